This design comes from an exercise in tuning for a short achievable clock period and few clock cycles on the open sky130 flow, not from production work. Where RTL was checked, it was by simulation tests only, not by an equivalence proof against the original. Runs are listed by start time; runs that overlapped did not see each other's results, and the first one shown may already differ from the original design. The series may have gaps, and a smaller design here may also do less where the tests do not look. Function not checked in run 2: the RTL went through the layout flow alone. No activity file was given, so power comes from the tool's default toggle rates.

$ cat design/flow/design.v
module mux2 #(parameter WIDTH = 32)
             (d0, d1,
              s, y);
    input  [WIDTH-1:0] d0, d1;
    input              s;
    output [WIDTH-1:0] y;
    assign y = ( s == 1'b1 ) ? d1:d0;
endmodule
module mux2_5 #(parameter WIDTH = 5)
             (d0, d1,
              s, y);
    input  [WIDTH-1:0] d0, d1;
    input              s;
    output [WIDTH-1:0] y;
    assign y = ( s == 1'b1 ) ? d1:d0;
endmodule
module mux2_1(d0, d1,
              s, y);
    input  d0, d1;
    input   s;
    output  y;
    assign y = ( s == 1'b1 ) ? d1:d0;
endmodule
module mux4 #(parameter WIDTH = 32)
             (d0, d1, d2, d3,
              s, y);
    input  [WIDTH-1:0] d0, d1, d2, d3;
    input  [1:0] s;
    output [WIDTH-1:0] y;
    reg [WIDTH-1:0] y_r;
    always @( * ) begin
        case ( s )
            2'b00: y_r = d0;
            2'b01: y_r = d1;
            2'b10: y_r = d2;
            2'b11: y_r = d3;
            default: ;
        endcase
    end  
    assign y = y_r;
endmodule
module mux4_5 #(parameter WIDTH = 5)
             (d0, d1, d2, d3,
              s, y);
    input  [WIDTH-1:0] d0, d1, d2, d3;
    input  [1:0] s;
    output [WIDTH-1:0] y;
    reg [WIDTH-1:0] y_r;
    always @( * ) begin
        case ( s )
            2'b00: y_r = d0;
            2'b01: y_r = d1;
            2'b10: y_r = d2;
            2'b11: y_r = d3;
            default: ;
        endcase
    end  
    assign y = y_r;
endmodule
module mux8 #(parameter WIDTH = 8)
             (d0, d1, d2, d3,
              d4, d5, d6, d7,
              s, y);
    input  [WIDTH-1:0] d0, d1, d2, d3;
    input  [WIDTH-1:0] d4, d5, d6, d7;
    input  [2:0]       s;
    output [WIDTH-1:0] y;
    reg [WIDTH-1:0] y_r;
    always @( * ) begin
        case ( s )
            3'd0: y_r = d0;
            3'd1: y_r = d1;
            3'd2: y_r = d2;
            3'd3: y_r = d3;
            3'd4: y_r = d4;
            3'd5: y_r = d5;
            3'd6: y_r = d6;
            3'd7: y_r = d7;
            default: ;
        endcase
    end  
    assign y = y_r;
endmodule
module mux16 #(parameter WIDTH = 8)
             (d0, d1, d2, d3,
              d4, d5, d6, d7,
              d8, d9, d10, d11,
              d12, d13, d14, d15,
              s, y);
    input [WIDTH-1:0] d0, d1, d2, d3;
    input [WIDTH-1:0] d4, d5, d6, d7;
    input [WIDTH-1:0] d8, d9, d10, d11;
    input [WIDTH-1:0] d12, d13, d14, d15;
    input [3:0] s;
    output [WIDTH-1:0] y;
    reg [WIDTH-1:0] y_r;
    always @( * ) begin
        case ( s )
            4'd0:  y_r = d0;
            4'd1:  y_r = d1;
            4'd2:  y_r = d2;
            4'd3:  y_r = d3;
            4'd4:  y_r = d4;
            4'd5:  y_r = d5;
            4'd6:  y_r = d6;
            4'd7:  y_r = d7;
            4'd8:  y_r = d8;
            4'd9:  y_r = d9;
            4'd10: y_r = d10;
            4'd11: y_r = d11;
            4'd12: y_r = d12;
            4'd13: y_r = d13;
            4'd14: y_r = d14;
            4'd15: y_r = d15;
            default: ;
        endcase
    end  
    assign y = y_r;
endmodule
module EXT16( Imm16,EXTOp,Imm32 );
   input  [15:0] Imm16;
   input         EXTOp;
   output [31:0] Imm32;
   assign Imm32 = (EXTOp) ? {{16{Imm16[15]}}, Imm16} : {16'd0, Imm16};  
endmodule
module EXT8( Imm8,EXTOp,Imm32 );
   input  [7:0]  Imm8;
   input         EXTOp;
   output [31:0] Imm32;
   assign Imm32 = (EXTOp) ? {{24{Imm8[7]}}, Imm8} : {24'd0, Imm8};  
endmodule
module alu(
   input  signed [31:0] A, B,
   input         [4:0]  ALUOp,
   output reg signed [31:0] C,
   output Zero
);
   integer    i;
   always @( * )
    begin
      case ( ALUOp )
          5'b00000:  C = A;                           
          5'b00010:  C = A + B;                       
          5'b00110:  C = A - B;                       
          5'b00011:  C = A & B;                       
          5'b00001:   C = A | B;                       
          5'b01101:  C = ~(A | B);                    
          5'b01110:  C = A ^ B;                       
          5'b00111:  C = (A < B) ? 32'd1 : 32'd0;     
          5'b01001:  C = (A > B) ? 32'd1 : 32'd0;     
          5'b01100: C = ({1'b0, A} < {1'b0, B}) ? 32'd1 : 32'd0;  
          5'b01111:  C = {B[15:0],16'b0};             
          5'b00100:  C = B << A[4:0];
          5'b00101:  C = B >>> A[4:0];
          5'b01000:  C = B >> A[4:0];
          5'b10000:  C = A | {16'b0,B[15:0]};
          5'b10010: C = A & {16'b0,B[15:0]};
          5'b10001: C = A ^ {16'b0,B[15:0]};
          5'b10011: C = (A > 0) ? 32'd0 : 32'd1; 
          5'b10100: C = (A >= 0) ? 32'd0 : 32'd1;
          5'b10101: C = (A <= 0) ? 32'd0 : 32'd1;
          5'b10110: C = (A < 0) ? 32'd0 : 32'd1;
          5'b10111:  C = (A != B) ? 32'd0 : 32'd1;
          default:   C = A;                           
      endcase
   end  
   assign Zero = (C == 32'b0);
endmodule
module PC( clk, rst, NPC, PC, PC_Write_Final );
  input              clk;
  input              rst;
  input             PC_Write_Final;
  input       [31:0] NPC;
  output reg  [31:0] PC;
  always @(posedge clk, posedge rst) 
    begin
    if (rst) 
      PC <= 32'h0000_0000;
    else
      begin
        if(PC_Write_Final)
          PC <= NPC;
        else
          PC <= PC;
      end
    end
endmodule
  module RF(   input         clk, 
               input         rst,
               input         RFWr, 
               input  [4:0]  A1, A2, A3, 
               input  [31:0] WD, 
               output [31:0] RD1, RD2,
               input  [4:0]  reg_sel,
               output [31:0] reg_data);
  reg [31:0] rf[0:31];
  integer i;
  always @(negedge clk, posedge rst) 
    if (rst) begin     
      for (i=0; i<32; i=i+1)
        rf[i] <= 0;  
    end
    else 
      if (RFWr) begin 
        rf[A3] <= (A3 != 0) ? WD : 0;
      end
  assign RD1 = (A1 != 0) ? rf[A1] : 0;
  assign RD2 = (A2 != 0) ? rf[A2] : 0;
  assign reg_data = (reg_sel != 0) ? rf[reg_sel] : 0; 
endmodule 
module Adder_PCPlus4(PC_o,PCPlus4);
    input [31:0] PC_o;
	output reg [31:0] PCPlus4;
	always@(*)
		begin
		PCPlus4 = PC_o + 32'd4;
		end
endmodule
module BranchAdd(
    input [31:0] PCPlus4,
    input [31:0] SignEXTOffset,
    output reg [31:0] BranchPC
);
always@(*)
		begin
		BranchPC <= PCPlus4 + (SignEXTOffset << 2);
		end
endmodule
module Branch_Jump_Detect(
    input [1:0] NPCType,
    input Zero,
    output reg [1:0] NextType
);
always@(*)
begin
    case(NPCType)
    2'b00:
    begin
        NextType <= 2'b00;  
    end
    2'b01:
    begin
        if(Zero == 1)  
        begin
            NextType <= 2'b01;
        end
        else  
        begin
            NextType <= 2'b10;  
        end
    end
    2'b10:
    begin
        NextType <= 2'b11;  
    end
    default:
        NextType <= 2'b00;
    endcase
end
endmodule
module JumpAddress(
    input [31:0] IDEXPCPlus4,
    input [31:0] IDEXInstruction,
    input [31:0] GPR_RS,
    input IDEXJumpSrc,
    output reg [31:0] JumpPC
);
always @(*)
begin
    if(IDEXJumpSrc == 0)  
    begin
        JumpPC <= {IDEXPCPlus4[31:28],IDEXInstruction[25:0],2'b00};
    end
    else  
    begin
        JumpPC <= GPR_RS;
    end
end
endmodule
module ForwardUnit(
    input EXMEMRegWrite,
    input [4:0] EXMEMRegRd,
    input [4:0] IDEXRegRs,
    input [4:0] IDEXRegRt,
    input MEMWBRegWrite,
    input MEMWBMemRead,
    input EXMEMMemWrite,
    input [4:0] MEMWBRegRd,
    output reg [1:0] ForwardA,
    output reg [1:0] ForwardB,
    output reg ForwardC
);
always @(*)
    begin
        ForwardA <= 2'b00;
        ForwardB <= 2'b00;
        ForwardC <= 1'b0;
        if(EXMEMRegWrite && (EXMEMRegRd != 5'b0) && (EXMEMRegRd == IDEXRegRs))
            begin
            ForwardA <=  2'b10;
            end
        if(EXMEMRegWrite && (EXMEMRegRd != 5'b0) && (EXMEMRegRd == IDEXRegRt))
            begin
            ForwardB <=  2'b10;
            end
        if(MEMWBRegWrite && (MEMWBRegRd!= 5'b0) &&
        !(EXMEMRegWrite && (EXMEMRegRd != 5'b0) && (EXMEMRegRd == IDEXRegRs)) &&
        (MEMWBRegRd == IDEXRegRs))
            begin
            ForwardA <= 2'b01;
            end
        if(MEMWBRegWrite && (MEMWBRegRd!= 5'b0) &&
        !(EXMEMRegWrite && (EXMEMRegRd != 5'b0) && (EXMEMRegRd == IDEXRegRt)) &&
        (MEMWBRegRd == IDEXRegRt))
            begin
            ForwardB <= 2'b01;
            end 
        if(MEMWBMemRead &&  EXMEMMemWrite && (MEMWBRegRd == EXMEMRegRd) && (MEMWBRegRd != 5'b0))
            begin
            ForwardC <= 1'b1;
            end
    end
endmodule
module Hazard_Detect(
    input [1:0] Nexttype, 
    input IDEXMEMRead,
    input [4:0] IDEXRt,  
    input [4:0] IFIDRs,
    input [4:0] IFIDRt,
    output reg IFIDStall,
    output reg IFIDFlush,
    output reg [1:0] PCSrc,  
    output reg PCWrite,
    output reg IDEXFlush
);
always @(*)
    begin
        PCSrc <= 2'b00;
        IFIDFlush <= 1'b0;
        if(IDEXMEMRead && ((IDEXRt == IFIDRs) || (IDEXRt == IFIDRt)))  
            begin
                PCWrite <= 1'b0;  
                IFIDStall <= 1'b1;
                IDEXFlush <= 1'b1;
            end
        else
            begin
                case(Nexttype)
                    2'b00:
                    begin
                        PCWrite <= 1'b1;
                        PCSrc <= 2'b00;   
                        IFIDStall <= 1'b0;
                        IFIDFlush <= 1'b0;
                        IDEXFlush <= 1'b0;
                    end
                    2'b01:
                    begin
                        PCWrite <= 1'b1;
                        PCSrc <= 2'b00;   
                        IFIDStall <= 1'b0;
                        IFIDFlush <= 1'b0;
                        IDEXFlush <= 1'b1;
                    end
                    2'b10:
                    begin
                        PCWrite <= 1'b1;
                        PCSrc <= 2'b10;   
                        IFIDStall <= 1'b0;
                        IFIDFlush <= 1'b1;
                        IDEXFlush <= 1'b1; 
                    end
                    2'b11:
                    begin
                        PCWrite <= 1'b1;
                        PCSrc <= 2'b01;   
                        IFIDStall <= 1'b0;
                        IFIDFlush <= 1'b1;
                        IDEXFlush <= 1'b1;
                    end
                endcase
            end
    end
endmodule
module Control(clk,rst,Op,Funct,Rs,Rt,PCSrc,NPCType,RegDst,MemRead,MemtoReg,ALUOp,MemWrite,ALUSrc_A,ALUSrc_B,RegWrite,MemWrBits,MemRBits,JumpSrc);
    input clk;
    input rst;
    input [5:0] Op;
    input [4:0] Rs; 
    input [4:0] Rt;  
    input [5:0] Funct;
    output reg  MemRead,MemWrite,RegWrite;
    output reg [1:0] NPCType;
    output reg [4:0] ALUOp;
    output reg [2:0] MemRBits;
    output reg [1:0] MemWrBits;
    output reg [1:0] MemtoReg;
    output reg [1:0] ALUSrc_A;
    output reg [1:0] ALUSrc_B;
    output reg [1:0] RegDst;
    output reg PCSrc;
    output reg JumpSrc;  
    always@(*)
    begin
    {MemRead,MemWrite,RegWrite} <= 3'b0;
    NPCType <= 2'b00;
    ALUOp <= 5'b00000;
    MemRBits <= 3'b0;
    MemWrBits <= 2'b0;
    MemtoReg <= 2'b0;
    ALUSrc_A <= 2'b0;
    ALUSrc_B <= 2'b0;
    RegDst <= 2'b0;
    PCSrc <= 1'b0;
    JumpSrc <= 1'b0;
    if(rst)
    begin
        {MemRead,MemWrite,RegWrite} <= 3'b0;
        NPCType <= 2'b00;
        ALUOp <= 4'b0000;
        MemRBits <= 3'b0;
        MemWrBits <= 2'b0;
        MemtoReg <= 2'b0;
        ALUSrc_A <= 2'b0;
        ALUSrc_B <= 2'b0;
        RegDst <= 2'b0;
        PCSrc <= 1'b0;
    end
    else
    begin
        case(Op)
            6'b000000,
            6'b000000,6'b000000:
            begin
                case(Funct)
                    6'b100000:
                    begin
                        RegWrite <= 1'b1;
                        RegDst <= 2'b01;  
                        MemtoReg <= 2'b00;
                        NPCType <= 2'b00;  
                        ALUOp <= 5'b00010;
                        MemRead <= 1'b0;
                        MemWrite <= 1'b0;
                        PCSrc <= 1'b0;  
                        ALUSrc_A <= 2'b00;  
                        ALUSrc_B <= 2'b00;  
                    end
                    6'b100001:
                    begin
                        RegWrite <= 1'b1;
                        RegDst <= 2'b01;  
                        MemtoReg <= 2'b00;
                        NPCType <= 2'b00;  
                        ALUOp <= 5'b00010;
                        MemRead <= 1'b0;
                        MemWrite <= 1'b0;
                        PCSrc <= 1'b0;  
                        ALUSrc_A <= 2'b00;  
                        ALUSrc_B <= 2'b00;  
                    end
                    6'b100010:
                    begin
                        RegWrite <= 1'b1;
                        RegDst <= 2'b01;  
                        MemtoReg <= 2'b00;
                        NPCType <= 2'b00;  
                        ALUOp <= 5'b00110;
                        MemRead <= 1'b0;
                        MemWrite <= 1'b0;
                        PCSrc <= 1'b0;  
                        ALUSrc_A <= 2'b00;  
                        ALUSrc_B <= 2'b00;  
                    end
                    6'b100011:
                    begin
                        RegWrite <= 1'b1;
                        RegDst <= 2'b01;  
                        MemtoReg <= 2'b00;
                        NPCType <= 2'b00;  
                        ALUOp <= 5'b00110;
                        MemRead <= 1'b0;
                        MemWrite <= 1'b0;
                        PCSrc <= 1'b0;  
                        ALUSrc_A <= 2'b00;  
                        ALUSrc_B <= 2'b00;  
                    end
                    6'b000000:
                    begin
                        RegWrite <= 1'b1;
                        RegDst <= 2'b01;  
                        MemtoReg <= 2'b00;
                        NPCType <= 2'b00;  
                        ALUOp <= 5'b00100;
                        MemRead <= 1'b0;
                        MemWrite <= 1'b0;
                        PCSrc <= 1'b0;  
                        ALUSrc_A <= 2'b01;  
                        ALUSrc_B <= 2'b00;  
                    end
                    6'b000011:
                    begin
                        RegWrite <= 1'b1;
                        RegDst <= 2'b01;  
                        MemtoReg <= 2'b00;
                        NPCType <= 2'b00;  
                        ALUOp <= 5'b00101;
                        MemRead <= 1'b0;
                        MemWrite <= 1'b0;
                        PCSrc <= 1'b0;  
                        ALUSrc_A <= 2'b01;  
                        ALUSrc_B <= 2'b00;  
                    end
                    6'b000010:
                    begin
                        RegWrite <= 1'b1;
                        RegDst <= 2'b01;  
                        MemtoReg <= 2'b00;
                        NPCType <= 2'b00;  
                        ALUOp <= 5'b01000;
                        MemRead <= 1'b0;
                        MemWrite <= 1'b0;
                        PCSrc <= 1'b0;  
                        ALUSrc_A <= 2'b01;  
                        ALUSrc_B <= 2'b00;  
                    end
                    6'b000110:
                    begin
                        RegWrite <= 1'b1;
                        RegDst <= 2'b01;  
                        MemtoReg <= 2'b00;
                        NPCType <= 2'b00;  
                        ALUOp <= 5'b01000;
                        MemRead <= 1'b0;
                        MemWrite <= 1'b0;
                        PCSrc <= 1'b0;  
                        ALUSrc_A <= 2'b00;  
                        ALUSrc_B <= 2'b00;  
                    end
                    6'b000111:
                    begin
                        RegWrite <= 1'b1;
                        RegDst <= 2'b01;  
                        MemtoReg <= 2'b00;
                        NPCType <= 2'b00;  
                        ALUOp <= 5'b00101;
                        MemRead <= 1'b0;
                        MemWrite <= 1'b0;
                        PCSrc <= 1'b0;  
                        ALUSrc_A <= 2'b00;  
                        ALUSrc_B <= 2'b00;  
                    end
                    6'b000100:
                    begin
                        RegWrite <= 1'b1;
                        RegDst <= 2'b01;  
                        MemtoReg <= 2'b00;
                        NPCType <= 2'b00;  
                        ALUOp <= 5'b00100;
                        MemRead <= 1'b0;
                        MemWrite <= 1'b0;
                        PCSrc <= 1'b0;  
                        ALUSrc_A <= 2'b00;  
                        ALUSrc_B <= 2'b00;  
                    end
                    6'b100100:
                    begin
                        RegWrite <= 1'b1;
                        RegDst <= 2'b01;  
                        MemtoReg <= 2'b00;
                        NPCType <= 2'b00;  
                        ALUOp <= 5'b00011;
                        MemRead <= 1'b0;
                        MemWrite <= 1'b0;
                        PCSrc <= 1'b0;  
                        ALUSrc_A <= 2'b00;  
                        ALUSrc_B <= 2'b00;  
                    end
                    6'b100101:
                    begin
                        RegWrite <= 1'b1;
                        RegDst <= 2'b01;  
                        MemtoReg <= 2'b00;
                        NPCType <= 2'b00;  
                        ALUOp <= 5'b00001;
                        MemRead <= 1'b0;
                        MemWrite <= 1'b0;
                        PCSrc <= 1'b0;  
                        ALUSrc_A <= 2'b00;  
                        ALUSrc_B <= 2'b00;  
                    end
                    6'b100110:
                    begin
                        RegWrite <= 1'b1;
                        RegDst <= 2'b01;  
                        MemtoReg <= 2'b00;
                        NPCType <= 2'b00;  
                        ALUOp <= 5'b01110;
                        MemRead <= 1'b0;
                        MemWrite <= 1'b0;
                        PCSrc <= 1'b0;  
                        ALUSrc_A <= 2'b00;  
                        ALUSrc_B <= 2'b00;  
                    end
                    6'b100111:
                    begin
                        RegWrite <= 1'b1;
                        RegDst <= 2'b01;  
                        MemtoReg <= 2'b00;
                        NPCType <= 2'b00;  
                        ALUOp <= 5'b01101;
                        MemRead <= 1'b0;
                        MemWrite <= 1'b0;
                        PCSrc <= 1'b0;  
                        ALUSrc_A <= 2'b00;  
                        ALUSrc_B <= 2'b00;  
                    end
                    6'b101010:
                    begin
                        RegWrite <= 1'b1;
                        RegDst <= 2'b01;  
                        MemtoReg <= 2'b00;
                        NPCType <= 2'b00;  
                        ALUOp <= 5'b00111;
                        MemRead <= 1'b0;
                        MemWrite <= 1'b0;
                        PCSrc <= 1'b0;  
                        ALUSrc_A <= 2'b00;  
                        ALUSrc_B <= 2'b00;  
                    end
                    6'b101011:
                    begin
                        RegWrite <= 1'b1;
                        RegDst <= 2'b01;  
                        MemtoReg <= 2'b00;
                        NPCType <= 2'b00;  
                        ALUOp <= 5'b01100;
                        MemRead <= 1'b0;
                        MemWrite <= 1'b0;
                        PCSrc <= 1'b0;  
                        ALUSrc_A <= 2'b00;  
                        ALUSrc_B <= 2'b00;  
                    end
                    6'b001001:
                    begin
                        RegWrite <= 1'b1;  
                        RegDst <= 2'b01;  
                        MemtoReg <= 2'b10;  
                        NPCType <= 2'b10;  
                        ALUOp <= 5'b00111;
                        MemRead <= 1'b0;
                        MemWrite <= 1'b0;
                        PCSrc <= 1'b0;  
                        ALUSrc_A <= 2'b00;  
                        ALUSrc_B <= 2'b00;  
                        JumpSrc <= 1'b1;  
                    end
                    6'b001000:  
                    begin
                        RegWrite <= 1'b0; 
                        RegDst <= 2'b00;
                        MemtoReg <= 2'b10;  
                        NPCType <= 2'b10;  
                        ALUOp <= 5'b00111;
                        MemRead <= 1'b0;
                        MemWrite <= 1'b0;
                        PCSrc <= 1'b0;  
                        ALUSrc_A <= 2'b00;  
                        ALUSrc_B <= 2'b00;  
                        JumpSrc <= 1'b1;  
                    end
                endcase
            end  
        6'b001000:
        begin
            RegDst <= 2'b00;  
            RegWrite <= 1'b1;
            MemtoReg <= 2'b00;  
            MemWrite <= 1'b0;
            MemRead <= 1'b0;
            PCSrc <= 1'b0;
            ALUSrc_A <= 2'b00 ;  
            ALUSrc_B <= 2'b01 ;  
            NPCType <= 2'b00 ;  
            ALUOp <= 5'b00010;
        end
        6'b001001:
        begin
            RegDst <= 2'b00;  
            RegWrite <= 1'b1;
            MemtoReg <= 2'b00;  
            MemWrite <= 1'b0;
            MemRead <= 1'b0;
            PCSrc <= 1'b0;
            ALUSrc_A <= 2'b00 ;  
            ALUSrc_B <= 2'b01 ;  
            NPCType <= 2'b00 ;  
            ALUOp <= 5'b00010;
        end
        6'b001100:
        begin
            RegDst <= 2'b00;  
            RegWrite <= 1'b1;
            MemtoReg <= 2'b00;  
            MemWrite <= 1'b0;
            MemRead <= 1'b0;
            PCSrc <= 1'b0;
            ALUSrc_A <= 2'b00 ;  
            ALUSrc_B <= 2'b01 ;  
            NPCType <= 2'b00 ;  
            ALUOp <= 5'b10010;
        end
        6'b001101:
        begin
            RegDst <= 2'b00;  
            RegWrite <= 1'b1;
            MemtoReg <= 2'b00;  
            MemWrite <= 1'b0;
            MemRead <= 1'b0;
            PCSrc <= 1'b0;
            ALUSrc_A <= 2'b00 ;  
            ALUSrc_B <= 2'b01 ;  
            NPCType <= 2'b00 ;  
            ALUOp <= 5'b10000;
        end
        6'b001110:
        begin
            RegDst <= 2'b00 ; 
            RegWrite <= 1'b1;
            MemtoReg <= 2'b00;  
            MemWrite <= 1'b0;
            MemRead <= 1'b0;
            PCSrc <= 1'b0;
            ALUSrc_A <= 2'b00 ;  
            ALUSrc_B <= 2'b01 ;  
            NPCType <= 2'b00 ;  
            ALUOp <= 5'b10001;
        end
        6'b001111:
        begin
            RegDst <= 2'b00;  
            RegWrite <= 1'b1;
            MemtoReg <= 2'b00;  
            MemWrite <= 1'b0;
            MemRead <= 1'b0;
            PCSrc <= 1'b0;
            ALUSrc_A <= 2'b00 ;  
            ALUSrc_B <= 2'b01 ;  
            NPCType <= 2'b00 ;  
            ALUOp <= 5'b01111;
        end
        6'b001010:
        begin
            RegDst <= 2'b00 ; 
            RegWrite <= 1'b1;
            MemtoReg <= 2'b00;  
            MemWrite <= 1'b0;
            MemRead <= 1'b0;
            PCSrc <= 1'b0;
            ALUSrc_A <= 2'b00 ;  
            ALUSrc_B <= 2'b01 ;  
            NPCType <= 2'b00 ;  
            ALUOp <= 5'b00111;
        end
        6'b001011:
        begin
            RegDst <= 2'b00;  
            RegWrite <= 1'b1;
            MemtoReg <= 2'b00;  
            MemWrite <= 1'b0;
            MemRead <= 1'b0;
            PCSrc <= 1'b0;
            ALUSrc_A <= 2'b00 ;  
            ALUSrc_B <= 2'b01 ;  
            NPCType <= 2'b00 ;  
            ALUOp <= 5'b01100;
        end
        6'b100011:
        begin
            RegDst <= 2'b00;  
            RegWrite <= 1'b1;
            MemtoReg <= 2'b01;  
            MemWrite <= 1'b0;
            MemRead <= 1'b1;
            MemRBits <= 3'b000;  
            PCSrc <= 1'b0;  
            ALUSrc_A <= 2'b00 ;  
            ALUSrc_B <= 2'b01 ;  
            NPCType <= 2'b00 ;  
            ALUOp <= 5'b00010;  
        end
        6'b100000:
        begin
            RegDst <= 2'b00;  
            RegWrite <= 1'b1;
            MemtoReg <= 2'b01;  
            MemWrite <= 1'b0;
            MemRead <= 1'b1;
            MemRBits <= 3'b011;  
            PCSrc <= 1'b0;  
            ALUSrc_A <= 2'b00 ;  
            ALUSrc_B <= 2'b01 ;  
            NPCType <= 2'b00 ;  
            ALUOp <= 5'b00010;  
        end
        6'b100100:
        begin
            RegDst <= 2'b00;  
            RegWrite <= 1'b1;
            MemtoReg <= 2'b01;  
            MemWrite <= 1'b0;
            MemRead <= 1'b1;
            MemRBits <= 3'b100;  
            PCSrc <= 1'b0;  
            ALUSrc_A <= 2'b00 ;  
            ALUSrc_B <= 2'b01 ;  
            NPCType <= 2'b00 ;  
            ALUOp <= 5'b00010;  
        end
        6'b100001:
        begin
            RegDst <= 2'b00; 
            RegWrite <= 1'b1;
            MemtoReg <= 2'b01;  
            MemWrite <= 1'b0;
            MemRead <= 1'b1;
            MemRBits <= 3'b001;  
            PCSrc <= 1'b0;  
            ALUSrc_A <= 2'b00 ;  
            ALUSrc_B <= 2'b01 ;  
            NPCType <= 2'b00 ;  
            ALUOp <= 5'b00010;  
        end
        6'b100101:
        begin
            RegDst <= 2'b00;  
            RegWrite <= 1'b1;
            MemtoReg <= 2'b01;  
            MemWrite <= 1'b0;
            MemRead <= 1'b1;
            MemRBits <= 3'b010;  
            PCSrc <= 1'b0;  
            ALUSrc_A <= 2'b00 ;  
            ALUSrc_B <= 2'b01 ;  
            NPCType <= 2'b00 ;  
            ALUOp <= 5'b00010;  
        end
        6'b101011:
        begin
            RegWrite <= 1'b0;
            MemWrite <= 1'b1;
            MemRead <= 1'b0;
            MemWrBits <= 2'b00;  
            PCSrc <= 1'b0;  
            ALUSrc_A <= 2'b00 ;  
            ALUSrc_B <= 2'b01 ;  
            NPCType <= 2'b00 ;  
            ALUOp <= 5'b00010;  
        end
        6'b101001:
        begin
            RegWrite <= 1'b0;
            MemWrite <= 1'b1;
            MemRead <= 1'b0;
            MemWrBits <= 2'b01;  
            PCSrc <= 1'b0;  
            ALUSrc_A <= 2'b00 ;  
            ALUSrc_B <= 2'b01 ;  
            NPCType <= 2'b00 ;  
            ALUOp <= 5'b00010;  
        end
        6'b101000:
        begin
            RegWrite <= 1'b0;
            MemWrite <= 1'b1;
            MemRead <= 1'b0;
            MemWrBits <= 2'b10;  
            PCSrc <= 1'b0;  
            ALUSrc_A <= 2'b00 ;  
            ALUSrc_B <= 2'b01 ;  
            NPCType <= 2'b00 ;  
            ALUOp <= 5'b00010;  
        end
        6'b000100:
        begin
            RegWrite <= 1'b0;
            MemWrite <= 1'b0;
            MemRead <= 1'b0;
            PCSrc <= 1'b1;  
            ALUSrc_A <= 2'b00 ;  
            ALUSrc_B <= 2'b00 ;  
            NPCType <= 2'b01 ;  
            ALUOp <= 5'b00110 ;  
        end
        6'b000110:
        begin
            RegWrite <= 1'b0;
            MemWrite <= 1'b0;
            MemRead <= 1'b0;
            PCSrc <= 1'b1;  
            ALUSrc_A <= 2'b00 ;  
            ALUSrc_B <= 2'b00 ;  
            NPCType <= 2'b01 ;  
            ALUOp <= 5'b10101 ;  
        end
        6'b000111:
        begin
            RegWrite <= 1'b0;
            MemWrite <= 1'b0;
            MemRead <= 1'b0;
            PCSrc <= 1'b1;  
            ALUSrc_A <= 2'b00 ;  
            ALUSrc_B <= 2'b00 ;  
            NPCType <= 2'b01 ;  
            ALUOp <= 5'b10011 ;  
        end
        6'b000101:
        begin
            RegWrite <= 1'b0;
            MemWrite <= 1'b0;
            MemRead <= 1'b0;
            PCSrc <= 1'b1;  
            ALUSrc_A <= 2'b00 ;  
            ALUSrc_B <= 2'b00 ;  
            NPCType <= 2'b01 ;  
            ALUOp <= 5'b10111;  
        end
        6'b000001:
        begin
            case(Rt)
                5'b00000:  
                begin
                    RegWrite <= 1'b0;
                    MemWrite <= 1'b0;
                    MemRead <= 1'b0;
                    PCSrc <= 1'b1;  
                    ALUSrc_A <= 2'b00 ;  
                    ALUSrc_B <= 2'b00 ;  
                    NPCType <= 2'b01 ;  
                    ALUOp <= 5'b10110 ; 
                end
                5'b00001:  
                begin
                    RegWrite <= 1'b0;
                    MemWrite <= 1'b0;
                    MemRead <= 1'b0;
                    PCSrc <= 1'b1;  
                    ALUSrc_A <= 2'b00 ;  
                    ALUSrc_B <= 2'b00 ;  
                    NPCType <= 2'b01 ;  
                    ALUOp <= 5'b10100 ; 
                end
            endcase
        end
        6'b000010:
        begin
            RegWrite <= 1'b0;
            MemWrite <= 1'b0;
            MemRead <= 1'b0;
            PCSrc <= 1'b0;  
            ALUSrc_A <= 2'b00 ;  
            ALUSrc_B <= 2'b00 ;  
            NPCType <= 2'b10 ;  
            ALUOp <= 5'b00000 ;   
            JumpSrc <= 1'b0;  
        end
        6'b000011:
        begin
            RegWrite <= 1'b1;
            RegDst <= 2'b10 ;  
            MemtoReg <= 2'b10;  
            MemWrite <= 1'b0;
            MemRead <= 1'b0;
            PCSrc <= 1'b0;  
            ALUSrc_A <= 2'b00 ;  
            ALUSrc_B <= 2'b00 ;  
            NPCType <= 2'b10 ;  
            ALUOp <= 5'b00000 ;   
            JumpSrc <= 1'b0 ;  
        end
        endcase
    end
    end
endmodule
module IFIDReg(clk,rst,IFIDStall,IFIDFlush,PCPlus4_i,PCPlus4_o,Instruction_i,IFIDInstruction);
    input clk;
    input rst;
    input IFIDStall;
    input IFIDFlush;
    input [31:0] PCPlus4_i;
    input [31:0] Instruction_i;
    output reg [31:0] PCPlus4_o;
    output reg [31:0] IFIDInstruction;
    always @(posedge clk) 
    begin
        if(rst)
        begin
            PCPlus4_o <= 32'b0;
            IFIDInstruction <= 32'b0;
        end
        else if(!IFIDStall)
        begin
            if(IFIDFlush)
                begin
                    PCPlus4_o <= 32'b0;
                    IFIDInstruction <= 32'b0;
                end
            else
                begin
                    PCPlus4_o <= PCPlus4_i;
                    IFIDInstruction <= Instruction_i;
                end
        end
    end
endmodule
module IDEXReg(
    input clk,
    input rst,
    input IDEXStall,
    input IDEXFlush,
    input [31:0] RD1_i,
    output reg [31:0] IDEXRD1,
    input [31:0] RD2_i,
    output reg [31:0] IDEXRD2,
    input [31:0] PCPlus4_i,
    output reg [31:0] IDEXPCPlus4,
    input [31:0] SignEXT_i,
    output reg [31:0] IDEXSignEXT,
    input [31:0] Instruction,
    output reg [31:0] IDEXInstruction,
    input [4:0] WriteBackDst, 
    output reg [4:0] IDEXRegRd,
    input RegWrite,
    output reg IDEXRegWrite,
    input [4:0] ALUOp,
    output reg [4:0] IDEXALUOp,
    input MemRead,
    output reg IDEXMemRead,
    input MemWrite,
    output reg IDEXMemWrite,
    input [1:0] NPCType,
    output reg [1:0] IDEXNPCType,
    input [2:0] MemRBits,
    output reg [2:0] IDEXMemRBits,
    input [1:0] MemWrBits,
    output reg [1:0] IDEXMemWrBits,
    input [1:0] MemtoReg,
    output reg [1:0] IDEXMemtoReg,
    input [1:0] ALUSrc_A,
    output reg [1:0] IDEXALUSrc_A,
    input [1:0] ALUSrc_B,
    output reg [1:0] IDEXALUSrc_B,
    input JumpSrc,
    output reg IDEXJumpSrc    
);
always @(posedge clk)
begin
    if(rst)
    begin
        IDEXALUSrc_A <= 2'b0;
        IDEXALUSrc_B <= 2'b0;
        IDEXSignEXT <= 1'b0;
        IDEXRegWrite <= 1'b0;
        IDEXRD2 <= 32'b0;
        IDEXRD1 <= 32'b0;
        IDEXPCPlus4 <= 32'b0;
        IDEXNPCType<= 2'b0;
        IDEXMemWrite <= 1'b0;
        IDEXMemWrBits <= 2'b0;
        IDEXMemtoReg <= 2'b0;
        IDEXMemRead <= 1'b0;
        IDEXMemRBits <= 3'b0;
        IDEXJumpSrc <= 1'b0;
        IDEXInstruction <= 32'b0;
        IDEXALUOp <= 5'b0;
        IDEXRegRd  <= 5'b0;
    end
    else if(!IDEXStall)
    begin
        if(IDEXFlush)
        begin
            IDEXALUSrc_A <= 2'b0;
            IDEXALUSrc_B <= 2'b0;
            IDEXSignEXT <= 1'b0;
            IDEXRegWrite <= 1'b0;
            IDEXRD2 <= 32'b0;
            IDEXRD1 <= 32'b0;
            IDEXPCPlus4 <= 32'b0;
            IDEXNPCType<= 2'b0;
            IDEXMemWrite <= 1'b0;
            IDEXMemWrBits <= 2'b0;
            IDEXMemtoReg <= 2'b0;
            IDEXMemRead <= 1'b0;
            IDEXMemRBits <= 3'b0;
            IDEXJumpSrc <= 1'b0;
            IDEXInstruction <= 32'b0;
            IDEXALUOp <= 5'b0;
            IDEXRegRd  <= 5'b0;
        end
        else
        begin
            IDEXALUSrc_A <= ALUSrc_A;
            IDEXALUSrc_B <= ALUSrc_B;
            IDEXSignEXT <= SignEXT_i;
            IDEXRegWrite <= RegWrite;
            IDEXRD2 <= RD2_i;
            IDEXRD1 <= RD1_i;
            IDEXPCPlus4 <= PCPlus4_i;
            IDEXNPCType<= NPCType;
            IDEXMemWrite <= MemWrite;
            IDEXMemWrBits <= MemWrBits;
            IDEXMemtoReg <= MemtoReg;
            IDEXMemRead <= MemRead;
            IDEXMemRBits <= MemRBits;
            IDEXJumpSrc <= JumpSrc;
            IDEXInstruction <= Instruction;
            IDEXALUOp <= ALUOp;
            IDEXRegRd  <= WriteBackDst;
        end
    end
end
endmodule
module EXMEMReg(
    input clk,
    input rst,
    input EXMEMStall,
    input EXMEMFlush,
    input [31:0] IDEXInstruction,
    output reg [31:0] EXMEMInstruction,
    input [31:0] IDEXPCPlus4,
    output reg [31:0] EXMEMPCPlus4,
    input [31:0] IDEXMemWriteData,
    output reg [31:0] EXMEMMemWriteData,
    input [31:0] ALUResult,
    output reg [31:0] EXMEMALUResult,
    input [4:0] IDEXRegRd,
    output reg [4:0] EXMEMRegRd,
    input IDEXRegWrite,
    output reg EXMEMRegWrite,
    input IDEXMemWrite,
    output reg EXMEMMemWrite,
    input [1:0] IDEXMemWrBits,
    output reg [1:0] EXMEMMemWrBits,
    input IDEXMemRead,
    output reg EXMEMMemRead,
    input [2:0] IDEXMemRBits,
    output reg [2:0] EXMEMMemRBits,
    input [1:0] IDEXMemtoReg,
    output reg [1:0] EXMEMMemtoReg
    );
always @(posedge clk)
    begin
        if(rst)
        begin
        EXMEMRegWrite <= 1'b0;
        EXMEMRegRd <= 5'b0;
        EXMEMPCPlus4 <= 32'b0;
        EXMEMMemWriteData <= 32'b0;
        EXMEMMemWrite<= 1'b0;
        EXMEMMemWrBits<= 2'b0;
        EXMEMMemtoReg<= 2'b0;
        EXMEMMemRead<= 1'b0;
        EXMEMMemRBits<= 3'b0;
        EXMEMInstruction<= 32'b0;
        EXMEMALUResult<= 32'b0;
        end
        else if(!EXMEMStall)
            begin
                if(EXMEMFlush)
                    begin
                        EXMEMRegWrite <= 1'b0;
                        EXMEMRegRd <= 5'b0;
                        EXMEMPCPlus4 <= 32'b0;
                        EXMEMMemWriteData <= 32'b0;
                        EXMEMMemWrite<= 1'b0;
                        EXMEMMemWrBits<= 2'b0;
                        EXMEMMemtoReg<= 2'b0;
                        EXMEMMemRead<= 1'b0;
                        EXMEMMemRBits<= 3'b0;
                        EXMEMInstruction<= 32'b0;
                        EXMEMALUResult<= 32'b0;
                    end
                else
                    begin
                        EXMEMRegWrite <= IDEXRegWrite;
                        EXMEMRegRd <= IDEXRegRd;
                        EXMEMPCPlus4 <= IDEXPCPlus4;
                        EXMEMMemWriteData <= IDEXMemWriteData;
                        EXMEMMemWrite<= IDEXMemWrite;
                        EXMEMMemWrBits<= IDEXMemWrBits;
                        EXMEMMemtoReg<= IDEXMemtoReg;
                        EXMEMMemRead<= IDEXMemRead;
                        EXMEMMemRBits<= IDEXMemRBits;
                        EXMEMInstruction<= IDEXInstruction;
                        EXMEMALUResult<= ALUResult;
                    end
            end
    end
endmodule
module MEMWBReg(
    input clk,
    input rst,
    input MEMWBStall,
    input MEMWBFlush,
    input [31:0] EXMEMInstruction,
    output reg [31:0] MEMWBInstruction,
    input [31:0] EXMEMPCPlus4,
    output reg [31:0] MEMWBPCPlus4,
    input [31:0] EXMEMALUResult,
    output reg [31:0] MEMWBALUResult,
    input [31:0] MemoryData,
    output reg [31:0] MEMWBMemoryData,
    input [4:0] EXMEMRegRd,
    output reg [4:0] MEMWBRegRd,
    input EXMEMRegWrite,
    output reg MEMWBRegWrite,
    input [1:0] EXMEMMemtoReg,
    output reg [1:0] MEMWBMemtoReg,
    input EXMEMMemRead,
    output reg MEMWBMemRead
);
always @(posedge clk)
    begin
        if(rst)
        begin
        MEMWBInstruction <= 32'b0;
        MEMWBPCPlus4  <= 32'b0;
        MEMWBALUResult  <= 32'b0;
        MEMWBMemoryData  <= 32'b0;
        MEMWBRegRd  <= 5'b0;
        MEMWBRegWrite  <= 1'b0;
        MEMWBMemtoReg  <= 2'b0;
        MEMWBMemRead <= 1'b0;
        end
        else if(!MEMWBStall)
        begin
            if(MEMWBFlush)
                begin
                    MEMWBInstruction <= 32'b0;
                    MEMWBPCPlus4  <= 32'b0;
                    MEMWBALUResult  <= 32'b0;
                    MEMWBMemoryData  <= 32'b0;
                    MEMWBRegRd  <= 5'b0;
                    MEMWBRegWrite  <= 1'b0;
                    MEMWBMemtoReg  <= 2'b0;
                    MEMWBMemRead <= 1'b0;
                end
            else
                begin
                    MEMWBInstruction <= EXMEMInstruction;
                    MEMWBPCPlus4 <= EXMEMPCPlus4;
                    MEMWBALUResult <= EXMEMALUResult;
                    MEMWBMemoryData <= MemoryData;
                    MEMWBRegRd <= EXMEMRegRd;
                    MEMWBRegWrite <= EXMEMRegWrite;
                    MEMWBMemtoReg <= EXMEMMemtoReg;
                    MEMWBMemRead <= EXMEMMemRead;
                end
        end
    end
endmodule
module PCPU(
    input clk,
    input reset,
    input MIO_ready,
    input [31:0]inst_in,
	input [31:0]Data_in,	
	input INT,
	output mem_w,
	output[31:0]PC_out,
	output[31:0]Addr_out,
	output[31:0]Data_out, 
	output CPU_MIO
);
    wire [1:0] NextType;
    wire IDEXFlush;
    wire [31:0] PCPlus4;
    wire [31:0] JumpPC;
    wire [31:0] IDEXPCPlus4; 
    wire [1:0] PCSrc1;
    wire [31:0] NPC_First;
    mux4 MUX_NPC1(
        .d0(PCPlus4),
        .d1(JumpPC),
        .d2(IDEXPCPlus4),
        .d3(32'b0),
        .s(PCSrc1),
        .y(NPC_First)
        );
    wire [31:0] BranchPC;
    wire [31:0] NPC;
    wire PCSrc2;
    mux2 MUX_NPC2(
        .d0(NPC_First),
        .d1(BranchPC),
        .s(PCSrc2 & (NextType == 2'b00)),
        .y(NPC)
        );
    wire [31:0] PC_o;
    wire PCWrite;
    PC my_PC(
        .clk(clk),
        .rst(reset),
        .NPC(NPC),
        .PC(PC_o),
        .PC_Write_Final(PCWrite)
        );
    wire [31:0] Instruction;
   Adder_PCPlus4 PCAdder4(
       .PC_o(PC_o),
       .PCPlus4(PCPlus4)
       );
   wire IFIDStall;
   wire IFIDFlush;
   wire [31:0] IFIDInstruction;
   wire [31:0] IFIDPCPlus4;
   IFIDReg IFIDReg(
       .clk(clk),
       .rst(reset),
       .IFIDStall(IFIDStall),
       .IFIDFlush(IFIDFlush),
       .PCPlus4_i(PCPlus4),
       .Instruction_i(Instruction),
       .PCPlus4_o(IFIDPCPlus4),
       .IFIDInstruction(IFIDInstruction)
       );
    wire [4:0] MEMWBRegRd;
    wire [31:0]WriteDataFinal;
    wire [31:0] ReadData1;
    wire [31:0] ReadData2;
    wire MEMWBRegWrite;
     RF my_RF(
         .clk(clk),
         .rst(reset),
         .RFWr(MEMWBRegWrite),
         .A1(IFIDInstruction[25:21]),
         .A2(IFIDInstruction[20:16]),
         .A3(MEMWBRegRd),
         .WD(WriteDataFinal),
         .RD1(ReadData1),
         .RD2(ReadData2),
         .reg_sel(5'b0),
         .reg_data()
         );
    wire [1:0] RegDst; 
    wire [4:0] RegDstIn;
    mux4_5 MUX_RegDst(
        .d0(IFIDInstruction[20:16]),
        .d1(IFIDInstruction[15:11]),
        .d2(5'b11111),
        .d3(5'b0),
        .s(RegDst),
        .y(RegDstIn)
        );
    wire [31:0] SignEXTOffset;
    EXT16 EXTOffset(
        .Imm16(IFIDInstruction[15:0]),
        .EXTOp(1'b1),
        .Imm32(SignEXTOffset)
        );
    BranchAdd BranchAdd(.PCPlus4(IFIDPCPlus4),.SignEXTOffset(SignEXTOffset),.BranchPC(BranchPC));
    wire MemRead;
    wire [1:0] MemtoReg;
    wire [4:0] ALUOp;
    wire MemWrite;
    wire [1:0] Sig_ALUSrcA;
    wire [1:0] Sig_ALUSrcB;
    wire [1:0] MemWrBits;
    wire [2:0] MemRBits;
    wire [1:0] NPCType;
    wire JumpSrc;
    wire RegWrite;
    Control Control(
        .clk(clk),
        .rst(reset),
        .Op(IFIDInstruction[31:26]),
        .Funct(IFIDInstruction[5:0]),
        .Rs(IFIDInstruction[25:21]),
        .Rt(IFIDInstruction[20:16]),
        .PCSrc(PCSrc2),
        .NPCType(NPCType),
        .JumpSrc(JumpSrc),
        .RegDst(RegDst),
        .MemRead(MemRead),
        .MemtoReg(MemtoReg),
        .ALUOp(ALUOp),
        .MemWrite(MemWrite),
        .ALUSrc_A(Sig_ALUSrcA),
        .ALUSrc_B(Sig_ALUSrcB),
        .RegWrite(RegWrite),
        .MemWrBits(MemWrBits),
        .MemRBits(MemRBits)
        );
    wire [31:0] IDEXInstruction;
    wire IDEXMemRead ;
    Hazard_Detect Hazard_Detect(
        .Nexttype(NextType),
        .IDEXMEMRead(IDEXMemRead),
        .IDEXRt(IDEXInstruction[20:16]),
        .IFIDRs(IFIDInstruction[25:21]),
        .IFIDRt(IFIDInstruction[20:16]),
        .IFIDStall(IFIDStall),
        .IFIDFlush(IFIDFlush),
        .PCSrc(PCSrc1),
        .PCWrite(PCWrite),
        .IDEXFlush(IDEXFlush)
        );
    wire IDEXStall;
    assign IDEXStall = 1'b0;
    wire [31:0] IDEXRD1;
    wire [31:0] IDEXRD2;
    wire [1:0] IDEXALUSrc_A ;
    wire [1:0] IDEXALUSrc_B;
    wire [31:0] IDEXSignEXT;  
    wire [1:0] IDEXNPCType ;
    wire IDEXMemWrite ;
    wire [1:0] IDEXMemWrBits; 
    wire [1:0] IDEXMemtoReg ;
    wire [2:0] IDEXMemRBits; 
    wire IDEXJumpSrc ;
    wire [4:0] IDEXALUOp ;
    wire [4:0] IDEXRegRd ;
    wire IDEXRegWrite;
    IDEXReg IDEXReg(
        .clk(clk),
        .rst(reset),
        .IDEXStall(IDEXStall),
        .IDEXFlush(IDEXFlush),
        .RD1_i(ReadData1),
        .IDEXRD1(IDEXRD1),
        .RD2_i(ReadData2),
        .IDEXRD2(IDEXRD2),
        .PCPlus4_i(IFIDPCPlus4),
        .IDEXPCPlus4(IDEXPCPlus4),
        .SignEXT_i(SignEXTOffset),
        .IDEXSignEXT(IDEXSignEXT),
        .Instruction(IFIDInstruction),
        .IDEXInstruction(IDEXInstruction),
        .WriteBackDst(RegDstIn),
        .IDEXRegRd(IDEXRegRd),
        .RegWrite(RegWrite),
        .IDEXRegWrite(IDEXRegWrite),
        .ALUOp(ALUOp),
        .IDEXALUOp(IDEXALUOp),
        .MemRead(MemRead),
        .IDEXMemRead(IDEXMemRead),
        .MemWrite(MemWrite),
        .IDEXMemWrite(IDEXMemWrite),
        .NPCType(NPCType),
        .IDEXNPCType(IDEXNPCType),
        .MemRBits(MemRBits),
        .IDEXMemRBits(IDEXMemRBits),
        .MemWrBits(MemWrBits),
        .IDEXMemWrBits(IDEXMemWrBits),
        .MemtoReg(MemtoReg),
        .IDEXMemtoReg(IDEXMemtoReg),
        .ALUSrc_A(Sig_ALUSrcA),
        .IDEXALUSrc_A(IDEXALUSrc_A),
        .ALUSrc_B(Sig_ALUSrcB),
        .IDEXALUSrc_B(IDEXALUSrc_B),
        .JumpSrc(JumpSrc),
        .IDEXJumpSrc(IDEXJumpSrc)
        );
    wire [1:0] ForwardA;
    wire  [31:0] ALUSrcA_First;
    wire [31:0] EXMEMALUResult;
    mux4 MUX_ForwardA(
        .d0(IDEXRD1),
        .d1(WriteDataFinal),
        .d2(EXMEMALUResult),
        .d3(32'b0),
        .s(ForwardA),
        .y(ALUSrcA_First)
        );
    wire [31:0] ALUSrcAData;
    mux4 MUX_ALUSrcA(
        .d0(ALUSrcA_First),
        .d1({27'b0,IDEXInstruction[10:6]}),
        .d2(32'b0),
        .d3(32'b0),
        .s(IDEXALUSrc_A),
        .y(ALUSrcAData)
        );
   JumpAddress JumpAddress(
       .IDEXPCPlus4(IDEXPCPlus4),
       .IDEXInstruction(IDEXInstruction),
       .GPR_RS(ALUSrcA_First),
       .IDEXJumpSrc(IDEXJumpSrc),
       .JumpPC(JumpPC)
       );
    wire [1:0] ForwardB;
    wire [31:0] ALUSrcB_First;
    mux4 MUX_ForwardB(
        .d0(IDEXRD2),
        .d1(WriteDataFinal),
        .d2(EXMEMALUResult),
        .d3(32'b0),
        .s(ForwardB),
        .y(ALUSrcB_First)
        );
    wire [31:0] ALUSrcBData;
    mux4 MUX_ALUSrcB(
        .d0(ALUSrcB_First),
        .d1(IDEXSignEXT),
        .d2(32'b0),
        .d3(32'b0),
        .s(IDEXALUSrc_B),
        .y(ALUSrcBData)
        );
    wire Zero;
    wire [31:0] ALUResult;
    alu ALU(
        .A(ALUSrcAData),
        .B(ALUSrcBData),
        .ALUOp(IDEXALUOp),
        .C(ALUResult),
        .Zero(Zero)
        );
    Branch_Jump_Detect Branch_Jump_Detect(
        .NPCType(IDEXNPCType),
        .Zero(Zero),
        .NextType(NextType)
        );
    wire EXMEMRegWrite;
    wire [4:0] EXMEMRegRd;
    wire ForwardC;
    wire MEMWBMemRead;
    wire EXMEMMemWrite;
    ForwardUnit ForwardUnit(
        .EXMEMRegWrite(EXMEMRegWrite),
        .EXMEMRegRd(EXMEMRegRd),
        .IDEXRegRs(IDEXInstruction[25:21]),
        .IDEXRegRt(IDEXInstruction[20:16]),
        .MEMWBRegWrite(MEMWBRegWrite),
        .MEMWBRegRd(MEMWBRegRd),
        .ForwardA(ForwardA),
        .ForwardB(ForwardB),
        .ForwardC(ForwardC),
        .MEMWBMemRead(MEMWBMemRead),
        .EXMEMMemWrite(EXMEMMemWrite)
        );
    wire EXMEMStall;
    assign EXMEMStall = 1'b0;
    wire EXMEMFlush;
    assign EXMEMFlush = 1'b0;
    wire [31:0] EXMEMInstruction;
    wire [31:0] EXMEMPCPlus4;
    wire [31:0] EXMEMMemWriteData;
    wire [1:0] EXMEMMemWrBits;
    wire EXMEMMemRead;
    wire [2:0] EXMEMMemRBits;
    wire [1:0] EXMEMMemtoReg;
    EXMEMReg EXMEMReg(
     .clk(clk),
     .rst(reset),
     .EXMEMStall(EXMEMStall),
     .EXMEMFlush(EXMEMFlush),
     .IDEXInstruction(IDEXInstruction),
     .EXMEMInstruction(EXMEMInstruction),
     .IDEXPCPlus4(IDEXPCPlus4),
     .EXMEMPCPlus4(EXMEMPCPlus4),
     .IDEXMemWriteData(ALUSrcB_First),  
     .EXMEMMemWriteData(EXMEMMemWriteData),
     .ALUResult(ALUResult),
     .EXMEMALUResult(EXMEMALUResult),
     .IDEXRegRd(IDEXRegRd),
     .EXMEMRegRd(EXMEMRegRd),
     .IDEXRegWrite(IDEXRegWrite),
     .EXMEMRegWrite(EXMEMRegWrite),
     .IDEXMemWrite(IDEXMemWrite),
     .EXMEMMemWrite(EXMEMMemWrite),
     .IDEXMemWrBits(IDEXMemWrBits),
     .EXMEMMemWrBits(EXMEMMemWrBits),
     .IDEXMemRead(IDEXMemRead),
     .EXMEMMemRead(EXMEMMemRead),
     .IDEXMemRBits(IDEXMemRBits),
     .EXMEMMemRBits(EXMEMMemRBits),
     .IDEXMemtoReg(IDEXMemtoReg),
     .EXMEMMemtoReg(EXMEMMemtoReg)
    );
    wire [31:0] EXMEMMemWriteDataFinal;
    mux2 MUX_ForwardC(
        .d0(EXMEMMemWriteData),
        .d1(WriteDataFinal),
        .s(ForwardC),
        .y(EXMEMMemWriteDataFinal)
        );
    wire [31:0] EXMEMMemReadData;
    wire MEMWBStall;
    assign MEMWBStall = 1'b0;
    wire MEMWBFlush;
    assign MEMWBFlush = 1'b0;
    wire [31:0] MEMWBInstruction;
    wire [31:0] MEMWBPCPlus4;
    wire [31:0] MEMWBALUResult;
    wire [31:0] MEMWBMemoryData;
    wire [1:0] MEMWBMemtoReg;
    MEMWBReg MEMWBReg(
        .clk(clk),
        .rst(reset),
        .MEMWBStall(MEMWBStall),
        .MEMWBFlush(MEMWBFlush),
        .EXMEMInstruction(EXMEMInstruction),
        .MEMWBInstruction(MEMWBInstruction),
        .EXMEMPCPlus4(EXMEMPCPlus4),
        .MEMWBPCPlus4(MEMWBPCPlus4),
        .EXMEMALUResult(EXMEMALUResult),
        .MEMWBALUResult(MEMWBALUResult),
        .MemoryData(EXMEMMemReadData),
        .MEMWBMemoryData(MEMWBMemoryData),
        .EXMEMRegRd(EXMEMRegRd),
        .MEMWBRegRd(MEMWBRegRd),
        .EXMEMRegWrite(EXMEMRegWrite),
        .MEMWBRegWrite(MEMWBRegWrite),
        .EXMEMMemtoReg(EXMEMMemtoReg),
        .MEMWBMemtoReg(MEMWBMemtoReg),
        .EXMEMMemRead(EXMEMMemRead),
        .MEMWBMemRead(MEMWBMemRead)
        );
    mux4 MUX_MemtoReg(
        .d0(MEMWBALUResult),
        .d1(MEMWBMemoryData),
        .d2(MEMWBPCPlus4),
        .d3(32'b0),
        .s(MEMWBMemtoReg),
        .y(WriteDataFinal)
        );
    assign EXMEMMemReadData = Data_in;
    assign Instruction = inst_in;
    assign PC_out = PC_o;
    assign mem_w = EXMEMMemWrite;
    assign Addr_out = EXMEMALUResult;
    assign Data_out = EXMEMMemWriteDataFinal;
    assign CPU_MIO = 1'b0;
endmodule
$ cat design/flow/run.sh
#!/bin/bash
# synth_recipe.tcl (not shown) runs the flow's synth.tcl, then flattens the netlist and writes it again
# the make line also repeats each setting of config.mk as NAME=value (left out here)
make -C /OpenROAD-flow-scripts/flow DESIGN_CONFIG=/design/flow/config.mk WORK_HOME=/design/flow/orfs CLKGATE_MAP_FILE= SYNTH_SCRIPT=/design/flow/synth_recipe.tcl finish
$ cat design/flow/config.mk
export PLATFORM = sky130hd
export DESIGN_NAME = PCPU
export DESIGN_NICKNAME = PCPU
export VERILOG_FILES = /design/flow/design.v
export SDC_FILE = /design/flow/constraint.sdc
export NUM_CORES = 4
export LEC_CHECK = 0
export CAP_MARGIN = 20
export CORE_MARGIN = 2
export CORE_UTILIZATION = 40
export PLACE_DENSITY = 0.6
export SLEW_MARGIN = 20
$ cat design/flow/constraint.sdc
create_clock -name core_clock -period 12.0 [get_ports {clk}]
set_input_delay 2.4000 -clock core_clock [delete_from_list [all_inputs] [get_ports {clk}]]
set_output_delay 2.4000 -clock core_clock [all_outputs]
set_load 0.01 [all_outputs]
==> metrics.yaml, run 1 <==
min_path:
  hold_path_depth: 2
  whs_endpoint: "EXMEMReg.EXMEMPCPlus4[1]"
  hold_path_class: "flop to flop"
  hp-start: "IDEXReg.IDEXPCPlus4[1]"
global_route:
  grt_max_degree: 116
  grt_use_total: 0.409
  grt_pass1_wl_um: 564000
  overflow: 0
  grt_pass1_vias: 72672
  antenna_found_initial: 17
clock_tree:
  cts_resized: 0
  htree_levels: 4
  cts_made_buffers: 152
  holdBufCountCts: 0
  cts_setup_buffers: 0
  cts_sinks: 1441
  clockRootBuffer: "clkbuf_16"
  clk_path_buf_depth: 3
  clock_latency_ns: 0.84
  cts.clk_slew.worst_paths_ns: 0.06
  cts_tree: "built"
power:
  power.switching_mw: 3.44
  p_int_mw: 8.31
  p_leak_nw: 35.1
  power.density_mw_per_mm2: 137
  switching_share: 0.293
  ir_drop_mv: 0.150
  combPwrFrac: 0.134
  seqPwrFrac: 0.447
  clkPwrFrac: 0.420
setup_path:
  r2r-start: "MEMWBReg.MEMWBRegRd[0]"
  critPathSlowestCell: "a2111oi_0"
  worstSetupPathType: "flop to flop"
  crit_path_end_kind: "flop"
  r2r_end: "my_PC.PC[16]"
  crit_arrival_ns: 11.76
  cpPeakStageDelay_ns: 0.92
  cp_data_required_time_ns: 12.73
  crit_path_start_kind: "flop"
  reg2reg_depth: 26
  cp_max_fo: 40
  cpMostUsedCell: "or4_1"
  rrSetupSlack_ns: 0.97
synth:
  synth_area_leaders: "dfrtn_1 (33%), dfxtp_1 (11%), o21ai_0 (8.0%), nand2_1 (6.9%), a22o_1 (4.0%)"
  synth_area_per_cell_sq_um: 8.70
  ys_types: 98
  synth_edf_count: 0
  ys_ff_latch: 1441
  synth.largest_area_cell: "dfrtn_1"
  synth-main-ff-cell: "dfrtn_1"
  ys_warn_count: 17
  async_flop_share: 0.711
  netlist.area_leader.share: 0.327
  netlist_instances: 8736
  ys_seq_area_frac: 0.447
  syn-cell-area_sq_mm: 0.0760
layout:
  multi_input_area_sq_mm: 0.0394
  area_growth_pct: 13.2
  nNetsFinal: 8731
  final_common_cell: "nand2_1"
  layout-drive-gt1-share: 0.0864
  fillers: 18175
  mostFrequentLayoutCells: "nand2_1 (1374), o21ai_0 (1207), dfrtn_1 (992)"
  final_util: 0.457
  finalInstanceArea_sq_mm: 0.0860
  seq_area_sq_mm: 0.0340
placed_design:
  hpwl_um: 254000
  place.gp.congestion: 1.08
  placed_area_sq_mm: 0.0807
  dp_worst_setup_slack_ns: 1.30
  io_buffers: 162
drt:
  wl_per_cell_um: 36.4
  routed_via_density: 7.02
  drtAntennaViolNets: 0
  vias: 78456
  drt_wl_total_um: 407000
  drc_errors: 0
  first_iter_violations: 12538
  first_pass_iters: 10
timing:
  setup_viol: 0
  tightest_slew_ns: 1.35
  rsz0062_at_grt: "no"
  final.setup.tns_ns: 0
  fin_crit_sh: 0.919
  worst_slack_ns: 0.968
  maxSlewViolCount: 0
  clock.fmax_mhz: 90.6
  hold_violations: 0
  fin_skew_ns: 0.105
  hold_ws_ns: 0.430
  max_slew_margin: 0.0929
  period_minus_slack_ns: 11.03
floorplan:
  rows: 159
  fp.dieW_um: 440
  start_util: 0.404
  core_area_sq_mm: 0.188
  die-area_sq_mm: 0.193
  die_h_um: 440
  io_pins: 166
status:
  status: "timing/DRC/antenna clean"
run:
  maxCapViolations: 0
stage by stage:
step / instances / total power [mW]
final: 11182 / 11.8
after global placement: 10865 / 6.82
after global routing: 11152 / 12.0
after floorplan: 8736 / 6.07
after detailed placement: 10867 / 6.83
after CTS: 11146 / 11.7
worst max-delay path by stage:
stage	start	to	cells past startpoint
global route	MEMWBReg.MEMWBRegRd[0]	my_PC.PC[16]	26
floorplan	reset	my_RF.rf[10][0]	3
finish	MEMWBReg.MEMWBRegRd[0]	my_PC.PC[16]	26
detailed placement	MEMWBReg.MEMWBRegRd[0]	my_PC.PC[16]	28
CTS	MEMWBReg.MEMWBRegRd[0]	my_PC.PC[16]	28
global placement	MEMWBReg.MEMWBRegRd[0]	my_PC.PC[16]	28
registers in the layout, summed over array words and instances (netlist names), 5 cells and up:
register,cells
my_RF.rf,992
EXMEMReg.EXMEMALUResult,32
EXMEMReg.EXMEMMemWriteData,32
EXMEMReg.EXMEMPCPlus4,32
IDEXReg.IDEXPCPlus4,32
IDEXReg.IDEXRD1,32
IDEXReg.IDEXRD2,32
IFIDReg.IFIDInstruction,32
IFIDReg.PCPlus4_o,32
MEMWBReg.MEMWBALUResult,32
MEMWBReg.MEMWBMemoryData,32
MEMWBReg.MEMWBPCPlus4,32
my_PC.PC,32
IDEXReg.IDEXInstruction,26
EXMEMReg.EXMEMRegRd,5
IDEXReg.IDEXALUOp,5
IDEXReg.IDEXRegRd,5
MEMWBReg.MEMWBRegRd,5
final cells by class:
cell class	count	share of cell area
clock buffer	223	0.0522
antenna	31	0.000902
tap	2495	0.0363
multi-input combinational	6375	0.458
timing repair buffer	434	0.0447
inverter	127	0.00563
clock inverter	56	0.00733
sequential	1441	0.395
power groups by stage:
stage               sequential, mW  clock [mW]  combinational [mW]
floorplan                     5.23           0               0.835
global placement              5.33           0                1.50
detailed placement            5.33           0                1.50
CTS                           5.24        4.92                1.51
global route                  5.26        5.11                1.63
finish                        5.25        4.93                1.57
metal layers:
| metal | vias up | share of wire | track usage |
|---|---|---|---|
| met3 | 2000 | 0.15 | 0.166 |
| met1 | 37859 | 0.37 | 0.517 |
| met2 | 6787 | 0.39 | 0.554 |
| met5 | - | 0.0012 | 0.0132 |
| met4 | 14 | 0.093 | 0.301 |
| li1 | 31796 | - | - |
logic make-up (layout without fill, tap and decap cells):
group	after synthesis	count (layout)	share of synthesized area
AO/OA/AOI/OAI	3125	3125	0.279
flip-flops	1441	1441	0.447
other	1	32	0.0000494
multiplexers	199	199	0.0275
AND/OR/NAND/NOR	2819	2819	0.167
buffers and inverters	920	840	0.0464
XOR/XNOR	99	99	0.0114
adder cells (fa/ha/maj)	132	132	0.0220
synthesized netlist by cell type (all sizes together) (112+ instances only):
cell type and n:
a21oi 271, a221oi 347, a22o 346, a22oi 299, clkbuf 693, dfrtn 992, dfxtp 417, ha 129
inv 123, mux2i 158, nand2 1400, nand3 216, nand4 112, nor2 449, nor2b 162, nor3 179
o21ai 1248
critical path: cells and delay by family (launching register included):
kind / cells / cell delay [ns]
AOI/OAI and AO/OA: 12 / 4.80
and+or+nand+nor: 9 / 3.74
buffers and inverters: 3 / 0.80
DFF: 1 / 0.67
adders and majority gates: 1 / 0.52
muxes: 1 / 0.35
Testbench counts, summed over its fixed seeds: cycles 117,420.
==> inputs of run 2 (changes only) <==
==> design/flow/design.v (replaced) <==
module PCPU(
    input clk,
    input reset,
    input MIO_ready,
    input [31:0]inst_in,
    input [31:0]Data_in,
    input INT,
    output mem_w,
    output[31:0]PC_out,
    output[31:0]Addr_out,
    output[31:0]Data_out,
    output CPU_MIO
);
    reg  [31:0] pc;
    reg  [31:0] ir;           
    reg  [31:0] id_pc4;
    reg  [4:0]  ex_rd;        
    reg         ex_load, ex_store;
    reg         ex_br;        
    reg  [2:0]  ex_brt;       
    reg  [31:0] ex_pc4;
    reg  [31:0] ex_a, ex_b, ex_sd;
    reg  [4:0]  ex_sh;
    reg         ex_shv;
    reg         ex_fa, ex_fb, ex_fsd, ex_fsdl;
    reg         ex_sub;
    reg         op_add, op_slt, op_sltu, op_and, op_or, op_xor, op_nor,
                op_sll, op_srl, op_sra, op_b;
    reg  [4:0]  mem_rd;
    reg         mem_load, mem_store;
    reg  [31:0] mem_res, mem_sd;
    reg  [31:0] rf [1:31];
    wire [31:0] wb_data = mem_load ? Data_in : mem_res;
    integer k;
    always @(posedge clk)
        for (k = 1; k < 32; k = k + 1)
            if (mem_rd == k) rf[k] <= wb_data;
    assign mem_w    = mem_store;
    assign Addr_out = mem_res;
    assign Data_out = mem_sd;
    assign CPU_MIO  = 1'b0;
    wire [31:0] a  = ex_fa ? mem_res : ex_a;
    wire [31:0] b  = ex_fb ? mem_res : ex_b;
    wire [31:0] sd = ex_fsdl ? Data_in : (ex_fsd ? mem_res : ex_sd);
    wire [31:0] bx  = b ^ {32{ex_sub}};
    wire [31:0] sum = a + bx + {31'b0, ex_sub};
    wire        lt  = (a[31] ^ b[31]) ? a[31] : sum[31];
    wire        ltu = (a[31] ^ b[31]) ? b[31] : sum[31];
    wire [4:0]  sha = ex_shv ? a[4:0] : ex_sh;
    wire [31:0] shl = b << sha;
    wire [32:0] shx = $signed({op_sra & b[31], b}) >>> sha;
    wire [31:0] shr = shx[31:0];
    wire [31:0] res =
          ({32{op_add}}  & sum)
        | ({32{op_slt}}  & {31'b0, lt})
        | ({32{op_sltu}} & {31'b0, ltu})
        | ({32{op_and}}  & (a & b))
        | ({32{op_or}}   & (a | b))
        | ({32{op_xor}}  & (a ^ b))
        | ({32{op_nor}}  & ~(a | b))
        | ({32{op_sll}}  & shl)
        | ({32{op_srl | op_sra}} & shr)
        | ({32{op_b}}    & b);
    wire a_zero = (a == 32'b0);
    reg  ex_taken;
    always @(*) begin
        case (ex_brt)
            3'd0: ex_taken = (a == b);             
            3'd1: ex_taken = (a != b);             
            3'd2: ex_taken = a[31] | a_zero;       
            3'd3: ex_taken = ~a[31] & ~a_zero;     
            3'd4: ex_taken = a[31];                
            default: ex_taken = ~a[31];            
        endcase
    end
    wire ex_redirect = ex_br & ~ex_taken;    
    wire [5:0]  op = ir[31:26];
    wire [5:0]  fn = ir[5:0];
    wire [4:0]  rs = ir[25:21];
    wire [4:0]  rt = ir[20:16];
    wire [4:0]  rdf = ir[15:11];
    wire [15:0] imm = ir[15:0];
    wire rtype   = (op == 6'h00);
    wire f_add   = rtype & (fn == 6'h20 || fn == 6'h21);
    wire f_sub   = rtype & (fn == 6'h22 || fn == 6'h23);
    wire f_and   = rtype & (fn == 6'h24);
    wire f_or    = rtype & (fn == 6'h25);
    wire f_xor   = rtype & (fn == 6'h26);
    wire f_nor   = rtype & (fn == 6'h27);
    wire f_slt   = rtype & (fn == 6'h2a);
    wire f_sltu  = rtype & (fn == 6'h2b);
    wire f_sll   = rtype & (fn == 6'h00);
    wire f_srl   = rtype & (fn == 6'h02);
    wire f_sra   = rtype & (fn == 6'h03);
    wire f_sllv  = rtype & (fn == 6'h04);
    wire f_srlv  = rtype & (fn == 6'h06);
    wire f_srav  = rtype & (fn == 6'h07);
    wire f_jr    = rtype & (fn == 6'h08);
    wire f_jalr  = rtype & (fn == 6'h09);
    wire r_alu   = f_add | f_sub | f_and | f_or | f_xor | f_nor | f_slt | f_sltu |
                   f_sll | f_srl | f_sra | f_sllv | f_srlv | f_srav;
    wire i_addi  = (op == 6'h08) | (op == 6'h09);
    wire i_slti  = (op == 6'h0a);
    wire i_sltiu = (op == 6'h0b);
    wire i_andi  = (op == 6'h0c);
    wire i_ori   = (op == 6'h0d);
    wire i_xori  = (op == 6'h0e);
    wire i_lui   = (op == 6'h0f);
    wire i_imm   = i_addi | i_slti | i_sltiu | i_andi | i_ori | i_xori | i_lui;
    wire i_load  = (op == 6'h23) | (op == 6'h20) | (op == 6'h24) | (op == 6'h21) | (op == 6'h25);
    wire i_store = (op == 6'h2b) | (op == 6'h28) | (op == 6'h29);
    wire b_beq   = (op == 6'h04);
    wire b_bne   = (op == 6'h05);
    wire b_blez  = (op == 6'h06);
    wire b_bgtz  = (op == 6'h07);
    wire b_rimm  = (op == 6'h01);
    wire i_br    = b_beq | b_bne | b_blez | b_bgtz | b_rimm;
    wire i_jal   = (op == 6'h03);
    wire i_j     = (op == 6'h02);
    wire i_jr    = f_jr | f_jalr;
    wire [2:0] brt = b_beq ? 3'd0 : b_bne ? 3'd1 : b_blez ? 3'd2 : b_bgtz ? 3'd3 :
                     rt[0] ? 3'd5 : 3'd4;
    wire uses_rs = ~(i_j | i_jal | i_lui | f_sll | f_srl | f_sra);
    wire uses_rt = r_alu | b_beq | b_bne;       
    wire rs_nz = (rs != 5'd0);
    wire rt_nz = (rt != 5'd0);
    wire [4:0] dest = (r_alu | f_jalr) ? rdf :
                      (i_imm | i_load) ? rt :
                      i_jal ? 5'd31 : 5'd0;
    wire [31:0] rf_rs = rs_nz ? rf[rs] : 32'b0;
    wire [31:0] rf_rt = rt_nz ? rf[rt] : 32'b0;
    wire byp_rs = rs_nz & (mem_rd == rs);
    wire byp_rt = rt_nz & (mem_rd == rt);
    wire [31:0] rsv_n = byp_rs ? mem_res : rf_rs;
    wire [31:0] rtv_n = byp_rt ? mem_res : rf_rt;
    wire [31:0] rsv   = byp_rs ? wb_data : rf_rs;
    wire [31:0] rtv   = byp_rt ? wb_data : rf_rt;
    wire dep_ex_rs  = rs_nz & (ex_rd == rs);
    wire dep_ex_rt  = rt_nz & (ex_rd == rt);
    wire dep_ml_rs  = rs_nz & mem_load & (mem_rd == rs);
    wire dep_ml_rt  = rt_nz & mem_load & (mem_rd == rt);
    wire load_use = ex_load & ((uses_rs & dep_ex_rs) | (uses_rt & dep_ex_rt));
    wire jr_haz   = i_jr & (dep_ex_rs | dep_ml_rs);
    wire id_stall = load_use | jr_haz;
    wire br_defer = (dep_ex_rs | dep_ml_rs) | (uses_rt & (dep_ex_rt | dep_ml_rt));
    wire rsn_zero = (rsv_n == 32'b0);
    reg  id_taken;
    always @(*) begin
        case (brt)
            3'd0: id_taken = (rsv_n == rtv_n);
            3'd1: id_taken = (rsv_n != rtv_n);
            3'd2: id_taken = rsv_n[31] | rsn_zero;
            3'd3: id_taken = ~rsv_n[31] & ~rsn_zero;
            3'd4: id_taken = rsv_n[31];
            default: id_taken = ~rsv_n[31];
        endcase
    end
    wire id_br_nt    = i_br & ~br_defer & ~id_taken;
    wire id_redirect = ~id_stall & (id_br_nt | i_jr);
    wire [31:0] id_target = i_jr ? rsv_n : id_pc4;
    wire [31:0] sext = {{16{imm[15]}}, imm};
    wire [31:0] zext = {16'b0, imm};
    wire [31:0] bsel = (i_addi | i_slti | i_sltiu | i_load | i_store) ? sext :
                       (i_andi | i_ori | i_xori) ? zext :
                       i_lui ? {imm, 16'b0} :
                       (i_jal | f_jalr) ? id_pc4 : rtv;
    wire b_is_rt = ~(i_imm | i_load | i_store | i_jal | f_jalr);
    wire [31:0] pc4 = pc + 32'd4;
    wire [5:0]  fop = inst_in[31:26];
    wire f_isbr = (fop == 6'h01) | (fop == 6'h04) | (fop == 6'h05) |
                  (fop == 6'h06) | (fop == 6'h07);
    wire f_isj  = (fop == 6'h02) | (fop == 6'h03);
    wire [16:0] lo    = {1'b0, pc4[17:2]} + {1'b0, inst_in[15:0]};
    wire [13:0] hi0   = pc4[31:18];
    wire [13:0] hip1  = pc4[31:18] + 14'd1;
    wire [13:0] him1  = pc4[31:18] - 14'd1;
    wire [13:0] hi    = inst_in[15] ? (lo[16] ? hi0 : him1) : (lo[16] ? hip1 : hi0);
    wire [31:0] brtgt = {hi, lo[15:0], 2'b00};
    wire [31:0] jtgt  = {pc4[31:28], inst_in[25:0], 2'b00};
    wire [31:0] npc = ex_redirect ? ex_pc4 :
                      id_stall    ? pc :
                      id_redirect ? id_target :
                      f_isj       ? jtgt :
                      f_isbr      ? brtgt : pc4;
    assign PC_out = pc;
    wire flush_if = ex_redirect | id_redirect;
    wire bubble_id = ex_redirect | id_stall;
    always @(posedge clk or posedge reset) begin
        if (reset) begin
            pc <= 32'b0;
            ir <= 32'b0;
        end else begin
            pc <= npc;
            if (flush_if)
                ir <= 32'b0;
            else if (!id_stall)
                ir <= inst_in;
        end
    end
    always @(posedge clk)
        if (!id_stall) id_pc4 <= pc4;
    always @(posedge clk or posedge reset) begin
        if (reset) begin
            ex_rd <= 5'b0; ex_load <= 1'b0; ex_store <= 1'b0; ex_br <= 1'b0;
        end else if (bubble_id) begin
            ex_rd <= 5'b0; ex_load <= 1'b0; ex_store <= 1'b0; ex_br <= 1'b0;
        end else begin
            ex_rd <= dest; ex_load <= i_load; ex_store <= i_store;
            ex_br <= i_br & br_defer;
        end
    end
    always @(posedge clk) begin
        ex_brt  <= brt;
        ex_pc4  <= id_pc4;
        ex_a    <= rsv;
        ex_b    <= bsel;
        ex_sd   <= rtv;
        ex_sh   <= ir[10:6];
        ex_shv  <= f_sllv | f_srlv | f_srav;
        ex_fa   <= uses_rs & dep_ex_rs;
        ex_fb   <= b_is_rt & dep_ex_rt;
        ex_fsd  <= dep_ex_rt & ~ex_load;
        ex_fsdl <= dep_ex_rt & ex_load;
        ex_sub  <= f_sub | f_slt | f_sltu | i_slti | i_sltiu;
        op_add  <= f_add | i_addi | i_load | i_store | f_sub;
        op_slt  <= f_slt | i_slti;
        op_sltu <= f_sltu | i_sltiu;
        op_and  <= f_and | i_andi;
        op_or   <= f_or | i_ori;
        op_xor  <= f_xor | i_xori;
        op_nor  <= f_nor;
        op_sll  <= f_sll | f_sllv;
        op_srl  <= f_srl | f_srlv;
        op_sra  <= f_sra | f_srav;
        op_b    <= i_lui | i_jal | f_jalr;
    end
    always @(posedge clk or posedge reset) begin
        if (reset) begin
            mem_rd <= 5'b0; mem_load <= 1'b0; mem_store <= 1'b0;
        end else begin
            mem_rd <= ex_rd; mem_load <= ex_load; mem_store <= ex_store;
        end
    end
    always @(posedge clk) begin
        mem_res <= res;
        mem_sd  <= sd;
    end
endmodule
--- a/design/flow/config.mk
+++ b/design/flow/config.mk
@@ -6,7 +6,9 @@
 export NUM_CORES = 4
 export LEC_CHECK = 0
+export ABC_CLOCK_PERIOD_IN_PS = 3000
 export CAP_MARGIN = 20
 export CORE_MARGIN = 2
 export CORE_UTILIZATION = 40
 export PLACE_DENSITY = 0.6
+export SETUP_SLACK_MARGIN = 5
 export SLEW_MARGIN = 20
==> run 2 against run 1 <==
Net effect: clock skew decreased by 0.041 ns; total power increased by 34%; largest cell class is now sequential cells; routed wire length decreased by 6.7%; design area decreased by 8.3%; final cell count decreased by 22%; critical path type unchanged; count of clock-buffer cells in the layout decreased by 43; maximum frequency increased by 51%; global-route usage increased by 0.94 points; setup slack improved by 3.7 ns; sequential cell count decreased by 121.
==> metrics.yaml, run 2 <==
status:
  status: "timing/DRC/antenna clean"
global_route:
  grt_max_degree: 107  # -7.8%
  overflow: 0  # unchanged
  antenna_found_initial: 56  # +39
  grt_pass1_wl_um: 503000  # -11%
  grt_use_total: 0.418  # +0.00937
  grt_pass1_vias: 59721  # -18%
synth:
  ys_top_cells_by_count: "edfxtp_1 (1024), and3_1 (732), nand2_1 (434)"
  netlist_instances: 6245  # -29%
  synth.largest_area_cell: "edfxtp_1"
  syn-cell-area_sq_mm: 0.0686  # -9.7%
  async_flop_share: 0.0598  # -0.651
  ys_types: 98  # unchanged
  ys_warn_count: 34  # +17
  ys_seq_area_frac: 0.540  # +0.0933
  synth_edf_count: 1024  # +1024
  synth_area_per_cell_sq_um: 11.0  # +26%
  netlist.area_leader.share: 0.448  # +0.122
  synth-main-ff-cell: "edfxtp_1"
  ys_ff_latch: 1320  # -8.4%
  synth_most_common_cell: "edfxtp_1"
  synth_area_leaders: "edfxtp_1 (45%), and3_1 (6.7%), dfxtp_1 (6.3%), a22oi_1 (3.5%), mux2i_1 (3.3%)"
timing:
  setup_viol: 0  # unchanged
  fin_crit_sh: 0.609  # -0.311
  clock.fmax_mhz: 137  # +51%
  maxSlewViolCount: 0  # unchanged
  rsz0062_at_grt: "no"
  fin_skew_ns: 0.0638  # -0.0413 ns
  max_slew_margin: 0.171  # +0.0783
  hold_violations: 0  # unchanged
  tightest_slew_ns: 1.24  # -0.110 ns
  period_minus_slack_ns: 7.31  # -3.73 ns
  hold_ws_ns: 0.348  # -0.0817 ns
  final.setup.tns_ns: 0  # unchanged
layout:
  fillers: 15423  # -15%
  mostFrequentLayoutCells: "edfxtp_1 (1024), and3_1 (730), nand2_1 (433)"
  area_growth_pct: 15.0
  top_register: "rf"
  largest_reg_flops: 992  # unchanged
  nNetsFinal: 6486  # -26%
  final_common_cell: "edfxtp_1"
  final_util: 0.464  # +0.00739
  layout-drive-gt1-share: 0.118  # +0.0314
  fin_cells: 8709  # -22%
floorplan:
  start_util: 0.404  # about the same
  die-area_sq_mm: 0.175  # -9.6%
  fp.dieW_um: 418  # -4.9%
  die_h_um: 418  # -4.9%
  io_pins: 166  # unchanged
  core_area_sq_mm: 0.170  # -9.7%
  rows: 151  # -5.0%
setup_path:
  crit_end: "pc[14]"
  crit_path_end_kind: "flop"
  worstSetupPathType: "flop to flop"
  crit_path_start_kind: "flop"
  cp.buffers_inverters: 2  # -1
  rrSetupSlack_ns: 4.69  # +3.73 ns
  reg2reg_depth: 16  # -38%
  worstPathCellList: "buf_4, or3b_2, nor2_4, buf_4, a2111oi_0, nand4_1, o21a_1, a21oi_1, xnor2_1, nor4_2, nand4_1, o211a_1, o31ai_4, nand2_4, a221oi_1, mux2_2"
  cp_data_required_time_ns: 12.79  # +0.06 ns
  cpPeakStageDelay_ns: 0.74  # -0.18 ns
  path_depth: 16  # -38%
  r2r-start: "ir[19]"
  critPathSlowestCell: "or3b_2"
  cp-startpoint: "ir[19]"
  crit_arrival_ns: 8.10  # -3.66 ns
  cp_max_fo: 26  # -35%
  r2r_end: "pc[14]"
  crit_family: "simple AND/OR/NAND/NOR gates"
drt:
  drt_wl_total_um: 380000  # -6.7%
  vias: 66369  # -15%
  first_pass_iters: 19  # +9
  drc_errors: 0  # unchanged
  drtAntennaViolNets: 0  # unchanged
  routed_via_density: 7.62  # +8.6%
  wl_per_cell_um: 43.6  # +20%
  first_iter_violations: 14881  # +19%
power:
  power.density_mw_per_mm2: 200  # +46%
  ir_drop_mv: 0.180  # +20%
  p_leak_nw: 30.3  # -14%
clock_tree:
  clk_path_buf_depth: 3  # unchanged
  clockRootBuffer: "clkbuf_16"
  cts.clk_slew.worst_paths_ns: 0.07  # about the same
  cts_tree: "built"
  htree_levels: 4  # unchanged
  cts_made_buffers: 146  # -3.9%
  clock_latency_ns: 0.88  # +0.04 ns
  holdBufCountCts: 0  # unchanged
  cts_sinks: 1320  # -8.4%
placed_design:
  dp.cells: 8356  # -23%
  place.gp.congestion: 1.06  # -1.6%
  io_buffers: 162  # unchanged
  hpwl_um: 236000  # -7.2%
min_path:
  hold_path_class: "flop to flop"
run:
  maxCapViolations: 0  # unchanged
[run 2: cell families (layout without fill, tap and decap cells)]
logic type                 count (synthesis)  count (layout)  share of synthesized area
DFF                                     1320            1320                      0.540
and+or+nand+nor                         2121            2122                      0.168
xor gates and xnor gates                 153             153                     0.0195
adders and majority gates                115             115                     0.0212
other                                      1              69                  0.0000547
muxes                                    294             294                     0.0442
buffers and inverters                    608             785                     0.0367
AOI/OAI and AO/OA                       1633            1633                      0.170
[run 2: timing repair]
| item | in CTS | in global routing |
|---|---|---|
| buffers inserted | 3 | 12 |
| setup endpoints to repair | 64 | 62 |
| pin swaps | 2 | 5 |
| cloned | 0 | 1 |
| gates resized for setup | 32 | 22 |
[run 2: through the flow]
step / power [mW] / setup WS, ns / area [sq um]
after floorplan: 8.52 / 6.39 / 68600
after global placement: 10.7 / 3.60 / 73300
after detailed placement: 10.7 / 3.53 / 73400
after CTS: 15.3 / 5.00 / 78400
after global routing: 16.0 / 5.10 / 78700
final: 15.8 / 4.69 / 78900
[run 2: worst min-delay path by stage]
stage	from	endpoint	slack (ns)	cells after the start
floorplan	ex_store	mem_store	0.33	0
global placement	ex_store	mem_store	0.33	0
detailed placement	ex_store	mem_store	0.35	0
CTS	ex_store	mem_store	0.35	0
global route	ex_store	mem_store	0.37	0
finish	ex_store	mem_store	0.35	0
[run 2: cell type report]
class / count / area, sq um / share of cell area
Antenna cell: 68 / 170 / 0.00216
Clock buffer: 180 / 3860 / 0.0490
Clock inverter: 88 / 1050 / 0.0133
Inverter: 113 / 425 / 0.00539
Multi-Input combinational cell: 4318 / 29900 / 0.379
Sequential cell: 1320 / 37100 / 0.470
Tap cell: 2218 / 2780 / 0.0352
Timing Repair Buffer: 404 / 3570 / 0.0452
[run 2: power breakdown]
group / total [mW] / internal, mW / leakage, nW / switching, mW
Combinational: 4.80 / 1.46 / 15.7 / 3.33
Sequential: 6.25 / 5.71 / 12.2 / 0.540
Clock: 4.72 / 2.63 / 2.36 / 2.09
[run 2: routing by layer]
metal,global-route usage,wire length (um),share of wire,vias to the layer above
met2,0.572,150000,0.40,7449
met4,0.320,36800,0.097,36
li1,-,-,-,24648
met5,0.0245,724,0.0019,-
met1,0.494,126000,0.33,31942
met3,0.210,66100,0.17,2294
==> inputs of run 3 (changes only) <==
==> design/flow/design.v (replaced) <==
module PCPU(
    input clk,
    input reset,
    input MIO_ready,
    input [31:0]inst_in,
    input [31:0]Data_in,
    input INT,
    output mem_w,
    output[31:0]PC_out,
    output[31:0]Addr_out,
    output[31:0]Data_out,
    output CPU_MIO
);
    function [32:0] ks_add32(input [31:0] x, input [31:0] y, input ci);
        reg [31:0] g, p, gn, pn;
        integer i, d;
        begin
            g = x & y;
            p = x ^ y;
            g[0] = g[0] | (p[0] & ci);
            for (d = 1; d < 32; d = d * 2) begin
                gn = g; pn = p;
                for (i = d; i < 32; i = i + 1) begin
                    gn[i] = g[i] | (p[i] & g[i-d]);
                    pn[i] = p[i] & p[i-d];
                end
                g = gn; p = pn;
            end
            ks_add32 = {g[31], (x ^ y) ^ {g[30:0], ci}};
        end
    endfunction
    function [16:0] ks_add16(input [15:0] x, input [15:0] y);
        reg [15:0] g, p, gn, pn;
        integer i, d;
        begin
            g = x & y;
            p = x ^ y;
            for (d = 1; d < 16; d = d * 2) begin
                gn = g; pn = p;
                for (i = d; i < 16; i = i + 1) begin
                    gn[i] = g[i] | (p[i] & g[i-d]);
                    pn[i] = p[i] & p[i-d];
                end
                g = gn; p = pn;
            end
            ks_add16 = {g[15], (x ^ y) ^ {g[14:0], 1'b0}};
        end
    endfunction
    reg  [31:0] pc;
    reg         id_v;         
    reg  [31:0] ir;
    reg  [31:0] id_pc4;
    reg  [31:0] id_ptgt;      
    reg  [31:0] id_rs_r, id_rt_r;    
    reg         bm_rs, bm_rt;        
    reg         bw_rs, bw_rt;        
    reg  [31:0] ras [0:3];
    reg  [1:0]  ras_p;        
    reg  [4:0]  ex_rd;        
    reg         ex_load, ex_store;
    reg         ex_br;        
    reg         ex_push, ex_pop;      
    reg         ex_fast;      
    reg  [2:0]  ex_brt;       
    reg  [31:0] ex_pc4;
    reg  [31:0] ex_a, ex_b, ex_sd;
    reg  [4:0]  ex_sh;
    reg         ex_shv;
    reg         ex_fa, ex_fb, ex_fsd, ex_fsdl;
    reg         ex_sub;
    reg         op_add, op_slt, op_sltu, op_and, op_or, op_xor, op_nor,
                op_sll, op_srl, op_sra, op_b;
    reg  [4:0]  mem_rd;
    reg         mem_load, mem_store;
    reg  [31:0] mem_res, mem_sd, mem_addr;
    reg  [31:0] wb_val;
    reg  [31:0] rf [1:31];
    wire [31:0] wb_data = mem_load ? Data_in : mem_res;
    integer k;
    always @(posedge clk)
        for (k = 1; k < 32; k = k + 1)
            if (mem_rd == k) rf[k] <= wb_data;
    always @(posedge clk) wb_val <= wb_data;
    assign mem_w    = mem_store;
    assign Addr_out = mem_addr;
    assign Data_out = mem_sd;
    assign CPU_MIO  = 1'b0;
    wire [31:0] a  = ex_fa ? mem_res : ex_a;
    wire [31:0] bx = ex_fb ? (mem_res ^ {32{ex_sub}}) : ex_b;
    wire [31:0] b  = bx;              
    wire [31:0] sd = ex_fsdl ? Data_in : (ex_fsd ? mem_res : ex_sd);
    wire [32:0] sumc = ks_add32(a, bx, ex_sub);
    wire [31:0] sum  = sumc[31:0];
    wire        lt   = (a[31] ^ ~bx[31]) ? a[31] : sum[31];
    wire        ltu  = (a[31] ^ ~bx[31]) ? ~bx[31] : sum[31];
    wire [4:0]  sha  = ex_shv ? a[4:0] : ex_sh;
    wire [31:0] shl  = b << sha;
    wire signed [32:0] shi = {op_sra & b[31], b};
    wire signed [32:0] shx = shi >>> sha;
    wire [31:0] shr  = shx[31:0];
    wire [31:0] res =
          ({32{op_add}}  & sum)
        | ({32{op_slt}}  & {31'b0, lt})
        | ({32{op_sltu}} & {31'b0, ltu})
        | ({32{op_and}}  & (a & b))
        | ({32{op_or}}   & (a | b))
        | ({32{op_xor}}  & (a ^ b))
        | ({32{op_nor}}  & ~(a | b))
        | ({32{op_sll}}  & shl)
        | ({32{op_srl | op_sra}} & shr)
        | ({32{op_b}}    & b);
    wire [31:0] fres = op_b ? b : (a | b);
    wire a_zero = ex_fa ? (mem_res == 32'b0) : (ex_a == 32'b0);
    wire a_neg  = ex_fa ? mem_res[31] : ex_a[31];
    wire ab_eq  = (ex_fa & ex_fb) | (ex_fa ? (mem_res == ex_b) :
                                     ex_fb ? (ex_a == mem_res) : (ex_a == ex_b));
    reg  ex_taken;
    always @(*) begin
        case (ex_brt)
            3'd0: ex_taken = ab_eq;                
            3'd1: ex_taken = ~ab_eq;               
            3'd2: ex_taken = a_neg | a_zero;       
            3'd3: ex_taken = ~a_neg & ~a_zero;     
            3'd4: ex_taken = a_neg;                
            default: ex_taken = ~a_neg;            
        endcase
    end
    wire ex_redirect = ex_br & ~ex_taken;    
    wire [5:0]  op = ir[31:26];
    wire [5:0]  fn = ir[5:0];
    wire [4:0]  rs = ir[25:21];
    wire [4:0]  rt = ir[20:16];
    wire [4:0]  rdf = ir[15:11];
    wire [15:0] imm = ir[15:0];
    wire rtype   = (op == 6'h00);
    wire f_add   = rtype & (fn == 6'h20 || fn == 6'h21);
    wire f_sub   = rtype & (fn == 6'h22 || fn == 6'h23);
    wire f_and   = rtype & (fn == 6'h24);
    wire f_or    = rtype & (fn == 6'h25);
    wire f_xor   = rtype & (fn == 6'h26);
    wire f_nor   = rtype & (fn == 6'h27);
    wire f_slt   = rtype & (fn == 6'h2a);
    wire f_sltu  = rtype & (fn == 6'h2b);
    wire f_sll   = rtype & (fn == 6'h00);
    wire f_srl   = rtype & (fn == 6'h02);
    wire f_sra   = rtype & (fn == 6'h03);
    wire f_sllv  = rtype & (fn == 6'h04);
    wire f_srlv  = rtype & (fn == 6'h06);
    wire f_srav  = rtype & (fn == 6'h07);
    wire f_jr    = id_v & rtype & (fn == 6'h08);
    wire f_jalr  = id_v & rtype & (fn == 6'h09);
    wire r_alu   = f_add | f_sub | f_and | f_or | f_xor | f_nor | f_slt | f_sltu |
                   f_sll | f_srl | f_sra | f_sllv | f_srlv | f_srav;
    wire i_addi  = (op == 6'h08) | (op == 6'h09);
    wire i_slti  = (op == 6'h0a);
    wire i_sltiu = (op == 6'h0b);
    wire i_andi  = (op == 6'h0c);
    wire i_ori   = (op == 6'h0d);
    wire i_xori  = (op == 6'h0e);
    wire i_lui   = (op == 6'h0f);
    wire i_imm   = i_addi | i_slti | i_sltiu | i_andi | i_ori | i_xori | i_lui;
    wire i_ld    = (op == 6'h23) | (op == 6'h20) | (op == 6'h24) | (op == 6'h21) | (op == 6'h25);
    wire i_st    = (op == 6'h2b) | (op == 6'h28) | (op == 6'h29);
    wire i_load  = id_v & i_ld;
    wire i_store = id_v & i_st;
    wire b_beq   = (op == 6'h04);
    wire b_bne   = (op == 6'h05);
    wire b_blez  = (op == 6'h06);
    wire b_bgtz  = (op == 6'h07);
    wire b_rimm  = (op == 6'h01);
    wire i_br    = id_v & (b_beq | b_bne | b_blez | b_bgtz | b_rimm);
    wire i_jal   = id_v & (op == 6'h03);
    wire i_j     = (op == 6'h02);
    wire i_jr    = f_jr | f_jalr;
    wire [2:0] brt = b_beq ? 3'd0 : b_bne ? 3'd1 : b_blez ? 3'd2 : b_bgtz ? 3'd3 :
                     rt[0] ? 3'd5 : 3'd4;
    wire uses_rs = id_v & ~(i_j | i_jal | i_lui | f_sll | f_srl | f_sra);
    wire uses_rt = id_v & (r_alu | b_beq | b_bne);    
    wire rs_nz = (rs != 5'd0);
    wire rt_nz = (rt != 5'd0);
    wire [4:0] dest = ~id_v ? 5'd0 :
                      (r_alu | f_jalr) ? rdf :
                      (i_imm | i_ld) ? rt :
                      i_jal ? 5'd31 : 5'd0;
    wire [31:0] rs_w  = bw_rs ? wb_val : id_rs_r;
    wire [31:0] rt_w  = bw_rt ? wb_val : id_rt_r;
    wire [31:0] rsv_n = bm_rs ? mem_res : rs_w;
    wire [31:0] rtv_n = bm_rt ? mem_res : rt_w;
    wire [31:0] rsv   = bm_rs ? wb_data : rs_w;
    wire [31:0] rtv   = bm_rt ? wb_data : rt_w;
    wire dep_ex_rs  = rs_nz & (ex_rd == rs);
    wire dep_ex_rt  = rt_nz & (ex_rd == rt);
    wire dep_ml_rs  = bm_rs & mem_load;
    wire dep_ml_rt  = bm_rt & mem_load;
    wire load_use = ex_load & ((uses_rs & dep_ex_rs) | (uses_rt & dep_ex_rt));
    wire jr_haz   = i_jr & ((dep_ex_rs & ~ex_fast) | dep_ml_rs);
    wire id_stall = load_use | jr_haz;
    wire br_defer = (dep_ex_rs | dep_ml_rs) | ((b_beq | b_bne) & (dep_ex_rt | dep_ml_rt));
    wire rsn_zero = (rsv_n == 32'b0);
    reg  id_taken;
    always @(*) begin
        case (brt)
            3'd0: id_taken = (rsv_n == rtv_n);
            3'd1: id_taken = (rsv_n != rtv_n);
            3'd2: id_taken = rsv_n[31] | rsn_zero;
            3'd3: id_taken = ~rsv_n[31] & ~rsn_zero;
            3'd4: id_taken = rsv_n[31];
            default: id_taken = ~rsv_n[31];
        endcase
    end
    wire id_br_nt    = i_br & ~br_defer & ~id_taken;
    wire jr_miss     = f_jalr | dep_ex_rs | (rsv_n != id_ptgt);
    wire id_redirect = ~id_stall & (id_br_nt | (i_jr & jr_miss));
    wire [31:0] jr_tgt    = dep_ex_rs ? fres : rsv_n;
    wire [31:0] id_target = i_jr ? jr_tgt : id_pc4;
    wire [31:0] sext = {{16{imm[15]}}, imm};
    wire [31:0] zext = {16'b0, imm};
    wire [31:0] bsel = (i_addi | i_slti | i_sltiu | i_ld | i_st) ? sext :
                       (i_andi | i_ori | i_xori) ? zext :
                       i_lui ? {imm, 16'b0} :
                       (i_jal | f_jalr) ? id_pc4 : rtv;
    wire id_sub  = f_sub | f_slt | f_sltu | i_slti | i_sltiu;
    wire b_is_rt = ~(i_imm | i_ld | i_st | i_jal | f_jalr);
    wire [31:0] pc4 = pc + 32'd4;
    wire [5:0]  fop = inst_in[31:26];
    wire [4:0]  f_rs = inst_in[25:21];
    wire [4:0]  f_rt = inst_in[20:16];
    wire f_isbr = (fop == 6'h01) | (fop == 6'h04) | (fop == 6'h05) |
                  (fop == 6'h06) | (fop == 6'h07);
    wire f_isj  = (fop == 6'h02) | (fop == 6'h03);
    wire f_isjr = (fop == 6'h00) & (inst_in[5:0] == 6'h08);
    wire [31:0] f_rsv = (f_rs == 5'd0) ? 32'b0 : rf[f_rs];
    wire [31:0] f_rtv = (f_rt == 5'd0) ? 32'b0 : rf[f_rt];
    wire [31:0] ras_top = ras[ras_p];
    wire [16:0] lo    = ks_add16(pc4[17:2], inst_in[15:0]);
    wire [13:0] hi0   = pc4[31:18];
    wire [13:0] hip1  = pc4[31:18] + 14'd1;
    wire [13:0] him1  = pc4[31:18] - 14'd1;
    wire [13:0] hi    = inst_in[15] ? (lo[16] ? hi0 : him1) : (lo[16] ? hip1 : hi0);
    wire [31:0] brtgt = {hi, lo[15:0], 2'b00};
    wire [31:0] jtgt  = {pc4[31:28], inst_in[25:0], 2'b00};
    wire [31:0] npc_e  = ex_redirect ? ex_pc4 :
                         id_stall    ? pc :
                         id_redirect ? id_target : pc4;
    wire [31:0] f_tgt  = f_isj ? jtgt : f_isbr ? brtgt : ras_top;
    wire        f_take = (f_isj | f_isbr | f_isjr) & ~(ex_redirect | id_stall | id_redirect);
    wire [31:0] npc    = f_take ? f_tgt : npc_e;
    assign PC_out = pc;
    wire flush_if  = ex_redirect | id_redirect;
    wire bubble_id = ex_redirect | id_stall;
    always @(posedge clk or posedge reset) begin
        if (reset) begin
            pc   <= 32'b0;
            id_v <= 1'b0;
        end else begin
            pc <= npc;
            if (flush_if)
                id_v <= 1'b0;
            else if (!id_stall)
                id_v <= 1'b1;
        end
    end
    always @(posedge clk) begin
        if (!id_stall) begin
            ir      <= inst_in;
            id_pc4  <= pc4;
            id_ptgt <= ras_top;
            id_rs_r <= f_rsv;
            id_rt_r <= f_rtv;
            bm_rs   <= (f_rs != 5'd0) & (ex_rd == f_rs);
            bm_rt   <= (f_rt != 5'd0) & (ex_rd == f_rt);
            bw_rs   <= (f_rs != 5'd0) & (mem_rd == f_rs);
            bw_rt   <= (f_rt != 5'd0) & (mem_rd == f_rt);
        end else begin
            id_rs_r <= rsv;
            id_rt_r <= rtv;
            bm_rs   <= dep_ex_rs;
            bm_rt   <= dep_ex_rt;
            bw_rs   <= 1'b0;
            bw_rt   <= 1'b0;
        end
    end
    integer j;
    always @(posedge clk or posedge reset) begin
        if (reset) begin
            ras_p <= 2'd0;
            for (j = 0; j < 4; j = j + 1) ras[j] <= 32'b0;
        end else if (ex_push) begin
            ras_p <= ras_p + 2'd1;
            ras[ras_p + 2'd1] <= ex_pc4;
        end else if (ex_pop)
            ras_p <= ras_p - 2'd1;
    end
    always @(posedge clk or posedge reset) begin
        if (reset) begin
            ex_rd <= 5'b0; ex_load <= 1'b0; ex_store <= 1'b0; ex_br <= 1'b0;
            ex_push <= 1'b0; ex_pop <= 1'b0;
        end else if (bubble_id) begin
            ex_rd <= 5'b0; ex_load <= 1'b0; ex_store <= 1'b0; ex_br <= 1'b0;
            ex_push <= 1'b0; ex_pop <= 1'b0;
        end else begin
            ex_rd <= dest; ex_load <= i_load; ex_store <= i_store;
            ex_br <= i_br & br_defer;
            ex_push <= i_jal | f_jalr; ex_pop <= f_jr;
        end
    end
    always @(posedge clk) begin
        ex_brt  <= brt;
        ex_pc4  <= id_pc4;
        ex_a    <= rsv;
        ex_b    <= bsel ^ {32{id_sub}};
        ex_sd   <= rtv;
        ex_sh   <= ir[10:6];
        ex_shv  <= f_sllv | f_srlv | f_srav;
        ex_fa   <= dep_ex_rs;
        ex_fb   <= b_is_rt & dep_ex_rt;
        ex_fsd  <= dep_ex_rt & ~ex_load;
        ex_fsdl <= dep_ex_rt & ex_load;
        ex_sub  <= id_sub;
        op_add  <= f_add | i_addi | i_ld | i_st | f_sub;
        op_slt  <= f_slt | i_slti;
        op_sltu <= f_sltu | i_sltiu;
        op_and  <= f_and | i_andi;
        op_or   <= f_or | i_ori;
        op_xor  <= f_xor | i_xori;
        op_nor  <= f_nor;
        op_sll  <= f_sll | f_sllv;
        op_srl  <= f_srl | f_srlv;
        op_sra  <= f_sra | f_srav;
        op_b    <= i_lui | i_jal | f_jalr;
        ex_fast <= f_or | i_ori | i_lui | i_jal | f_jalr;
    end
    always @(posedge clk or posedge reset) begin
        if (reset) begin
            mem_rd <= 5'b0; mem_load <= 1'b0; mem_store <= 1'b0;
        end else begin
            mem_rd <= ex_rd; mem_load <= ex_load; mem_store <= ex_store;
        end
    end
    always @(posedge clk) begin
        mem_res  <= res;
        mem_addr <= sum;
        mem_sd   <= sd;
    end
endmodule
==> design/flow/flow/run.sh (new file) <==
#!/bin/bash
set -euo pipefail
MARGIN="${MARGIN:-8.3}"
sed "s|\"\${@:-finish}\"|SETUP_SLACK_MARGIN=${MARGIN} \"\${@:-finish}\"|" standard.sh > standard_tight.sh
grep -q "SETUP_SLACK_MARGIN=${MARGIN}" standard_tight.sh
bash standard_tight.sh > flow_make.log 2>&1
==> design/flow/standard.sh (new file) <==
#!/bin/bash
# synth_recipe.tcl (not shown) runs the flow's synth.tcl, then flattens the netlist and writes it again
# the make line also repeats each setting of config.mk as NAME=value (left out here)
make -C /OpenROAD-flow-scripts/flow DESIGN_CONFIG=/design/flow/config.mk WORK_HOME=/design/flow/orfs CLKGATE_MAP_FILE= SYNTH_SCRIPT=/design/flow/synth_recipe.tcl "${@:-finish}"
--- a/design/flow/config.mk
+++ b/design/flow/config.mk
@@ -10,5 +10,4 @@
 export CORE_MARGIN = 2
 export CORE_UTILIZATION = 40
-export PLACE_DENSITY = 0.6
-export SETUP_SLACK_MARGIN = 5
+export PLACE_DENSITY = 0.55
 export SLEW_MARGIN = 20
removed: design/flow/run.sh
==> run 3 against run 2 <==
Net effect: still clean; count of clock-buffer cells in the layout is 40 higher; synthesized area is 14% higher; sequential cell count is 298 higher; critical endpoint is now mem_res[31]; largest cell class unchanged; highest routed layer unchanged.
==> metrics.yaml, run 3 <==
setup_path:
  worstSetupPathType: "flop to flop"
  cp_max_fo: 8  # -69%
  crit_family: "compound AO/OA/AOI/OAI gates"
  crit_path_end_kind: "flop"
  crit_path_start_kind: "flop"
  crit_arrival_ns: 5.29  # -2.81 ns
  cpPeakStageDelay_ns: 0.39  # -0.35 ns
  cp_data_required_time_ns: 12.68  # -0.11 ns
  r2r-start: "ex_sub"
  cp.buffers_inverters: 2  # unchanged
  reg2reg_depth: 20  # +4
  worstPathCellList: "buf_12, xnor2_4, a21oi_4, ha_4, a21o_1, a21oi_2, nor2b_2, o21a_2, a31o_4, a311o_1, a31oi_4, o22ai_4, o31a_1, nor2_2, o21a_1, fa_1, inv_2, a222oi_1, and3_1, nand3_1"
  r2r_end: "mem_res[31]"
  path_depth: 20  # +4
  rrSetupSlack_ns: 7.39  # +2.70 ns
  critPathSlowestCell: "dfxtp_4"
synth:
  ys_top_cells_by_count: "edfxtp_1 (1088), a22oi_1 (613), a21oi_1 (442)"
  netlist.area_leader.share: 0.418  # -0.0300
  async_flop_share: 0.111  # +0.0514
  synth.largest_area_cell: "edfxtp_1"
  syn-cell-area_sq_mm: 0.0781  # +14%
  ys_warn_count: 35  # +2.9%
  synth_area_per_cell_sq_um: 11.3  # +2.9%
  ys_types: 97  # -1.0%
  ys_ff_latch: 1618  # +23%
  synth_edf_count: 1088  # +6.3%
  synth_area_leaders: "edfxtp_1 (42%), dfxtp_1 (9.0%), a22oi_1 (5.9%), dfrtp_1 (5.8%), mux2i_1 (3.7%)"
  synth_most_common_cell: "edfxtp_1"
  synth-main-ff-cell: "edfxtp_1"
  netlist_instances: 6907  # +11%
  ys_seq_area_frac: 0.566  # +0.0253
drt:
  wl_per_cell_um: 41.4  # -5.0%
  first_pass_iters: 13  # -6
  drt_wl_total_um: 424000  # +12%
  drtAntennaViolNets: 0  # unchanged
  drc_errors: 0  # unchanged
  routed_via_density: 7.15  # -6.2%
  first_iter_violations: 15391  # +3.4%
  vias: 73246  # +10%
clock_tree:
  cts_sinks: 1618  # +23%
  cts_made_buffers: 174  # +19%
  cts_tree: "built"
  clockRootBuffer: "clkbuf_16"
  cts.clk_slew.worst_paths_ns: 0.06  # about the same
  htree_levels: 4  # unchanged
  clock_latency_ns: 0.91  # +0.03 ns
  clk_path_buf_depth: 3  # unchanged
  holdBufCountCts: 0  # unchanged
layout:
  top_register: "rf"
  largest_reg_flops: 992  # unchanged
  area_growth_pct: 30.2
  reg.largest.list: "rf: 992 flops, ras: 128 flops"
  final_common_cell: "edfxtp_1"
  final_util: 0.523  # +0.0589
  layout-drive-gt1-share: 0.269  # +0.151
  nNetsFinal: 7690  # +19%
  mostFrequentLayoutCells: "edfxtp_1 (1088), a22oi_1 (571), buf_4 (450)"
power:
  power.density_mw_per_mm2: 172  # -14%
  ir_drop_mv: 0.159  # -12%
  p_leak_nw: 36.9  # +22%
floorplan:
  core_area_sq_mm: 0.194  # +14%
  rows: 162  # +7.3%
  start_util: 0.402  # -0.00207
  fp.dieW_um: 446  # +6.6%
  io_pins: 166  # unchanged
  die-area_sq_mm: 0.199  # +14%
  die_h_um: 446  # +6.6%
placed_design:
  io_buffers: 162  # unchanged
  hpwl_um: 232000  # -1.4%
  place.gp.congestion: 1.01  # -4.9%
global_route:
  grt_max_degree: 181  # +69%
  overflow: 0  # unchanged
  grt_pass1_vias: 65896  # +10%
  antenna_found_initial: 36  # -36%
  grt_use_total: 0.396  # -0.0222
  grt_pass1_wl_um: 545000  # +8.2%
min_path:
  hold_path_class: "flop to flop"
  hold_path_depth: 0  # unchanged
  hp-start: "ex_store"
  whs_endpoint: "mem_store"
status:
  status: "timing/DRC/antenna clean"
timing:
  fin_crit_sh: 0.384  # -0.225
  hold_violations: 0  # unchanged
  hold_ws_ns: 0.346  # -0.00203 ns
  setup_viol: 0  # unchanged
  final.setup.tns_ns: 0  # unchanged
  maxSlewViolCount: 0  # unchanged
  max_slew_margin: 0.127  # -0.0444
  period_minus_slack_ns: 4.61  # -2.70 ns
  fin_skew_ns: 0.0901  # +0.0263 ns
  clock.fmax_mhz: 217  # +59%
  tightest_slew_ns: 1.31  # +0.0681 ns
  rsz0062_at_grt: "yes"
run:
  maxCapViolations: 0  # unchanged
==> run 3: cell type report <==
cell class / instances / area, sq um
Clock inverter: 106 / 1210
Timing Repair Buffer: 971 / 11700
Timing Repair inverter: 4 / 30.0
Tap cell: 2542 / 3180
Clock buffer: 220 / 4660
Multi-Input combinational cell: 4574 / 35800
Antenna cell: 25 / 62.6
Sequential cell: 1618 / 44300
Inverter: 186 / 748
Fill cell: 16570 / 92700
==> run 3: kinds of logic (layout without fill, tap and decap cells) <==
kind of cell,after synthesis,after routing,synth area share
flip-flops,1618,1618,0.566
other,1,26,0.0000480
AO/OA/AOI/OAI,2110,2113,0.189
adder cells (fa/ha/maj),93,93,0.0154
XOR/XNOR,286,286,0.0321
buffers and inverters,721,1487,0.0357
AND/OR/NAND/NOR,1654,1657,0.105
multiplexers,424,424,0.0568
==> run 3: report_power, final <==
group / internal, mW / switching, mW
registers: 6.68 / 0.570
clock network: 3.11 / 2.49
logic: 1.78 / 2.91
total: 11.6 / 5.97
==> run 3: worst max-delay path by stage <==
stage                 from           to
3_5_place_dp   inst_in[22]   id_rs_r[7]
6_report            ex_sub  mem_res[31]
2_1_floorplan   inst_in[0]       pc[30]
4_1_cts              ex_fa  mem_res[31]
3_3_place_gp   inst_in[18]   id_rt_r[6]
5_1_grt        mem_res[22]  mem_res[31]
==> run 3: through the flow <==
stage | std cells | total power, mW | setup slack (ns) | instance area [sq um]
floorplan | 6907 | 9.17 | 6.96 | 80200
global placement | 9271 | 10.9 | 5.63 | 83700
detailed placement | 9271 | 10.9 | 5.63 | 83700
CTS | 9978 | 17.0 | 7.44 | 96900
global route | 10224 | 17.9 | 7.25 | 102000
finish | 10246 | 17.5 | 7.39 | 102000
==> run 3: repair_timing <==
item	4_1_cts	5_1_grt
gates resized for setup	1333	403
buffers inserted	347	200
pin swaps	242	308
gates cloned	34	35
setup endpoints to repair	348	337
==> run 3: layer usage <==
layer	vias to the layer above	routed length, um	GRT usage
met2	7480	171000	0.570
met5	-	1030	0.00708
met3	2262	65100	0.139
met1	35292	142000	0.486
li1	28176	-	-
met4	36	45300	0.297
Testbench counts for the RTL of run 3, summed over its fixed seeds: cycles 95,458.
==> inputs of run 4 (changes only) <==
--- a/design/flow/design.v
+++ b/design/flow/design.v
@@ -12,39 +12,4 @@
     output CPU_MIO
 );
-    function [32:0] ks_add32(input [31:0] x, input [31:0] y, input ci);
-        reg [31:0] g, p, gn, pn;
-        integer i, d;
-        begin
-            g = x & y;
-            p = x ^ y;
-            g[0] = g[0] | (p[0] & ci);
-            for (d = 1; d < 32; d = d * 2) begin
-                gn = g; pn = p;
-                for (i = d; i < 32; i = i + 1) begin
-                    gn[i] = g[i] | (p[i] & g[i-d]);
-                    pn[i] = p[i] & p[i-d];
-                end
-                g = gn; p = pn;
-            end
-            ks_add32 = {g[31], (x ^ y) ^ {g[30:0], ci}};
-        end
-    endfunction
-    function [16:0] ks_add16(input [15:0] x, input [15:0] y);
-        reg [15:0] g, p, gn, pn;
-        integer i, d;
-        begin
-            g = x & y;
-            p = x ^ y;
-            for (d = 1; d < 16; d = d * 2) begin
-                gn = g; pn = p;
-                for (i = d; i < 16; i = i + 1) begin
-                    gn[i] = g[i] | (p[i] & g[i-d]);
-                    pn[i] = p[i] & p[i-d];
-                end
-                g = gn; p = pn;
-            end
-            ks_add16 = {g[15], (x ^ y) ^ {g[14:0], 1'b0}};
-        end
-    endfunction
     reg  [31:0] pc;
     reg         id_v;         
@@ -90,24 +55,12 @@
     wire [31:0] b  = bx;              
     wire [31:0] sd = ex_fsdl ? Data_in : (ex_fsd ? mem_res : ex_sd);
-    wire [32:0] sumc = ks_add32(a, bx, ex_sub);
-    wire [31:0] sum  = sumc[31:0];
-    wire        lt   = (a[31] ^ ~bx[31]) ? a[31] : sum[31];
-    wire        ltu  = (a[31] ^ ~bx[31]) ? ~bx[31] : sum[31];
-    wire [4:0]  sha  = ex_shv ? a[4:0] : ex_sh;
-    wire [31:0] shl  = b << sha;
-    wire signed [32:0] shi = {op_sra & b[31], b};
-    wire signed [32:0] shx = shi >>> sha;
-    wire [31:0] shr  = shx[31:0];
-    wire [31:0] res =
-          ({32{op_add}}  & sum)
-        | ({32{op_slt}}  & {31'b0, lt})
-        | ({32{op_sltu}} & {31'b0, ltu})
-        | ({32{op_and}}  & (a & b))
-        | ({32{op_or}}   & (a | b))
-        | ({32{op_xor}}  & (a ^ b))
-        | ({32{op_nor}}  & ~(a | b))
-        | ({32{op_sll}}  & shl)
-        | ({32{op_srl | op_sra}} & shr)
-        | ({32{op_b}}    & b);
+    wire [31:0] sum, res;
+    pcpu_alu alu (
+        .ex_a(ex_a), .ex_b(ex_b), .mem_res(mem_res),
+        .ex_fa(ex_fa), .ex_fb(ex_fb), .ex_sub(ex_sub), .ex_shv(ex_shv), .ex_sh(ex_sh),
+        .op_add(op_add), .op_slt(op_slt), .op_sltu(op_sltu), .op_and(op_and),
+        .op_or(op_or), .op_xor(op_xor), .op_nor(op_nor), .op_sll(op_sll),
+        .op_srl(op_srl), .op_sra(op_sra), .op_b(op_b),
+        .sum(sum), .res(res));
     wire [31:0] fres = op_b ? b : (a | b);
     wire a_zero = ex_fa ? (mem_res == 32'b0) : (ex_a == 32'b0);
@@ -197,18 +150,31 @@
     wire id_stall = load_use | jr_haz;
     wire br_defer = (dep_ex_rs | dep_ml_rs) | ((b_beq | b_bne) & (dep_ex_rt | dep_ml_rt));
-    wire rsn_zero = (rsv_n == 32'b0);
+    wire s_rs_m = bm_rs, s_rs_w = ~bm_rs & bw_rs, s_rs_r = ~bm_rs & ~bw_rs;
+    wire s_rt_m = bm_rt, s_rt_w = ~bm_rt & bw_rt, s_rt_r = ~bm_rt & ~bw_rt;
+    wire eq_rr = (id_rs_r == id_rt_r);
+    wire eq_rw = (id_rs_r == wb_val);
+    wire eq_rm = (id_rs_r == mem_res);
+    wire eq_wr = (wb_val  == id_rt_r);
+    wire eq_wm = (wb_val  == mem_res);
+    wire eq_mr = (mem_res == id_rt_r);
+    wire id_eq = s_rs_r ? (s_rt_r ? eq_rr : s_rt_w ? eq_rw : eq_rm) :
+                 s_rs_w ? (s_rt_r ? eq_wr : s_rt_w ? 1'b1  : eq_wm) :
+                          (s_rt_r ? eq_mr : s_rt_w ? eq_wm : 1'b1);
+    wire rsn_zero = s_rs_r ? (id_rs_r == 32'b0) : s_rs_w ? (wb_val == 32'b0) : (mem_res == 32'b0);
+    wire rsn_neg  = rsv_n[31];
     reg  id_taken;
     always @(*) begin
         case (brt)
-            3'd0: id_taken = (rsv_n == rtv_n);
-            3'd1: id_taken = (rsv_n != rtv_n);
-            3'd2: id_taken = rsv_n[31] | rsn_zero;
-            3'd3: id_taken = ~rsv_n[31] & ~rsn_zero;
-            3'd4: id_taken = rsv_n[31];
-            default: id_taken = ~rsv_n[31];
+            3'd0: id_taken = id_eq;
+            3'd1: id_taken = ~id_eq;
+            3'd2: id_taken = rsn_neg | rsn_zero;
+            3'd3: id_taken = ~rsn_neg & ~rsn_zero;
+            3'd4: id_taken = rsn_neg;
+            default: id_taken = ~rsn_neg;
         endcase
     end
     wire id_br_nt    = i_br & ~br_defer & ~id_taken;
-    wire jr_miss     = f_jalr | dep_ex_rs | (rsv_n != id_ptgt);
+    wire pt_ne = s_rs_r ? (id_rs_r != id_ptgt) : s_rs_w ? (wb_val != id_ptgt) : (mem_res != id_ptgt);
+    wire jr_miss     = f_jalr | dep_ex_rs | pt_ne;
     wire id_redirect = ~id_stall & (id_br_nt | (i_jr & jr_miss));
     wire [31:0] jr_tgt    = dep_ex_rs ? fres : rsv_n;
@@ -226,24 +192,22 @@
     wire [4:0]  f_rs = inst_in[25:21];
     wire [4:0]  f_rt = inst_in[20:16];
-    wire f_isbr = (fop == 6'h01) | (fop == 6'h04) | (fop == 6'h05) |
-                  (fop == 6'h06) | (fop == 6'h07);
-    wire f_isj  = (fop == 6'h02) | (fop == 6'h03);
-    wire f_isjr = (fop == 6'h00) & (inst_in[5:0] == 6'h08);
-    wire [31:0] f_rsv = (f_rs == 5'd0) ? 32'b0 : rf[f_rs];
-    wire [31:0] f_rtv = (f_rt == 5'd0) ? 32'b0 : rf[f_rt];
+    wire [32*32-1:0] rf_flat;
+    assign rf_flat[31:0] = 32'b0;
+    genvar gi;
+    generate
+        for (gi = 1; gi < 32; gi = gi + 1) begin : rff
+            assign rf_flat[gi*32 +: 32] = rf[gi];
+        end
+    endgenerate
+    wire [31:0] f_rsv, f_rtv;
+    pcpu_rfread rd_rs (.rf(rf_flat), .ra(f_rs), .rd(f_rsv));
+    pcpu_rfread rd_rt (.rf(rf_flat), .ra(f_rt), .rd(f_rtv));
     wire [31:0] ras_top = ras[ras_p];
-    wire [16:0] lo    = ks_add16(pc4[17:2], inst_in[15:0]);
-    wire [13:0] hi0   = pc4[31:18];
-    wire [13:0] hip1  = pc4[31:18] + 14'd1;
-    wire [13:0] him1  = pc4[31:18] - 14'd1;
-    wire [13:0] hi    = inst_in[15] ? (lo[16] ? hi0 : him1) : (lo[16] ? hip1 : hi0);
-    wire [31:0] brtgt = {hi, lo[15:0], 2'b00};
-    wire [31:0] jtgt  = {pc4[31:28], inst_in[25:0], 2'b00};
     wire [31:0] npc_e  = ex_redirect ? ex_pc4 :
                          id_stall    ? pc :
                          id_redirect ? id_target : pc4;
-    wire [31:0] f_tgt  = f_isj ? jtgt : f_isbr ? brtgt : ras_top;
-    wire        f_take = (f_isj | f_isbr | f_isjr) & ~(ex_redirect | id_stall | id_redirect);
-    wire [31:0] npc    = f_take ? f_tgt : npc_e;
+    wire [31:0] npc;
+    pcpu_npc npcg (.inst(inst_in), .pc4(pc4), .ras_top(ras_top), .npc_e(npc_e),
+                   .blk(ex_redirect | id_stall | id_redirect), .npc(npc));
     assign PC_out = pc;
     wire flush_if  = ex_redirect | id_redirect;
@@ -344,2 +308,142 @@
     end
 endmodule
+module pcpu_alu(
+    input  [31:0] ex_a, ex_b, mem_res,
+    input         ex_fa, ex_fb, ex_sub, ex_shv,
+    input  [4:0]  ex_sh,
+    input         op_add, op_slt, op_sltu, op_and, op_or, op_xor, op_nor,
+                  op_sll, op_srl, op_sra, op_b,
+    output [31:0] sum, res
+);
+    function [32:0] ks_add32(input [31:0] x, input [31:0] y, input ci);
+        reg [31:0] g, p, gn, pn;
+        integer i, d;
+        begin
+            g = x & y;
+            p = x ^ y;
+            g[0] = g[0] | (p[0] & ci);
+            for (d = 1; d < 32; d = d * 2) begin
+                gn = g; pn = p;
+                for (i = d; i < 32; i = i + 1) begin
+                    gn[i] = g[i] | (p[i] & g[i-d]);
+                    pn[i] = p[i] & p[i-d];
+                end
+                g = gn; p = pn;
+            end
+            ks_add32 = {g[31], (x ^ y) ^ {g[30:0], ci}};
+        end
+    endfunction
+    function [16:0] ks_add16(input [15:0] x, input [15:0] y);
+        reg [15:0] g, p, gn, pn;
+        integer i, d;
+        begin
+            g = x & y;
+            p = x ^ y;
+            for (d = 1; d < 16; d = d * 2) begin
+                gn = g; pn = p;
+                for (i = d; i < 16; i = i + 1) begin
+                    gn[i] = g[i] | (p[i] & g[i-d]);
+                    pn[i] = p[i] & p[i-d];
+                end
+                g = gn; p = pn;
+            end
+            ks_add16 = {g[15], (x ^ y) ^ {g[14:0], 1'b0}};
+        end
+    endfunction
+    wire [31:0] a  = ex_fa ? mem_res : ex_a;
+    wire [31:0] mbx = mem_res ^ {32{ex_sub}};
+    wire [31:0] bx  = ex_fb ? mbx : ex_b;
+    wire [31:0] b   = bx;             
+    wire [32:0] sum_rr = ks_add32(ex_a,    ex_b, ex_sub);
+    wire [32:0] sum_mr = ks_add32(mem_res, ex_b, ex_sub);
+    wire [32:0] sum_rm = ks_add32(ex_a,    mbx,  ex_sub);
+    wire [32:0] sum_mm = ks_add32(mem_res, mbx,  ex_sub);
+    assign sum = ex_fa ? (ex_fb ? sum_mm[31:0] : sum_mr[31:0]) :
+                         (ex_fb ? sum_rm[31:0] : sum_rr[31:0]);
+    wire        lt   = (a[31] ^ ~bx[31]) ? a[31] : sum[31];
+    wire        ltu  = (a[31] ^ ~bx[31]) ? ~bx[31] : sum[31];
+    wire [4:0]  sha  = ex_shv ? a[4:0] : ex_sh;
+    wire [31:0] shl  = b << sha;
+    wire signed [32:0] shi = {op_sra & b[31], b};
+    wire signed [32:0] shx = shi >>> sha;
+    wire [31:0] shr  = shx[31:0];
+    assign res =
+          ({32{op_add}}  & sum)
+        | ({32{op_slt}}  & {31'b0, lt})
+        | ({32{op_sltu}} & {31'b0, ltu})
+        | ({32{op_and}}  & (a & b))
+        | ({32{op_or}}   & (a | b))
+        | ({32{op_xor}}  & (a ^ b))
+        | ({32{op_nor}}  & ~(a | b))
+        | ({32{op_sll}}  & shl)
+        | ({32{op_srl | op_sra}} & shr)
+        | ({32{op_b}}    & b);
+endmodule
+module pcpu_npc(
+    input  [31:0] inst, pc4, ras_top, npc_e,
+    input         blk,
+    output [31:0] npc
+);
+    function [32:0] ks_add32(input [31:0] x, input [31:0] y, input ci);
+        reg [31:0] g, p, gn, pn;
+        integer i, d;
+        begin
+            g = x & y;
+            p = x ^ y;
+            g[0] = g[0] | (p[0] & ci);
+            for (d = 1; d < 32; d = d * 2) begin
+                gn = g; pn = p;
+                for (i = d; i < 32; i = i + 1) begin
+                    gn[i] = g[i] | (p[i] & g[i-d]);
+                    pn[i] = p[i] & p[i-d];
+                end
+                g = gn; p = pn;
+            end
+            ks_add32 = {g[31], (x ^ y) ^ {g[30:0], ci}};
+        end
+    endfunction
+    function [16:0] ks_add16(input [15:0] x, input [15:0] y);
+        reg [15:0] g, p, gn, pn;
+        integer i, d;
+        begin
+            g = x & y;
+            p = x ^ y;
+            for (d = 1; d < 16; d = d * 2) begin
+                gn = g; pn = p;
+                for (i = d; i < 16; i = i + 1) begin
+                    gn[i] = g[i] | (p[i] & g[i-d]);
+                    pn[i] = p[i] & p[i-d];
+                end
+                g = gn; p = pn;
+            end
+            ks_add16 = {g[15], (x ^ y) ^ {g[14:0], 1'b0}};
+        end
+    endfunction
+    wire [5:0] fop = inst[31:26];
+    wire f_isbr = (fop == 6'h01) | (fop == 6'h04) | (fop == 6'h05) |
+                  (fop == 6'h06) | (fop == 6'h07);
+    wire f_isj  = (fop == 6'h02) | (fop == 6'h03);
+    wire f_isjr = (fop == 6'h00) & (inst[5:0] == 6'h08);
+    wire [16:0] lo    = ks_add16(pc4[17:2], inst[15:0]);
+    wire [13:0] hi0   = pc4[31:18];
+    wire [13:0] hip1  = pc4[31:18] + 14'd1;
+    wire [13:0] him1  = pc4[31:18] - 14'd1;
+    wire [31:0] jtgt  = {pc4[31:28], inst[25:0], 2'b00};
+    wire        f_take = (f_isj | f_isbr | f_isjr) & ~blk;
+    wire        f_brt  = f_take & f_isbr & ~f_isj;      
+    wire [31:0] npc_o  = ~f_take ? npc_e : f_isj ? jtgt : ras_top;
+    wire [13:0] hi_c1  = inst[15] ? hi0 : hip1;
+    wire [13:0] hi_c0  = inst[15] ? him1 : hi0;
+    wire [13:0] npc_h1 = f_brt ? hi_c1 : npc_o[31:18];
+    wire [13:0] npc_h0 = f_brt ? hi_c0 : npc_o[31:18];
+    assign npc = {lo[16] ? npc_h1 : npc_h0,
+                  f_brt ? lo[15:0] : npc_o[17:2],
+                  f_brt ? 2'b00 : npc_o[1:0]};
+endmodule
+module pcpu_rfread(
+    input  [32*32-1:0] rf,
+    input  [4:0]       ra,
+    output [31:0]      rd
+);
+    assign rd = rf[ra*32 +: 32];
+endmodule
==> design/flow/flow/run.sh (replaced) <==
#!/bin/bash
set -euo pipefail
MARGIN="${MARGIN:-8.0}"
sed "s|\"\${@:-finish}\"|SETUP_SLACK_MARGIN=${MARGIN} MATCH_CELL_FOOTPRINT=0 \"\${@:-finish}\"|" standard.sh > standard_tight.sh
grep -q "SETUP_SLACK_MARGIN=${MARGIN} MATCH_CELL_FOOTPRINT=0" standard_tight.sh
bash standard_tight.sh > flow_make.log 2>&1
--- a/design/flow/config.mk
+++ b/design/flow/config.mk
@@ -12,2 +12,3 @@
 export PLACE_DENSITY = 0.55
 export SLEW_MARGIN = 20
+export SYNTH_HIERARCHICAL = 1
==> run 4 against run 3 <==
Net effect: maximum frequency up 4.6%; non-clock buffer count down 350; still clean on timing, DRC and antenna; sequential share of layout area down 3.9 points; register-to-register slack better by 0.20 ns; clock skew down 0.028 ns; critical endpoint is now pc[31]; via count up 6.7%; first-iteration DRC count down 30%; synthesized area up 20%.
==> metrics.yaml, run 4 <==
synth:
  ys_types: 105  # +8.2%
  synth_most_common_cell: "mux2i_1"
  synth-xor-area-share: 0.0450  # +0.0129
  synth_area_leaders: "edfxtp_1 (35%), mux2i_1 (15%), dfxtp_1 (7.5%), dfrtp_1 (4.8%), mux2_2 (3.2%)"
  ys_ff_latch: 1618  # unchanged
  synth.largest_area_cell: "edfxtp_1"
  yosys.area_share.simple: 0.0945  # -0.0104
  synth_area_per_cell_sq_um: 10.9  # -3.4%
  synth_edf_count: 1088  # unchanged
  synth_top_family_by_area: "multiplexers"
  syn-cell-area_sq_mm: 0.0939  # +20%
  ys_seq_area_frac: 0.470  # -0.0953
  synth_mux_area_frac: 0.187  # +0.130
  netlist.area_leader.share: 0.348  # -0.0705
  synth_compound_area_frac: 0.133  # -0.0568
  ys_warn_count: 11  # -69%
  synth_adder_area_share: 0.0291  # +0.0137
  ys_top_cells_by_count: "mux2i_1 (1420), edfxtp_1 (1088), nand2_1 (622)"
  async_flop_share: 0.111  # unchanged
  netlist_instances: 8596  # +24%
  synth-main-ff-cell: "edfxtp_1"
layout:
  nNetsFinal: 9168  # +19%
  reg.largest.list: "rf: 992 flops, ras: 128 flops"
  area_growth_pct: 18.7
  largest_reg_flops: 992  # unchanged
  fin_cells: 12190  # +19%
  top_register: "rf"
  mostFrequentLayoutCells: "mux2i_1 (1403), edfxtp_1 (1088), nand2_1 (610)"
  final_common_cell: "mux2i_1"
  layout-drive-gt1-share: 0.164  # -0.105
floorplan:
  start_util: 0.403  # +0.00139
  die_h_um: 489  # +9.6%
  io_pins: 166  # unchanged
  fp.dieW_um: 489  # +9.6%
  core_area_sq_mm: 0.233  # +20%
  rows: 177  # +9.3%
  die-area_sq_mm: 0.239  # +20%
timing:
  max_slew_margin: 0.0629  # -0.0639
  final.setup.tns_ns: 0  # unchanged
  rsz0062_at_grt: "yes"
  tightest_slew_ns: 1.39  # +0.0826 ns
  worst_slack_ns: 7.60  # +0.204 ns
  maxSlewViolCount: 0  # unchanged
  fin_crit_sh: 0.367  # -0.0170
  clock.fmax_mhz: 227  # +4.6%
  fin_skew_ns: 0.0619  # -0.0282 ns
  hold_violations: 0  # unchanged
  period_minus_slack_ns: 4.41  # -0.204 ns
  setup_viol: 0  # unchanged
drt:
  wl_per_cell_um: 35.2  # -15%
  drtAntennaViolNets: 0  # unchanged
  vias: 78138  # +6.7%
  first_pass_iters: 8  # -5
  drt_wl_total_um: 430000  # +1.3%
  first_iter_violations: 10704  # -30%
  drc_errors: 0  # unchanged
  routed_via_density: 6.41  # -10%
global_route:
  grt_use_total: 0.342  # -0.0539
  grt_pass1_wl_um: 576000  # +5.7%
  overflow: 0  # unchanged
  antenna_found_initial: 41  # +14%
  grt_pass1_vias: 73596  # +12%
  grt_max_degree: 181  # unchanged
setup_path:
  cp_data_required_time_ns: 12.76  # +0.08 ns
  worstSetupPathType: "flop to flop"
  crit_arrival_ns: 5.17  # -0.12 ns
  cp_max_fo: 15  # +7
  reg2reg_depth: 17  # -15%
  crit_path_start_kind: "flop"
  crit_path_end_kind: "flop"
placed_design:
  io_buffers: 162  # unchanged
  place.gp.congestion: 0.995  # -1.3%
  hpwl_um: 259000  # +11%
  dp.cells: 11570  # +25%
  dp_worst_setup_slack_ns: 5.62  # -0.00857 ns
clock_tree:
  htree_levels: 4  # unchanged
  cts_made_buffers: 181  # +4.0%
  clock_latency_ns: 0.90  # about the same
  cts.clk_slew.worst_paths_ns: 0.07  # about the same
  holdBufCountCts: 0  # unchanged
  cts_tree: "built"
  clk_path_buf_depth: 3  # unchanged
  cts_sinks: 1618  # unchanged
  clockRootBuffer: "clkbuf_16"
run:
  maxCapViolations: 0  # unchanged
power:
  p_leak_nw: 44.8  # +21%
  power.density_mw_per_mm2: 178  # +3.5%
  p_total_mw: 19.9  # +14%
  ir_drop_mv: 0.139  # -13%
min_path:
  hold_path_depth: 0  # unchanged
  hold_path_class: "flop to flop"
status:
  status: "timing/DRC/antenna clean"
==> run 4: cell types whose count changed after synthesis, moves of 79 or more <==
cell / change
mux2i_1: +1132
a22oi_1: -387
nand2_1: +196
xnor2_1: +153
clkbuf_1: -143
mux2_2: +142
nand4_1: -127
nand3_1: +124
ha_1: +121
a221oi_1: -109
a21oi_1: +99
a31oi_1: +88
buf_2: +79
buf_4: +79
==> run 4: cell families (layout without fill, tap and decap cells) <==
family / count (synthesis) / after routing
simple gates: 1854 / 1860
xor+xnor: 482 / 482
flops: 1618 / 1618
other cells: 1 / 83
fa+ha+maj: 215 / 215
compound gates: 1883 / 1884
buf+inv: 840 / 1213
mux: 1703 / 1703
==> run 4: final cells by class <==
class | count | area (sq um)
fill | 21087 | 121000
antenna | 18 | 45.0
sequential | 1618 | 44300
multi-input combinational | 6209 | 48500
timing repair buffer | 621 | 7640
clock inverter | 91 | 1110
timing repair inverter | 2 | 15.0
clock buffer | 247 | 5060
inverter | 252 | 963
tap | 3132 | 3920
==> run 4: worst max-delay path, stage by stage, from the launching register on <==
cell and delay [ns]:
dfxtp_1 0.43, nor4_1 0.80, nand2_1 0.13, nor3_1 0.47, a2111oi_0 0.21, xnor2_1 0.18, o311a_1 0.32, o221a_4 0.13
a21oi_4 0.21, buf_12 0.14, nand2b_4 0.06, nand2b_4 0.16, buf_6 0.15, a21o_4 0.20, buf_12 0.16, buf_4 0.16
a21oi_2 0.23, nand3_1 0.11
==> run 4: power breakdown <==
part	internal, mW	total (mW)	switching, mW
Clock	3.29	5.79	2.50
Combinational	2.39	6.68	4.29
Sequential	6.71	7.44	0.727
==> run 4: path summary, 6_finish.rpt <==
path	slack [ns]	start	end
setup / recovery	7.60	id_rs_r[16]	pc[31]
hold / removal	0.37	ex_store	mem_store
setup reg to reg	7.60	id_rs_r[16]	pc[31]
hold reg to reg	0.37	ex_store	mem_store
max in group asynchronous	9.05	reset	pc[11]
min in group asynchronous	1.95	reset	pc[27]
==> run 4: timing repair <==
action | CTS | global route
hold endpoints to repair | 0 | 0
setup buffers | 113 | 76
setup endpoints to repair | 310 | 174
cloned | 51 | 20
pin swaps | 57 | 69
gates resized for setup | 540 | 204
==> run 4: routing by layer <==
metal,vias to the layer above,global-route usage,share of wire
li1,32951,-,-
met1,39082,0.450,0.39
met2,4917,0.513,0.43
met3,1176,0.0808,0.11
met4,12,0.196,0.064
met5,-,0,0.00018
==> run 4: per-module statistics from Yosys, one instance, submodules excluded <==
module | cells | flops+latches | times used
pcpu_npc | 356 | 0 | 1
pcpu_rfread | 1158 | 0 | 2
PCPU | 3944 | 1618 | 1
pcpu_alu | 1980 | 0 | 1
==> run 4: through the flow <==
step | hold WS, ns | util | cell area (sq um)
CTS | 0.364 | 0.469 | 109000
finish | 0.366 | 0.479 | 112000
global route | 0.386 | 0.479 | 112000
detailed placement | 0.337 | 0.425 | 99100
global placement | 0.334 | 0.425 | 99100
floorplan | 0.331 | - | 94300
Testbench counts for the RTL of run 4, summed over its fixed seeds: cycles 95,458.
==> inputs of run 5 (changes only) <==
--- a/design/flow/design.v
+++ b/design/flow/design.v
@@ -33,4 +33,6 @@
     reg         ex_shv;
     reg         ex_fa, ex_fb, ex_fsd, ex_fsdl;
+    reg  [3:0]  ex_fsel;      
+    reg  [3:0]  ex_asel;      
     reg         ex_sub;
     reg         op_add, op_slt, op_sltu, op_and, op_or, op_xor, op_nor,
@@ -59,13 +61,18 @@
         .ex_a(ex_a), .ex_b(ex_b), .mem_res(mem_res),
         .ex_fa(ex_fa), .ex_fb(ex_fb), .ex_sub(ex_sub), .ex_shv(ex_shv), .ex_sh(ex_sh),
-        .op_add(op_add), .op_slt(op_slt), .op_sltu(op_sltu), .op_and(op_and),
+        .fsel(ex_fsel), .asel(ex_asel), .op_slt(op_slt), .op_sltu(op_sltu), .op_and(op_and),
         .op_or(op_or), .op_xor(op_xor), .op_nor(op_nor), .op_sll(op_sll),
         .op_srl(op_srl), .op_sra(op_sra), .op_b(op_b),
         .sum(sum), .res(res));
     wire [31:0] fres = op_b ? b : (a | b);
-    wire a_zero = ex_fa ? (mem_res == 32'b0) : (ex_a == 32'b0);
+    wire xz_m, xz_r, xe_mr, xe_rm, xe_rr;
+    pcpu_eq32 x_zm (.x(mem_res), .y(32'b0),   .eq(xz_m));
+    pcpu_eq32 x_zr (.x(ex_a),    .y(32'b0),   .eq(xz_r));
+    pcpu_eq32 x_mr (.x(mem_res), .y(ex_b),    .eq(xe_mr));
+    pcpu_eq32 x_rm (.x(ex_a),    .y(mem_res), .eq(xe_rm));
+    pcpu_eq32 x_rr (.x(ex_a),    .y(ex_b),    .eq(xe_rr));
+    wire a_zero = ex_fa ? xz_m : xz_r;
     wire a_neg  = ex_fa ? mem_res[31] : ex_a[31];
-    wire ab_eq  = (ex_fa & ex_fb) | (ex_fa ? (mem_res == ex_b) :
-                                     ex_fb ? (ex_a == mem_res) : (ex_a == ex_b));
+    wire ab_eq  = (ex_fa & ex_fb) | (ex_fa ? xe_mr : ex_fb ? xe_rm : xe_rr);
     reg  ex_taken;
     always @(*) begin
@@ -152,14 +159,22 @@
     wire s_rs_m = bm_rs, s_rs_w = ~bm_rs & bw_rs, s_rs_r = ~bm_rs & ~bw_rs;
     wire s_rt_m = bm_rt, s_rt_w = ~bm_rt & bw_rt, s_rt_r = ~bm_rt & ~bw_rt;
-    wire eq_rr = (id_rs_r == id_rt_r);
-    wire eq_rw = (id_rs_r == wb_val);
-    wire eq_rm = (id_rs_r == mem_res);
-    wire eq_wr = (wb_val  == id_rt_r);
-    wire eq_wm = (wb_val  == mem_res);
-    wire eq_mr = (mem_res == id_rt_r);
+    wire eq_rr, eq_rw, eq_rm, eq_wr, eq_wm, eq_mr;
+    pcpu_eq32 c_rr (.x(id_rs_r), .y(id_rt_r), .eq(eq_rr));
+    pcpu_eq32 c_rw (.x(id_rs_r), .y(wb_val),  .eq(eq_rw));
+    pcpu_eq32 c_rm (.x(id_rs_r), .y(mem_res), .eq(eq_rm));
+    pcpu_eq32 c_wr (.x(wb_val),  .y(id_rt_r), .eq(eq_wr));
+    pcpu_eq32 c_wm (.x(wb_val),  .y(mem_res), .eq(eq_wm));
+    pcpu_eq32 c_mr (.x(mem_res), .y(id_rt_r), .eq(eq_mr));
+    wire z_r, z_w, z_m, p_r, p_w, p_m;
+    pcpu_eq32 c_zr (.x(id_rs_r), .y(32'b0),   .eq(z_r));
+    pcpu_eq32 c_zw (.x(wb_val),  .y(32'b0),   .eq(z_w));
+    pcpu_eq32 c_zm (.x(mem_res), .y(32'b0),   .eq(z_m));
+    pcpu_eq32 c_pr (.x(id_rs_r), .y(id_ptgt), .eq(p_r));
+    pcpu_eq32 c_pw (.x(wb_val),  .y(id_ptgt), .eq(p_w));
+    pcpu_eq32 c_pm (.x(mem_res), .y(id_ptgt), .eq(p_m));
     wire id_eq = s_rs_r ? (s_rt_r ? eq_rr : s_rt_w ? eq_rw : eq_rm) :
                  s_rs_w ? (s_rt_r ? eq_wr : s_rt_w ? 1'b1  : eq_wm) :
                           (s_rt_r ? eq_mr : s_rt_w ? eq_wm : 1'b1);
-    wire rsn_zero = s_rs_r ? (id_rs_r == 32'b0) : s_rs_w ? (wb_val == 32'b0) : (mem_res == 32'b0);
+    wire rsn_zero = s_rs_r ? z_r : s_rs_w ? z_w : z_m;
     wire rsn_neg  = rsv_n[31];
     reg  id_taken;
@@ -175,5 +190,27 @@
     end
     wire id_br_nt    = i_br & ~br_defer & ~id_taken;
-    wire pt_ne = s_rs_r ? (id_rs_r != id_ptgt) : s_rs_w ? (wb_val != id_ptgt) : (mem_res != id_ptgt);
+    wire go   = ~id_stall & i_br & ~br_defer;
+    wire go_q = go & b_beq, go_n = go & b_bne;
+    wire go_lez = go & (brt == 3'd2), go_gtz = go & (brt == 3'd3);
+    wire go_ltz = go & (brt == 3'd4), go_gez = go & (brt == 3'd5);
+    wire go_j = ~id_stall & i_jr;
+    wire p_rr = s_rs_r & s_rt_r, p_rw = s_rs_r & s_rt_w, p_rm = s_rs_r & s_rt_m;
+    wire p_wr = s_rs_w & s_rt_r, p_ww = s_rs_w & s_rt_w, p_wm = s_rs_w & s_rt_m;
+    wire p_mr = s_rs_m & s_rt_r, p_mw = s_rs_m & s_rt_w, p_mm = s_rs_m & s_rt_m;
+    wire [11:0] late = {p_m, p_w, p_r, z_m, z_w, z_r, eq_mr, eq_wm, eq_wr, eq_rm, eq_rw, eq_rr};
+    wire [11:0] c1 = {3'b000,
+                      {go_gtz & s_rs_m, go_gtz & s_rs_w, go_gtz & s_rs_r},
+                      {go_n & p_mr, go_n & (p_wm | p_mw), go_n & p_wr,
+                       go_n & p_rm, go_n & p_rw, go_n & p_rr}};
+    wire [11:0] c0 = {{go_j & s_rs_m, go_j & s_rs_w, go_j & s_rs_r},
+                      {go_lez & ~rsn_neg & s_rs_m, go_lez & ~rsn_neg & s_rs_w,
+                       go_lez & ~rsn_neg & s_rs_r},
+                      {go_q & p_mr, go_q & (p_wm | p_mw), go_q & p_wr,
+                       go_q & p_rm, go_q & p_rw, go_q & p_rr}};
+    wire e_id = (go_n & (p_ww | p_mm)) | (go_gtz & rsn_neg) | (go_ltz & ~rsn_neg) |
+                (go_gez & rsn_neg) | (go_j & (f_jalr | dep_ex_rs));
+    wire blk;
+    pcpu_redir redir (.e(e_id | ex_redirect | id_stall), .c1(c1), .c0(c0), .l(late), .r(blk));
+    wire pt_ne = ~(s_rs_r ? p_r : s_rs_w ? p_w : p_m);
     wire jr_miss     = f_jalr | dep_ex_rs | pt_ne;
     wire id_redirect = ~id_stall & (id_br_nt | (i_jr & jr_miss));
@@ -188,4 +225,6 @@
     wire id_sub  = f_sub | f_slt | f_sltu | i_slti | i_sltiu;
     wire b_is_rt = ~(i_imm | i_ld | i_st | i_jal | f_jalr);
+    wire id_fb   = b_is_rt & dep_ex_rt;
+    wire id_add  = f_add | i_addi | i_ld | i_st | f_sub;
     wire [31:0] pc4 = pc + 32'd4;
     wire [5:0]  fop = inst_in[31:26];
@@ -205,9 +244,8 @@
     wire [31:0] ras_top = ras[ras_p];
     wire [31:0] npc_e  = ex_redirect ? ex_pc4 :
-                         id_stall    ? pc :
-                         id_redirect ? id_target : pc4;
+                         id_stall    ? pc : id_target;
     wire [31:0] npc;
     pcpu_npc npcg (.inst(inst_in), .pc4(pc4), .ras_top(ras_top), .npc_e(npc_e),
-                   .blk(ex_redirect | id_stall | id_redirect), .npc(npc));
+                   .blk(blk), .npc(npc));
     assign PC_out = pc;
     wire flush_if  = ex_redirect | id_redirect;
@@ -279,8 +317,11 @@
         ex_fa   <= dep_ex_rs;
         ex_fb   <= b_is_rt & dep_ex_rt;
+        ex_fsel <= {dep_ex_rs & id_fb, ~dep_ex_rs & id_fb, dep_ex_rs & ~id_fb, ~dep_ex_rs & ~id_fb};
+        ex_asel <= {4{id_add}} &
+                   {dep_ex_rs & id_fb, ~dep_ex_rs & id_fb, dep_ex_rs & ~id_fb, ~dep_ex_rs & ~id_fb};
         ex_fsd  <= dep_ex_rt & ~ex_load;
         ex_fsdl <= dep_ex_rt & ex_load;
         ex_sub  <= id_sub;
-        op_add  <= f_add | i_addi | i_ld | i_st | f_sub;
+        op_add  <= id_add;
         op_slt  <= f_slt | i_slti;
         op_sltu <= f_sltu | i_sltiu;
@@ -312,55 +353,39 @@
     input         ex_fa, ex_fb, ex_sub, ex_shv,
     input  [4:0]  ex_sh,
-    input         op_add, op_slt, op_sltu, op_and, op_or, op_xor, op_nor,
+    input  [3:0]  fsel, asel,
+    input         op_slt, op_sltu, op_and, op_or, op_xor, op_nor,
                   op_sll, op_srl, op_sra, op_b,
     output [31:0] sum, res
 );
-    function [32:0] ks_add32(input [31:0] x, input [31:0] y, input ci);
-        reg [31:0] g, p, gn, pn;
-        integer i, d;
-        begin
-            g = x & y;
-            p = x ^ y;
-            g[0] = g[0] | (p[0] & ci);
-            for (d = 1; d < 32; d = d * 2) begin
-                gn = g; pn = p;
-                for (i = d; i < 32; i = i + 1) begin
-                    gn[i] = g[i] | (p[i] & g[i-d]);
-                    pn[i] = p[i] & p[i-d];
-                end
-                g = gn; p = pn;
-            end
-            ks_add32 = {g[31], (x ^ y) ^ {g[30:0], ci}};
-        end
-    endfunction
-    function [16:0] ks_add16(input [15:0] x, input [15:0] y);
-        reg [15:0] g, p, gn, pn;
-        integer i, d;
-        begin
-            g = x & y;
-            p = x ^ y;
-            for (d = 1; d < 16; d = d * 2) begin
-                gn = g; pn = p;
-                for (i = d; i < 16; i = i + 1) begin
-                    gn[i] = g[i] | (p[i] & g[i-d]);
-                    pn[i] = p[i] & p[i-d];
-                end
-                g = gn; p = pn;
-            end
-            ks_add16 = {g[15], (x ^ y) ^ {g[14:0], 1'b0}};
-        end
-    endfunction
-    wire [31:0] a  = ex_fa ? mem_res : ex_a;
     wire [31:0] mbx = mem_res ^ {32{ex_sub}};
-    wire [31:0] bx  = ex_fb ? mbx : ex_b;
-    wire [31:0] b   = bx;             
-    wire [32:0] sum_rr = ks_add32(ex_a,    ex_b, ex_sub);
-    wire [32:0] sum_mr = ks_add32(mem_res, ex_b, ex_sub);
-    wire [32:0] sum_rm = ks_add32(ex_a,    mbx,  ex_sub);
-    wire [32:0] sum_mm = ks_add32(mem_res, mbx,  ex_sub);
-    assign sum = ex_fa ? (ex_fb ? sum_mm[31:0] : sum_mr[31:0]) :
-                         (ex_fb ? sum_rm[31:0] : sum_rr[31:0]);
-    wire        lt   = (a[31] ^ ~bx[31]) ? a[31] : sum[31];
-    wire        ltu  = (a[31] ^ ~bx[31]) ? ~bx[31] : sum[31];
+    wire [31:0] sum_rr, sum_mr, sum_rm, sum_mm;
+    pcpu_add32 a_rr (.x(ex_a),    .y(ex_b), .ci(ex_sub), .s(sum_rr));
+    pcpu_add32 a_mr (.x(mem_res), .y(ex_b), .ci(ex_sub), .s(sum_mr));
+    pcpu_add32 a_rm (.x(ex_a),    .y(mbx),  .ci(ex_sub), .s(sum_rm));
+    pcpu_add32 a_mm (.x(mem_res), .y(mbx),  .ci(ex_sub), .s(sum_mm));
+    assign sum = ({32{fsel[0]}} & sum_rr) | ({32{fsel[1]}} & sum_mr) |
+                 ({32{fsel[2]}} & sum_rm) | ({32{fsel[3]}} & sum_mm);
+    wire [31:0] res_o;
+    pcpu_alu_o other (.ex_a(ex_a), .ex_b(ex_b), .mem_res(mem_res), .mbx(mbx),
+        .ex_fa(ex_fa), .ex_fb(ex_fb), .ex_shv(ex_shv), .ex_sh(ex_sh),
+        .op_and(op_and), .op_or(op_or), .op_xor(op_xor), .op_nor(op_nor),
+        .op_sll(op_sll), .op_srl(op_srl), .op_sra(op_sra), .op_b(op_b), .res_o(res_o));
+    wire        a31 = ex_fa ? mem_res[31] : ex_a[31];
+    wire        b31 = ~(ex_fb ? mbx[31] : ex_b[31]);
+    wire        lt  = (a31 ^ b31) ? a31 : sum[31];
+    wire        ltu = (a31 ^ b31) ? b31 : sum[31];
+    assign res = ({32{asel[0]}} & sum_rr) | ({32{asel[1]}} & sum_mr) |
+                 ({32{asel[2]}} & sum_rm) | ({32{asel[3]}} & sum_mm) |
+                 res_o | {31'b0, (op_slt & lt) | (op_sltu & ltu)};
+endmodule
+module pcpu_alu_o(
+    input  [31:0] ex_a, ex_b, mem_res, mbx,
+    input         ex_fa, ex_fb, ex_shv,
+    input  [4:0]  ex_sh,
+    input         op_and, op_or, op_xor, op_nor, op_sll, op_srl, op_sra, op_b,
+    output [31:0] res_o
+);
+    wire [31:0] a  = ex_fa ? mem_res : ex_a;
+    wire [31:0] b  = ex_fb ? mbx : ex_b;       
     wire [4:0]  sha  = ex_shv ? a[4:0] : ex_sh;
     wire [31:0] shl  = b << sha;
@@ -368,9 +393,6 @@
     wire signed [32:0] shx = shi >>> sha;
     wire [31:0] shr  = shx[31:0];
-    assign res =
-          ({32{op_add}}  & sum)
-        | ({32{op_slt}}  & {31'b0, lt})
-        | ({32{op_sltu}} & {31'b0, ltu})
-        | ({32{op_and}}  & (a & b))
+    assign res_o =
+          ({32{op_and}}  & (a & b))
         | ({32{op_or}}   & (a | b))
         | ({32{op_xor}}  & (a ^ b))
@@ -430,14 +452,14 @@
     wire [13:0] him1  = pc4[31:18] - 14'd1;
     wire [31:0] jtgt  = {pc4[31:28], inst[25:0], 2'b00};
-    wire        f_take = (f_isj | f_isbr | f_isjr) & ~blk;
-    wire        f_brt  = f_take & f_isbr & ~f_isj;      
-    wire [31:0] npc_o  = ~f_take ? npc_e : f_isj ? jtgt : ras_top;
+    wire        f_brt  = f_isbr & ~f_isj;      
+    wire [31:0] npc_o  = f_isj ? jtgt : f_isjr ? ras_top : pc4;
     wire [13:0] hi_c1  = inst[15] ? hi0 : hip1;
     wire [13:0] hi_c0  = inst[15] ? him1 : hi0;
     wire [13:0] npc_h1 = f_brt ? hi_c1 : npc_o[31:18];
     wire [13:0] npc_h0 = f_brt ? hi_c0 : npc_o[31:18];
-    assign npc = {lo[16] ? npc_h1 : npc_h0,
-                  f_brt ? lo[15:0] : npc_o[17:2],
-                  f_brt ? 2'b00 : npc_o[1:0]};
+    wire [31:0] npc_p  = {lo[16] ? npc_h1 : npc_h0,
+                          f_brt ? lo[15:0] : npc_o[17:2],
+                          f_brt ? 2'b00 : npc_o[1:0]};
+    assign npc = blk ? npc_e : npc_p;
 endmodule
 module pcpu_rfread(
@@ -448,2 +470,37 @@
     assign rd = rf[ra*32 +: 32];
 endmodule
+module pcpu_eq32(
+    input  [31:0] x, y,
+    output        eq
+);
+    assign eq = (x == y);
+endmodule
+module pcpu_add32(
+    input  [31:0] x, y,
+    input         ci,
+    output [31:0] s
+);
+    reg [31:0] g, p, gn, pn;
+    integer i, d;
+    always @(*) begin
+        g = x & y;
+        p = x ^ y;
+        g[0] = g[0] | (p[0] & ci);
+        for (d = 1; d < 32; d = d * 2) begin
+            gn = g; pn = p;
+            for (i = d; i < 32; i = i + 1) begin
+                gn[i] = g[i] | (p[i] & g[i-d]);
+                pn[i] = p[i] & p[i-d];
+            end
+            g = gn; p = pn;
+        end
+    end
+    assign s = (x ^ y) ^ {g[30:0], ci};
+endmodule
+module pcpu_redir(
+    input         e,
+    input  [11:0] c1, c0, l,
+    output        r
+);
+    assign r = e | (|(c1 & l)) | (|(c0 & ~l));
+endmodule
==> run 5 against run 4 <==
Net effect: utilization shrank 0.82 points; final cell count increased by 4.1%; die area up 3.7%; combinational power shrank 7.6%; maximum frequency increased by 4.0%; sequential cell count rose by 7; synthesized cell count increased by 3.5%; critical path type unchanged; largest power group unchanged.
==> metrics.yaml, run 5 <==
setup_path:
  cp.buffers_inverters: 3  # -1
  cpPeakStageDelay_ns: 0.62  # -0.18 ns
  worstSetupPathType: "flop to flop"
  cp_data_required_time_ns: 12.83  # +0.07 ns
  crit_arrival_ns: 5.07  # -0.10 ns
  cp_max_fo: 7  # -8
  critPathSlowestCell: "dfxtp_2"
  crit_path_start_kind: "flop"
  worstPathCellList: "xor2_1, nor4_1, nand4_1, nor2_1, mux2i_1, mux2i_1, xor2_1, a221oi_4, clkbuf_16, nor3_4, o2111ai_2, a2111oi_4, nand4_1, buf_6, buf_16, or3_1, mux2i_1, a221o_1"
  cpMostUsedCell: "mux2i_1"
  crit_path_end_kind: "flop"
  crit_family: "simple AND/OR/NAND/NOR gates"
  rrSetupSlack_ns: 7.76  # +0.17 ns
synth:
  ys_warn_count: 11  # unchanged
  netlist_instances: 8894  # +3.5%
  synth_area_per_cell_sq_um: 11.0  # +0.21%
  synth-main-ff-cell: "edfxtp_1"
  ys_top_cells_by_count: "mux2i_1 (1372), edfxtp_1 (1088), xor2_1 (697)"
  synth_edf_count: 1088  # unchanged
  netlist.area_leader.share: 0.335  # -0.0124
  ys_types: 117  # +11%
  syn-cell-area_sq_mm: 0.0974  # +3.7%
  synth.largest_area_cell: "edfxtp_1"
  ys_seq_area_frac: 0.455  # -0.0153
  synth_most_common_cell: "mux2i_1"
  ys_ff_latch: 1625  # +0.43%
  async_flop_share: 0.111  # -0.000479
  synth_area_leaders: "edfxtp_1 (34%), mux2i_1 (14%), dfxtp_1 (7.3%), xor2_1 (6.3%), dfrtp_1 (4.6%)"
timing:
  maxSlewViolCount: 0  # unchanged
  fin_skew_ns: 0.0926  # +0.0308 ns
  setup_viol: 0  # unchanged
  tightest_slew_ns: 1.21  # -0.182 ns
  hold_violations: 0  # unchanged
  max_slew_margin: 0.185  # +0.123
  fin_crit_sh: 0.353  # -0.0141
  clock.fmax_mhz: 236  # +4.0%
  rsz0062_at_grt: "yes"
  final.setup.tns_ns: 0  # unchanged
  period_minus_slack_ns: 4.24  # -0.169 ns
layout:
  nNetsFinal: 9602  # +4.7%
  reg.largest.list: "rf: 992 flops, ras: 128 flops"
  final_common_cell: "mux2i_1"
  top_register: "rf"
  area_growth_pct: 17.3
  fin_cells: 12695  # +4.1%
  mostFrequentLayoutCells: "mux2i_1 (1348), edfxtp_1 (1088), xor2_1 (680)"
  layout-drive-gt1-share: 0.140  # -0.0231
  final_util: 0.471  # -0.00817
  largest_reg_flops: 992  # unchanged
drt:
  drt_wl_total_um: 446000  # +3.7%
  drtAntennaViolNets: 0  # unchanged
  wl_per_cell_um: 35.1  # -0.39%
  vias: 81065  # +3.7%
  drc_errors: 0  # unchanged
  routed_via_density: 6.39  # -0.38%
  first_iter_violations: 10204  # -4.7%
  first_pass_iters: 10  # +2
clock_tree:
  cts_made_buffers: 183  # +1.1%
  clockRootBuffer: "clkbuf_16"
  holdBufCountCts: 0  # unchanged
  cts_sinks: 1625  # +0.43%
  htree_levels: 4  # unchanged
  cts.clk_slew.worst_paths_ns: 0.07  # about the same
  cts_tree: "built"
  clk_path_buf_depth: 3  # unchanged
  clock_latency_ns: 0.90  # about the same
run:
  maxCapViolations: 0  # unchanged
placed_design:
  dp.cells: 12122  # +4.8%
  place.gp.congestion: 0.973  # -2.2%
  io_buffers: 162  # unchanged
  hpwl_um: 275000  # +6.1%
status:
  status: "timing/DRC/antenna clean"
floorplan:
  die_h_um: 497  # +1.8%
  io_pins: 166  # unchanged
  start_util: 0.401  # -0.00200
  fp.dieW_um: 497  # +1.8%
  rows: 181  # +2.3%
  die-area_sq_mm: 0.247  # +3.7%
  core_area_sq_mm: 0.243  # +4.2%
power:
  clkPwrFrac: 0.293  # +0.002
  power.density_mw_per_mm2: 170  # -5.0%
  p_int_mw: 12.1  # -2.2%
  seqPwrFrac: 0.389  # +0.015
  switching_share: 0.375  # -0.00271
  p_total_mw: 19.4  # -2.6%
  combPwrFrac: 0.318  # -0.017
  p_leak_nw: 47.2  # +5.4%
  power.switching_mw: 7.26  # -3.3%
  ir_drop_mv: 0.122  # -12%
global_route:
  grt_use_total: 0.343  # +0.00137
  grt_pass1_vias: 76861  # +4.4%
  grt_max_degree: 77  # -57%
  antenna_found_initial: 33  # -20%
  overflow: 0  # unchanged
  grt_pass1_wl_um: 605000  # +5.1%
min_path:
  hold_path_class: "flop to flop"
## run 5: cell types whose count changed after synthesis, sizes merged, moves of 68 or more
| cell | before | now |
|---|---|---|
| xor2 | 172 | 698 |
| xnor2 | 310 | 128 |
| o21ai | 330 | 200 |
| nor4 | 80 | 199 |
| inv | 252 | 151 |
| a22oi | 226 | 319 |
| a211oi | 76 | 144 |
## run 5: stage by stage
stage | hold slack (ns) | cell area [sq um] | setup WS, ns
global route | 0.373 | 114000 | 7.67
finish | 0.351 | 114000 | 7.76
detailed placement | 0.342 | 103000 | 5.56
floorplan | 0.331 | 98300 | 7.29
CTS | 0.351 | 113000 | 7.80
global placement | 0.338 | 103000 | 5.51
## run 5: metal layers
layer	global-route usage	wire, um	share of wire
met5	0	69	0.00015
met4	0.203	31100	0.070
met3	0.0601	39400	0.088
met2	0.526	195000	0.44
met1	0.454	180000	0.40
## run 5: logic make-up (layout without fill, tap and decap cells)
group / Yosys count / in the layout / share of synthesized area
mux: 1625 / 1627 / 0.171
other cells: 1 / 246 / 0.0000385
fa+ha+maj: 217 / 217 / 0.0286
compound gates: 1914 / 1914 / 0.137
flops: 1625 / 1625 / 0.455
xor+xnor: 826 / 826 / 0.0743
simple gates: 1967 / 1975 / 0.0976
buf+inv: 719 / 1063 / 0.0362
## run 5: path summary, 6_finish.rpt
kind,from,endpoint,cells after the start
hold / removal,ex_store,mem_store,0
max in group asynchronous,reset,pc[27],4
hold reg to reg,ex_store,mem_store,0
setup / recovery,ex_a[29],pc[9],18
min in group asynchronous,reset,pc[18],3
setup reg to reg,ex_a[29],pc[9],18
## run 5: modules after synthesis (local to each module, per instance)
module,flops+latches,cell area [sq um],cells inside
pcpu_add32,0,1630,222
pcpu_npc,0,2470,377
PCPU,1625,56600,3379
pcpu_alu_o,0,6340,920
pcpu_eq32,0,347,43
pcpu_alu,0,1680,262
pcpu_rfread,0,8890,1158
pcpu_redir,0,165,21
## run 5: power groups by stage
stage,registers [mW],logic [mW],clock network (mW)
floorplan,7.29,3.31,0
global placement,7.60,5.42,0
detailed placement,7.62,5.46,0
CTS,7.49,5.88,5.74
global route,7.54,6.45,5.95
finish,7.54,6.17,5.68
## run 5: cell type report
| cell class | instances | area [sq um] |
|---|---|---|
| diodes | 18 | 45.0 |
| clock buffers | 257 | 5110 |
| clock inverters | 86 | 922 |
| fillers | 22203 | 129000 |
| inverters | 154 | 601 |
| multi-input cells | 6787 | 52200 |
| flip-flops and latches | 1625 | 44500 |
| well taps | 3202 | 4010 |
| repair buffers | 566 | 6790 |
## run 5: timing repair
action,CTS,global route
setup buffers,134,25
gates resized for setup,602,142
setup endpoints to repair,377,155
cloned,42,11
pin swaps,45,33
Testbench counts for the RTL of run 5, summed over its fixed seeds: cycles 95,458.
==> inputs of run 6 (changes only) <==
==> design/flow/flow/run.sh (replaced) <==
#!/bin/bash
set -euo pipefail
MARGIN="${MARGIN:-8.4}"
sed "s|\"\${@:-finish}\"|SETUP_SLACK_MARGIN=${MARGIN} MATCH_CELL_FOOTPRINT=0 \"\${@:-finish}\"|" standard.sh > standard_tight.sh
grep -q "SETUP_SLACK_MARGIN=${MARGIN} MATCH_CELL_FOOTPRINT=0" standard_tight.sh
bash standard_tight.sh > flow_make.log 2>&1
==> run 6 against run 5 <==
Net effect: still clean on timing, DRC and antenna; die area stayed put; critical path depth is 1 higher; design area is 3.4% higher; global-route usage is 0.39 points higher.
==> metrics.yaml, run 6 <==
layout:
  final_util: 0.487  # +0.0161
  area_growth_pct: 21.3
  layout-drive-gt1-share: 0.195  # +0.0544
  finalInstanceArea_sq_mm: 0.118  # +3.4%
  top_register: "rf"
  reg.largest.list: "rf: 992 flops, ras: 128 flops"
  largest_reg_flops: 992  # unchanged
  nNetsFinal: 9830  # +2.4%
  mostFrequentLayoutCells: "mux2i_1 (1338), edfxtp_1 (1088), xor2_1 (677)"
  final_common_cell: "mux2i_1"
  fin_cells: 12925  # +1.8%
timing:
  rsz0062_at_grt: "yes"
  setup_viol: 0  # unchanged
  clock.fmax_mhz: 235  # -0.28%
  tightest_slew_ns: 1.21  # -0.000257 ns
  hold_ws_ns: 0.352  # +0.000810 ns
  period_minus_slack_ns: 4.25  # +0.0118 ns
  hold_violations: 0  # unchanged
  fin_skew_ns: 0.0947  # +0.00202 ns
  max_slew_margin: 0.194  # +0.00869
  worst_slack_ns: 7.75  # -0.0118 ns
  fin_crit_sh: 0.354  # +0.000985
  maxSlewViolCount: 0  # unchanged
  final.setup.tns_ns: 0  # unchanged
placed_design:
  place.gp.congestion: 0.983  # +1.1%
  placed_area_sq_mm: 0.103  # about the same
  hpwl_um: 272000  # -1.2%
  dp.cells: 12128  # +0.049%
  dp_worst_setup_slack_ns: 5.05  # -0.510 ns
  io_buffers: 162  # unchanged
synth:
  ys_types: 117  # unchanged
  netlist.area_leader.share: 0.335  # unchanged
  synth_area_per_cell_sq_um: 11.0  # unchanged
  ys_seq_area_frac: 0.455  # unchanged
  ys_top_cells_by_count: "mux2i_1 (1372), edfxtp_1 (1088), xor2_1 (697)"
  synth_edf_count: 1088  # unchanged
  synth_most_common_cell: "mux2i_1"
  netlist_instances: 8894  # unchanged
  ys_warn_count: 11  # unchanged
  synth-main-ff-cell: "edfxtp_1"
  syn-cell-area_sq_mm: 0.0974  # unchanged
  ys_ff_latch: 1625  # unchanged
  async_flop_share: 0.111  # unchanged
  synth.largest_area_cell: "edfxtp_1"
  synth_area_leaders: "edfxtp_1 (34%), mux2i_1 (14%), dfxtp_1 (7.3%), xor2_1 (6.3%), dfrtp_1 (4.6%)"
clock_tree:
  htree_levels: 4  # unchanged
  cts.clk_slew.worst_paths_ns: 0.06  # about the same
  clockRootBuffer: "clkbuf_16"
  cts_made_buffers: 183  # unchanged
  cts_sinks: 1625  # unchanged
  cts_tree: "built"
  clock_latency_ns: 0.90  # about the same
  clk_path_buf_depth: 3  # unchanged
power:
  ir_drop_mv: 0.121  # -1.3%
  p_leak_nw: 48.3  # +2.4%
  p_total_mw: 19.8  # +2.2%
  power.density_mw_per_mm2: 168  # -1.2%
drt:
  first_iter_violations: 11512  # +13%
  routed_via_density: 6.44  # +0.80%
  first_pass_iters: 8  # -2
  drtAntennaViolNets: 0  # unchanged
  wl_per_cell_um: 35.1  # about the same
  drc_errors: 0  # unchanged
  drt_wl_total_um: 454000  # +1.8%
  vias: 83191  # +2.6%
global_route:
  antenna_found_initial: 46  # +39%
  overflow: 0  # unchanged
  grt_use_total: 0.347  # +0.00388
  grt_max_degree: 125  # +62%
  grt_pass1_vias: 77888  # +1.3%
  grt_pass1_wl_um: 612000  # +1.2%
setup_path:
  rrSetupSlack_ns: 7.75  # about the same
  worstSetupPathType: "flop to flop"
  crit_path_start_kind: "flop"
  crit_arrival_ns: 5.00  # -0.07 ns
  cp_data_required_time_ns: 12.75  # -0.08 ns
  reg2reg_depth: 19  # +1
  r2r_end: "pc[26]"
  cp-startpoint: "ex_b[15]"
  cp_max_fo: 6  # -1
  crit_path_end_kind: "flop"
  crit_end: "pc[26]"
  r2r-start: "ex_b[15]"
floorplan:
  start_util: 0.401  # unchanged
  core_area_sq_mm: 0.243  # unchanged
  rows: 181  # unchanged
  die_h_um: 497  # unchanged
  die-area_sq_mm: 0.247  # unchanged
  fp.dieW_um: 497  # unchanged
  io_pins: 166  # unchanged
min_path:
  hold_path_class: "flop to flop"
status:
  status: "timing/DRC/antenna clean"
run:
  maxCapViolations: 0  # unchanged
==> run 6: layer usage <==
| layer | part of all wire | GRT usage | vias up |
|---|---|---|---|
| li1 | - | - | 34893 |
| met1 | 0.39 | 0.453 | 41736 |
| met2 | 0.43 | 0.519 | 5286 |
| met3 | 0.11 | 0.0777 | 1258 |
| met4 | 0.075 | 0.222 | 18 |
| met5 | 0.00028 | 0 | - |
==> run 6: worst min path at each step <==
stage                     end  depth (start not counted)     start  slack [ns]
floorplan           mem_store                          0  ex_store        0.33
global placement    mem_store                          0  ex_store        0.34
detailed placement  mem_store                          0  ex_store        0.34
CTS                 mem_store                          0  ex_store        0.35
global route        mem_store                          0  ex_store        0.35
finish              mem_store                          0  ex_store        0.35
==> run 6: final cells by class <==
class	count	area, sq um
diodes	20	50.0
well taps	3202	4010
inverters	154	607
repair buffers	776	9150
clock buffers	253	5120
fillers	21791	125000
clock inverters	90	1020
multi-input cells	6805	53600
flip-flops and latches	1625	44600
==> run 6: timing repair <==
action	4_1_cts	5_1_grt
endpoints found under the setup margin	426	346
cloned	74	20
hold endpoints to repair	0	0
gates resized for setup	1123	316
pin swaps	75	72
setup buffers	217	123
hold buffers	0	0
==> run 6: cell families (layout without fill, tap and decap cells) <==
kind of cell	count (synthesis)	after routing	synth area share
other	1	248	0.0000385
multiplexers	1625	1646	0.171
adder cells (fa/ha/maj)	217	217	0.0286
XOR/XNOR	826	826	0.0743
AND/OR/NAND/NOR	1967	1974	0.0976
AO/OA/AOI/OAI	1914	1914	0.137
flip-flops	1625	1625	0.455
buffers and inverters	719	1273	0.0362
==> run 6: power breakdown <==
| part | internal [mW] | switching [mW] | leakage [nW] |
|---|---|---|---|
| clock | 3.25 | 2.51 | 2.98 |
| sequential | 6.69 | 0.849 | 15.6 |
| combinational | 2.48 | 4.03 | 29.7 |
| total | 12.4 | 7.39 | 48.3 |
==> run 6: critical path: stages (launching register included) <==
cell	delay (ns)
dfxtp_2	0.64
xor2_1	0.13
nor4_1	0.35
nand4_1	0.14
nor2_1	0.16
mux2i_2	0.12
mux2i_2	0.29
xor2_2	0.23
a221oi_4	0.11
nor3_4	0.23
o2111ai_2	0.18
a2111oi_2	0.37
nand4_1	0.15
buf_6	0.16
clkbuf_16	0.18
nor2_4	0.20
buf_12	0.14
o211ai_1	0.08
o22ai_1	0.17
a21oi_1	0.06
==> run 6: Yosys stat by module, one instance, submodules excluded <==
| module | copies in the design | cell area, sq um | flops+latches |
|---|---|---|---|
| pcpu_rfread | 2 | 8890 | 0 |
| pcpu_alu | 1 | 1680 | 0 |
| pcpu_npc | 1 | 2470 | 0 |
| pcpu_eq32 | 17 | 347 | 0 |
| pcpu_redir | 1 | 165 | 0 |
| PCPU | 1 | 56600 | 1625 |
| pcpu_add32 | 4 | 1630 | 0 |
| pcpu_alu_o | 1 | 6340 | 0 |
==> inputs of run 7 (changes only) <==
--- a/design/flow/design.v
+++ b/design/flow/design.v
@@ -198,10 +198,14 @@
     wire p_wr = s_rs_w & s_rt_r, p_ww = s_rs_w & s_rt_w, p_wm = s_rs_w & s_rt_m;
     wire p_mr = s_rs_m & s_rt_r, p_mw = s_rs_m & s_rt_w, p_mm = s_rs_m & s_rt_m;
-    wire [11:0] late = {p_m, p_w, p_r, z_m, z_w, z_r, eq_mr, eq_wm, eq_wr, eq_rm, eq_rw, eq_rr};
-    wire [11:0] c1 = {3'b000,
+    wire p_f;
+    pcpu_eq32 c_pf (.x(fres), .y(id_ptgt), .eq(p_f));
+    wire [12:0] late = {p_f, p_m, p_w, p_r, z_m, z_w, z_r, eq_mr, eq_wm, eq_wr, eq_rm, eq_rw, eq_rr};
+    wire [12:0] c1 = {4'b0000,
                       {go_gtz & s_rs_m, go_gtz & s_rs_w, go_gtz & s_rs_r},
                       {go_n & p_mr, go_n & (p_wm | p_mw), go_n & p_wr,
                        go_n & p_rm, go_n & p_rw, go_n & p_rr}};
-    wire [11:0] c0 = {{go_j & s_rs_m, go_j & s_rs_w, go_j & s_rs_r},
+    wire go_jr = go_j & ~dep_ex_rs;      
+    wire [12:0] c0 = {go_j & dep_ex_rs,   
+                      {go_jr & s_rs_m, go_jr & s_rs_w, go_jr & s_rs_r},
                       {go_lez & ~rsn_neg & s_rs_m, go_lez & ~rsn_neg & s_rs_w,
                        go_lez & ~rsn_neg & s_rs_r},
@@ -209,9 +213,9 @@
                        go_q & p_rm, go_q & p_rw, go_q & p_rr}};
     wire e_id = (go_n & (p_ww | p_mm)) | (go_gtz & rsn_neg) | (go_ltz & ~rsn_neg) |
-                (go_gez & rsn_neg) | (go_j & (f_jalr | dep_ex_rs));
+                (go_gez & rsn_neg);
     wire blk;
     pcpu_redir redir (.e(e_id | ex_redirect | id_stall), .c1(c1), .c0(c0), .l(late), .r(blk));
     wire pt_ne = ~(s_rs_r ? p_r : s_rs_w ? p_w : p_m);
-    wire jr_miss     = f_jalr | dep_ex_rs | pt_ne;
+    wire jr_miss     = dep_ex_rs ? ~p_f : pt_ne;
     wire id_redirect = ~id_stall & (id_br_nt | (i_jr & jr_miss));
     wire [31:0] jr_tgt    = dep_ex_rs ? fres : rsv_n;
@@ -243,8 +247,11 @@
     pcpu_rfread rd_rt (.rf(rf_flat), .ra(f_rt), .rd(f_rtv));
     wire [31:0] ras_top = ras[ras_p];
+    wire [31:0] jalr_pred = (dep_ex_rs ? fres : rsv_n) | zext;
+    wire        f_isjalr  = (inst_in[31:26] == 6'h00) & (inst_in[5:0] == 6'h09);
+    wire [31:0] jr_pred   = f_isjalr ? jalr_pred : ras_top;
     wire [31:0] npc_e  = ex_redirect ? ex_pc4 :
                          id_stall    ? pc : id_target;
     wire [31:0] npc;
-    pcpu_npc npcg (.inst(inst_in), .pc4(pc4), .ras_top(ras_top), .npc_e(npc_e),
+    pcpu_npc npcg (.inst(inst_in), .pc4(pc4), .ras_top(jr_pred), .npc_e(npc_e),
                    .blk(blk), .npc(npc));
     assign PC_out = pc;
@@ -267,5 +274,5 @@
             ir      <= inst_in;
             id_pc4  <= pc4;
-            id_ptgt <= ras_top;
+            id_ptgt <= jr_pred;
             id_rs_r <= f_rsv;
             id_rt_r <= f_rtv;
@@ -446,5 +453,5 @@
                   (fop == 6'h06) | (fop == 6'h07);
     wire f_isj  = (fop == 6'h02) | (fop == 6'h03);
-    wire f_isjr = (fop == 6'h00) & (inst[5:0] == 6'h08);
+    wire f_isjr = (fop == 6'h00) & ((inst[5:0] == 6'h08) | (inst[5:0] == 6'h09));
     wire [16:0] lo    = ks_add16(pc4[17:2], inst[15:0]);
     wire [13:0] hi0   = pc4[31:18];
@@ -500,5 +507,5 @@
 module pcpu_redir(
     input         e,
-    input  [11:0] c1, c0, l,
+    input  [12:0] c1, c0, l,
     output        r
 );
==> design/flow/flow/run.sh (replaced) <==
#!/bin/bash
set -euo pipefail
MARGIN="${MARGIN:-8.0}"
sed "s|\"\${@:-finish}\"|SETUP_SLACK_MARGIN=${MARGIN} MATCH_CELL_FOOTPRINT=0 \"\${@:-finish}\"|" standard.sh > standard_tight.sh
grep -q "SETUP_SLACK_MARGIN=${MARGIN} MATCH_CELL_FOOTPRINT=0" standard_tight.sh
bash standard_tight.sh > flow_make.log 2>&1
==> run 7 against run 6 <==
Net effect: largest cell class unchanged; sequential power up 2.7%; register-to-register slack about the same; maximum frequency down 0.31%; largest power group unchanged; synthesized area up 0.78%; first-iteration DRC count down 14%; utilization down 1.1 points; non-clock buffer count down 187; die area up 0.77%.
==> metrics.yaml, run 7 <==
synth:
  synth_area_per_cell_sq_um: 10.8  # -1.2%
  ys_types: 110  # -6.0%
  netlist.area_leader.share: 0.333  # -0.00258
  synth_compound_area_frac: 0.139  # +0.00199
  yosys.area_share.simple: 0.0981  # +0.000485
  synth-xor-area-share: 0.0780  # +0.00362
  ys_top_cells_by_count: "mux2i_1 (1363), edfxtp_1 (1088), xor2_1 (743)"
  syn-cell-area_sq_mm: 0.0982  # +0.78%
  synth.largest_area_cell: "edfxtp_1"
  async_flop_share: 0.111  # unchanged
  netlist_instances: 9076  # +2.0%
  ys_warn_count: 11  # unchanged
  ys_seq_area_frac: 0.452  # -0.00350
  synth_most_common_cell: "mux2i_1"
  ys_ff_latch: 1625  # unchanged
  synth_edf_count: 1088  # unchanged
  synth_top_family_by_area: "multiplexers"
  synth_mux_area_frac: 0.169  # -0.00239
  synth_adder_area_share: 0.0283  # -0.000220
  synth-main-ff-cell: "edfxtp_1"
  synth_area_leaders: "edfxtp_1 (33%), mux2i_1 (14%), dfxtp_1 (7.3%), xor2_1 (6.6%), dfrtp_1 (4.6%)"
clock_tree:
  clk_path_buf_depth: 3  # unchanged
  htree_levels: 4  # unchanged
  cts_sinks: 1625  # unchanged
  cts_made_buffers: 186  # +1.6%
  clockRootBuffer: "clkbuf_16"
  cts_tree: "built"
  cts.clk_slew.worst_paths_ns: 0.06  # about the same
  clock_latency_ns: 0.90  # about the same
timing:
  hold_violations: 0  # unchanged
  max_slew_margin: 0.162  # -0.0320
  fin_skew_ns: 0.0876  # -0.00709 ns
  rsz0062_at_grt: "yes"
  period_minus_slack_ns: 4.26  # +0.0132 ns
  final.setup.tns_ns: 0  # unchanged
  clock.fmax_mhz: 235  # -0.31%
  setup_viol: 0  # unchanged
  maxSlewViolCount: 0  # unchanged
  tightest_slew_ns: 1.22  # +0.0130 ns
  fin_crit_sh: 0.355  # +0.00110
floorplan:
  io_pins: 166  # unchanged
  die_h_um: 499  # +0.38%
  core_area_sq_mm: 0.244  # +0.37%
  die-area_sq_mm: 0.249  # +0.77%
  fp.dieW_um: 499  # +0.38%
  start_util: 0.403  # +0.00161
  rows: 181  # unchanged
power:
  clkPwrFrac: 0.301  # +0.010
  switching_share: 0.374  # +0.00112
  combPwrFrac: 0.312  # -0.017
  p_int_mw: 12.5  # +0.70%
  power.density_mw_per_mm2: 172  # +2.8%
  power.switching_mw: 7.48  # +1.2%
  ir_drop_mv: 0.122  # +1.0%
  p_leak_nw: 48.2  # -0.29%
  seqPwrFrac: 0.387  # +0.007
drt:
  first_iter_violations: 9949  # -14%
  vias: 81705  # -1.8%
  drtAntennaViolNets: 0  # unchanged
  wl_per_cell_um: 33.6  # -4.4%
  routed_via_density: 6.34  # -1.4%
  first_pass_iters: 9  # +1
  drc_errors: 0  # unchanged
  drt_wl_total_um: 432000  # -4.7%
setup_path:
  crit_path_end_kind: "flop"
  worstPathCellList: "xor2_1, nor4_1, nand4_1, nor2_1, mux2_4, nor4_4, a211o_1, o221a_4, a211o_1, a21oi_2, nand4_1, or3_4, buf_12, buf_8, or4_1, nand3_1"
  reg2reg_depth: 16  # -3
  cp_data_required_time_ns: 12.77  # +0.02 ns
  crit_family: "simple AND/OR/NAND/NOR gates"
  cpPeakStageDelay_ns: 0.50  # -0.14 ns
  crit_arrival_ns: 5.03  # +0.03 ns
  path_depth: 16  # -3
  crit_path_start_kind: "flop"
  cp.buffers_inverters: 2  # -1
  worstSetupPathType: "flop to flop"
  critPathSlowestCell: "or4_1"
  cp_max_fo: 7  # +1
layout:
  reg.largest.list: "rf: 992 flops, ras: 128 flops"
  fillers: 22046  # +1.2%
  final_common_cell: "mux2i_1"
  area_growth_pct: 18.1
  nNetsFinal: 9788  # -0.43%
  fin_cells: 12880  # -0.35%
  finalInstanceArea_sq_mm: 0.116  # -1.9%
  top_register: "rf"
  largest_reg_flops: 992  # unchanged
  seq_area_sq_mm: 0.0446  # about the same
  multi_input_area_sq_mm: 0.0533  # -0.57%
  layout-drive-gt1-share: 0.147  # -0.0482
  mostFrequentLayoutCells: "mux2i_1 (1337), edfxtp_1 (1088), xor2_1 (733)"
placed_design:
  placed_area_sq_mm: 0.104  # +0.46%
  place.gp.congestion: 0.965  # -1.8%
  io_buffers: 162  # unchanged
  hpwl_um: 271000  # -0.12%
  dp.cells: 12258  # +1.1%
global_route:
  grt_pass1_vias: 79215  # +1.7%
  grt_max_degree: 178  # +42%
  grt_pass1_wl_um: 598000  # -2.3%
  antenna_found_initial: 33  # -28%
  overflow: 0  # unchanged
  grt_use_total: 0.333  # -0.0140
run:
  maxCapViolations: 0  # unchanged
status:
  status: "timing/DRC/antenna clean"
min_path:
  hold_path_depth: 0  # unchanged
  hold_path_class: "flop to flop"
==> run 7: cell types whose count changed after synthesis, sizes merged, moves of 33 or more <==
cell and change:
a2111o +39, a211oi -35, nand2b +35, nor2 +42, o21ai +99, o2bb2ai -33, xor2 +46
==> run 7: power groups by stage <==
stage                     clock (mW)  sequential (mW)  combinational (mW)
after detailed placement           0             7.90                5.47
after global placement             0             7.89                5.41
after CTS                       6.08             7.68                5.97
after floorplan                    0             7.37                3.48
after global routing            6.30             7.74                6.59
final                           6.02             7.74                6.23
==> run 7: metrics by stage <==
step	utilization	hold slack, ns	worst slack [ns]	total power, mW
after CTS	0.471	0.369	7.89	19.7
after global routing	0.476	0.386	7.69	20.6
after floorplan	-	0.331	7.29	10.9
after global placement	0.425	0.340	5.48	13.3
after detailed placement	0.425	0.355	5.45	13.4
final	0.476	0.363	7.74	20.0
==> run 7: worst reg2reg max path: cells and delay by family (launching register included) <==
kind	cells	cell delay (ns)
AO/OA/AOI/OAI	4	0.96
XOR/XNOR	1	0.22
buffers and inverters	2	0.31
flip-flops	1	0.48
multiplexers	1	0.25
AND/OR/NAND/NOR	8	1.95
==> run 7: final cells by class <==
type | instances | area share
multi-input combinational | 6960 | 0.460
sequential | 1625 | 0.384
timing repair buffer | 589 | 0.0603
clock buffer | 260 | 0.0464
tap | 3202 | 0.0346
clock inverter | 91 | 0.00965
inverter | 141 | 0.00469
antenna | 12 | 0.000259
==> run 7: what timing repair did <==
| item | CTS | global route |
|---|---|---|
| pin swaps | 47 | 23 |
| gates resized for setup | 631 | 179 |
| setup buffers | 186 | 29 |
| hold buffers | 0 | 0 |
| setup endpoints to repair | 390 | 158 |
| gates cloned | 37 | 6 |
==> run 7: Yosys stat by module (local to each module, per instance) <==
module / cell area [sq um] / cells / times used / flops+latches
PCPU: 56800 / 3438 / 1 / 1625
pcpu_rfread: 8890 / 1158 / 2 / 0
pcpu_alu_o: 6340 / 920 / 1 / 0
pcpu_npc: 2610 / 429 / 1 / 0
pcpu_alu: 1680 / 262 / 1 / 0
pcpu_add32: 1650 / 228 / 4 / 0
pcpu_eq32: 347 / 43 / 18 / 0
pcpu_redir: 174 / 25 / 1 / 0
==> run 7: cell families after synthesis <==
kind of cell	Yosys count
adder cells (fa/ha/maj)	217
multiplexers	1615
AO/OA/AOI/OAI	1988
other	1
XOR/XNOR	873
buffers and inverters	729
AND/OR/NAND/NOR	2028
flip-flops	1625
==> run 7: final timing paths <==
| path | startpoint | to | slack, ns |
|---|---|---|---|
| worst max register to register | ex_a[15] | pc[14] | 7.74 |
| min in group asynchronous | reset | ras[3][17] | 1.80 |
| worst min register to register | ex_store | mem_store | 0.36 |
| worst max-delay path | ex_a[15] | pc[14] | 7.74 |
| worst min-delay path | ex_store | mem_store | 0.36 |
| max in group asynchronous | reset | pc[28] | 8.84 |
==> run 7: per-layer routing <==
layer | wire (um) | track usage | up-vias
li1 | - | - | 35065
met1 | 175000 | 0.437 | 41181
met2 | 187000 | 0.504 | 4357
met3 | 40900 | 0.0732 | 1086
met4 | 28600 | 0.196 | 16
met5 | 106 | 0 | -
Testbench counts for the RTL of run 7, summed over its fixed seeds: cycles 93,850.
==> inputs of run 8 (changes only) <==
--- a/design/flow/design.v
+++ b/design/flow/design.v
@@ -20,4 +20,6 @@
     reg         bm_rs, bm_rt;        
     reg         bw_rs, bw_rt;        
+    reg         pd_beq, pd_bne, pd_lez, pd_gtz, pd_rimm, pd_br, pd_jr, pd_jalr,
+                pd_usesrs, pd_usesrt;
     reg  [31:0] ras [0:3];
     reg  [1:0]  ras_p;        
@@ -75,16 +77,15 @@
     wire a_neg  = ex_fa ? mem_res[31] : ex_a[31];
     wire ab_eq  = (ex_fa & ex_fb) | (ex_fa ? xe_mr : ex_fb ? xe_rm : xe_rr);
-    reg  ex_taken;
-    always @(*) begin
-        case (ex_brt)
-            3'd0: ex_taken = ab_eq;                
-            3'd1: ex_taken = ~ab_eq;               
-            3'd2: ex_taken = a_neg | a_zero;       
-            3'd3: ex_taken = ~a_neg & ~a_zero;     
-            3'd4: ex_taken = a_neg;                
-            default: ex_taken = ~a_neg;            
-        endcase
-    end
-    wire ex_redirect = ex_br & ~ex_taken;    
+    wire x_q = ex_br & (ex_brt == 3'd0), x_n = ex_br & (ex_brt == 3'd1);
+    wire x_lez = ex_br & (ex_brt == 3'd2), x_gtz = ex_br & (ex_brt == 3'd3);
+    wire x_ltz = ex_br & (ex_brt == 3'd4), x_gez = ex_br & (ex_brt[2:1] == 2'b11 || ex_brt == 3'd5);
+    wire fx_rr = ~ex_fa & ~ex_fb, fx_mr = ex_fa & ~ex_fb, fx_rm = ~ex_fa & ex_fb, fx_mm = ex_fa & ex_fb;
+    wire [12:0] xl  = {8'b0, xz_m, xz_r, xe_rm, xe_mr, xe_rr};
+    wire [12:0] xc1 = {8'b0, x_gtz & ex_fa, x_gtz & ~ex_fa, x_n & fx_rm, x_n & fx_mr, x_n & fx_rr};
+    wire [12:0] xc0 = {8'b0, x_lez & ~a_neg & ex_fa, x_lez & ~a_neg & ~ex_fa,
+                       x_q & fx_rm, x_q & fx_mr, x_q & fx_rr};
+    wire xe = (x_n & fx_mm) | (x_gtz & a_neg) | (x_ltz & ~a_neg) | (x_gez & a_neg);
+    wire ex_redirect;
+    pcpu_redir xredir (.e(xe), .c1(xc1), .c0(xc0), .l(xl), .r(ex_redirect));
     wire [5:0]  op = ir[31:26];
     wire [5:0]  fn = ir[5:0];
@@ -108,6 +109,6 @@
     wire f_srlv  = rtype & (fn == 6'h06);
     wire f_srav  = rtype & (fn == 6'h07);
-    wire f_jr    = id_v & rtype & (fn == 6'h08);
-    wire f_jalr  = id_v & rtype & (fn == 6'h09);
+    wire f_jr    = id_v & pd_jr;
+    wire f_jalr  = id_v & pd_jalr;
     wire r_alu   = f_add | f_sub | f_and | f_or | f_xor | f_nor | f_slt | f_sltu |
                    f_sll | f_srl | f_sra | f_sllv | f_srlv | f_srav;
@@ -124,10 +125,10 @@
     wire i_load  = id_v & i_ld;
     wire i_store = id_v & i_st;
-    wire b_beq   = (op == 6'h04);
-    wire b_bne   = (op == 6'h05);
-    wire b_blez  = (op == 6'h06);
-    wire b_bgtz  = (op == 6'h07);
-    wire b_rimm  = (op == 6'h01);
-    wire i_br    = id_v & (b_beq | b_bne | b_blez | b_bgtz | b_rimm);
+    wire b_beq   = pd_beq;
+    wire b_bne   = pd_bne;
+    wire b_blez  = pd_lez;
+    wire b_bgtz  = pd_gtz;
+    wire b_rimm  = pd_rimm;
+    wire i_br    = id_v & pd_br;
     wire i_jal   = id_v & (op == 6'h03);
     wire i_j     = (op == 6'h02);
@@ -135,6 +136,6 @@
     wire [2:0] brt = b_beq ? 3'd0 : b_bne ? 3'd1 : b_blez ? 3'd2 : b_bgtz ? 3'd3 :
                      rt[0] ? 3'd5 : 3'd4;
-    wire uses_rs = id_v & ~(i_j | i_jal | i_lui | f_sll | f_srl | f_sra);
-    wire uses_rt = id_v & (r_alu | b_beq | b_bne);    
+    wire uses_rs = id_v & pd_usesrs;
+    wire uses_rt = id_v & pd_usesrt;    
     wire rs_nz = (rs != 5'd0);
     wire rt_nz = (rt != 5'd0);
@@ -214,6 +215,6 @@
     wire e_id = (go_n & (p_ww | p_mm)) | (go_gtz & rsn_neg) | (go_ltz & ~rsn_neg) |
                 (go_gez & rsn_neg);
-    wire blk;
-    pcpu_redir redir (.e(e_id | ex_redirect | id_stall), .c1(c1), .c0(c0), .l(late), .r(blk));
+    wire blk;        
+    pcpu_redir redir (.e(e_id | id_stall), .c1(c1), .c0(c0), .l(late), .r(blk));
     wire pt_ne = ~(s_rs_r ? p_r : s_rs_w ? p_w : p_m);
     wire jr_miss     = dep_ex_rs ? ~p_f : pt_ne;
@@ -235,4 +236,10 @@
     wire [4:0]  f_rs = inst_in[25:21];
     wire [4:0]  f_rt = inst_in[20:16];
+    wire [5:0]  ffn  = inst_in[5:0];
+    wire f_rtype = (fop == 6'h00);
+    wire f_ralu  = f_rtype & ((ffn[5:3] == 3'b100) | (ffn == 6'h2a) | (ffn == 6'h2b) |
+                              (ffn == 6'h00) | (ffn == 6'h02) | (ffn == 6'h03) |
+                              (ffn == 6'h04) | (ffn == 6'h06) | (ffn == 6'h07));
+    wire f_shi   = f_rtype & ((ffn == 6'h00) | (ffn == 6'h02) | (ffn == 6'h03));
     wire [32*32-1:0] rf_flat;
     assign rf_flat[31:0] = 32'b0;
@@ -250,9 +257,10 @@
     wire        f_isjalr  = (inst_in[31:26] == 6'h00) & (inst_in[5:0] == 6'h09);
     wire [31:0] jr_pred   = f_isjalr ? jalr_pred : ras_top;
-    wire [31:0] npc_e  = ex_redirect ? ex_pc4 :
-                         id_stall    ? pc : id_target;
+    wire [31:0] npc_e  = id_stall ? pc : id_target;
     wire [31:0] npc;
+    wire [31:0] npc1;
     pcpu_npc npcg (.inst(inst_in), .pc4(pc4), .ras_top(jr_pred), .npc_e(npc_e),
-                   .blk(blk), .npc(npc));
+                   .blk(blk), .npc(npc1));
+    pcpu_mux32 fin2 (.s(ex_redirect), .d1(ex_pc4), .d0(npc1), .y(npc));
     assign PC_out = pc;
     wire flush_if  = ex_redirect | id_redirect;
@@ -275,4 +283,15 @@
             id_pc4  <= pc4;
             id_ptgt <= jr_pred;
+            pd_beq  <= (fop == 6'h04);
+            pd_bne  <= (fop == 6'h05);
+            pd_lez  <= (fop == 6'h06);
+            pd_gtz  <= (fop == 6'h07);
+            pd_rimm <= (fop == 6'h01);
+            pd_br   <= (fop == 6'h01) | (fop == 6'h04) | (fop == 6'h05) |
+                       (fop == 6'h06) | (fop == 6'h07);
+            pd_jr   <= f_rtype & (ffn == 6'h08);
+            pd_jalr <= f_rtype & (ffn == 6'h09);
+            pd_usesrs <= ~((fop == 6'h02) | (fop == 6'h03) | (fop == 6'h0f) | f_shi);
+            pd_usesrt <= f_ralu | (fop == 6'h04) | (fop == 6'h05);
             id_rs_r <= f_rsv;
             id_rt_r <= f_rtv;
@@ -468,5 +487,5 @@
                           f_brt ? lo[15:0] : npc_o[17:2],
                           f_brt ? 2'b00 : npc_o[1:0]};
-    assign npc = blk ? npc_e : npc_p;
+    pcpu_mux32 fin (.s(blk), .d1(npc_e), .d0(npc_p), .y(npc));
 endmodule
 module pcpu_rfread(
@@ -512,2 +531,9 @@
     assign r = e | (|(c1 & l)) | (|(c0 & ~l));
 endmodule
+module pcpu_mux32(
+    input         s,
+    input  [31:0] d1, d0,
+    output [31:0] y
+);
+    assign y = s ? d1 : d0;
+endmodule
==> run 8 against run 7 <==
Net effect: still clean on timing, DRC and antenna; clock skew shrank 0.00074 ns; synthesized cell count is 0.94% lower; die area up 0.84%; first-iteration DRC count fell by 0.11%; worst hold slack got worse by 0.053 ns; via count down 0.70%; sequential power is 12% lower; largest cell class unchanged.
==> metrics.yaml, run 8 <==
synth:
  netlist.area_leader.share: 0.333  # about the same
  synth.largest_area_cell: "edfxtp_1"
  syn-cell-area_sq_mm: 0.0990  # +0.84%
  synth-main-ff-cell: "edfxtp_1"
  synth_area_per_cell_sq_um: 11.0  # +1.8%
  synth_area_leaders: "edfxtp_1 (33%), mux2i_1 (14%), dfxtp_1 (7.2%), xor2_1 (6.7%), dfrtp_1 (4.6%)"
  netlist_instances: 8991  # -0.94%
  ys_seq_area_frac: 0.450  # -0.00105
  ys_ff_latch: 1634  # +0.55%
  ys_types: 115  # +4.5%
  synth_most_common_cell: "mux2i_1"
  ys_top_cells_by_count: "mux2i_1 (1389), edfxtp_1 (1097), xor2_1 (752)"
  synth_edf_count: 1097  # +0.83%
  async_flop_share: 0.110  # -0.000610
  ys_warn_count: 11  # unchanged
timing:
  setup_viol: 0  # unchanged
  clock.fmax_mhz: 231  # -1.6%
  final.setup.tns_ns: 0  # unchanged
  period_minus_slack_ns: 4.33  # +0.0685 ns
  tightest_slew_ns: 1.28  # +0.0626 ns
  fin_skew_ns: 0.0868  # -0.000745 ns
  hold_violations: 0  # unchanged
  worst_slack_ns: 7.67  # -0.0685 ns
  rsz0062_at_grt: "yes"
  max_slew_margin: 0.119  # -0.0429
  maxSlewViolCount: 0  # unchanged
  fin_crit_sh: 0.361  # +0.00571
clock_tree:
  holdBufCountCts: 0  # unchanged
  clock_latency_ns: 0.89  # about the same
  htree_levels: 4  # unchanged
  cts_tree: "built"
  clockRootBuffer: "clkbuf_16"
  cts_made_buffers: 184  # -1.1%
  cts.clk_slew.worst_paths_ns: 0.06  # about the same
  cts_sinks: 1634  # +0.55%
  clk_path_buf_depth: 3  # unchanged
setup_path:
  worstSetupPathType: "input pin to flop"
  crit_arrival_ns: 5.03  # about the same
  cp_data_required_time_ns: 12.70  # -0.07 ns
  cpPeakStageDelay_ns: 0.53  # +0.03 ns
  cp-startpoint: "inst_in[0]"
  cp_max_fo: 4  # -3
  crit_path_start_kind: "input pin"
  r2r-start: "ir[23]"
  critPathSlowestCell: "or4_4"
  worstPathCellList: "buf_12, ha_4, fa_2, a211oi_2, or3_4, a21oi_4, buf_6, or4_4, o2111ai_2, nand3_1, mux2_4, mux2_4"
  reg2reg_depth: 12  # -4
  cpMostUsedCell: "mux2_4"
  crit_path_end_kind: "flop"
global_route:
  overflow: 0  # unchanged
  grt_pass1_vias: 77383  # -2.3%
  grt_pass1_wl_um: 600000  # +0.29%
  grt_max_degree: 76  # -57%
  grt_use_total: 0.336  # +0.00289
  antenna_found_initial: 42  # +27%
layout:
  reg.largest.list: "rf: 992 flops, ras: 128 flops"
  final_common_cell: "mux2i_1"
  top_register: "rf"
  final_util: 0.474  # -0.00157
  area_growth_pct: 17.8
  nNetsFinal: 9730  # -0.59%
  largest_reg_flops: 992  # unchanged
  fillers: 22264  # +0.99%
  layout-drive-gt1-share: 0.161  # +0.0144
  mostFrequentLayoutCells: "mux2i_1 (1358), edfxtp_1 (1097), xor2_1 (728)"
floorplan:
  core_area_sq_mm: 0.246  # +0.93%
  fp.dieW_um: 501  # +0.42%
  rows: 182  # +0.55%
  start_util: 0.402  # about the same
  io_pins: 166  # unchanged
  die_h_um: 501  # +0.42%
  die-area_sq_mm: 0.251  # +0.84%
placed_design:
  place.gp.congestion: 1.00  # +4.0%
  hpwl_um: 279000  # +2.7%
  io_buffers: 162  # unchanged
  dp_worst_setup_slack_ns: 5.68  # +0.232 ns
drt:
  routed_via_density: 6.32  # -0.34%
  vias: 81134  # -0.70%
  drtAntennaViolNets: 0  # unchanged
  drt_wl_total_um: 444000  # +2.7%
  first_pass_iters: 9  # unchanged
  first_iter_violations: 9938  # -0.11%
  drc_errors: 0  # unchanged
  wl_per_cell_um: 34.6  # +3.1%
power:
  power.density_mw_per_mm2: 146  # -15%
  p_total_mw: 17.1  # -15%
  ir_drop_mv: 0.129  # +5.4%
  p_leak_nw: 49.2  # +2.2%
status:
  status: "timing/DRC/antenna clean"
min_path:
  hold_path_class: "flop to flop"
  hp-start: "ex_store"
  hold_path_depth: 0  # unchanged
run:
  maxCapViolations: 0  # unchanged
-- run 8: cell types whose count changed after synthesis, moves of 60 or more --
cell     before  now
nand2_1     706  638
mux2_4        0   60
mux2_1       64    0
nor2_1      385  316
mux2_2      176  248
-- run 8: worst paths after layout --
path / end / slack, ns
max: pc[25] / 7.67
min: mem_store / 0.31
min reg2reg: mem_store / 0.31
max in group asynchronous: pc[0] / 8.40
min in group asynchronous: ras[0][13] / 2.10
max reg2reg: pc[20] / 7.71
-- run 8: power by group --
| part | total, mW | internal [mW] | leakage, nW | switching (mW) |
|---|---|---|---|---|
| sequential | 6.83 | 6.36 | 15.8 | 0.466 |
| combinational | 4.43 | 1.58 | 30.4 | 2.85 |
| clock | 5.79 | 3.28 | 2.97 | 2.50 |
-- run 8: cell families (layout without fill, tap and decap cells) --
family	after synthesis	after routing	synth area share
other	1	272	0.0000379
XOR/XNOR	861	861	0.0763
adder cells (fa/ha/maj)	217	217	0.0281
buffers and inverters	701	1038	0.0355
AO/OA/AOI/OAI	1962	1964	0.137
AND/OR/NAND/NOR	1906	1913	0.0927
multiplexers	1709	1715	0.180
flip-flops	1634	1634	0.450
-- run 8: area by class of cell --
| class | count | area, sq um | share of cell area |
|---|---|---|---|
| inverters | 136 | 523 | 0.00448 |
| multi-input cells | 6928 | 54500 | 0.467 |
| well taps | 3220 | 4030 | 0.0345 |
| repair inverters | 1 | 5.00 | 0.0000429 |
| diodes | 14 | 35.0 | 0.000300 |
| flip-flops and latches | 1634 | 44700 | 0.384 |
| clock buffers | 238 | 5000 | 0.0429 |
| clock inverters | 103 | 1140 | 0.00976 |
| repair buffers | 560 | 6630 | 0.0568 |
-- run 8: per-layer routing --
metal  wire (um)  global-route usage  vias up
met1      167000               0.408    40796
met4       41800               0.261       22
met2      198000               0.529     4349
met3       37200              0.0600     1180
li1            -                   -    34787
met5         150                   0        -
-- run 8: what timing repair did --
action | CTS | global route
gates resized for setup | 611 | 268
endpoints found under the setup margin | 414 | 124
pin swaps | 30 | 50
buffers inserted | 94 | 52
cloned | 35 | 20
-- run 8: worst max-delay path, delay by kind of cell --
family / cells / cell delay, ns
AOI/OAI and AO/OA: 3 / 0.44
adders and majority gates: 2 / 0.55
and+or+nand+nor: 3 / 0.84
muxes: 2 / 0.53
buffers and inverters: 2 / 0.26
-- run 8: through the flow --
| stage | cell area (sq um) | instances | hold WS, ns |
|---|---|---|---|
| after floorplan | 100000 | 9248 | 0.331 |
| after global placement | 105000 | 12275 | 0.339 |
| after detailed placement | 105000 | 12276 | 0.351 |
| after CTS | 114000 | 12746 | 0.314 |
| after global routing | 117000 | 12823 | 0.337 |
| final | 117000 | 12834 | 0.311 |
-- run 8: modules after synthesis (local to each module, per instance) --
module       cell area [sq um]  copies in the design  cells inside
pcpu_npc                  2450                     1           354
pcpu_redir                 174                     2            25
pcpu_alu_o                6340                     1           920
pcpu_alu                  1680                     1           262
pcpu_add32                1660                     4           214
pcpu_mux32                 544                     2            36
pcpu_rfread               8890                     2          1158
pcpu_eq32                  347                    18            43
PCPU                     56400                     1          3387
Testbench counts for the RTL of run 8, summed over its fixed seeds: cycles 93,850.
==> inputs of run 9 (changes only) <==
==> design/flow/design.v: back to that of run 7 <==
--- a/design/flow/config.mk
+++ b/design/flow/config.mk
@@ -9,6 +9,6 @@
 export CAP_MARGIN = 20
 export CORE_MARGIN = 2
-export CORE_UTILIZATION = 40
-export PLACE_DENSITY = 0.55
+export CORE_UTILIZATION = 50
+export PLACE_DENSITY = 0.62
 export SLEW_MARGIN = 20
 export SYNTH_HIERARCHICAL = 1
==> run 9 against run 8 <==
Net effect: now fails the layout checks on capacitance limit, slew limit; final cell count is 4.6% lower; critical path depth increased by 9; sequential cell count decreased by 9; largest power group unchanged; via count up 1.6%; utilization grew 11 points; maximum frequency is 0.36% lower; sequential share of layout area grew 0.79 points.
==> metrics.yaml, run 9 <==
status:
  status: "finished with violations"
  so.violations: "capacitance limit, slew limit"
setup_path:
  crit_family: "simple AND/OR/NAND/NOR gates"
  cpPeakStageDelay_ns: 0.46  # -0.07 ns
  critPathSlowestCell: "or3_4"
  crit_path_end_kind: "flop"
  reg2reg_depth: 21  # +9
  r2r_end: "pc[27]"
  worstPathCellList: "buf_12, xor2_1, nor4_1, nand4_1, nor2_2, mux2i_1, mux2i_2, xnor2_2, o221a_4, a211o_1, a21oi_2, nand4_1, or3_4, buf_12, buf_12, nor2_4, buf_12, o21ai_2, a31oi_1, o21ai_1, o221a_2"
  crit_path_start_kind: "flop"
  cp-startpoint: "mem_res[15]"
  crit_arrival_ns: 5.10  # +0.07 ns
  cp_data_required_time_ns: 12.75  # +0.05 ns
  cp_max_fo: 13  # +9
  worstSetupPathType: "flop to flop"
  cp.buffers_inverters: 4  # +2
  rrSetupSlack_ns: 7.66  # -0.05 ns
  cpMostUsedCell: "buf_12"
  r2r-start: "mem_res[15]"
global_route:
  use_met3: 0.0867  # +0.0267
  grt_use_total: 0.399  # +0.0627
  overflow: 0  # unchanged
  antenna_found_initial: 25  # -40%
  busiest_layer: "met2"
  met2_usage: 0.597  # +0.0686
  grt_max_degree: 72  # -5.3%
  grt_pass1_wl_um: 573000  # -4.5%
  grtUsageMet1: 0.527  # +0.119
  grt_pass1_vias: 78655  # +1.6%
synth:
  netlist_instances: 9076  # +0.95%
  ys_ff_latch: 1625  # -0.55%
  async_flop_share: 0.111  # +0.000610
  synth_adder_area_share: 0.0283  # +0.000237
  synth_area_per_cell_sq_um: 10.8  # -1.8%
  synth_top_family_by_area: "multiplexers"
  synth-xor-area-share: 0.0780  # +0.00171
  synth_most_common_cell: "mux2i_1"
  netlist.area_leader.share: 0.333  # about the same
  ys_warn_count: 11  # unchanged
  synth_mux_area_frac: 0.169  # -0.0112
  synth-main-ff-cell: "edfxtp_1"
  ys_seq_area_frac: 0.452  # +0.00105
  syn-cell-area_sq_mm: 0.0982  # -0.84%
  synth_area_leaders: "edfxtp_1 (33%), mux2i_1 (14%), dfxtp_1 (7.3%), xor2_1 (6.6%), dfrtp_1 (4.6%)"
  synth_edf_count: 1088  # -0.82%
  yosys.area_share.simple: 0.0981  # +0.00540
  synth.largest_area_cell: "edfxtp_1"
  synth_compound_area_frac: 0.139  # +0.00210
  ys_types: 110  # -4.3%
  ys_top_cells_by_count: "mux2i_1 (1363), edfxtp_1 (1088), xor2_1 (743)"
timing:
  clock.fmax_mhz: 230  # -0.36%
  maxSlewViolCount: 1  # +1
  fin_skew_ns: 0.0745  # -0.0123 ns
  hold_violations: 0  # unchanged
  final.setup.tns_ns: 0  # unchanged
  setup_viol: 0  # unchanged
  max_slew_margin: -0.00975  # -0.129
  fin_crit_sh: 0.362  # +0.00130
  tightest_slew_ns: 1.50  # +0.214 ns
  period_minus_slack_ns: 4.34  # +0.0156 ns
  rsz0062_at_grt: "yes"
min_path:
  hold_path_depth: 0  # unchanged
  hp-start: "ex_store"
  hold_path_class: "flop to flop"
  whs_endpoint: "mem_store"
layout:
  top_register: "rf"
  nNetsFinal: 9741  # +0.11%
  fin_cells: 12249  # -4.6%
  reg.largest.list: "rf: 992 flops, ras: 128 flops"
  mostFrequentLayoutCells: "mux2i_1 (1350), edfxtp_1 (1088), xor2_1 (732)"
  area_growth_pct: 16.0
  layout-drive-gt1-share: 0.139  # -0.0221
  final_common_cell: "mux2i_1"
  final_util: 0.584  # +0.110
  largest_reg_flops: 992  # unchanged
power:
  ir_drop_mv: 0.162  # +26%
  power.density_mw_per_mm2: 172  # +17%
  p_leak_nw: 47.5  # -3.5%
floorplan:
  rows: 162  # -11%
  die_h_um: 447  # -11%
  fp.dieW_um: 447  # -11%
  io_pins: 166  # unchanged
  die-area_sq_mm: 0.200  # -21%
  core_area_sq_mm: 0.195  # -21%
  start_util: 0.503  # +0.101
drt:
  vias: 82405  # +1.6%
  wl_per_cell_um: 33.7  # -2.7%
  first_iter_violations: 11191  # +13%
  routed_via_density: 6.73  # +6.4%
  drc_errors: 0  # unchanged
  drtAntennaViolNets: 0  # unchanged
  first_pass_iters: 9  # unchanged
  drt_wl_total_um: 412000  # -7.1%
clock_tree:
  cts_made_buffers: 178  # -3.3%
  cts.clk_slew.worst_paths_ns: 0.06  # about the same
  clockRootBuffer: "clkbuf_16"
  clock_latency_ns: 0.89  # about the same
  clk_path_buf_depth: 3  # unchanged
  cts_sinks: 1625  # -0.55%
  htree_levels: 4  # unchanged
  cts_tree: "built"
  holdBufCountCts: 0  # unchanged
placed_design:
  place.gp.congestion: 0.983  # -2.1%
  dp.cells: 11690  # -4.8%
  hpwl_um: 266000  # -4.7%
  io_buffers: 162  # unchanged
run:
  maxCapViolations: 1  # +1
[run 9: changes by cell type after synthesis, sizes merged, moves of 31 or more]
cell    change
mux2       -68
o221ai     +31
nand2      +68
clkbuf     +40
a21oi      -39
a21o       -35
a2111o     +39
nor2       +69
[run 9: power by group]
part | total, mW | switching [mW] | internal (mW)
Clock | 5.73 | 2.45 | 3.28
Sequential | 7.75 | 1.03 | 6.72
Combinational | 6.06 | 3.78 | 2.28
Total | 19.6 | 7.27 | 12.3
[run 9: worst reg2reg max path, stage by stage, from the launching register on]
cell and delay [ns]:
dfxtp_4 0.45, buf_12 0.24, xor2_1 0.13, nor4_1 0.34, nand4_1 0.18, nor2_2 0.18, mux2i_1 0.10, mux2i_2 0.33
xnor2_2 0.15, o221a_4 0.25, a211o_1 0.26, a21oi_2 0.12, nand4_1 0.10, or3_4 0.46, buf_12 0.16, buf_12 0.12
nor2_4 0.14, buf_12 0.13, o21ai_2 0.05, a31oi_1 0.13, o21ai_1 0.09, o221a_2 0.15
[run 9: final cells by class]
class                      instances  area [sq um]
clock inverter                    98          1140
tap                             2624          3280
multi-input combinational       6954         53000
timing repair buffer             556          6330
sequential                      1625         44600
inverter                         141           544
clock buffer                     237          4930
fill                           16309         81100
antenna                           14          35.0
[run 9: timing repair]
item | in CTS | in global routing
gates resized for setup | 629 | 167
gates cloned | 16 | 9
setup buffers | 132 | 53
endpoints found under the setup margin | 352 | 165
pin swaps | 48 | 44
[run 9: how the worst max path moves through the flow]
| stage | endpoint | slack, ns | cells after the start |
|---|---|---|---|
| after floorplan | ex_br | 7.29 | 1 |
| after global placement | id_rs_r[3] | 5.29 | 8 |
| after detailed placement | id_rs_r[15] | 5.27 | 8 |
| after CTS | pc[27] | 7.75 | 21 |
| after global routing | pc[27] | 7.57 | 21 |
| final | pc[27] | 7.66 | 21 |
[run 9: cell families after synthesis]
| group | count (synthesis) |
|---|---|
| mux | 1615 |
| flops | 1625 |
| fa+ha+maj | 217 |
| simple gates | 2028 |
| other cells | 1 |
| compound gates | 1988 |
| buf+inv | 729 |
| xor+xnor | 873 |
[run 9: per-module statistics from Yosys (local to each module, per instance)]
| module | cell area, sq um | flip-flops and latches |
|---|---|---|
| PCPU | 56800 | 1625 |
| pcpu_rfread | 8890 | 0 |
| pcpu_alu_o | 6340 | 0 |
| pcpu_npc | 2610 | 0 |
| pcpu_alu | 1680 | 0 |
| pcpu_add32 | 1650 | 0 |
| pcpu_eq32 | 347 | 0 |
| pcpu_redir | 174 | 0 |
[run 9: metal layers]
| layer | vias to the layer above | part of all wire |
|---|---|---|
| li1 | 34949 | - |
| met1 | 40900 | 0.39 |
| met2 | 5297 | 0.43 |
| met3 | 1235 | 0.11 |
| met4 | 24 | 0.070 |
| met5 | - | 0.00040 |
[run 9: stage by stage]
step | setup slack [ns] | total power [mW] | hold slack [ns] | area (sq um)
3_3_place_gp | 5.29 | 13.1 | 0.336 | 103000
3_5_place_dp | 5.27 | 13.2 | 0.340 | 103000
6_report | 7.66 | 19.6 | 0.396 | 114000
2_1_floorplan | 7.29 | 10.9 | 0.331 | 99200
5_1_grt | 7.57 | 20.1 | 0.391 | 114000
4_1_cts | 7.75 | 19.2 | 0.393 | 113000
Testbench counts for the RTL of run 9, summed over its fixed seeds: cycles 93,850.
==> inputs of run 10 (changes only) <==
==> design/flow/flow/run.sh (replaced) <==
#!/bin/bash
set -euo pipefail
MARGIN="${MARGIN:-8.2}"
sed "s|\"\${@:-finish}\"|SETUP_SLACK_MARGIN=${MARGIN} MATCH_CELL_FOOTPRINT=0 \"\${@:-finish}\"|" standard.sh > standard_tight.sh
grep -q "SETUP_SLACK_MARGIN=${MARGIN} MATCH_CELL_FOOTPRINT=0" standard_tight.sh
bash standard_tight.sh > flow_make.log 2>&1
--- a/design/flow/config.mk
+++ b/design/flow/config.mk
@@ -9,6 +9,6 @@
 export CAP_MARGIN = 20
 export CORE_MARGIN = 2
-export CORE_UTILIZATION = 50
-export PLACE_DENSITY = 0.62
+export CORE_UTILIZATION = 45
+export PLACE_DENSITY = 0.6
 export SLEW_MARGIN = 20
 export SYNTH_HIERARCHICAL = 1
==> run 10 against run 9 <==
Net effect: the run now finishes clean; synthesized area unchanged; largest power group unchanged; clock skew down 0.0031 ns; critical endpoint unchanged; total power up 1.2%; highest routed layer unchanged.
==> metrics.yaml, run 10 <==
status:
  status: "timing/DRC/antenna clean"
placed_design:
  dp_worst_setup_slack_ns: 5.52  # +0.250 ns
  hpwl_um: 267000  # +0.49%
  io_buffers: 162  # unchanged
  place.gp.congestion: 0.976  # -0.71%
  dp.cells: 11908  # +1.9%
layout:
  fillers: 18834  # +15%
  layout-drive-gt1-share: 0.168  # +0.0292
  area_growth_pct: 18.5
  fin_cells: 12649  # +3.3%
  top_register: "rf"
  mostFrequentLayoutCells: "mux2i_1 (1334), edfxtp_1 (1088), xor2_1 (728)"
  final_util: 0.536  # -0.0477
  final_common_cell: "mux2i_1"
  largest_reg_flops: 992  # unchanged
  reg.largest.list: "rf: 992 flops, ras: 128 flops"
  seq_area_sq_mm: 0.0446  # about the same
  multi_input_area_sq_mm: 0.0537  # +1.4%
  nNetsFinal: 9911  # +1.7%
drt:
  first_pass_iters: 15  # +6
  drc_errors: 0  # unchanged
  wl_per_cell_um: 34.8  # +3.4%
  drt_wl_total_um: 440000  # +6.7%
  first_iter_violations: 11955  # +6.8%
  drtAntennaViolNets: 0  # unchanged
  vias: 84286  # +2.3%
  routed_via_density: 6.66  # -0.95%
clock_tree:
  cts.clk_slew.worst_paths_ns: 0.06  # about the same
  clock_latency_ns: 0.89  # about the same
  htree_levels: 4  # unchanged
  clockRootBuffer: "clkbuf_16"
  cts_sinks: 1625  # unchanged
  clk_path_buf_depth: 3  # unchanged
  cts_tree: "built"
  cts_made_buffers: 180  # +1.1%
global_route:
  grt_use_total: 0.380  # -0.0191
  grt_pass1_vias: 80256  # +2.0%
  grt_max_degree: 150  # +110%
  overflow: 0  # unchanged
  grt_pass1_wl_um: 606000  # +5.8%
  antenna_found_initial: 24  # -4.0%
timing:
  final.setup.tns_ns: 0  # unchanged
  worst_slack_ns: 7.81  # +0.153 ns
  fin_skew_ns: 0.0714  # -0.00308 ns
  hold_ws_ns: 0.402  # +0.00537 ns
  setup_viol: 0  # unchanged
  period_minus_slack_ns: 4.19  # -0.153 ns
  max_slew_margin: 0.170  # +0.180
  clock.fmax_mhz: 239  # +3.7%
  rsz0062_at_grt: "yes"
  maxSlewViolCount: 0  # -1
  fin_crit_sh: 0.349  # -0.0128
  tightest_slew_ns: 1.21  # -0.288 ns
  hold_violations: 0  # unchanged
setup_path:
  cp_max_fo: 5  # -8
  crit_arrival_ns: 4.96  # -0.14 ns
  crit_path_end_kind: "flop"
  crit_path_start_kind: "flop"
  cp_data_required_time_ns: 12.77  # +0.02 ns
  rrSetupSlack_ns: 7.81  # +0.15 ns
  worstSetupPathType: "flop to flop"
synth:
  synth_edf_count: 1088  # unchanged
  synth_mux_area_frac: 0.169  # unchanged
  synth_top_family_by_area: "multiplexers"
  synth_area_per_cell_sq_um: 10.8  # unchanged
  synth_adder_area_share: 0.0283  # unchanged
  ys_ff_latch: 1625  # unchanged
  synth-main-ff-cell: "edfxtp_1"
  synth-xor-area-share: 0.0780  # unchanged
  synth_compound_area_frac: 0.139  # unchanged
  ys_seq_area_frac: 0.452  # unchanged
  netlist.area_leader.share: 0.333  # unchanged
  ys_top_cells_by_count: "mux2i_1 (1363), edfxtp_1 (1088), xor2_1 (743)"
  netlist_instances: 9076  # unchanged
  synth_area_leaders: "edfxtp_1 (33%), mux2i_1 (14%), dfxtp_1 (7.3%), xor2_1 (6.6%), dfrtp_1 (4.6%)"
  synth_most_common_cell: "mux2i_1"
  synth.largest_area_cell: "edfxtp_1"
  ys_warn_count: 11  # unchanged
  yosys.area_share.simple: 0.0981  # unchanged
  syn-cell-area_sq_mm: 0.0982  # unchanged
  async_flop_share: 0.111  # unchanged
  ys_types: 110  # unchanged
floorplan:
  io_pins: 166  # unchanged
  rows: 171  # +5.6%
  die_h_um: 471  # +5.4%
  die-area_sq_mm: 0.222  # +11%
  core_area_sq_mm: 0.217  # +11%
  start_util: 0.452  # -0.0510
  fp.dieW_um: 471  # +5.4%
min_path:
  hold_path_class: "flop to flop"
power:
  power.density_mw_per_mm2: 170  # -0.91%
  p_leak_nw: 48.1  # +1.3%
  ir_drop_mv: 0.172  # +6.5%
run:
  maxCapViolations: 0  # -1
run 10: worst max-delay path: stages, from the launching register on:
cell and delay [ns]:
dfxtp_4 0.40, buf_12 0.14, xor2_1 0.14, nor4_1 0.23, nand4_1 0.30, nor2_4 0.24, mux2_4 0.27, nor4_4 0.05
a211o_1 0.26, o221a_4 0.28, a211o_1 0.24, a21oi_2 0.11, nand4_1 0.11, or3_4 0.39, buf_12 0.17, nor2_4 0.13
buf_12 0.14, o21ai_0 0.09, a31oi_1 0.14, o21ai_0 0.10, o221a_2 0.13
run 10: through the flow:
stage                     total power, mW  instance area, sq um
after global placement               13.3                103000
final                                19.8                116000
after global routing                 20.4                116000
after detailed placement             13.3                103000
after floorplan                      10.9                 99700
after CTS                            19.4                115000
run 10: logic make-up (layout without fill, tap and decap cells):
group / after synthesis / count (layout)
compound gates: 1988 / 1990
xor+xnor: 873 / 873
fa+ha+maj: 217 / 217
buf+inv: 729 / 1193
flops: 1625 / 1625
mux: 1615 / 1617
other cells: 1 / 243
simple gates: 2028 / 2037
run 10: per-layer routing:
layer / track usage / vias up / share of wire
met5: 0 / - / 0.00057
met3: 0.0938 / 1248 / 0.12
met2: 0.556 / 5487 / 0.42
li1: - / 35346 / -
met4: 0.213 / 22 / 0.065
met1: 0.512 / 42183 / 0.40
run 10: final timing paths:
kind                        startpoint   endpoint  cells after the start
min in group asynchronous        reset     pc[10]                      2
min reg2reg                   ex_store  mem_store                      0
min                           ex_store  mem_store                      0
max in group asynchronous        reset     pc[25]                      3
max                        mem_res[28]     pc[27]                     20
max reg2reg                mem_res[28]     pc[27]                     20
run 10: report_power, final:
part	internal (mW)	leakage [nW]	switching [mW]
registers	6.72	15.6	1.02
clock network	3.15	2.87	2.47
logic	2.43	29.6	4.00
run 10: per-module statistics from Yosys (local to each module, per instance):
module | cells inside | area [sq um]
PCPU | 3438 | 56800
pcpu_add32 | 228 | 1650
pcpu_alu | 262 | 1680
pcpu_alu_o | 920 | 6340
pcpu_eq32 | 43 | 347
pcpu_npc | 429 | 2610
pcpu_redir | 25 | 174
pcpu_rfread | 1158 | 8890
run 10: what timing repair did:
action	4_1_cts	5_1_grt
pin swaps	73	37
setup buffers	269	53
gates resized for setup	796	178
cloned	53	15
endpoints found under the setup margin	410	149
hold buffers	0	0
run 10: cell type report:
type | count | area share
clock inverters | 88 | 0.00749
repair buffers | 715 | 0.0681
multi-input cells | 6963 | 0.462
clock buffers | 249 | 0.0433
inverters | 141 | 0.00475
flip-flops and latches | 1625 | 0.383
well taps | 2854 | 0.0307
diodes | 14 | 0.000301

-- port drivers added, routing unchanged --
How much do the figures lean on ideal ports? The routed layouts below were timed once more, with nothing changed but the port constraints.
Step 1 sets driving cells, clkbuf_16 on the clock port and buf_2 on the other inputs (assumed; they add their load-dependent delay and slew).
Step 2, shift: input delay + t, output delay - t, t = (earliest + latest rising clock arrival at the registers) / 2. This alone moves slack from input paths to output paths.
Slacks: ideal / step 1 / step 2; pairs: ideal / step 1.
run	shift t [ns]	slack for setup (ns)	slew at the worst register clock pin (ns)	pins driven straight from the clock port
run 2	0.930	4.694 / 4.694 / 4.694	0.07 / 0.07	1
run 3	0.952	7.391 / 7.391 / 6.552	0.07 / 0.07	1
run 4	0.970	7.595 / 7.595 / 6.889	0.07 / 0.07	1
run 5	0.948	7.764 / 7.764 / 6.919	0.08 / 0.08	1
run 6	0.949	7.753 / 7.753 / 6.987	0.07 / 0.07	1
run 7	0.953	7.739 / 7.739 / 6.817	0.08 / 0.08	1
run 8	0.941	7.671 / 7.706 / 6.772	0.08 / 0.08	1
run 9	0.944	7.655 / 7.655 / 6.714	0.07 / 0.07	1
run 10	0.959	7.809 / 7.809 / 6.966	0.07 / 0.07	1
For run 9, which loses most, drivers alone change the setup slack by 0.000 ns; drivers and shift together by -0.941 ns.
